This design comes from an exercise in tuning for small area on the open sky130 flow, not from production work. Only simulation tests tie the RTL to the original design; equivalence was not proved. The runs stand in the order in which they began. Some may have run side by side, so a run need not build on the results above it, and the first need not be the original design. Some runs may be left out. An edit can pass the tests and still lose a function that they never use. Power is estimated from default activity; no workload was simulated.

===== DAC_filter_coeffs.mem =====
0000a
00014
00026
00041
00068
000a0
000ed
00155
001de
00290
00372
00490
005f3
007a6
009b6
00c31
00f23
0129c
016aa
01b5c
020bf
026e1
02dce
03593
03e37
047c2
05237
05d98
069e2
0770e
08511
093da
0a355
0b368
0c3f4
0d4d3
0e5de
0f6e4
107b5
11819
127d7
136b2
1446c
150c8
15b86
1646c
16b3d
16fc6
171d6
17143
16deb
167b4
15e90
15279
14377
1319b
11d06
105e2
0ec66
0d0d8
0b384
094c4
074f8
0548b
033ec
0138c
3f3e4
3d565
3b883
39dac
38549
36fb6
35d48
34e44
342e3
33b4c
33795
337c3
33bc8
34383
34ec2
35d40
36eaa
3829c
398a7
3b051
3c916
3e26f
3fbd2
014b3
02c8d
042e0
05733
0691c
0783d
0844a
08d09
09254
09417
09255
08d27
084b8
07947
06b25
05ab3
0485e
034a0
01ff9
00aee
3f607
3e1c5
3cea9
3bd29
3adb0
3a09c
39639
38ec1
38a5b
38919
38af8
38fe1
397a9
3a210
3aec8
3bd71
3cda3
3dee8
3f0c7
002c2
0145e
02521
0349b
04263
04e1e
05782
05e53
0626c
063b6
06233
05df7
05729
04e02
042cc
035de
0279b
0186f
008ca
3f922
3e9e7
3db88
3ce6b
3c2ee
3b95f
3b1fe
3acfd
3aa78
3aa7a
3acfc
3b1e3
3b903
3c21f
3ccee
3d918
3e63d
3f3f8
001dd
00f85
01c87
02883
03320
03c11
04317
04801
04ab0
04b17
04938
04529
03f10
03722
02da1
022dc
0172b
00aeb
3fe7f
3f245
3e69f
3dbe5
3d269
3ca71
3c439
3bfed
3bda8
3bd76
3bf55
3c32e
3c8de
3d032
3d8ec
3e2c2
3ed63
3f879
003a7
00e97
018f1
02264
02aa6
03178
036a8
03a10
03b9a
03b3f
03906
03507
02f66
02856
02015
016e7
00d1a
002ff
3f8ea
3ef2c
3e613
3dde8
3d6ec
3d153
3cd48
3cae8
3ca42
3cb56
3ce18
3d26b
3d828
3df1d
3e70d
3efb4
3f8c8
001fe
00b09
013a0
01b7d
02260
02812
02c69
02f43
0308e
03041
02e64
02b0b
02655
0206d
01988
011e1
009ba
00158
3f904
3f100
3e98f
3e2ef
3dd55
3d8ed
3d5d8
3d42d
3d3f6
3d532
3d7d2
3dbbc
3e0cd
3e6d6
3eda2
3f4f7
3fc94
00438
00ba5
0129b
018e1
01e44
02298
025bb
02797
0281e
02751
02538
021ea
01d85
01831
0121f
00b83
00498
3fd99
3f6c1
3f04b
3ea6b
3e554
3e12e
3de19
3dc2f
3db7b
3dc00
3ddb8
3e08f
3e46b
3e929
3ee9d
3f497
3fae2
00146
0078f
00d86
012f9
017ba
01ba3
01e94
02076
0213c
020e3
01f70
01cf3
01984
01543
01057
00aeb
00531
3ff5b
3f999
3f41f
3ef1a
3eab5
3e714
3e453
3e28a
3e1c4
3e205
3e348
3e580
3e897
3ec70
3f0e7
3f5d5
3fb0c
0005f
005a1
00aa3
00f3b
01342
01697
0191e
01ac4
01b7d
01b46
01a22
0181f
01550
011d0
00dbe
00941
00481
3ffa7
3fade
3f64f
3f221
3ee78
3eb73
3e929
3e7ad
3e709
3e740
3e84f
3ea2a
3ecbd
3eff1
3f3a8
3f7c0
3fc14
0007d
004d5
008f6
00cbd
0100a
012c0
014cb
01619
016a3
01664
01563
013a9
01148
00e57
00af1
00735
00345
3ff46
3fb57
3f79e
3f439
3f146
3eedd
3ed12
3ebf2
3eb86
3ebcf
3ecc9
3ee68
3f09d
3f352
3f66f
3f9d6
3fd69
00106
00491
007e8
00aef
00d8d
00fab
01138
01229
01278
01222
0112e
00fa5
00d97
00b18
0083f
00527
001ea
3fea9
3fb7c
3f881
3f5d2
3f386
3f1af
3f05d
3ef99
3ef68
3efca
3f0bb
3f22f
3f419
3f666
3f900
3fbcf
3febb
001a7
0047b
0071f
0097b
00b7b
00d0f
00e2a
00ec4
00ed9
00e6a
00d7d
00c1c
00a54
00836
005d7
0034c
000ad
3fe11
3fb8f
3f93c
3f72e
3f575
3f41f
3f338
3f2c5
3f2c9
3f342
3f42b
3f57a
3f721
3f912
3fb3a
3fd84
3ffdc
0022d
00462
00669
00830
009a8
00ac4
00b7d
00bcd
00bb2
00b30
00a4d
00910
00788
005c2
003cf
001c2
3ffad
3fda2
3fbb3
3f9f2
3f86e
3f732
3f649
3f5bb
3f58a
3f5b7
3f63f
3f71c
3f846
3f9af
3fb4c
3fd0d
3fee1
000b8
00282
0042f
005b0
006f8
007fd
008b7
00921
00937
008fa
0086f
0079a
00684
00538
003c3
00231
00093
3fef6
3fd69
3fbf8
3fab1
3f99f
3f8cb
3f83a
3f7f1
3f7f1
3f83a
3f8c7
3f992
3fa94
3fbc2
3fd11
3fe76
3ffe2
00149
0029f
003d9
004eb
005cc
00676
006e3
00710
006fd
006ac
00621
00561
00473
00362
00237
000fc
3ffc0
3fe89
3fd66
3fc5e
3fb7b
3fac5
3fa41
3f9f3
3f9dc
3f9fd
3fa54
3fadc
3fb90
3fc68
3fd5e
3fe66
3ff79
0008b
00194
0028a
00365
0041e
004ae
00512
00546
0054a
0051e
004c5
00443
0039c
002d8
001fe
00116
00028
3ff3e
3fe5e
3fd91
3fcdd
3fc49
3fbda
3fb91
3fb72
3fb7d
3fbb0
3fc09
3fc84
3fd1d
3fdcc
3fe8d
3ff56
00021
000e8
001a3
0024c
002dd
00351
003a5
003d7
003e5
003cf
00397
00340
002ce
00244
001a8
00100
00053
3ffa7
3ff00
3fe66
3fddd
3fd6b
3fd12
3fcd5
3fcb6
3fcb5
3fcd3
3fd0c
3fd5f
3fdc9
3fe44
3fecc
3ff5d
3fff0
00080
0010a
00187
001f4
0024d
00290
002b9
002c9
002c0
0029e
00264
00217
001b7
0014b
000d4
00059
3ffde
3ff66
3fef6
3fe92
3fe3d
3fdfa
3fdca
3fdb0
3fdab
3fdbc
3fde0
3fe18
3fe5f
3feb4
3ff13
3ff78
3ffe0
00045
000a7
00101
00150
00191
001c2
001e2
001f1
001ed
001d8
001b2
0017e
0013e
000f3
000a2
0004c
3fff7
3ffa4
3ff55
3ff0e
3fed2
3fea1
3fe7f
3fe6b
3fe65
3fe6f
3fe87
3feab
3fedb
3ff14
3ff55
3ff9a
3ffe1
00026
00069
000a7
000de
0010b
0012e
00145
00150
0014e
00141
00128
00106
000db
000a9
00072
00039
00000
3ffc7
3ff92
3ff62
3ff39
3ff18
3ff00
3fef2
3feee
3fef4
3ff04
3ff1c
3ff3b
3ff61
3ff8c
3ffba
3ffe9
00017
00043
0006c
00091
000af
000c6
000d5
000dc
000db
000d2
000c2
000ac
0008f
0006f
0004b
00025
00000
3ffdb
3ffb9
3ff9a
3ff7f
3ff6a
3ff5b
3ff52
3ff50
3ff54
3ff5e
3ff6e
3ff83
3ff9b
3ffb7
3ffd4
3fff3
00010
0002c
00046
0005d
00070
0007e
00087
0008b
0008a
00084
0007a
0006b
00059
00044
0002d
00015
3fffe
3ffe7
3ffd1
3ffbe
3ffae
3ffa1
3ff98
3ff93
3ff93
3ff96
3ff9d
3ffa7
3ffb4
3ffc4
3ffd6
3ffe8
3fffb
0000c
0001e
0002d
0003b
00046
0004e
00053
00055
00054
0004f
00048
0003f
00033
00026
00018
00009
3fffc
3ffee
3ffe2
3ffd6
3ffcd
3ffc6
3ffc1
3ffbf
3ffbf
3ffc2
3ffc6
3ffcd
3ffd6
3ffdf
3ffea
3fff5
00000
0000a
00014
0001d
00025
0002b
0002f
00031
00032
00030
0002d
00028
00022
0001b
00013
0000b
00002
3fffb
3fff3
3ffec
3ffe6
3ffe1
3ffde
3ffdc
3ffdb
3ffdc
3ffde
3ffe1
3ffe5
3ffea
3fff0
3fff6
3fffd
00002
00008
0000d
00012
00016
00019
0001b
0001b
0001b
0001a
00018
00014
00011
0000d
00008
00003
00000
3fffb
3fff7
3fff3
3fff0
3ffee
3ffed
3ffec
3ffec
3ffed
3ffef
3fff1
3fff3
3fff6
3fffa
3fffd
00000
00003
00006
00009
0000b
0000d
0000e
0000e
0000e
0000e
0000d
0000b
00009
00007
00005
00002
00000
3fffe
3fffc
3fffa
3fff8
3fff7
3fff6
3fff6
3fff6
3fff6
3fff7
3fff8
3fffa
3fffb
3fffd
3ffff
00000
00001
00003
00004
00005
00006
00007
00007
00007
00007
00006
00005
00004
00003
00002
00001
00000
3ffff
3fffe
3fffd
3fffc
3fffc
3fffb
3fffb
3fffb
3fffc
3fffc
3fffd
3fffd
3fffe
3ffff
00000
00000
00001
00001
00002
00002
00003
00003
00003
00003
00003
00002
00002
00001
00001
00000
00000
00000
00000
3ffff
3ffff
3fffe
3fffe
3fffe
3fffe
3fffe
3fffe
3ffff
3ffff
3ffff
00000
00000
00000
00000
00000
00001
00001
00001
00001
00001
00001
00001
00001
00001
00000
00000
00000
00000
00000
00000
00000
00000
00000
3ffff
3ffff
3ffff
00000

===== run.sh =====
#!/bin/bash
# synth_recipe.tcl (not shown) runs the flow's synth.tcl, then flattens the netlist and writes it again
# the make line also repeats each setting of config.mk as NAME=value (left out here)
make -C /OpenROAD-flow-scripts/flow DESIGN_CONFIG=/design/flow/config.mk WORK_HOME=/design/flow/orfs CLKGATE_MAP_FILE= SYNTH_SCRIPT=/design/flow/synth_recipe.tcl finish

===== config.mk =====
export PLATFORM = sky130hd
export DESIGN_NAME = top_level
export DESIGN_NICKNAME = top_level
export VERILOG_FILES = /design/flow/design.v
export SDC_FILE = /design/flow/constraint.sdc
export NUM_CORES = 4
export LEC_CHECK = 0
export CAP_MARGIN = 20
export CORE_MARGIN = 2
export CORE_UTILIZATION = 40
export SLEW_MARGIN = 20
export SYNTH_MEMORY_MAX_BITS = 32768

===== constraint.sdc =====
create_clock -name core_clock -period 14.0 [get_ports {clk_100mhz}]
set_input_delay 2.8000 -clock core_clock [delete_from_list [all_inputs] [get_ports {clk_100mhz}]]
set_output_delay 2.8000 -clock core_clock [all_outputs]
set_load 0.01 [all_outputs]

===== design.v =====
`timescale 1ns / 1ps
`default_nettype none
module divider #(
    parameter WIDTH = 32
) (
    input wire clk,
    input wire rst,
    input wire [WIDTH-1:0] dividend,
    input wire [WIDTH-1:0] divisor,
    input wire data_in_valid,
    output logic [WIDTH-1:0] quotient,
    output logic [WIDTH-1:0] remainder,
    output logic data_out_valid,
    output logic busy
);
  logic [$clog2(WIDTH)-1:0] i;
  logic                     divisor_fits;
  logic [      WIDTH*2-1:0] running_divisor;
  assign divisor_fits = running_divisor[WIDTH-1:0] <= remainder
                      && running_divisor[2*WIDTH-1:WIDTH] == 0;
  always_ff @(posedge clk) begin
    if (rst) begin
      quotient <= 0;
      remainder <= 0;
      data_out_valid <= 1'b0;
      busy <= 1'b0;
      i <= 0;
    end else if (busy) begin
      i <= i + 1;
      busy <= i != WIDTH - 1;
      data_out_valid <= i == WIDTH - 1;
      remainder <= divisor_fits ? remainder - running_divisor[WIDTH-1:0] : remainder;
      quotient <= {quotient[WIDTH-2:0], divisor_fits};
      running_divisor <= running_divisor >> 1;
    end else if (data_in_valid) begin
      i <= 0;
      busy <= 1'b1;
      data_out_valid <= 1'b0;
      remainder <= dividend;
      quotient <= 0;
      running_divisor <= divisor << WIDTH - 1;
    end else begin
      data_out_valid <= 1'b0;
      busy <= 1'b0;
    end
  end
endmodule   
`default_nettype wire
`timescale 1ns / 1ps
`default_nettype none
module counter (
    input wire clk,
    input wire rst,
    input wire [31:0] period,
    output logic [31:0] count
);
  always_ff @(posedge clk) begin
    if ((count >= period - 1) || rst) begin
      count <= 0;
    end else begin
      count <= count + 1;
    end
  end
endmodule
`default_nettype wire
`timescale 1ns / 1ps  
`default_nettype none
module uart_receive #(
    parameter INPUT_CLOCK_FREQ = 100_000_000,
    parameter BAUD_RATE = 9600
) (
    input  wire        clk,
    input  wire        rst,
    input  wire        din,
    output logic       dout_valid,
    output logic [7:0] dout
);
  localparam BAUD_BIT_PERIOD = INPUT_CLOCK_FREQ / BAUD_RATE;
  logic [$clog2(BAUD_BIT_PERIOD)-1:0] baud_count;
  logic [$clog2(BAUD_BIT_PERIOD)-1:0] next_baud_count;
  typedef enum {
    IDLE = 0,
    START = 1,
    DATA = 2,
    STOP = 3,
    TRANSMIT = 4
  } uart_state_t;
  logic              baud_trigger;
  uart_state_t       state;
  uart_state_t       next_state;
  logic        [7:0] data_recieved;
  logic        [7:0] next_data_recieved;
  logic        [2:0] bit_count;
  logic        [2:0] next_bit_count;
  assign dout_valid = state == TRANSMIT;
  assign dout = data_recieved;
  always_comb begin
    if (!rst && state != IDLE) begin
      if (baud_count == (BAUD_BIT_PERIOD - 1)) begin
        baud_trigger = 1'b1;
        next_baud_count = 0;
      end else begin
        baud_trigger = 1'b0;
        next_baud_count = baud_count + 1;
      end
    end else begin
      baud_trigger = 1'b0;
      next_baud_count = BAUD_BIT_PERIOD >> 1;
    end
  end
  always_comb begin
    if (rst) begin
      next_state = IDLE;
      next_bit_count = 3'b000;
      next_data_recieved = 8'h00;
    end else if (state == IDLE && ~din) begin
      next_state = START;
      next_bit_count = 3'b000;
      next_data_recieved = 8'h00;
    end else if (state == START && baud_trigger) begin
      if (din) begin
        next_state = IDLE;
        next_bit_count = 3'b000;
      end else begin
        next_state = DATA;
        next_bit_count = 3'b000;
      end
      next_data_recieved = 8'h00;
    end else if (state == DATA && baud_trigger) begin
      if (bit_count == 3'b111) begin
        next_state = STOP;
        next_bit_count = 3'b000;
      end else begin
        next_state = DATA;
        next_bit_count = bit_count + 1;
      end
      next_data_recieved = {din, data_recieved[7:1]};
    end else if (state == STOP && baud_trigger) begin
      if (din) begin
        next_state = TRANSMIT;
        next_data_recieved = data_recieved;
      end else begin
        next_state = IDLE;
        next_data_recieved = 8'h00;
      end
      next_bit_count = 3'b000;
    end else if (state == TRANSMIT) begin
      next_state = IDLE;
      next_bit_count = 3'b000;
      next_data_recieved = 8'h00;
    end else begin
      next_state = state;
      next_bit_count = bit_count;
      next_data_recieved = data_recieved;
    end
  end
  always_ff @(posedge clk) begin
    baud_count <= next_baud_count;
    state <= next_state;
    data_recieved <= next_data_recieved;
    bit_count <= next_bit_count;
  end
endmodule   
`default_nettype wire
`timescale 1ns / 1ps
`default_nettype none
module midi_receive (
    input wire clk,
    input wire rst,
    input wire din,
    output logic dout_valid,
    output logic [6:0] status,
    output logic [6:0] data1,
    output logic [6:0] data2
);
  logic uart_dout_valid;
  logic [7:0] uart_dout;
  logic is_reading_data;
  logic has_recieved_data_byte;
  logic is_single_data;   
  always_ff @(posedge clk) begin
    if (rst) begin
      dout_valid <= 0;
      is_reading_data <= 0;
      is_single_data <= 1'b0;
      has_recieved_data_byte <= 1'b0;
    end else begin
      if (uart_dout_valid) begin
        if (uart_dout[7]) begin
          status <= uart_dout[6:0];
          is_single_data <= uart_dout[6:5] == 2'b10;
          has_recieved_data_byte <= 0;
          is_reading_data <= 1'b1;
        end else if (is_reading_data) begin
          has_recieved_data_byte <= 1'b1;
          if (has_recieved_data_byte) begin
            data2 <= uart_dout[6:0];
          end else begin
            data1 <= uart_dout[6:0];
          end
          if (has_recieved_data_byte == 1 || is_single_data) begin
            dout_valid <= 1;
            is_reading_data <= 0;
          end
        end
      end else if (dout_valid) begin
        dout_valid <= 0;
      end
    end
  end
  uart_receive #(
      .BAUD_RATE(31250)
  ) uart_midi (
      .clk(clk),
      .rst(rst),
      .din(din),
      .dout_valid(uart_dout_valid),
      .dout(uart_dout)
  );
endmodule
`default_nettype wire
`timescale 1ns / 1ps
`default_nettype none
module sin_gen (
    input wire clk,
    input wire rst,
    input wire [29:0] delta_angle,   
    input wire get_next_sample,
    output logic [15:0] current_sample
);
  logic        is_negative;
  logic        last_is_negative;
  logic [30:0] current_angle;
  logic [31:0] next_angle;
  logic        next_angle_overflow;
  logic        next_angle_ready;
  logic [31:0] pi;
  logic [15:0] next_sample;
  logic [15:0] cordic_out;
  logic        cordic_busy;
  logic        cordic_out_valid;
  CORDIC_sin cordic (
      .clk(clk),
      .rst(rst),
      .angle_in(current_angle[30:7]),
      .input_valid(get_next_sample && !cordic_busy),
      .out(cordic_out),
      .out_valid(cordic_out_valid),
      .busy(cordic_busy)
  );
  assign next_angle_overflow = ((next_angle > {1'b0, pi[31:1]}) && next_angle[31] == 0);
  always_ff @(posedge clk) begin
    if (rst) begin
      current_angle <= 32'b0;
      next_angle <= 32'b0;
      next_angle_ready <= 1'b0;
      current_sample <= 16'b0;
      next_sample <= 16'b0;
      is_negative <= 1'b0;
      last_is_negative <= 1'b0;
      pi <= 32'h6487ED51;
    end else begin
      if (get_next_sample) begin
        next_angle <= {current_angle[30], current_angle} + {2'b0, delta_angle};
        next_angle_ready <= 1'b1;
        current_sample <= last_is_negative ? -next_sample : next_sample;
      end else begin
        next_angle_ready <= 1'b0;
      end
      if (next_angle_ready) begin
        current_angle <= next_angle_overflow ? next_angle - pi : next_angle;
        is_negative <= next_angle_overflow ? !is_negative : is_negative;
        last_is_negative <= is_negative;
      end
      if (cordic_out_valid) begin
        next_sample <= cordic_out;
      end
    end
  end
endmodule   
module CORDIC_sin (
    input  wire         clk,
    input  wire         rst,
    input  wire  [23:0] angle_in,
    input  wire         input_valid,
    output logic [15:0] out,
    output logic        out_valid,
    output logic        busy
);
  logic        [23:0] arc_tan_table  [7:0];
  logic        [23:0] arc_tan_approx;
  logic signed [23:0] x;
  logic signed [23:0] y;
  logic        [23:0] angle_error;
  logic        [ 4:0] i;
  logic        [23:0] arc_tan;
  logic               clk_wise;
  assign out = (y[22:6] + 17'h00001) >> 1;
  assign arc_tan = i < 8 ? arc_tan_table[i[2:0]] : arc_tan_approx;
  assign clk_wise = angle_error[23];   
  always_ff @(posedge clk) begin
    if (rst) begin
      i <= 5'b0;
      x <= 24'h26DD12;
      y <= 24'b0;
      angle_error <= 24'b0;
      busy <= 1'b0;
      out_valid <= 1'b0;
      arc_tan_approx <= 24'h400000;
      arc_tan_table[0] <= 24'h3243F7;
      arc_tan_table[1] <= 24'h1DAC67;
      arc_tan_table[2] <= 24'h0FADBB;
      arc_tan_table[3] <= 24'h07F56F;
      arc_tan_table[4] <= 24'h03FEAB;
      arc_tan_table[5] <= 24'h01FFD5;
      arc_tan_table[6] <= 24'h00FFFB;
      arc_tan_table[7] <= 24'h007FFF;
    end else if (busy) begin
      i <= i + 1;
      x <= clk_wise ? x + (y >>> i) : x - (y >>> i);
      y <= clk_wise ? y - (x >>> i) : y + (x >>> i);
      angle_error <= angle_error + (clk_wise ? arc_tan : -arc_tan);
      busy <= i < 19;
      out_valid <= i == 19;
      arc_tan_approx <= {1'b0, arc_tan_approx[23:1]};
    end else if (input_valid) begin
      i <= 5'b0;
      x <= 24'h26DD12;
      y <= 24'b0;
      angle_error <= angle_in;
      busy <= 1'b1;
      out_valid <= 1'b0;
      arc_tan_approx <= 24'h400000;
    end else begin   
      busy <= 1'b0;
      out_valid <= 1'b0;
    end
  end
endmodule   
`default_nettype wire
`timescale 1ns / 1ps
`default_nettype none
module dist_ram #(
    parameter WIDTH = 16,
    parameter DEPTH = 64
) (
    input  wire                      clk,
    input  wire  [$clog2(DEPTH)-1:0] addr,
    input  wire                      we,
    input  wire  [        WIDTH-1:0] din,
    output logic [        WIDTH-1:0] dout
);
  logic [WIDTH-1:0] data[DEPTH-1:0];
  assign dout = data[addr];
  always_ff @(posedge clk) begin
    if (we) begin
      data[addr] <= din;
    end
  end
endmodule
`default_nettype wire
`timescale 1ns / 1ps
`default_nettype none
module filter_coeff_rom (
    input  wire         clk,
    input  wire         rst,
    input  wire  [ 9:0] addr,
    output logic [17:0] dout
);
  logic [17:0] rom[0:1023];
  logic [17:0] ram_data;
  initial $readmemh("DAC_filter_coeffs.mem", rom);
  always_ff @(posedge clk) begin
    ram_data <= rom[addr];
  end
  always_ff @(posedge clk) begin
    if (rst) dout <= 18'd0;
    else dout <= ram_data;
  end
endmodule
`default_nettype wire
`timescale 1ns / 1ps
`default_nettype none
module upsampler (
    input wire clk,
    input wire rst,
    input wire [15:0] sample_in,
    input wire sample_in_valid,   
    output logic [15:0] sample_out   
);
  logic [15:0] sample_buffer_out;
  logic [15:0] sample_buffer_in;
  logic sample_buffer_we;
  logic [5:0] sample_buffer_addr;
  dist_ram sample_buffer_lutram (
      .clk (clk),
      .addr(sample_buffer_addr),
      .we  (sample_buffer_we),
      .din (sample_buffer_in),
      .dout(sample_buffer_out)
  );
  logic [5:0] buffer_start;
  logic [5:0] sample_index;
  logic [3:0] upsample_index;
  logic [9:0] filter_index;
  logic [7:0] sample_timer;
  assign sample_index = sample_timer[5:0];
  assign filter_index = {sample_index, upsample_index};
  logic signed [17:0] filter_data;
  logic signed [47:0] accum;
  logic signed [47:0] accumulator_next;
  always_comb begin
    if (sample_in_valid) begin
      sample_buffer_we   = 1'b1;
      sample_buffer_addr = buffer_start - 6'h1;
      sample_buffer_in   = sample_in;
    end else begin
      sample_buffer_we   = 1'b0;
      sample_buffer_addr = buffer_start + sample_index - 6'd2;
      sample_buffer_in   = 16'h0000;
    end
  end
  assign accumulator_next = accum + (filter_data * $signed(sample_buffer_out));
  logic next_upsample;
  assign next_upsample = sample_timer == 141;
  filter_coeff_rom image_BROM (
      .clk (clk),
      .rst (rst),
      .addr(filter_index),
      .dout(filter_data)
  );
  logic [15:0] next_sample_out;
  always_comb begin
    if ($signed(accum[47:32]) < -15'sd1) begin
      next_sample_out = 16'h8000;
    end else if ($signed(accum[47:32]) > 15'sd0) begin
      next_sample_out = 16'h7FFF;
    end else begin
      next_sample_out = accum[32:17];
    end
  end
  always_ff @(posedge clk) begin
    if (rst) begin
      sample_out <= 0;
    end else if (sample_timer == 66) begin
      sample_out <= next_sample_out;
    end
  end
  always_ff @(posedge clk) begin
    if (rst || sample_in_valid || next_upsample) begin
      accum <= 0;
      sample_timer <= 0;
    end else begin
      accum <= sample_timer < 8'd2 ? accum : accumulator_next;
      sample_timer <= sample_timer + 8'h1;
    end
  end
  always_ff @(posedge clk) begin
    if (rst) begin
      buffer_start   <= 0;
      upsample_index <= 0;
    end else begin
      if (sample_in_valid) begin
        upsample_index <= 0;
        buffer_start   <= buffer_start - 6'h1;
      end else if (next_upsample) begin
        upsample_index <= upsample_index + 4'h1;
      end
    end
  end
endmodule
`default_nettype wire
`timescale 1ns / 1ps
`default_nettype none
module dlt_sig_dac_1st_order (
    input wire clk,
    input wire rst,
    input wire [15:0] current_sample,
    output logic audio_out
);
  logic [23:0] noise_source;   
  logic [19:0] error_sum;
  logic [19:0] current_error;
  assign audio_out = error_sum[19] ? 0 : error_sum[18:0] >= 20'h20000 + noise_source[23:8];
  assign current_error = {3'b0 - {2'b0, audio_out}, 1'b0, ~current_sample[15], current_sample[14:0]} + 20'h02000;
  always_ff @(posedge clk) begin
    if (rst) begin
      noise_source <= 24'hFFFFFF;
      error_sum <= 0;
    end else begin
      noise_source <= {
        noise_source[22] ^ noise_source[23],
        noise_source[21] ^ noise_source[23],
        noise_source[20:17],
        noise_source[16] ^ noise_source[23],
        noise_source[15:0],
        noise_source[23]
      };
      error_sum <= error_sum + current_error;
    end
  end
endmodule   
module dlt_sig_dac_2nd_order (
    input wire clk,
    input wire rst,
    input wire [15:0] current_sample,
    output logic audio_out
);
  logic [23:0] noise_source;   
  logic [23:0] noise;
  logic [23:0] last_noise;
  logic [23:0] dither;
  logic [17:0] scaled_input;
  logic [23:0] a_sum;
  logic [23:0] a_error;
  logic [23:0] b_sum;
  logic [23:0] b_error;
  logic [23:0] next_a_sum;
  logic [23:0] next_b_sum;
  logic last_out;
  assign scaled_input = $signed(current_sample) + ($signed(current_sample) <<< 1);
  assign noise = $signed(
      {
        noise_source[19],
        noise_source[16],
        noise_source[22],
        noise_source[18],
        noise_source[15],
        noise_source[0],
        noise_source[8],
        noise_source[11],
        noise_source[4],
        noise_source[9],
        noise_source[12],
        noise_source[7],
        noise_source[2],
        noise_source[13],
        noise_source[5],
        noise_source[14],
        noise_source[3],
        noise_source[1],
        noise_source[6],
        noise_source[10]
      }
  );
  assign dither = noise - last_noise;
  assign audio_out = !last_out && ($signed(b_sum) >= 0);
  assign a_error = {~scaled_input[17], scaled_input[16:0]} - (audio_out << 19);
  assign b_error = a_sum + a_error - (audio_out << 19) + dither;
  always_comb begin
    next_a_sum = a_sum + a_error;
    next_b_sum = b_sum + b_error;
    if (next_a_sum[23] && ~next_a_sum[22]) begin   
      next_a_sum = 24'hC00000;   
    end else if (~next_a_sum[23] && next_a_sum[22]) begin   
      next_a_sum = 24'h400000;   
    end
    if (next_b_sum[23] && ~next_b_sum[22]) begin   
      next_b_sum = 24'hC00000;   
    end else if (~next_b_sum[23] && next_b_sum[22]) begin   
      next_b_sum = 24'h400000;   
    end
  end
  always_ff @(posedge clk) begin
    if (rst) begin
      noise_source <= 24'hFFFFFF;
      a_sum <= 0;
      b_sum <= 0;
      last_out <= 0;
      last_noise <= 0;
    end else begin
      last_out <= audio_out;
      noise_source <= {
        noise_source[22] ^ noise_source[23],
        noise_source[21] ^ noise_source[23],
        noise_source[20:17],
        noise_source[16] ^ noise_source[23],
        noise_source[15:0],
        noise_source[23]
      };
      last_noise <= noise;
      a_sum <= next_a_sum;
      b_sum <= next_b_sum;
    end
  end
endmodule
`default_nettype wire
`timescale 1ns / 1ps
`default_nettype none
module top_level (
    input  wire         clk_100mhz,
    output logic [15:0] led,
    input  wire  [15:0] sw,
    input  wire  [ 4:0] btn,
    output logic        spk,
    output logic        aud_sd_n,
    input wire JA1
);
  logic clk;
  assign clk = clk_100mhz;
  assign aud_sd_n = 1'b1;   
  assign led[7:0] = sw[7:0];
  assign led[15] = 1'b0;
  logic sys_rst;
  assign sys_rst = btn[0];
  logic        spk_out;
  logic        sin_wave;
  logic        square_wave;
  logic        impulse_approx;   
  logic [ 3:0] wave_shift;
  logic [31:0] wave_period;
  logic [31:0] wave_frequency;
  logic [31:0] square_count;
  logic        square_state;
  logic        divider_busy;
  logic [31:0] divider_out;
  logic        divider_out_valid;
  divider my_divide (
      .clk(clk_100mhz),
      .rst(sys_rst),
      .dividend(32'd50_000_000),
      .divisor(wave_frequency),
      .data_in_valid(!divider_busy),
      .quotient(divider_out),
      .remainder(),
      .data_out_valid(divider_out_valid),
      .busy(divider_busy)
  );
  always_ff @(posedge clk_100mhz) begin
    wave_frequency <= {27'b0, 1'b1, sw[15:12]} << sw[11:8];
    wave_shift <= 4'hF - sw[7:4];
    wave_period <= divider_out_valid ? divider_out : wave_period;
  end
  counter wave_count (
      .clk(clk_100mhz),
      .rst(sys_rst),
      .period(wave_period),
      .count(square_count)
  );
  logic midi_valid;
  logic [6:0] midi_status;
  logic [6:0] midi_data1;
  logic [6:0] midi_data2;
  midi_receive my_midi_receiver (
      .clk(clk_100mhz),
      .rst(sys_rst),
      .din(JA1),
      .dout_valid(midi_valid),
      .status(midi_status),
      .data1(midi_data1),
      .data2(midi_data2)
  );
  always_ff @(posedge clk) begin
    if (midi_valid) begin
      led[14:8] <= midi_status;
    end
  end
  logic signed [19:0] additive_sample;
  logic additive_sample_valid;
  assign additive_sample = 20'sd0;
  assign additive_sample_valid = 1'b0;
  logic [31:0] sample_cycle_count;
  counter sampled_counter (
      .clk(clk_100mhz),
      .rst(sys_rst),
      .period(2272),
      .count(sample_cycle_count)
  );
  logic [15:0] sin_sample;
  logic [15:0] sin_upsample;
  logic [15:0] sample_out;
  always_ff @(posedge clk_100mhz) begin
    sample_out <= sw[2] ? $signed(sin_upsample) >>> wave_shift : 0;
  end
  sin_gen my_sin_gen (
      .clk(clk_100mhz),
      .rst(sys_rst),
      .delta_angle(wave_frequency << 16),
      .get_next_sample(sample_cycle_count == 0),
      .current_sample(sin_sample)
  );
  logic [15:0] upsample_in;
  logic        upsample_in_valid;
  assign upsample_in = sw[0] ? sin_sample : additive_sample[17:2];
  assign upsample_in_valid = sw[0] ? sample_cycle_count == 2 : additive_sample_valid;
  upsampler my_upsample (
      .clk(clk_100mhz),
      .rst(sys_rst),
      .sample_in(upsample_in),
      .sample_in_valid(upsample_in_valid),
      .sample_out(sin_upsample)
  );
  dlt_sig_dac_2nd_order ds_dac (
      .clk(clk_100mhz),
      .rst(sys_rst),
      .current_sample(sample_out),
      .audio_out(sin_wave)
  );
  always_ff @(posedge clk_100mhz) begin
    if (sys_rst) begin
      square_state <= 1'b0;
    end else begin
      square_state <= (square_count == 0) ^ square_state;
    end
    impulse_approx <= square_state && (square_count < 1000);
    square_wave <= square_state;
  end
  always_ff @(posedge clk_100mhz) begin
    case (sw[1:0])
      2'b00:   spk_out <= sw[2] ? square_wave : 0;
      2'b01:   spk_out <= sw[2] ? impulse_approx : 0;
      default: spk_out <= sin_wave;
    endcase
    spk <= spk_out;
  end
endmodule
`default_nettype wire

==> impl_metrics.csv, run 1 <==
group,metric,value,unit
die,io_pins,41,
setup_path,crit_type,"input pin to flop",
layout,fillers,24100,
setup_path,reg2reg_to,"my_upsample.accum[42]",
detailed_routing,drc,0,
sta,max_freq,0.0731,GHz
status,status,"no timing/DRC/antenna violations",
setup_path,rrSetupSlack,1490,ps
global_route,grt_pass1_vias,87100,
synthesis,yosys_warnings,13,
pwr,leakagePower,48.8,nW
synthesis,syn_inst,10700,
pwr,p_sw,0.00860,W
setup_path,cp_common_cell,"buf_4",
placed_design,dp_hpwl,294000,um
die,core_area,259000,um2
pwr,combPwrFrac,53.4,%
detailed_routing,vias,90000,
sta,hold_viol_final,0,
sta,finalCritPeriodShare,97.7,%
synthesis,yosysMostFrequentCell,"edfxtp_1",
die,dieHeight,515,um
sta,fin_skew,129,ps
global_route,grt-ovfl-total,0,
setup_path,required,14760,ps
layout,nets,12000,
layout,areaGrowthSynthToFinish,15.4,%
sta,worst_pin_slew,1360,ps
synthesis,yosys.area.top_type,"edfxtp_1",
setup_path,reg2reg_from,"my_upsample.sample_timer[1]",
setup_path,r2r_cells,57,
synthesis,netlist_area,104000,um2
synthesis,netlist_top_cells_count,"edfxtp_1 (1,121), nor2_1 (1,032), nand2_1 (956)",
detailed_routing,first_pass_iters,9,
synthesis,synth-seq-cells,1742,
clocking,cts.htree.levels,4,
layout,ff_latch_area,46100,um2
sta,timing.final.ws_setup,321,ps
synthesis,syn_area_per_cell,9.76,um2
sta,period_minus_slack,13680,ps
setup_path,cp.arrival,14440,ps
clocking,cts_tree,"built",
synthesis,ys_seq_area_share,44.2,%
sta,setup_viol,0,
global_route,grt_usage,30.9,%
setup_path,crit_fanout,14,
detailed_routing,route.final.wire_length,422000,um
setup_path,cp-startpoint,"sw[0]",
pwr,internal_power,0.0142,W
layout,layout-drive-gt1-share,13.9,%
pwr,p_clk_share,21.7,%
placed_design,dp_slack,-1170,ps
pwr,seq_power_share,24.9,%
sta,slew_viol_final,0,
synthesis,ys.flop_type,"edfxtp_1",
clocking,numCtsBuffers,191,
hold_path,holdCritPathClass,"flop to flop",
synthesis,ys_top_cells_by_area,"edfxtp_1 (32%), dfxtp_1 (12%), fa_1 (6.2%), ha_1 (5.4%), nor2_1 (3.7%)",
setup_path,cp-endpoint,"my_upsample.accum[42]",
die,dieArea,265000,um2
detailed_routing,wl_met2,182000,um
setup_path,cp-start-kind,"input pin",
placed_design,gp_congestion,1.02,
setup_path,max_stage_delay,540,ps
layout,multi_input_area,53600,um2
global_route,grt_max_degree,159,
clocking,clk_latency,900,ps
die,dieWidth,515,um
placed_design,portBuffers,32,
pwr,power.density,190,nW/um2
global_route,antenna_found_initial,40,
setup_path,end_kind,"flop",
synthesis,ys_async_sr_fraction,0,%
job,cap_violations,0,
pwr,vdd_drop_max,0.000333,V
detailed_routing,drt_iter0_markers,10100,
clocking,cts-root-buf,"clkbuf_16",
synthesis,yosysUniqueCellTypes,101,
die,start_util,40.2,%
synthesis,synth_top_area_share,32.2,%
detailed_routing,wl_per_cell,28.6,um
setup_path,cp_slowest_cell,"fa_1",
die,num_rows,187,
detailed_routing,vias_per_cell,6.10,
detailed_routing,wl_met3,43100,um
clocking,clock_sinks,1742,
clocking,cts_buffer_depth,4,
sta,holdWs,331,ps
sta,maxSlewHeadroom,8.52,%
clocking,cts_hold_buf,0,
detailed_routing,routedLengthMet1,173000,um
detailed_routing,highest_layer,"met5",
synthesis,synth_edf_count,1121,
clocking,clk_pin_slew,60,ps
detailed_routing,postRouteAntennaNets,0,
pwr,swShare,37.7,%
global_route,grt_pass1_wl,606000,um
## power by group through the flow
stage	registers (W)	logic, W	clock network [W]
floorplan	0.00574	0.00724	0
global placement	0.00579	0.0117	0
detailed placement	0.00579	0.0118	0
CTS	0.00568	0.0119	0.00505
global route	0.00569	0.0135	0.00524
finish	0.00568	0.0122	0.00496
## registers in the layout, summed over array words and instances, names as in the netlist, 31 cells and up
register	count
my_sin_gen.current_angle	31
my_divide.remainder	32
my_upsample.sample_buffer_lutram.data	1024
sampled_counter.count	32
my_upsample.accum	48
wave_count.count	32
my_divide.running_divisor	51
wave_period	32
my_divide.quotient	32
my_sin_gen.next_angle	32
## critical path, delay by kind of cell
family	cells	cell delay [ps]
AOI/OAI and AO/OA	19	3280
xor gates and xnor gates	2	240
adders and majority gates	8	3540
buffers and inverters	14	2250
and+or+nand+nor	9	2290
## through the flow
step                power (W)  std cells  util [%]  setup TNS (ps)  area, um2
finish                 0.0228      14700      46.4               0     120000
global route           0.0244      14700      46.4            -466     120000
CTS                    0.0227      14700      46.2               0     120000
detailed placement     0.0176      14300      43.8          -17050     114000
global placement       0.0175      14300      43.8          -15820     114000
floorplan              0.0130      10700         -               0     104000
## per-layer routing
| metal | vias to the layer above | global-route usage [%] |
|---|---|---|
| met5 | - | 0 |
| met4 | 24 | 15.2 |
| met3 | 1127 | 8.43 |
| met2 | 4489 | 46.7 |
| met1 | 44500 | 40.7 |
| li1 | 39900 | - |
## worst min-delay path by stage
| stage | from | end | slack, ps | cells past startpoint |
|---|---|---|---|---|
| finish | spk_out | spk | 330 | 0 |
| floorplan | spk_out | spk | 310 | 0 |
| global placement | spk_out | spk | 320 | 0 |
| detailed placement | spk_out | spk | 320 | 0 |
| global route | spk_out | spk | 340 | 0 |
| CTS | spk_out | spk | 340 | 0 |
## logic make-up (layout without fill, tap and decap cells)
group,Yosys count,count (layout),synth area share (%)
adders and majority gates,772,772,11.6
muxes,238,238,3.17
buffers and inverters,1344,1947,5.16
other,2,38,0.00719
DFF,1742,1742,44.2
AOI/OAI and AO/OA,2882,2884,17.7
xor gates and xnor gates,461,461,3.88
and+or+nand+nor,3258,3258,14.4
## cells in the final DEF, fill, tap and decap left out, types with 75 or more instances in the layout
cell       Yosys  routed
edfxtp_1    1121    1121
nor2_1      1032    1005
nand2_1      956     949
buf_4         36     860
a21oi_1      760     746
inv_1        646     641
dfxtp_1      621     608
o21ai_0      521     511
ha_1         447     443
o22ai_1      406     406
fa_1         324     323
nor3_1       321     309
xnor2_1      288     286
nand3_1      202     201
clkbuf_16      0     198
a211oi_1     181     177
xor2_1       172     171
and2_1       174     156
a31oi_1      134     131
mux2i_1      126     125
a21o_1       122     122
nor2b_1      102      97
o221ai_1      97      96
o211ai_1      84      84
and3_1        76      75
or2_2         75      75
## repair_timing
action / in CTS / in global routing
gates resized for setup: 14 / 74
buffers inserted: 6 / 25
cloned: 1 / 5
pin swaps: 2 / 37
setup endpoints to repair: 11 / 20
## area by class of cell
cell class	instances	share of cell area [%]
clock inverter	86	0.650
antenna	16	0.0332
multi-input combinational	7635	44.5
sequential	1742	38.3
inverter	655	2.05
tap	3402	3.53
clock buffer	257	4.40
timing repair buffer	949	6.55
==> inputs of run 2 (changes only) <==
==> design.v (replaced) <==
`timescale 1ns / 1ps
`default_nettype none
module divider (
    input  wire         clk,
    input  wire         rst,
    input  wire  [ 3:0] freq_m,
    input  wire  [ 3:0] freq_s,
    output logic [21:0] period
);
  logic [5:0] phase;   
  logic       out_valid;
  logic [7:0] loaded;   
  logic [7:0] result;   
  always_ff @(posedge clk) begin
    if (rst) begin
      phase <= 6'd0;
      out_valid <= 1'b0;
    end else begin
      phase <= phase[5] ? 6'd0 : phase + 6'd1;
      out_valid <= phase[5];
    end
    if (!rst && phase == 6'd0) loaded <= {freq_m, freq_s};
    if (out_valid) result <= loaded;
  end
  logic [21:0] base;
  always_comb begin
    case (result[7:4])
      4'd0: base = 22'd3125000;
      4'd1: base = 22'd2941176;
      4'd2: base = 22'd2777777;
      4'd3: base = 22'd2631578;
      4'd4: base = 22'd2500000;
      4'd5: base = 22'd2380952;
      4'd6: base = 22'd2272727;
      4'd7: base = 22'd2173913;
      4'd8: base = 22'd2083333;
      4'd9: base = 22'd2000000;
      4'd10: base = 22'd1923076;
      4'd11: base = 22'd1851851;
      4'd12: base = 22'd1785714;
      4'd13: base = 22'd1724137;
      4'd14: base = 22'd1666666;
      default: base = 22'd1612903;
    endcase
  end
  assign period = base >> result[3:0];
endmodule   
`default_nettype wire
`timescale 1ns / 1ps
`default_nettype none
module counter #(
    parameter W = 32
) (
    input  wire          clk,
    input  wire          rst,
    input  wire  [W-1:0] last,
    output logic [W-1:0] count
);
  always_ff @(posedge clk) begin
    if ((count >= last) || rst) begin
      count <= 0;
    end else begin
      count <= count + 1;
    end
  end
endmodule
`default_nettype wire
`timescale 1ns / 1ps  
`default_nettype none
module uart_receive #(
    parameter INPUT_CLOCK_FREQ = 100_000_000,
    parameter BAUD_RATE = 9600
) (
    input  wire        clk,
    input  wire        rst,
    input  wire        din,
    output logic       dout_valid,
    output logic [7:0] dout
);
  localparam BAUD_BIT_PERIOD = INPUT_CLOCK_FREQ / BAUD_RATE;
  logic [$clog2(BAUD_BIT_PERIOD)-1:0] baud_count;
  logic [$clog2(BAUD_BIT_PERIOD)-1:0] next_baud_count;
  typedef enum {
    IDLE = 0,
    START = 1,
    DATA = 2,
    STOP = 3,
    TRANSMIT = 4
  } uart_state_t;
  logic              baud_trigger;
  uart_state_t       state;
  uart_state_t       next_state;
  logic        [7:0] data_recieved;
  logic        [7:0] next_data_recieved;
  logic        [2:0] bit_count;
  logic        [2:0] next_bit_count;
  assign dout_valid = state == TRANSMIT;
  assign dout = data_recieved;
  always_comb begin
    if (!rst && state != IDLE) begin
      if (baud_count == (BAUD_BIT_PERIOD - 1)) begin
        baud_trigger = 1'b1;
        next_baud_count = 0;
      end else begin
        baud_trigger = 1'b0;
        next_baud_count = baud_count + 1;
      end
    end else begin
      baud_trigger = 1'b0;
      next_baud_count = BAUD_BIT_PERIOD >> 1;
    end
  end
  always_comb begin
    if (rst) begin
      next_state = IDLE;
      next_bit_count = 3'b000;
      next_data_recieved = 8'h00;
    end else if (state == IDLE && ~din) begin
      next_state = START;
      next_bit_count = 3'b000;
      next_data_recieved = 8'h00;
    end else if (state == START && baud_trigger) begin
      if (din) begin
        next_state = IDLE;
        next_bit_count = 3'b000;
      end else begin
        next_state = DATA;
        next_bit_count = 3'b000;
      end
      next_data_recieved = 8'h00;
    end else if (state == DATA && baud_trigger) begin
      if (bit_count == 3'b111) begin
        next_state = STOP;
        next_bit_count = 3'b000;
      end else begin
        next_state = DATA;
        next_bit_count = bit_count + 1;
      end
      next_data_recieved = {din, data_recieved[7:1]};
    end else if (state == STOP && baud_trigger) begin
      if (din) begin
        next_state = TRANSMIT;
        next_data_recieved = data_recieved;
      end else begin
        next_state = IDLE;
        next_data_recieved = 8'h00;
      end
      next_bit_count = 3'b000;
    end else if (state == TRANSMIT) begin
      next_state = IDLE;
      next_bit_count = 3'b000;
      next_data_recieved = 8'h00;
    end else begin
      next_state = state;
      next_bit_count = bit_count;
      next_data_recieved = data_recieved;
    end
  end
  always_ff @(posedge clk) begin
    baud_count <= next_baud_count;
    state <= next_state;
    data_recieved <= next_data_recieved;
    bit_count <= next_bit_count;
  end
endmodule   
`default_nettype wire
`timescale 1ns / 1ps
`default_nettype none
module midi_receive (
    input wire clk,
    input wire rst,
    input wire din,
    output logic dout_valid,
    output logic [6:0] status
);
  logic uart_dout_valid;
  logic [7:0] uart_dout;
  logic is_reading_data;
  logic has_recieved_data_byte;
  logic is_single_data;   
  always_ff @(posedge clk) begin
    if (rst) begin
      dout_valid <= 0;
      is_reading_data <= 0;
      is_single_data <= 1'b0;
      has_recieved_data_byte <= 1'b0;
    end else begin
      if (uart_dout_valid) begin
        if (uart_dout[7]) begin
          status <= uart_dout[6:0];
          is_single_data <= uart_dout[6:5] == 2'b10;
          has_recieved_data_byte <= 0;
          is_reading_data <= 1'b1;
        end else if (is_reading_data) begin
          has_recieved_data_byte <= 1'b1;
          if (has_recieved_data_byte == 1 || is_single_data) begin
            dout_valid <= 1;
            is_reading_data <= 0;
          end
        end
      end else if (dout_valid) begin
        dout_valid <= 0;
      end
    end
  end
  uart_receive #(
      .BAUD_RATE(31250)
  ) uart_midi (
      .clk(clk),
      .rst(rst),
      .din(din),
      .dout_valid(uart_dout_valid),
      .dout(uart_dout)
  );
endmodule
`default_nettype wire
`timescale 1ns / 1ps
`default_nettype none
module sin_gen (
    input  wire         clk,
    input  wire         rst,
    input  wire  [ 3:0] freq_m,
    input  wire  [ 3:0] freq_s,
    input  wire         get_next_sample,
    output logic [15:0] sample,
    output logic        sample_zero
);
  localparam logic [31:0] PI = 32'h6487ED51;
  logic        is_negative;
  logic        last_is_negative;
  logic [30:0] current_angle;
  logic        cordic_zero;   
  logic [29:0] delta_angle;
  assign delta_angle = {({9'd0, 1'b1, freq_m} << freq_s), 16'd0};
  logic [31:0] next_angle;
  logic        next_angle_overflow;
  assign next_angle = {current_angle[30], current_angle} + {2'b0, delta_angle};
  assign next_angle_overflow = (next_angle > {1'b0, PI[31:1]}) && next_angle[31] == 0;
  logic [15:0] cordic_out;
  logic        start;
  assign start = get_next_sample && !rst;
  CORDIC_sin cordic (
      .clk(clk),
      .rst(rst),
      .angle_in(current_angle[30:7]),
      .input_valid(start),
      .out(cordic_out)
  );
  always_ff @(posedge clk) begin
    if (rst) begin
      current_angle <= 31'b0;
      is_negative <= 1'b0;
      last_is_negative <= 1'b0;
      cordic_zero <= 1'b1;
      sample_zero <= 1'b1;
    end else if (start) begin
      current_angle <= next_angle_overflow ? 31'(next_angle - PI) : next_angle[30:0];
      is_negative <= next_angle_overflow ? !is_negative : is_negative;
      last_is_negative <= is_negative;
      cordic_zero <= 1'b0;
      sample_zero <= cordic_zero;
    end
    if (start && !cordic_zero) begin
      sample <= last_is_negative ? -cordic_out : cordic_out;
    end
  end
endmodule   
module CORDIC_sin (
    input  wire         clk,
    input  wire         rst,
    input  wire  [23:0] angle_in,
    input  wire         input_valid,
    output logic [15:0] out
);
  logic signed [23:0] x;
  logic signed [23:0] y;
  logic        [23:0] angle_error;
  logic        [ 4:0] i;
  logic               busy;
  logic        [23:0] arc_tan;
  logic               clk_wise;
  assign out = 16'((y[22:6] + 17'h00001) >> 1);
  always_comb begin
    case (i)
      5'd0: arc_tan = 24'h3243F7;
      5'd1: arc_tan = 24'h1DAC67;
      5'd2: arc_tan = 24'h0FADBB;
      5'd3: arc_tan = 24'h07F56F;
      5'd4: arc_tan = 24'h03FEAB;
      5'd5: arc_tan = 24'h01FFD5;
      5'd6: arc_tan = 24'h00FFFB;
      5'd7: arc_tan = 24'h007FFF;
      default: arc_tan = 24'h400000 >> i;
    endcase
  end
  assign clk_wise = angle_error[23];   
  always_ff @(posedge clk) begin
    if (rst) begin
      i <= 5'b0;
      x <= 24'h26DD12;
      y <= 24'b0;
      angle_error <= 24'b0;
      busy <= 1'b0;
    end else if (busy) begin
      i <= i + 1;
      x <= clk_wise ? x + (y >>> i) : x - (y >>> i);
      y <= clk_wise ? y - (x >>> i) : y + (x >>> i);
      angle_error <= angle_error + (clk_wise ? arc_tan : -arc_tan);
      busy <= i < 19;
    end else if (input_valid) begin
      i <= 5'b0;
      x <= 24'h26DD12;
      y <= 24'b0;
      angle_error <= angle_in;
      busy <= 1'b1;
    end
  end
endmodule   
`default_nettype wire
`timescale 1ns / 1ps
`default_nettype none
module dist_ram #(
    parameter WIDTH = 16,
    parameter DEPTH = 64
) (
    input  wire              clk,
    input  wire              replace,
    input  wire  [WIDTH-1:0] din,
    output logic [WIDTH-1:0] tap,
    output logic [WIDTH-1:0] dout
);
  logic [WIDTH-1:0] data[DEPTH-1:0];
  assign tap  = data[DEPTH-1];
  assign dout = replace ? din : tap;
  always_ff @(posedge clk) begin
    data[0] <= dout;
    for (int k = 1; k < DEPTH; k++) data[k] <= data[k-1];
  end
endmodule
`default_nettype wire
`timescale 1ns / 1ps
`default_nettype none
module filter_coeff_rom (
    input  wire  [ 9:0] addr,
    output logic [17:0] dout
);
  logic [17:0] rom[0:1023];
  initial $readmemh("DAC_filter_coeffs.mem", rom);
  assign dout = rom[addr];
endmodule
`default_nettype wire
`timescale 1ns / 1ps
`default_nettype none
module upsampler (
    input wire clk,
    input wire rst,
    input wire [15:0] sample_in,
    input wire sample_in_zero,   
    input wire sample_in_valid,   
    output logic [15:0] sample_out   
);
  logic [5:0] buffer_start;
  logic [3:0] upsample_index;
  logic [7:0] sample_timer;
  logic [5:0] tap_addr;   
  logic pend_valid;
  logic [5:0] pend_addr;
  logic pend_zero;
  logic hit_sample;
  logic hit_zero;
  assign hit_sample = pend_valid && tap_addr == pend_addr;
  assign hit_zero = pend_zero && tap_addr == 6'd63;
  logic [15:0] x;
  logic [15:0] tap_unused;
  dist_ram sample_buffer_lutram (
      .clk(clk),
      .replace(hit_sample || hit_zero),
      .din(hit_zero ? 16'd0 : sample_in),
      .tap(tap_unused),
      .dout(x)
  );
  always_ff @(posedge clk) begin
    tap_addr <= tap_addr + 6'd1;
    pend_valid <= pend_valid && !hit_sample;
    pend_zero  <= pend_zero && !hit_zero;
    if (sample_in_valid) begin
      if (sample_in_zero) begin
        pend_zero <= 1'b1;
        if (pend_addr == 6'd63) pend_valid <= 1'b0;
      end else begin
        pend_valid <= 1'b1;
        pend_addr  <= buffer_start - 6'd1;
        if (buffer_start == 6'd0) pend_zero <= 1'b0;
      end
    end
  end
  logic [5:0] coeff_index;
  assign coeff_index = tap_addr + 6'd1 - buffer_start;
  logic [17:0] rom_out;
  filter_coeff_rom image_BROM (
      .addr({coeff_index, upsample_index}),
      .dout(rom_out)
  );
  logic signed [17:0] filter_data;
  always_ff @(posedge clk) filter_data <= rom_out;
  logic signed [33:0] product;
  logic signed [34:0] accum;
  assign product = filter_data * $signed(x);
  always_ff @(posedge clk) begin
    accum <= (sample_timer == 8'd2) ? 35'(product) : accum + 35'(product);
  end
  logic [15:0] next_sample_out;
  always_comb begin
    if (accum[34] && !(accum[33] && accum[32])) begin
      next_sample_out = 16'h8000;
    end else if (!accum[34] && (accum[33] || accum[32])) begin
      next_sample_out = 16'h7FFF;
    end else begin
      next_sample_out = accum[32:17];
    end
  end
  always_ff @(posedge clk) begin
    if (rst) begin
      sample_out <= 0;
    end else if (sample_timer == 66) begin
      sample_out <= next_sample_out;
    end
  end
  always_ff @(posedge clk) begin
    if (rst || sample_in_valid || sample_timer == 141) begin
      sample_timer <= 0;
    end else begin
      sample_timer <= sample_timer + 8'h1;
    end
  end
  always_ff @(posedge clk) begin
    if (rst) begin
      buffer_start   <= 0;
      upsample_index <= 0;
    end else begin
      if (sample_in_valid) begin
        upsample_index <= 0;
        buffer_start   <= buffer_start - 6'h1;
      end else if (sample_timer == 141) begin
        upsample_index <= upsample_index + 4'h1;
      end
    end
  end
endmodule
`default_nettype wire
`timescale 1ns / 1ps
`default_nettype none
module dlt_sig_dac_2nd_order (
    input wire clk,
    input wire rst,
    input wire [15:0] current_sample,
    output logic audio_out
);
  logic [23:0] noise_source;   
  logic [23:0] noise;
  logic [19:0] last_noise;   
  logic [23:0] dither;
  logic [17:0] scaled_input;
  logic [23:0] a_sum;
  logic [23:0] a_error;
  logic [23:0] b_sum;
  logic [23:0] b_error;
  logic [23:0] next_a_sum;
  logic [23:0] next_b_sum;
  logic last_out;
  assign scaled_input = $signed(current_sample) + ($signed(current_sample) <<< 1);
  assign noise = $signed(
      {
        noise_source[19],
        noise_source[16],
        noise_source[22],
        noise_source[18],
        noise_source[15],
        noise_source[0],
        noise_source[8],
        noise_source[11],
        noise_source[4],
        noise_source[9],
        noise_source[12],
        noise_source[7],
        noise_source[2],
        noise_source[13],
        noise_source[5],
        noise_source[14],
        noise_source[3],
        noise_source[1],
        noise_source[6],
        noise_source[10]
      }
  );
  assign dither = noise - {{4{last_noise[19]}}, last_noise};
  assign audio_out = !last_out && ($signed(b_sum) >= 0);
  assign a_error = {~scaled_input[17], scaled_input[16:0]} - (audio_out << 19);
  assign b_error = a_sum + a_error - (audio_out << 19) + dither;
  always_comb begin
    next_a_sum = a_sum + a_error;
    next_b_sum = b_sum + b_error;
    if (next_a_sum[23] && ~next_a_sum[22]) begin   
      next_a_sum = 24'hC00000;   
    end else if (~next_a_sum[23] && next_a_sum[22]) begin   
      next_a_sum = 24'h400000;   
    end
    if (next_b_sum[23] && ~next_b_sum[22]) begin   
      next_b_sum = 24'hC00000;   
    end else if (~next_b_sum[23] && next_b_sum[22]) begin   
      next_b_sum = 24'h400000;   
    end
  end
  always_ff @(posedge clk) begin
    if (rst) begin
      noise_source <= 24'hFFFFFF;
      a_sum <= 0;
      b_sum <= 0;
      last_out <= 0;
      last_noise <= 0;
    end else begin
      last_out <= audio_out;
      noise_source <= {
        noise_source[22] ^ noise_source[23],
        noise_source[21] ^ noise_source[23],
        noise_source[20:17],
        noise_source[16] ^ noise_source[23],
        noise_source[15:0],
        noise_source[23]
      };
      last_noise <= noise[19:0];
      a_sum <= next_a_sum;
      b_sum <= next_b_sum;
    end
  end
endmodule
`default_nettype wire
`timescale 1ns / 1ps
`default_nettype none
module top_level (
    input  wire         clk_100mhz,
    output logic [15:0] led,
    input  wire  [15:0] sw,
    input  wire  [ 4:0] btn,
    output logic        spk,
    output logic        aud_sd_n,
    input wire JA1
);
  assign aud_sd_n = 1'b1;   
  assign led[7:0] = sw[7:0];
  assign led[15] = 1'b0;
  logic sys_rst;
  assign sys_rst = btn[0];
  logic [3:0] freq_m;
  logic [3:0] freq_s;
  logic [3:0] shift_sw;   
  always_ff @(posedge clk_100mhz) begin
    freq_m   <= sw[15:12];
    freq_s   <= sw[11:8];
    shift_sw <= sw[7:4];
  end
  logic [21:0] wave_period;
  divider my_divide (
      .clk(clk_100mhz),
      .rst(sys_rst),
      .freq_m(freq_m),
      .freq_s(freq_s),
      .period(wave_period)
  );
  logic [21:0] square_count;
  counter #(
      .W(22)
  ) wave_count (
      .clk(clk_100mhz),
      .rst(sys_rst),
      .last(wave_period - 22'd1),
      .count(square_count)
  );
  logic square_state;
  logic impulse_approx;
  logic square_wave;
  always_ff @(posedge clk_100mhz) begin
    if (sys_rst) begin
      square_state <= 1'b0;
    end else begin
      square_state <= (square_count == 0) ^ square_state;
    end
    impulse_approx <= square_state && (square_count < 1000);
    square_wave <= square_state;
  end
  logic midi_valid;
  logic [6:0] midi_status;
  midi_receive my_midi_receiver (
      .clk(clk_100mhz),
      .rst(sys_rst),
      .din(JA1),
      .dout_valid(midi_valid),
      .status(midi_status)
  );
  always_ff @(posedge clk_100mhz) begin
    if (midi_valid) begin
      led[14:8] <= midi_status;
    end
  end
  logic [11:0] sample_cycle_count;
  counter #(
      .W(12)
  ) sampled_counter (
      .clk(clk_100mhz),
      .rst(sys_rst),
      .last(12'd2271),
      .count(sample_cycle_count)
  );
  logic [15:0] sin_sample;
  logic        sin_zero;
  sin_gen my_sin_gen (
      .clk(clk_100mhz),
      .rst(sys_rst),
      .freq_m(freq_m),
      .freq_s(freq_s),
      .get_next_sample(sample_cycle_count == 0),
      .sample(sin_sample),
      .sample_zero(sin_zero)
  );
  logic [15:0] sin_upsample;
  upsampler my_upsample (
      .clk(clk_100mhz),
      .rst(sys_rst),
      .sample_in(sin_sample),
      .sample_in_zero(sin_zero),
      .sample_in_valid(sw[0] && sample_cycle_count == 2),
      .sample_out(sin_upsample)
  );
  logic [15:0] sample_out;
  always_ff @(posedge clk_100mhz) begin
    sample_out <= sw[2] ? $signed(sin_upsample) >>> ~shift_sw : 16'sd0;
  end
  logic sin_wave;
  dlt_sig_dac_2nd_order ds_dac (
      .clk(clk_100mhz),
      .rst(sys_rst),
      .current_sample(sample_out),
      .audio_out(sin_wave)
  );
  logic spk_out;
  always_ff @(posedge clk_100mhz) begin
    case (sw[1:0])
      2'b00:   spk_out <= sw[2] ? square_wave : 1'b0;
      2'b01:   spk_out <= sw[2] ? impulse_approx : 1'b0;
      default: spk_out <= sin_wave;
    endcase
    spk <= spk_out;
  end
endmodule
`default_nettype wire
==> run 2 against run 1 <==
Net effect:
- still clean
- fmax increased by 33%
- combinational power decreased by 59%
- cell count decreased by 23%
- sequential power decreased by 14%
- worst hold slack got worse by 66 ps
- largest cell class unchanged
- highest routed layer unchanged
==> impl_metrics.csv, run 2 <==
group,metric,value,unit
status,status,"no timing/DRC/antenna violations",
detailed_routing,vias,67900,
synthesis,yosysMostFrequentCell,"dfxtp_1",
setup_path,crit_buf_inv,3,
pwr,leakagePower,36.9,nW
layout,layout.cells.most_common_list,"dfxtp_1 (1,444), nand2_1 (782), nor2_1 (695)",
synthesis,ys_seq_area_share,38.5,%
setup_path,cp.arrival,10910,ps
synthesis,yosysUniqueCellTypes,103,
synthesis,yosys_warnings,13,
setup_path,cp_slowest_cell,"fa_1",
die,dieWidth,450,um
global_route,grt_usage,31.1,%
pwr,p_clk_share,29.9,%
synthesis,yosys.area.top_type,"dfxtp_1",
sta,period_minus_slack,10250,ps
setup_path,reg2reg_to,"my_upsample.accum[34]",
global_route,grt-ovfl-total,0,
setup_path,crit_family,"adder cells",
die,num_rows,163,
pwr,internal_power,0.00897,W
global_route,antenna_found_initial,54,
setup_path,max_stage_delay,550,ps
placed_design,dpl.cell_count,11000,
clocking,cts.htree.levels,4,
sta,setup_viol,0,
setup_path,end_kind,"flop",
sta,holdWs,265,ps
sta,fin_setup_tns,0,ps
layout,nets,9295,
global_route,grt_pass1_vias,65700,
clocking,cts_setup_buffers,0,
setup_path,crit_type,"flop to flop",
placed_design,dp_hpwl,222000,um
job,cap_violations,0,
synthesis,netlist_area,79500,um2
global_route,grt_pass1_wl,462000,um
setup_path,cp_common_cell,"fa_1",
synthesis,synth_edf_count,52,
sta,slew_viol_final,0,
layout,layout_commonest_cell,"dfxtp_1",
placed_design,dp_slack,3100,ps
die,dieArea,202000,um2
synthesis,netlist_top_cells_count,"dfxtp_1 (1,451), nand2_1 (787), nor2_1 (716)",
hold_path,holdCritPathClass,"flop to flop",
sta,max_freq,0.0975,GHz
pwr,seq_power_share,34.7,%
setup_path,rrSetupSlack,3750,ps
placed_design,portBuffers,32,
detailed_routing,drc,0,
pwr,total_power,0.0141,W
pwr,power.density,159,nW/um2
clocking,numCtsBuffers,153,
layout,final_cells,11400,
pwr,swShare,36.2,%
clocking,cts_hold_buf,0,
die,core_area,197000,um2
sta,worst_pin_slew,1350,ps
detailed_routing,wl_per_cell,28.3,um
synthesis,syn_area_per_cell,9.11,um2
clocking,clk_latency,870,ps
setup_path,crit_fanout,14,
clocking,cts_tree,"built",
clocking,clock_sinks,1503,
clocking,clk_pin_slew,60,ps
sta,hold_viol_final,0,
synthesis,synth-seq-cells,1503,
clocking,ctsResizeCount,0,
hold_path,hp-start,"my_upsample.sample_buffer_lutram.data[22][1]",
detailed_routing,route.final.wire_length,321000,um
setup_path,reg2reg_from,"my_upsample.pend_addr[0]",
layout,layout-drive-gt1-share,8.57,%
setup_path,cp-start-kind,"flop",
hold_path,min_path_cells,0,
clocking,cts_buffer_depth,3,
setup_path,required,14660,ps
hold_path,hold_path_end,"my_upsample.sample_buffer_lutram.data[23][1]",
die,io_pins,41,
sta,finalCritPeriodShare,73.2,%
placed_design,gp_congestion,1.09,
pwr,vdd_drop_max,0.000307,V
layout,largest_register_ff_count,1024,
sta,rsz0062_at_grt,"no",
layout,regMostFlops,"my_upsample.sample_buffer_lutram.data",
synthesis,synth_top_area_share,36.6,%
synthesis,ys_top_cells_by_area,"dfxtp_1 (37%), fa_1 (8.1%), ha_1 (6.3%), a21oi_1 (3.8%), nand2_1 (3.7%)",
pwr,combPwrFrac,35.4,%
detailed_routing,first_pass_iters,7,
setup_path,r2r_cells,35,
sta,timing.final.ws_setup,3750,ps
detailed_routing,drt_iter0_markers,7890,
layout,areaGrowthSynthToFinish,11.2,%
synthesis,ys.flop_type,"dfxtp_1",
sta,maxSlewHeadroom,8.60,%
sta,fin_skew,81.1,ps
layout,reg_top3,"my_upsample.sample_buffer_lutram.data (1024), my_upsample.accum (35), my_sin_gen.current_angle (31)",
die,start_util,40.3,%
die,dieHeight,450,um
detailed_routing,postRouteAntennaNets,0,
global_route,grt_max_degree,149,
pwr,p_sw,0.00510,W
synthesis,ys_async_sr_fraction,0,%
detailed_routing,vias_per_cell,5.97,
clocking,cts-root-buf,"clkbuf_16",
synthesis,syn_inst,8725,
## run 2: cell count changes after synthesis, moves of 96 or more
cell / change
buf_2: -96
dfxtp_1: +830
o22ai_1: -338
nor2_1: -316
nand2_1: -169
a21oi_1: -155
nor3_1: -120
edfxtp_1: -1069
## run 2: final cells by class
class	instances	area (um2)
clock buffer	198	4180
antenna	62	155
inverter	557	2090
timing repair buffer	235	1950
fill	19100	109000
clock inverter	79	1160
tap	2640	3300
sequential	1503	30600
multi-input combinational	6099	44900
## run 2: layer usage
metal	global-route usage (%)	vias to the layer above	wire, um
met5	0	-	327
met4	21.2	42	26600
met3	9.65	1101	31900
met2	45.7	3560	135000
met1	38.9	33100	128000
li1	-	30100	-
## run 2: cells by family (layout without fill, tap and decap cells)
kind of cell / after synthesis / in the layout / share of synthesized area, %
other: 2 / 64 / 0.00945
multiplexers: 233 / 233 / 4.47
XOR/XNOR: 410 / 410 / 4.52
buffers and inverters: 1123 / 1069 / 5.43
AND/OR/NAND/NOR: 2531 / 2531 / 14.8
adder cells (fa/ha/maj): 723 / 723 / 14.4
AO/OA/AOI/OAI: 2200 / 2200 / 17.8
flip-flops: 1503 / 1503 / 38.5
## run 2: metrics by stage
stage	cell area [um2]	utilization (%)
finish	88400	44.8
global placement	82700	41.9
CTS	88100	44.6
detailed placement	82800	41.9
floorplan	79500	-
global route	88300	44.7
## run 2: worst max path at each step
stage | slack [ps] | depth (start not counted) | end | from
after floorplan | 4460 | 37 | my_upsample.accum[34] | my_upsample.pend_addr[0]
after global placement | 3090 | 33 | my_upsample.accum[33] | my_upsample.tap_addr[0]
after detailed placement | 3100 | 33 | my_upsample.accum[33] | my_upsample.tap_addr[0]
after CTS | 2980 | 33 | my_upsample.accum[33] | my_upsample.tap_addr[0]
after global routing | 2980 | 37 | my_upsample.accum[34] | my_upsample.tap_addr[0]
final | 3750 | 35 | my_upsample.accum[34] | my_upsample.pend_addr[0]
## run 2: power by group through the flow
stage / clock network (W) / registers, W / logic (W)
finish: 0.00421 / 0.00488 / 0.00497
global route: 0.00451 / 0.00490 / 0.00549
CTS: 0.00434 / 0.00487 / 0.00491
detailed placement: 0 / 0.00497 / 0.00487
global placement: 0 / 0.00495 / 0.00476
floorplan: 0 / 0.00473 / 0.00385
==> inputs of run 3 (changes only) <==
--- a/design.v
+++ b/design.v
@@ -222,96 +222,170 @@
     input  wire  [ 3:0] freq_m,
     input  wire  [ 3:0] freq_s,
-    input  wire         get_next_sample,
+    input  wire  [11:0] cnt,
     output logic [15:0] sample,
     output logic        sample_zero
 );
   localparam logic [31:0] PI = 32'h6487ED51;
+  localparam logic [31:0] HALF_PI = {1'b0, PI[31:1]};
+  localparam logic [23:0] X0 = 24'h26DD12;
+  logic start;
+  assign start = (cnt == 12'd0) && !rst;
+  logic [4:0] b;
+  assign b = cnt[4:0];
+  logic pass1;   
+  logic pass2;   
+  assign pass1 = cnt[11:5] == 7'd0;
+  assign pass2 = cnt[11:5] == 7'd1;
+  logic [31:0] ang;
+  logic        ang_zero;   
+  logic [ 7:0] delta_code;   
+  logic        carry;
+  logic        gt;   
+  logic        wlast;   
   logic        is_negative;
   logic        last_is_negative;
-  logic [30:0] current_angle;
-  logic        cordic_zero;   
-  logic [29:0] delta_angle;
-  assign delta_angle = {({9'd0, 1'b1, freq_m} << freq_s), 16'd0};
-  logic [31:0] next_angle;
-  logic        next_angle_overflow;
-  assign next_angle = {current_angle[30], current_angle} + {2'b0, delta_angle};
-  assign next_angle_overflow = (next_angle > {1'b0, PI[31:1]}) && next_angle[31] == 0;
-  logic [15:0] cordic_out;
-  logic        start;
-  assign start = get_next_sample && !rst;
-  CORDIC_sin cordic (
-      .clk(clk),
-      .rst(rst),
-      .angle_in(current_angle[30:7]),
-      .input_valid(start),
-      .out(cordic_out)
-  );
+  logic        cordic_zero;
+  logic        a_bit;
+  assign a_bit = ang[0] && !ang_zero;
+  logic       dbit;
+  logic [4:0] u;
+  assign u = {1'b0, b[3:0]} - {1'b0, delta_code[3:0]};
+  always_comb begin
+    dbit = 1'b0;
+    if (b[4] && b[3:0] <= 4'd13 && !u[4] && u <= 5'd4) dbit = (u == 5'd4) ? 1'b1 : delta_code[4+u[1:0]];
+  end
+  logic cin;
+  assign cin = (b == 5'd0) ? 1'b0 : carry;
+  logic sum1;   
+  assign sum1 = a_bit ^ dbit ^ cin;
+  logic dif2;   
+  assign dif2 = ang[0] ^ PI[b] ^ cin;
+  logic ang_in;
+  always_comb begin
+    if (pass1) ang_in = sum1;
+    else if (pass2) ang_in = (b == 5'd31) ? wlast : (gt ? dif2 : ang[0]);
+    else ang_in = ang[0];
+  end
   always_ff @(posedge clk) begin
+    ang <= {ang_in, ang[31:1]};
+    wlast <= ang_in;
+    if (start) delta_code <= {freq_m, freq_s};
+    if (pass1) begin
+      carry <= (a_bit & dbit) | (a_bit & cin) | (dbit & cin);
+      if (b == 5'd31) gt <= !sum1 && gt;
+      else if (sum1 != HALF_PI[b]) gt <= sum1;
+      else if (b == 5'd0) gt <= 1'b0;
+    end else begin
+      carry <= (!ang[0] & PI[b]) | (!(ang[0] ^ PI[b]) & cin);
+    end
     if (rst) begin
-      current_angle <= 31'b0;
+      ang_zero <= 1'b1;
       is_negative <= 1'b0;
       last_is_negative <= 1'b0;
       cordic_zero <= 1'b1;
       sample_zero <= 1'b1;
-    end else if (start) begin
-      current_angle <= next_angle_overflow ? 31'(next_angle - PI) : next_angle[30:0];
-      is_negative <= next_angle_overflow ? !is_negative : is_negative;
-      last_is_negative <= is_negative;
-      cordic_zero <= 1'b0;
-      sample_zero <= cordic_zero;
-    end
-    if (start && !cordic_zero) begin
-      sample <= last_is_negative ? -cordic_out : cordic_out;
+    end else begin
+      if (pass1 && b == 5'd31) begin
+        ang_zero <= 1'b0;
+        is_negative <= is_negative ^ (!sum1 && gt);
+      end
+      if (start) begin
+        last_is_negative <= is_negative;
+        cordic_zero <= 1'b0;
+        sample_zero <= cordic_zero;
+      end
     end
   end
-endmodule   
-module CORDIC_sin (
-    input  wire         clk,
-    input  wire         rst,
-    input  wire  [23:0] angle_in,
-    input  wire         input_valid,
-    output logic [15:0] out
-);
-  logic signed [23:0] x;
-  logic signed [23:0] y;
-  logic        [23:0] angle_error;
-  logic        [ 4:0] i;
-  logic               busy;
-  logic        [23:0] arc_tan;
-  logic               clk_wise;
-  assign out = 16'((y[22:6] + 17'h00001) >> 1);
+  logic [23:0] x;
+  logic [23:0] y;
+  logic [23:0] z;
+  logic [ 4:0] bb;   
+  logic [ 4:0] it;   
+  logic        run;
+  logic        cw;   
+  logic        xsign;
+  logic        ysign;
+  logic cx, cy, cz;
+  logic load;   
+  assign load = pass1 && b >= 5'd7 && b <= 5'd30;
+  logic [23:0] atan;
   always_comb begin
-    case (i)
-      5'd0: arc_tan = 24'h3243F7;
-      5'd1: arc_tan = 24'h1DAC67;
-      5'd2: arc_tan = 24'h0FADBB;
-      5'd3: arc_tan = 24'h07F56F;
-      5'd4: arc_tan = 24'h03FEAB;
-      5'd5: arc_tan = 24'h01FFD5;
-      5'd6: arc_tan = 24'h00FFFB;
-      5'd7: arc_tan = 24'h007FFF;
-      default: arc_tan = 24'h400000 >> i;
+    case (it)
+      5'd0: atan = 24'h3243F7;
+      5'd1: atan = 24'h1DAC67;
+      5'd2: atan = 24'h0FADBB;
+      5'd3: atan = 24'h07F56F;
+      5'd4: atan = 24'h03FEAB;
+      5'd5: atan = 24'h01FFD5;
+      5'd6: atan = 24'h00FFFB;
+      5'd7: atan = 24'h007FFF;
+      default: atan = 24'h400000 >> it;
     endcase
   end
-  assign clk_wise = angle_error[23];   
+  logic beyond;   
+  assign beyond = ({1'b0, bb} + {1'b0, it}) > 6'd23;
+  logic xs, ys;   
+  assign xs = beyond ? xsign : x[it];
+  assign ys = beyond ? ysign : y[it];
+  logic first;
+  assign first = bb == 5'd0;
+  logic ox, oy, oz;
+  assign ox = ys ^ !cw;
+  assign oy = xs ^ cw;
+  assign oz = atan[bb] ^ !cw;
+  logic kx, ky, kz;
+  assign kx = first ? !cw : cx;
+  assign ky = first ? cw : cy;
+  assign kz = first ? !cw : cz;
+  logic sx, sy, sz;
+  assign sx = x[0] ^ ox ^ kx;
+  assign sy = y[0] ^ oy ^ ky;
+  assign sz = z[0] ^ oz ^ kz;
+  logic xin, yin, zin;
+  assign xin = load ? X0[b-5'd7] : sx;
+  assign yin = load ? 1'b0 : sy;
+  assign zin = load ? a_bit : sz;
+  logic inc_c;
+  logic seen;
+  logic v;
+  assign v = sy ^ inc_c;
+  logic last_step;
+  assign last_step = run && it == 5'd19;
   always_ff @(posedge clk) begin
+    x <= {xin, x[23:1]};
+    y <= {yin, y[23:1]};
+    z <= {zin, z[23:1]};
+    cx <= (x[0] & ox) | (x[0] & kx) | (ox & kx);
+    cy <= (y[0] & oy) | (y[0] & ky) | (oy & ky);
+    cz <= (z[0] & oz) | (z[0] & kz) | (oz & kz);
+    if (first) begin
+      xsign <= x[23];
+      ysign <= y[23];
+    end
+    if ((pass1 && b == 5'd30) || (run && bb == 5'd23)) cw <= zin;
     if (rst) begin
-      i <= 5'b0;
-      x <= 24'h26DD12;
-      y <= 24'b0;
-      angle_error <= 24'b0;
-      busy <= 1'b0;
-    end else if (busy) begin
-      i <= i + 1;
-      x <= clk_wise ? x + (y >>> i) : x - (y >>> i);
-      y <= clk_wise ? y - (x >>> i) : y + (x >>> i);
-      angle_error <= angle_error + (clk_wise ? arc_tan : -arc_tan);
-      busy <= i < 19;
-    end else if (input_valid) begin
-      i <= 5'b0;
-      x <= 24'h26DD12;
-      y <= 24'b0;
-      angle_error <= angle_in;
-      busy <= 1'b1;
+      run <= 1'b0;
+    end else if (pass1 && b == 5'd30) begin
+      run <= 1'b1;
+      bb  <= 5'd0;
+      it  <= 5'd0;
+    end else if (run) begin
+      if (bb == 5'd23) begin
+        bb <= 5'd0;
+        it <= it + 5'd1;
+        if (it == 5'd19) run <= 1'b0;
+      end else begin
+        bb <= bb + 5'd1;
+      end
+    end
+    if (last_step) begin
+      if (bb == 5'd6) begin
+        inc_c <= sy;
+        seen  <= 1'b0;
+      end else begin
+        inc_c <= sy & inc_c;
+        seen  <= seen | v;
+      end
+      if (bb >= 5'd7 && bb <= 5'd22) sample <= {v ^ (last_is_negative & seen), sample[15:1]};
     end
   end
@@ -402,11 +476,23 @@
       .dout(rom_out)
   );
-  logic signed [17:0] filter_data;
+  logic [17:0] filter_data;
   always_ff @(posedge clk) filter_data <= rom_out;
-  logic signed [33:0] product;
-  logic signed [34:0] accum;
-  assign product = filter_data * $signed(x);
+  logic        clear;
+  assign clear = sample_timer == 8'd1;
+  logic [34:0] accum;
+  logic        accum_carry;   
+  logic [34:0] mac_sum;
+  logic        mac_carry;
+  mac_core mac (
+      .c(filter_data),
+      .x(sample_timer == 8'd65 ? 16'd0 : x),
+      .accin(clear ? 35'd0 : accum),
+      .cin_hi(!clear && accum_carry),
+      .sum(mac_sum),
+      .cout_lo(mac_carry)
+  );
   always_ff @(posedge clk) begin
-    accum <= (sample_timer == 8'd2) ? 35'(product) : accum + 35'(product);
+    accum <= mac_sum;
+    accum_carry <= mac_carry;
   end
   logic [15:0] next_sample_out;
@@ -448,4 +534,582 @@
   end
 endmodule
+module mac_core (
+    input  wire [17:0] c,
+    input  wire [15:0] x,
+    input  wire [34:0] accin,
+    input  wire        cin_hi,
+    output wire [34:0] sum,
+    output wire        cout_lo
+);
+  wire neg0 = x[1];
+  wire one0 = x[0] ^ 1'b0;
+  wire two0 = (x[1] & ~x[0] & ~1'b0) | (~x[1] & x[0] & 1'b0);
+  wire pp0_0 = ((one0 & c[0]) | (two0 & 1'b0)) ^ neg0;
+  wire pp0_1 = ((one0 & c[1]) | (two0 & c[0])) ^ neg0;
+  wire pp0_2 = ((one0 & c[2]) | (two0 & c[1])) ^ neg0;
+  wire pp0_3 = ((one0 & c[3]) | (two0 & c[2])) ^ neg0;
+  wire pp0_4 = ((one0 & c[4]) | (two0 & c[3])) ^ neg0;
+  wire pp0_5 = ((one0 & c[5]) | (two0 & c[4])) ^ neg0;
+  wire pp0_6 = ((one0 & c[6]) | (two0 & c[5])) ^ neg0;
+  wire pp0_7 = ((one0 & c[7]) | (two0 & c[6])) ^ neg0;
+  wire pp0_8 = ((one0 & c[8]) | (two0 & c[7])) ^ neg0;
+  wire pp0_9 = ((one0 & c[9]) | (two0 & c[8])) ^ neg0;
+  wire pp0_10 = ((one0 & c[10]) | (two0 & c[9])) ^ neg0;
+  wire pp0_11 = ((one0 & c[11]) | (two0 & c[10])) ^ neg0;
+  wire pp0_12 = ((one0 & c[12]) | (two0 & c[11])) ^ neg0;
+  wire pp0_13 = ((one0 & c[13]) | (two0 & c[12])) ^ neg0;
+  wire pp0_14 = ((one0 & c[14]) | (two0 & c[13])) ^ neg0;
+  wire pp0_15 = ((one0 & c[15]) | (two0 & c[14])) ^ neg0;
+  wire pp0_16 = ((one0 & c[16]) | (two0 & c[15])) ^ neg0;
+  wire pp0_17 = ((one0 & c[17]) | (two0 & c[16])) ^ neg0;
+  wire pp0_18 = ((one0 & c[17]) | (two0 & c[17])) ^ neg0;
+  wire neg1 = x[3];
+  wire one1 = x[2] ^ x[1];
+  wire two1 = (x[3] & ~x[2] & ~x[1]) | (~x[3] & x[2] & x[1]);
+  wire pp1_0 = ((one1 & c[0]) | (two1 & 1'b0)) ^ neg1;
+  wire pp1_1 = ((one1 & c[1]) | (two1 & c[0])) ^ neg1;
+  wire pp1_2 = ((one1 & c[2]) | (two1 & c[1])) ^ neg1;
+  wire pp1_3 = ((one1 & c[3]) | (two1 & c[2])) ^ neg1;
+  wire pp1_4 = ((one1 & c[4]) | (two1 & c[3])) ^ neg1;
+  wire pp1_5 = ((one1 & c[5]) | (two1 & c[4])) ^ neg1;
+  wire pp1_6 = ((one1 & c[6]) | (two1 & c[5])) ^ neg1;
+  wire pp1_7 = ((one1 & c[7]) | (two1 & c[6])) ^ neg1;
+  wire pp1_8 = ((one1 & c[8]) | (two1 & c[7])) ^ neg1;
+  wire pp1_9 = ((one1 & c[9]) | (two1 & c[8])) ^ neg1;
+  wire pp1_10 = ((one1 & c[10]) | (two1 & c[9])) ^ neg1;
+  wire pp1_11 = ((one1 & c[11]) | (two1 & c[10])) ^ neg1;
+  wire pp1_12 = ((one1 & c[12]) | (two1 & c[11])) ^ neg1;
+  wire pp1_13 = ((one1 & c[13]) | (two1 & c[12])) ^ neg1;
+  wire pp1_14 = ((one1 & c[14]) | (two1 & c[13])) ^ neg1;
+  wire pp1_15 = ((one1 & c[15]) | (two1 & c[14])) ^ neg1;
+  wire pp1_16 = ((one1 & c[16]) | (two1 & c[15])) ^ neg1;
+  wire pp1_17 = ((one1 & c[17]) | (two1 & c[16])) ^ neg1;
+  wire pp1_18 = ((one1 & c[17]) | (two1 & c[17])) ^ neg1;
+  wire neg2 = x[5];
+  wire one2 = x[4] ^ x[3];
+  wire two2 = (x[5] & ~x[4] & ~x[3]) | (~x[5] & x[4] & x[3]);
+  wire pp2_0 = ((one2 & c[0]) | (two2 & 1'b0)) ^ neg2;
+  wire pp2_1 = ((one2 & c[1]) | (two2 & c[0])) ^ neg2;
+  wire pp2_2 = ((one2 & c[2]) | (two2 & c[1])) ^ neg2;
+  wire pp2_3 = ((one2 & c[3]) | (two2 & c[2])) ^ neg2;
+  wire pp2_4 = ((one2 & c[4]) | (two2 & c[3])) ^ neg2;
+  wire pp2_5 = ((one2 & c[5]) | (two2 & c[4])) ^ neg2;
+  wire pp2_6 = ((one2 & c[6]) | (two2 & c[5])) ^ neg2;
+  wire pp2_7 = ((one2 & c[7]) | (two2 & c[6])) ^ neg2;
+  wire pp2_8 = ((one2 & c[8]) | (two2 & c[7])) ^ neg2;
+  wire pp2_9 = ((one2 & c[9]) | (two2 & c[8])) ^ neg2;
+  wire pp2_10 = ((one2 & c[10]) | (two2 & c[9])) ^ neg2;
+  wire pp2_11 = ((one2 & c[11]) | (two2 & c[10])) ^ neg2;
+  wire pp2_12 = ((one2 & c[12]) | (two2 & c[11])) ^ neg2;
+  wire pp2_13 = ((one2 & c[13]) | (two2 & c[12])) ^ neg2;
+  wire pp2_14 = ((one2 & c[14]) | (two2 & c[13])) ^ neg2;
+  wire pp2_15 = ((one2 & c[15]) | (two2 & c[14])) ^ neg2;
+  wire pp2_16 = ((one2 & c[16]) | (two2 & c[15])) ^ neg2;
+  wire pp2_17 = ((one2 & c[17]) | (two2 & c[16])) ^ neg2;
+  wire pp2_18 = ((one2 & c[17]) | (two2 & c[17])) ^ neg2;
+  wire neg3 = x[7];
+  wire one3 = x[6] ^ x[5];
+  wire two3 = (x[7] & ~x[6] & ~x[5]) | (~x[7] & x[6] & x[5]);
+  wire pp3_0 = ((one3 & c[0]) | (two3 & 1'b0)) ^ neg3;
+  wire pp3_1 = ((one3 & c[1]) | (two3 & c[0])) ^ neg3;
+  wire pp3_2 = ((one3 & c[2]) | (two3 & c[1])) ^ neg3;
+  wire pp3_3 = ((one3 & c[3]) | (two3 & c[2])) ^ neg3;
+  wire pp3_4 = ((one3 & c[4]) | (two3 & c[3])) ^ neg3;
+  wire pp3_5 = ((one3 & c[5]) | (two3 & c[4])) ^ neg3;
+  wire pp3_6 = ((one3 & c[6]) | (two3 & c[5])) ^ neg3;
+  wire pp3_7 = ((one3 & c[7]) | (two3 & c[6])) ^ neg3;
+  wire pp3_8 = ((one3 & c[8]) | (two3 & c[7])) ^ neg3;
+  wire pp3_9 = ((one3 & c[9]) | (two3 & c[8])) ^ neg3;
+  wire pp3_10 = ((one3 & c[10]) | (two3 & c[9])) ^ neg3;
+  wire pp3_11 = ((one3 & c[11]) | (two3 & c[10])) ^ neg3;
+  wire pp3_12 = ((one3 & c[12]) | (two3 & c[11])) ^ neg3;
+  wire pp3_13 = ((one3 & c[13]) | (two3 & c[12])) ^ neg3;
+  wire pp3_14 = ((one3 & c[14]) | (two3 & c[13])) ^ neg3;
+  wire pp3_15 = ((one3 & c[15]) | (two3 & c[14])) ^ neg3;
+  wire pp3_16 = ((one3 & c[16]) | (two3 & c[15])) ^ neg3;
+  wire pp3_17 = ((one3 & c[17]) | (two3 & c[16])) ^ neg3;
+  wire pp3_18 = ((one3 & c[17]) | (two3 & c[17])) ^ neg3;
+  wire neg4 = x[9];
+  wire one4 = x[8] ^ x[7];
+  wire two4 = (x[9] & ~x[8] & ~x[7]) | (~x[9] & x[8] & x[7]);
+  wire pp4_0 = ((one4 & c[0]) | (two4 & 1'b0)) ^ neg4;
+  wire pp4_1 = ((one4 & c[1]) | (two4 & c[0])) ^ neg4;
+  wire pp4_2 = ((one4 & c[2]) | (two4 & c[1])) ^ neg4;
+  wire pp4_3 = ((one4 & c[3]) | (two4 & c[2])) ^ neg4;
+  wire pp4_4 = ((one4 & c[4]) | (two4 & c[3])) ^ neg4;
+  wire pp4_5 = ((one4 & c[5]) | (two4 & c[4])) ^ neg4;
+  wire pp4_6 = ((one4 & c[6]) | (two4 & c[5])) ^ neg4;
+  wire pp4_7 = ((one4 & c[7]) | (two4 & c[6])) ^ neg4;
+  wire pp4_8 = ((one4 & c[8]) | (two4 & c[7])) ^ neg4;
+  wire pp4_9 = ((one4 & c[9]) | (two4 & c[8])) ^ neg4;
+  wire pp4_10 = ((one4 & c[10]) | (two4 & c[9])) ^ neg4;
+  wire pp4_11 = ((one4 & c[11]) | (two4 & c[10])) ^ neg4;
+  wire pp4_12 = ((one4 & c[12]) | (two4 & c[11])) ^ neg4;
+  wire pp4_13 = ((one4 & c[13]) | (two4 & c[12])) ^ neg4;
+  wire pp4_14 = ((one4 & c[14]) | (two4 & c[13])) ^ neg4;
+  wire pp4_15 = ((one4 & c[15]) | (two4 & c[14])) ^ neg4;
+  wire pp4_16 = ((one4 & c[16]) | (two4 & c[15])) ^ neg4;
+  wire pp4_17 = ((one4 & c[17]) | (two4 & c[16])) ^ neg4;
+  wire pp4_18 = ((one4 & c[17]) | (two4 & c[17])) ^ neg4;
+  wire neg5 = x[11];
+  wire one5 = x[10] ^ x[9];
+  wire two5 = (x[11] & ~x[10] & ~x[9]) | (~x[11] & x[10] & x[9]);
+  wire pp5_0 = ((one5 & c[0]) | (two5 & 1'b0)) ^ neg5;
+  wire pp5_1 = ((one5 & c[1]) | (two5 & c[0])) ^ neg5;
+  wire pp5_2 = ((one5 & c[2]) | (two5 & c[1])) ^ neg5;
+  wire pp5_3 = ((one5 & c[3]) | (two5 & c[2])) ^ neg5;
+  wire pp5_4 = ((one5 & c[4]) | (two5 & c[3])) ^ neg5;
+  wire pp5_5 = ((one5 & c[5]) | (two5 & c[4])) ^ neg5;
+  wire pp5_6 = ((one5 & c[6]) | (two5 & c[5])) ^ neg5;
+  wire pp5_7 = ((one5 & c[7]) | (two5 & c[6])) ^ neg5;
+  wire pp5_8 = ((one5 & c[8]) | (two5 & c[7])) ^ neg5;
+  wire pp5_9 = ((one5 & c[9]) | (two5 & c[8])) ^ neg5;
+  wire pp5_10 = ((one5 & c[10]) | (two5 & c[9])) ^ neg5;
+  wire pp5_11 = ((one5 & c[11]) | (two5 & c[10])) ^ neg5;
+  wire pp5_12 = ((one5 & c[12]) | (two5 & c[11])) ^ neg5;
+  wire pp5_13 = ((one5 & c[13]) | (two5 & c[12])) ^ neg5;
+  wire pp5_14 = ((one5 & c[14]) | (two5 & c[13])) ^ neg5;
+  wire pp5_15 = ((one5 & c[15]) | (two5 & c[14])) ^ neg5;
+  wire pp5_16 = ((one5 & c[16]) | (two5 & c[15])) ^ neg5;
+  wire pp5_17 = ((one5 & c[17]) | (two5 & c[16])) ^ neg5;
+  wire pp5_18 = ((one5 & c[17]) | (two5 & c[17])) ^ neg5;
+  wire neg6 = x[13];
+  wire one6 = x[12] ^ x[11];
+  wire two6 = (x[13] & ~x[12] & ~x[11]) | (~x[13] & x[12] & x[11]);
+  wire pp6_0 = ((one6 & c[0]) | (two6 & 1'b0)) ^ neg6;
+  wire pp6_1 = ((one6 & c[1]) | (two6 & c[0])) ^ neg6;
+  wire pp6_2 = ((one6 & c[2]) | (two6 & c[1])) ^ neg6;
+  wire pp6_3 = ((one6 & c[3]) | (two6 & c[2])) ^ neg6;
+  wire pp6_4 = ((one6 & c[4]) | (two6 & c[3])) ^ neg6;
+  wire pp6_5 = ((one6 & c[5]) | (two6 & c[4])) ^ neg6;
+  wire pp6_6 = ((one6 & c[6]) | (two6 & c[5])) ^ neg6;
+  wire pp6_7 = ((one6 & c[7]) | (two6 & c[6])) ^ neg6;
+  wire pp6_8 = ((one6 & c[8]) | (two6 & c[7])) ^ neg6;
+  wire pp6_9 = ((one6 & c[9]) | (two6 & c[8])) ^ neg6;
+  wire pp6_10 = ((one6 & c[10]) | (two6 & c[9])) ^ neg6;
+  wire pp6_11 = ((one6 & c[11]) | (two6 & c[10])) ^ neg6;
+  wire pp6_12 = ((one6 & c[12]) | (two6 & c[11])) ^ neg6;
+  wire pp6_13 = ((one6 & c[13]) | (two6 & c[12])) ^ neg6;
+  wire pp6_14 = ((one6 & c[14]) | (two6 & c[13])) ^ neg6;
+  wire pp6_15 = ((one6 & c[15]) | (two6 & c[14])) ^ neg6;
+  wire pp6_16 = ((one6 & c[16]) | (two6 & c[15])) ^ neg6;
+  wire pp6_17 = ((one6 & c[17]) | (two6 & c[16])) ^ neg6;
+  wire pp6_18 = ((one6 & c[17]) | (two6 & c[17])) ^ neg6;
+  wire neg7 = x[15];
+  wire one7 = x[14] ^ x[13];
+  wire two7 = (x[15] & ~x[14] & ~x[13]) | (~x[15] & x[14] & x[13]);
+  wire pp7_0 = ((one7 & c[0]) | (two7 & 1'b0)) ^ neg7;
+  wire pp7_1 = ((one7 & c[1]) | (two7 & c[0])) ^ neg7;
+  wire pp7_2 = ((one7 & c[2]) | (two7 & c[1])) ^ neg7;
+  wire pp7_3 = ((one7 & c[3]) | (two7 & c[2])) ^ neg7;
+  wire pp7_4 = ((one7 & c[4]) | (two7 & c[3])) ^ neg7;
+  wire pp7_5 = ((one7 & c[5]) | (two7 & c[4])) ^ neg7;
+  wire pp7_6 = ((one7 & c[6]) | (two7 & c[5])) ^ neg7;
+  wire pp7_7 = ((one7 & c[7]) | (two7 & c[6])) ^ neg7;
+  wire pp7_8 = ((one7 & c[8]) | (two7 & c[7])) ^ neg7;
+  wire pp7_9 = ((one7 & c[9]) | (two7 & c[8])) ^ neg7;
+  wire pp7_10 = ((one7 & c[10]) | (two7 & c[9])) ^ neg7;
+  wire pp7_11 = ((one7 & c[11]) | (two7 & c[10])) ^ neg7;
+  wire pp7_12 = ((one7 & c[12]) | (two7 & c[11])) ^ neg7;
+  wire pp7_13 = ((one7 & c[13]) | (two7 & c[12])) ^ neg7;
+  wire pp7_14 = ((one7 & c[14]) | (two7 & c[13])) ^ neg7;
+  wire pp7_15 = ((one7 & c[15]) | (two7 & c[14])) ^ neg7;
+  wire pp7_16 = ((one7 & c[16]) | (two7 & c[15])) ^ neg7;
+  wire pp7_17 = ((one7 & c[17]) | (two7 & c[16])) ^ neg7;
+  wire pp7_18 = ((one7 & c[17]) | (two7 & c[17])) ^ neg7;
+  wire s1 = (pp0_14) ^ (pp1_12);
+  wire c2 = (pp0_14) & (pp1_12);
+  wire s3 = (pp0_15) ^ (pp1_13);
+  wire c4 = (pp0_15) & (pp1_13);
+  wire s5 = (pp0_16) ^ (pp1_14);
+  wire c6 = (pp0_16) & (pp1_14);
+  wire s7 = (pp0_17) ^ (pp1_15);
+  wire c8 = (pp0_17) & (pp1_15);
+  wire s9 = (~pp0_18) ^ (pp1_16) ^ (pp2_14);
+  wire c10 = ((~pp0_18) & (pp1_16)) | ((~pp0_18) & (pp2_14)) | ((pp1_16) & (pp2_14));
+  wire s11 = (pp1_17) ^ (pp2_15);
+  wire c12 = (pp1_17) & (pp2_15);
+  wire s13 = (pp0_8) ^ (pp1_6);
+  wire c14 = (pp0_8) & (pp1_6);
+  wire s15 = (pp0_9) ^ (pp1_7);
+  wire c16 = (pp0_9) & (pp1_7);
+  wire s17 = (pp0_10) ^ (pp1_8) ^ (pp2_6);
+  wire c18 = ((pp0_10) & (pp1_8)) | ((pp0_10) & (pp2_6)) | ((pp1_8) & (pp2_6));
+  wire s19 = (pp3_4) ^ (pp4_2);
+  wire c20 = (pp3_4) & (pp4_2);
+  wire s21 = (pp0_11) ^ (pp1_9) ^ (pp2_7);
+  wire c22 = ((pp0_11) & (pp1_9)) | ((pp0_11) & (pp2_7)) | ((pp1_9) & (pp2_7));
+  wire s23 = (pp3_5) ^ (pp4_3);
+  wire c24 = (pp3_5) & (pp4_3);
+  wire s25 = (pp0_12) ^ (pp1_10) ^ (pp2_8);
+  wire c26 = ((pp0_12) & (pp1_10)) | ((pp0_12) & (pp2_8)) | ((pp1_10) & (pp2_8));
+  wire s27 = (pp3_6) ^ (pp4_4) ^ (pp5_2);
+  wire c28 = ((pp3_6) & (pp4_4)) | ((pp3_6) & (pp5_2)) | ((pp4_4) & (pp5_2));
+  wire s29 = (pp6_0) ^ (neg6);
+  wire c30 = (pp6_0) & (neg6);
+  wire s31 = (pp0_13) ^ (pp1_11) ^ (pp2_9);
+  wire c32 = ((pp0_13) & (pp1_11)) | ((pp0_13) & (pp2_9)) | ((pp1_11) & (pp2_9));
+  wire s33 = (pp3_7) ^ (pp4_5) ^ (pp5_3);
+  wire c34 = ((pp3_7) & (pp4_5)) | ((pp3_7) & (pp5_3)) | ((pp4_5) & (pp5_3));
+  wire s35 = (pp6_1) ^ accin[13];
+  wire c36 = (pp6_1) & accin[13];
+  wire s37 = (pp2_10) ^ (pp3_8) ^ (pp4_6);
+  wire c38 = ((pp2_10) & (pp3_8)) | ((pp2_10) & (pp4_6)) | ((pp3_8) & (pp4_6));
+  wire s39 = (pp5_4) ^ (pp6_2) ^ (pp7_0);
+  wire c40 = ((pp5_4) & (pp6_2)) | ((pp5_4) & (pp7_0)) | ((pp6_2) & (pp7_0));
+  wire s41 = (neg7) ^ accin[14] ^ s1;
+  wire c42 = ((neg7) & accin[14]) | ((neg7) & s1) | (accin[14] & s1);
+  wire s43 = (pp2_11) ^ (pp3_9) ^ (pp4_7);
+  wire c44 = ((pp2_11) & (pp3_9)) | ((pp2_11) & (pp4_7)) | ((pp3_9) & (pp4_7));
+  wire s45 = (pp5_5) ^ (pp6_3) ^ (pp7_1);
+  wire c46 = ((pp5_5) & (pp6_3)) | ((pp5_5) & (pp7_1)) | ((pp6_3) & (pp7_1));
+  wire s47 = accin[15] ^ c2 ^ s3;
+  wire c48 = (accin[15] & c2) | (accin[15] & s3) | (c2 & s3);
+  wire s49 = (pp2_12) ^ (pp3_10) ^ (pp4_8);
+  wire c50 = ((pp2_12) & (pp3_10)) | ((pp2_12) & (pp4_8)) | ((pp3_10) & (pp4_8));
+  wire s51 = (pp5_6) ^ (pp6_4) ^ (pp7_2);
+  wire c52 = ((pp5_6) & (pp6_4)) | ((pp5_6) & (pp7_2)) | ((pp6_4) & (pp7_2));
+  wire s53 = accin[16] ^ c4 ^ s5;
+  wire c54 = (accin[16] & c4) | (accin[16] & s5) | (c4 & s5);
+  wire s55 = (pp2_13) ^ (pp3_11) ^ (pp4_9);
+  wire c56 = ((pp2_13) & (pp3_11)) | ((pp2_13) & (pp4_9)) | ((pp3_11) & (pp4_9));
+  wire s57 = (pp5_7) ^ (pp6_5) ^ (pp7_3);
+  wire c58 = ((pp5_7) & (pp6_5)) | ((pp5_7) & (pp7_3)) | ((pp6_5) & (pp7_3));
+  wire s59 = accin[17] ^ c6 ^ s7;
+  wire c60 = (accin[17] & c6) | (accin[17] & s7) | (c6 & s7);
+  wire s61 = (pp3_12) ^ (pp4_10) ^ (pp5_8);
+  wire c62 = ((pp3_12) & (pp4_10)) | ((pp3_12) & (pp5_8)) | ((pp4_10) & (pp5_8));
+  wire s63 = (pp6_6) ^ (pp7_4) ^ (1'b1);
+  wire c64 = ((pp6_6) & (pp7_4)) | ((pp6_6) & (1'b1)) | ((pp7_4) & (1'b1));
+  wire s65 = accin[18] ^ c8 ^ s9;
+  wire c66 = (accin[18] & c8) | (accin[18] & s9) | (c8 & s9);
+  wire s67 = (pp3_13) ^ (pp4_11) ^ (pp5_9);
+  wire c68 = ((pp3_13) & (pp4_11)) | ((pp3_13) & (pp5_9)) | ((pp4_11) & (pp5_9));
+  wire s69 = (pp6_7) ^ (pp7_5) ^ (1'b1);
+  wire c70 = ((pp6_7) & (pp7_5)) | ((pp6_7) & (1'b1)) | ((pp7_5) & (1'b1));
+  wire s71 = accin[19] ^ c10 ^ s11;
+  wire c72 = (accin[19] & c10) | (accin[19] & s11) | (c10 & s11);
+  wire s73 = (~pp1_18) ^ (pp2_16) ^ (pp3_14);
+  wire c74 = ((~pp1_18) & (pp2_16)) | ((~pp1_18) & (pp3_14)) | ((pp2_16) & (pp3_14));
+  wire s75 = (pp4_12) ^ (pp5_10) ^ (pp6_8);
+  wire c76 = ((pp4_12) & (pp5_10)) | ((pp4_12) & (pp6_8)) | ((pp5_10) & (pp6_8));
+  wire s77 = (pp7_6) ^ accin[20] ^ c12;
+  wire c78 = ((pp7_6) & accin[20]) | ((pp7_6) & c12) | (accin[20] & c12);
+  wire s79 = (pp2_17) ^ (pp3_15) ^ (pp4_13);
+  wire c80 = ((pp2_17) & (pp3_15)) | ((pp2_17) & (pp4_13)) | ((pp3_15) & (pp4_13));
+  wire s81 = (pp5_11) ^ (pp6_9) ^ (pp7_7);
+  wire c82 = ((pp5_11) & (pp6_9)) | ((pp5_11) & (pp7_7)) | ((pp6_9) & (pp7_7));
+  wire s83 = (1'b1) ^ accin[21];
+  wire c84 = (1'b1) & accin[21];
+  wire s85 = (~pp2_18) ^ (pp3_16) ^ (pp4_14);
+  wire c86 = ((~pp2_18) & (pp3_16)) | ((~pp2_18) & (pp4_14)) | ((pp3_16) & (pp4_14));
+  wire s87 = (pp5_12) ^ (pp6_10) ^ (pp7_8);
+  wire c88 = ((pp5_12) & (pp6_10)) | ((pp5_12) & (pp7_8)) | ((pp6_10) & (pp7_8));
+  wire s89 = (pp3_17) ^ (pp4_15) ^ (pp5_13);
+  wire c90 = ((pp3_17) & (pp4_15)) | ((pp3_17) & (pp5_13)) | ((pp4_15) & (pp5_13));
+  wire s91 = (pp6_11) ^ (pp7_9);
+  wire c92 = (pp6_11) & (pp7_9);
+  wire s93 = (~pp3_18) ^ (pp4_16) ^ (pp5_14);
+  wire c94 = ((~pp3_18) & (pp4_16)) | ((~pp3_18) & (pp5_14)) | ((pp4_16) & (pp5_14));
+  wire s95 = (pp4_17) ^ (pp5_15);
+  wire c96 = (pp4_17) & (pp5_15);
+  wire s97 = (pp0_4) ^ (pp1_2);
+  wire c98 = (pp0_4) & (pp1_2);
+  wire s99 = (pp0_5) ^ (pp1_3);
+  wire c100 = (pp0_5) & (pp1_3);
+  wire s101 = (pp0_6) ^ (pp1_4) ^ (pp2_2);
+  wire c102 = ((pp0_6) & (pp1_4)) | ((pp0_6) & (pp2_2)) | ((pp1_4) & (pp2_2));
+  wire s103 = (pp3_0) ^ (neg3);
+  wire c104 = (pp3_0) & (neg3);
+  wire s105 = (pp0_7) ^ (pp1_5) ^ (pp2_3);
+  wire c106 = ((pp0_7) & (pp1_5)) | ((pp0_7) & (pp2_3)) | ((pp1_5) & (pp2_3));
+  wire s107 = (pp3_1) ^ accin[7];
+  wire c108 = (pp3_1) & accin[7];
+  wire s109 = (pp2_4) ^ (pp3_2) ^ (pp4_0);
+  wire c110 = ((pp2_4) & (pp3_2)) | ((pp2_4) & (pp4_0)) | ((pp3_2) & (pp4_0));
+  wire s111 = (neg4) ^ accin[8] ^ s13;
+  wire c112 = ((neg4) & accin[8]) | ((neg4) & s13) | (accin[8] & s13);
+  wire s113 = (pp2_5) ^ (pp3_3) ^ (pp4_1);
+  wire c114 = ((pp2_5) & (pp3_3)) | ((pp2_5) & (pp4_1)) | ((pp3_3) & (pp4_1));
+  wire s115 = accin[9] ^ c14 ^ s15;
+  wire c116 = (accin[9] & c14) | (accin[9] & s15) | (c14 & s15);
+  wire s117 = (pp5_0) ^ (neg5) ^ accin[10];
+  wire c118 = ((pp5_0) & (neg5)) | ((pp5_0) & accin[10]) | ((neg5) & accin[10]);
+  wire s119 = c16 ^ s17 ^ s19;
+  wire c120 = (c16 & s17) | (c16 & s19) | (s17 & s19);
+  wire s121 = (pp5_1) ^ accin[11] ^ c18;
+  wire c122 = ((pp5_1) & accin[11]) | ((pp5_1) & c18) | (accin[11] & c18);
+  wire s123 = c20 ^ s21 ^ s23;
+  wire c124 = (c20 & s21) | (c20 & s23) | (s21 & s23);
+  wire s125 = accin[12] ^ c22 ^ c24;
+  wire c126 = (accin[12] & c22) | (accin[12] & c24) | (c22 & c24);
+  wire s127 = s25 ^ s27 ^ s29;
+  wire c128 = (s25 & s27) | (s25 & s29) | (s27 & s29);
+  wire s129 = c26 ^ c28 ^ c30;
+  wire c130 = (c26 & c28) | (c26 & c30) | (c28 & c30);
+  wire s131 = s31 ^ s33 ^ s35;
+  wire c132 = (s31 & s33) | (s31 & s35) | (s33 & s35);
+  wire s133 = c32 ^ c34 ^ c36;
+  wire c134 = (c32 & c34) | (c32 & c36) | (c34 & c36);
+  wire s135 = s37 ^ s39 ^ s41;
+  wire c136 = (s37 & s39) | (s37 & s41) | (s39 & s41);
+  wire s137 = c38 ^ c40 ^ c42;
+  wire c138 = (c38 & c40) | (c38 & c42) | (c40 & c42);
+  wire s139 = s43 ^ s45 ^ s47;
+  wire c140 = (s43 & s45) | (s43 & s47) | (s45 & s47);
+  wire s141 = c44 ^ c46 ^ c48;
+  wire c142 = (c44 & c46) | (c44 & c48) | (c46 & c48);
+  wire s143 = s49 ^ s51 ^ s53;
+  wire c144 = (s49 & s51) | (s49 & s53) | (s51 & s53);
+  wire s145 = c50 ^ c52 ^ c54;
+  wire c146 = (c50 & c52) | (c50 & c54) | (c52 & c54);
+  wire s147 = s55 ^ s57 ^ s59;
+  wire c148 = (s55 & s57) | (s55 & s59) | (s57 & s59);
+  wire s149 = c56 ^ c58 ^ c60;
+  wire c150 = (c56 & c58) | (c56 & c60) | (c58 & c60);
+  wire s151 = s61 ^ s63 ^ s65;
+  wire c152 = (s61 & s63) | (s61 & s65) | (s63 & s65);
+  wire s153 = c62 ^ c64 ^ c66;
+  wire c154 = (c62 & c64) | (c62 & c66) | (c64 & c66);
+  wire s155 = s67 ^ s69 ^ s71;
+  wire c156 = (s67 & s69) | (s67 & s71) | (s69 & s71);
+  wire s157 = c68 ^ c70 ^ c72;
+  wire c158 = (c68 & c70) | (c68 & c72) | (c70 & c72);
+  wire s159 = s73 ^ s75 ^ s77;
+  wire c160 = (s73 & s75) | (s73 & s77) | (s75 & s77);
+  wire s161 = c74 ^ c76 ^ c78;
+  wire c162 = (c74 & c76) | (c74 & c78) | (c76 & c78);
+  wire s163 = s79 ^ s81 ^ s83;
+  wire c164 = (s79 & s81) | (s79 & s83) | (s81 & s83);
+  wire s165 = accin[22] ^ c80 ^ c82;
+  wire c166 = (accin[22] & c80) | (accin[22] & c82) | (c80 & c82);
+  wire s167 = c84 ^ s85 ^ s87;
+  wire c168 = (c84 & s85) | (c84 & s87) | (s85 & s87);
+  wire s169 = (1'b1) ^ accin[23] ^ c86;
+  wire c170 = ((1'b1) & accin[23]) | ((1'b1) & c86) | (accin[23] & c86);
+  wire s171 = c88 ^ s89 ^ s91;
+  wire c172 = (c88 & s89) | (c88 & s91) | (s89 & s91);
+  wire s173 = (pp6_12) ^ (pp7_10) ^ accin[24];
+  wire c174 = ((pp6_12) & (pp7_10)) | ((pp6_12) & accin[24]) | ((pp7_10) & accin[24]);
+  wire s175 = c90 ^ c92 ^ s93;
+  wire c176 = (c90 & c92) | (c90 & s93) | (c92 & s93);
+  wire s177 = (pp6_13) ^ (pp7_11) ^ (1'b1);
+  wire c178 = ((pp6_13) & (pp7_11)) | ((pp6_13) & (1'b1)) | ((pp7_11) & (1'b1));
+  wire s179 = accin[25] ^ c94 ^ s95;
+  wire c180 = (accin[25] & c94) | (accin[25] & s95) | (c94 & s95);
+  wire s181 = (~pp4_18) ^ (pp5_16) ^ (pp6_14);
+  wire c182 = ((~pp4_18) & (pp5_16)) | ((~pp4_18) & (pp6_14)) | ((pp5_16) & (pp6_14));
+  wire s183 = (pp7_12) ^ accin[26] ^ c96;
+  wire c184 = ((pp7_12) & accin[26]) | ((pp7_12) & c96) | (accin[26] & c96);
+  wire s185 = (pp5_17) ^ (pp6_15) ^ (pp7_13);
+  wire c186 = ((pp5_17) & (pp6_15)) | ((pp5_17) & (pp7_13)) | ((pp6_15) & (pp7_13));
+  wire s187 = (1'b1) ^ accin[27];
+  wire c188 = (1'b1) & accin[27];
+  wire s189 = (~pp5_18) ^ (pp6_16) ^ (pp7_14);
+  wire c190 = ((~pp5_18) & (pp6_16)) | ((~pp5_18) & (pp7_14)) | ((pp6_16) & (pp7_14));
+  wire s191 = (pp6_17) ^ (pp7_15);
+  wire c192 = (pp6_17) & (pp7_15);
+  wire s193 = (pp0_2) ^ (pp1_0);
+  wire c194 = (pp0_2) & (pp1_0);
+  wire s195 = (pp0_3) ^ (pp1_1);
+  wire c196 = (pp0_3) & (pp1_1);
+  wire s197 = (pp2_0) ^ (neg2) ^ accin[4];
+  wire c198 = ((pp2_0) & (neg2)) | ((pp2_0) & accin[4]) | ((neg2) & accin[4]);
+  wire s199 = (pp2_1) ^ accin[5] ^ c98;
+  wire c200 = ((pp2_1) & accin[5]) | ((pp2_1) & c98) | (accin[5] & c98);
+  wire s201 = accin[6] ^ c100 ^ s101;
+  wire c202 = (accin[6] & c100) | (accin[6] & s101) | (c100 & s101);
+  wire s203 = c102 ^ c104 ^ s105;
+  wire c204 = (c102 & c104) | (c102 & s105) | (c104 & s105);
+  wire s205 = c106 ^ c108 ^ s109;
+  wire c206 = (c106 & c108) | (c106 & s109) | (c108 & s109);
+  wire s207 = c110 ^ c112 ^ s113;
+  wire c208 = (c110 & c112) | (c110 & s113) | (c112 & s113);
+  wire s209 = c114 ^ c116 ^ s117;
+  wire c210 = (c114 & c116) | (c114 & s117) | (c116 & s117);
+  wire s211 = c118 ^ c120 ^ s121;
+  wire c212 = (c118 & c120) | (c118 & s121) | (c120 & s121);
+  wire s213 = c122 ^ c124 ^ s125;
+  wire c214 = (c122 & c124) | (c122 & s125) | (c124 & s125);
+  wire s215 = c126 ^ c128 ^ s129;
+  wire c216 = (c126 & c128) | (c126 & s129) | (c128 & s129);
+  wire s217 = c130 ^ c132 ^ s133;
+  wire c218 = (c130 & c132) | (c130 & s133) | (c132 & s133);
+  wire s219 = c134 ^ c136 ^ s137;
+  wire c220 = (c134 & c136) | (c134 & s137) | (c136 & s137);
+  wire s221 = c138 ^ c140 ^ s141;
+  wire c222 = (c138 & c140) | (c138 & s141) | (c140 & s141);
+  wire s223 = c142 ^ c144 ^ s145;
+  wire c224 = (c142 & c144) | (c142 & s145) | (c144 & s145);
+  wire s225 = c146 ^ c148 ^ s149;
+  wire c226 = (c146 & c148) | (c146 & s149) | (c148 & s149);
+  wire s227 = c150 ^ c152 ^ s153;
+  wire c228 = (c150 & c152) | (c150 & s153) | (c152 & s153);
+  wire s229 = c154 ^ c156 ^ s157;
+  wire c230 = (c154 & c156) | (c154 & s157) | (c156 & s157);
+  wire s231 = c158 ^ c160 ^ s161;
+  wire c232 = (c158 & c160) | (c158 & s161) | (c160 & s161);
+  wire s233 = c162 ^ c164 ^ s165;
+  wire c234 = (c162 & c164) | (c162 & s165) | (c164 & s165);
+  wire s235 = c166 ^ c168 ^ s169;
+  wire c236 = (c166 & c168) | (c166 & s169) | (c168 & s169);
+  wire s237 = c170 ^ c172 ^ s173;
+  wire c238 = (c170 & c172) | (c170 & s173) | (c172 & s173);
+  wire s239 = c174 ^ c176 ^ s177;
+  wire c240 = (c174 & c176) | (c174 & s177) | (c176 & s177);
+  wire s241 = c178 ^ c180 ^ s181;
+  wire c242 = (c178 & c180) | (c178 & s181) | (c180 & s181);
+  wire s243 = c182 ^ c184 ^ s185;
+  wire c244 = (c182 & c184) | (c182 & s185) | (c184 & s185);
+  wire s245 = accin[28] ^ c186 ^ c188;
+  wire c246 = (accin[28] & c186) | (accin[28] & c188) | (c186 & c188);
+  wire s247 = (1'b1) ^ accin[29] ^ c190;
+  wire c248 = ((1'b1) & accin[29]) | ((1'b1) & c190) | (accin[29] & c190);
+  wire s249 = (~pp6_18) ^ (pp7_16) ^ accin[30];
+  wire c250 = ((~pp6_18) & (pp7_16)) | ((~pp6_18) & accin[30]) | ((pp7_16) & accin[30]);
+  wire s251 = (pp7_17) ^ (1'b1);
+  wire c252 = (pp7_17) & (1'b1);
+  wire s253 = (pp0_0) ^ (neg0);
+  wire c254 = (pp0_0) & (neg0);
+  wire s255 = (pp0_1) ^ accin[1];
+  wire c256 = (pp0_1) & accin[1];
+  wire s257 = (neg1) ^ accin[2] ^ s193;
+  wire c258 = ((neg1) & accin[2]) | ((neg1) & s193) | (accin[2] & s193);
+  wire s259 = accin[3] ^ c194 ^ s195;
+  wire c260 = (accin[3] & c194) | (accin[3] & s195) | (c194 & s195);
+  wire s261 = s97 ^ c196 ^ s197;
+  wire c262 = (s97 & c196) | (s97 & s197) | (c196 & s197);
+  wire s263 = s99 ^ c198 ^ s199;
+  wire c264 = (s99 & c198) | (s99 & s199) | (c198 & s199);
+  wire s265 = s103 ^ c200 ^ s201;
+  wire c266 = (s103 & c200) | (s103 & s201) | (c200 & s201);
+  wire s267 = s107 ^ c202 ^ s203;
+  wire c268 = (s107 & c202) | (s107 & s203) | (c202 & s203);
+  wire s269 = s111 ^ c204 ^ s205;
+  wire c270 = (s111 & c204) | (s111 & s205) | (c204 & s205);
+  wire s271 = s115 ^ c206 ^ s207;
+  wire c272 = (s115 & c206) | (s115 & s207) | (c206 & s207);
+  wire s273 = s119 ^ c208 ^ s209;
+  wire c274 = (s119 & c208) | (s119 & s209) | (c208 & s209);
+  wire s275 = s123 ^ c210 ^ s211;
+  wire c276 = (s123 & c210) | (s123 & s211) | (c210 & s211);
+  wire s277 = s127 ^ c212 ^ s213;
+  wire c278 = (s127 & c212) | (s127 & s213) | (c212 & s213);
+  wire s279 = s131 ^ c214 ^ s215;
+  wire c280 = (s131 & c214) | (s131 & s215) | (c214 & s215);
+  wire s281 = s135 ^ c216 ^ s217;
+  wire c282 = (s135 & c216) | (s135 & s217) | (c216 & s217);
+  wire s283 = s139 ^ c218 ^ s219;
+  wire c284 = (s139 & c218) | (s139 & s219) | (c218 & s219);
+  wire s285 = s143 ^ c220 ^ s221;
+  wire c286 = (s143 & c220) | (s143 & s221) | (c220 & s221);
+  wire s287 = s147 ^ c222 ^ s223;
+  wire c288 = (s147 & c222) | (s147 & s223) | (c222 & s223);
+  wire s289 = s151 ^ c224 ^ s225;
+  wire c290 = (s151 & c224) | (s151 & s225) | (c224 & s225);
+  wire s291 = s155 ^ c226 ^ s227;
+  wire c292 = (s155 & c226) | (s155 & s227) | (c226 & s227);
+  wire s293 = s159 ^ c228 ^ s229;
+  wire c294 = (s159 & c228) | (s159 & s229) | (c228 & s229);
+  wire s295 = s163 ^ c230 ^ s231;
+  wire c296 = (s163 & c230) | (s163 & s231) | (c230 & s231);
+  wire s297 = s167 ^ c232 ^ s233;
+  wire c298 = (s167 & c232) | (s167 & s233) | (c232 & s233);
+  wire s299 = s171 ^ c234 ^ s235;
+  wire c300 = (s171 & c234) | (s171 & s235) | (c234 & s235);
+  wire s301 = s175 ^ c236 ^ s237;
+  wire c302 = (s175 & c236) | (s175 & s237) | (c236 & s237);
+  wire s303 = s179 ^ c238 ^ s239;
+  wire c304 = (s179 & c238) | (s179 & s239) | (c238 & s239);
+  wire s305 = s183 ^ c240 ^ s241;
+  wire c306 = (s183 & c240) | (s183 & s241) | (c240 & s241);
+  wire s307 = s187 ^ c242 ^ s243;
+  wire c308 = (s187 & c242) | (s187 & s243) | (c242 & s243);
+  wire s309 = s189 ^ c244 ^ s245;
+  wire c310 = (s189 & c244) | (s189 & s245) | (c244 & s245);
+  wire s311 = s191 ^ c246 ^ s247;
+  wire c312 = (s191 & c246) | (s191 & s247) | (c246 & s247);
+  wire s313 = c192 ^ c248 ^ s249;
+  wire c314 = (c192 & c248) | (c192 & s249) | (c248 & s249);
+  wire s315 = accin[31] ^ c250 ^ s251;
+  wire c316 = (accin[31] & c250) | (accin[31] & s251) | (c250 & s251);
+  wire s317 = (~pp7_18) ^ accin[32] ^ c252;
+  wire c318 = ((~pp7_18) & accin[32]) | ((~pp7_18) & c252) | (accin[32] & c252);
+  wire s319 = (1'b1) ^ accin[33];
+  wire c320 = (1'b1) & accin[33];
+  wire s321 = (1'b1) ^ accin[34];
+  wire c322 = (1'b1) & accin[34];
+  assign sum[0] = accin[0] ^ s253 ^ 1'b0;
+  wire k323 = (accin[0] & s253) | (accin[0] & 1'b0) | (s253 & 1'b0);
+  assign sum[1] = c254 ^ s255 ^ k323;
+  wire k324 = (c254 & s255) | (c254 & k323) | (s255 & k323);
+  assign sum[2] = c256 ^ s257 ^ k324;
+  wire k325 = (c256 & s257) | (c256 & k324) | (s257 & k324);
+  assign sum[3] = c258 ^ s259 ^ k325;
+  wire k326 = (c258 & s259) | (c258 & k325) | (s259 & k325);
+  assign sum[4] = c260 ^ s261 ^ k326;
+  wire k327 = (c260 & s261) | (c260 & k326) | (s261 & k326);
+  assign sum[5] = c262 ^ s263 ^ k327;
+  wire k328 = (c262 & s263) | (c262 & k327) | (s263 & k327);
+  assign sum[6] = c264 ^ s265 ^ k328;
+  wire k329 = (c264 & s265) | (c264 & k328) | (s265 & k328);
+  assign sum[7] = c266 ^ s267 ^ k329;
+  wire k330 = (c266 & s267) | (c266 & k329) | (s267 & k329);
+  assign sum[8] = c268 ^ s269 ^ k330;
+  wire k331 = (c268 & s269) | (c268 & k330) | (s269 & k330);
+  assign sum[9] = c270 ^ s271 ^ k331;
+  wire k332 = (c270 & s271) | (c270 & k331) | (s271 & k331);
+  assign sum[10] = c272 ^ s273 ^ k332;
+  wire k333 = (c272 & s273) | (c272 & k332) | (s273 & k332);
+  assign sum[11] = c274 ^ s275 ^ k333;
+  wire k334 = (c274 & s275) | (c274 & k333) | (s275 & k333);
+  assign sum[12] = c276 ^ s277 ^ k334;
+  wire k335 = (c276 & s277) | (c276 & k334) | (s277 & k334);
+  assign sum[13] = c278 ^ s279 ^ k335;
+  wire k336 = (c278 & s279) | (c278 & k335) | (s279 & k335);
+  assign sum[14] = c280 ^ s281 ^ k336;
+  wire k337 = (c280 & s281) | (c280 & k336) | (s281 & k336);
+  assign sum[15] = c282 ^ s283 ^ k337;
+  wire k338 = (c282 & s283) | (c282 & k337) | (s283 & k337);
+  assign sum[16] = c284 ^ s285 ^ k338;
+  wire k339 = (c284 & s285) | (c284 & k338) | (s285 & k338);
+  assign cout_lo = k339;
+  assign sum[17] = c286 ^ s287 ^ cin_hi;
+  wire k340 = (c286 & s287) | (c286 & cin_hi) | (s287 & cin_hi);
+  assign sum[18] = c288 ^ s289 ^ k340;
+  wire k341 = (c288 & s289) | (c288 & k340) | (s289 & k340);
+  assign sum[19] = c290 ^ s291 ^ k341;
+  wire k342 = (c290 & s291) | (c290 & k341) | (s291 & k341);
+  assign sum[20] = c292 ^ s293 ^ k342;
+  wire k343 = (c292 & s293) | (c292 & k342) | (s293 & k342);
+  assign sum[21] = c294 ^ s295 ^ k343;
+  wire k344 = (c294 & s295) | (c294 & k343) | (s295 & k343);
+  assign sum[22] = c296 ^ s297 ^ k344;
+  wire k345 = (c296 & s297) | (c296 & k344) | (s297 & k344);
+  assign sum[23] = c298 ^ s299 ^ k345;
+  wire k346 = (c298 & s299) | (c298 & k345) | (s299 & k345);
+  assign sum[24] = c300 ^ s301 ^ k346;
+  wire k347 = (c300 & s301) | (c300 & k346) | (s301 & k346);
+  assign sum[25] = c302 ^ s303 ^ k347;
+  wire k348 = (c302 & s303) | (c302 & k347) | (s303 & k347);
+  assign sum[26] = c304 ^ s305 ^ k348;
+  wire k349 = (c304 & s305) | (c304 & k348) | (s305 & k348);
+  assign sum[27] = c306 ^ s307 ^ k349;
+  wire k350 = (c306 & s307) | (c306 & k349) | (s307 & k349);
+  assign sum[28] = c308 ^ s309 ^ k350;
+  wire k351 = (c308 & s309) | (c308 & k350) | (s309 & k350);
+  assign sum[29] = c310 ^ s311 ^ k351;
+  wire k352 = (c310 & s311) | (c310 & k351) | (s311 & k351);
+  assign sum[30] = c312 ^ s313 ^ k352;
+  wire k353 = (c312 & s313) | (c312 & k352) | (s313 & k352);
+  assign sum[31] = c314 ^ s315 ^ k353;
+  wire k354 = (c314 & s315) | (c314 & k353) | (s315 & k353);
+  assign sum[32] = c316 ^ s317 ^ k354;
+  wire k355 = (c316 & s317) | (c316 & k354) | (s317 & k354);
+  assign sum[33] = c318 ^ s319 ^ k355;
+  wire k356 = (c318 & s319) | (c318 & k355) | (s319 & k355);
+  assign sum[34] = c320 ^ s321 ^ k356;
+  wire k357 = (c320 & s321) | (c320 & k356) | (s321 & k356);
+endmodule
 `default_nettype wire
 `timescale 1ns / 1ps
@@ -619,5 +1283,5 @@
       .freq_m(freq_m),
       .freq_s(freq_s),
-      .get_next_sample(sample_cycle_count == 0),
+      .cnt(sample_cycle_count),
       .sample(sin_sample),
       .sample_zero(sin_zero)
==> run 3 against run 2 <==
Net effect:
- worst hold slack better by 13 ps
- die area down 15%
- design area fell by 14%
- non-clock buffer count rose by 32
- synthesized area decreased by 15%
- global-route usage increased by 1.5 points
- register-to-register slack lost 2100 ps
- largest cell class unchanged
- largest power group is now sequential cells
- highest routed layer unchanged
==> impl_metrics.csv, run 3 <==
group,metric,value,unit
placed_design,portBuffers,32,
synthesis,netlist_top_cells_count,"dfxtp_1 (1,452), nor2_1 (661), nand2_1 (636)",
sta,max_freq,0.0809,GHz
setup_path,cp.arrival,13050,ps
synthesis,synth-seq-cells,1529,
die,dieArea,172000,um2
sta,finalCritPeriodShare,88.3,%
layout,ff_latch_area,31400,um2
sta,setup_viol,0,
global_route,grt_usage,32.6,%
synthesis,ys_async_sr_fraction,0,%
layout,multi_input_area,32900,um2
placed_design,dp_hpwl,196000,um
placed_design,dpl.cell_count,9127,
detailed_routing,first_pass_iters,7,
job,cap_violations,0,
die,num_rows,150,
synthesis,ys.flop_type,"dfxtp_1",
clocking,cts-root-buf,"clkbuf_16",
setup_path,cp_common_cell,"fa_1",
setup_path,r2r_cells,38,
placed_design,gp_congestion,1.11,
setup_path,cp_slowest_cell,"or2_2",
synthesis,ys_seq_area_share,46.5,%
synthesis,ys_top_cells_by_area,"dfxtp_1 (43%), fa_1 (5.8%), o21ai_0 (4.6%), ha_1 (4.3%), a21oi_1 (3.8%)",
setup_path,crit_fanout,20,
pwr,leakagePower,30.2,nW
clocking,cts_buffer_depth,3,
synthesis,syn_area_per_cell,9.34,um2
clocking,numCtsBuffers,152,
pwr,combPwrFrac,31.8,%
synthesis,yosysUniqueCellTypes,93,
sta,timing.final.ws_setup,1640,ps
detailed_routing,postRouteAntennaNets,0,
setup_path,cp-start-kind,"flop",
pwr,p_sw,0.00445,W
pwr,swShare,34.1,%
synthesis,netlist_area,67500,um2
layout,regMostFlops,"my_upsample.sample_buffer_lutram.data",
sta,slew_viol_final,0,
placed_design,dp_slack,1650,ps
detailed_routing,drc,0,
global_route,grt_pass1_wl,404000,um
die,io_pins,41,
layout,fillers,16000,
die,start_util,40.3,%
detailed_routing,drt_iter0_markers,7711,
detailed_routing,vias,57500,
global_route,grt_pass1_vias,54200,
pwr,vdd_drop_max,0.000505,V
detailed_routing,vias_per_cell,6.07,
sta,rsz0062_at_grt,"no",
setup_path,required,14700,ps
detailed_routing,wl_per_cell,30.4,um
setup_path,crit_type,"flop to flop",
die,core_area,167000,um2
setup_path,max_stage_delay,560,ps
layout,layout_commonest_cell,"dfxtp_1",
clocking,clk_pin_slew,60,ps
hold_path,min_path_cells,0,
layout,reg_top3,"my_upsample.sample_buffer_lutram.data (1024), my_upsample.accum (35), my_sin_gen.ang (32)",
clocking,clock_sinks,1529,
synthesis,yosysMostFrequentCell,"dfxtp_1",
clocking,ctsResizeCount,0,
setup_path,end_kind,"flop",
layout,layout.cells.most_common_list,"dfxtp_1 (1,448), nor2_1 (646), nand2_1 (631)",
clocking,cts_hold_buf,0,
global_route,grt-ovfl-total,0,
pwr,internal_power,0.00860,W
layout,areaGrowthSynthToFinish,12.9,%
layout,nets,7533,
sta,fin_skew,64.1,ps
die,dieHeight,415,um
pwr,seq_power_share,35.4,%
status,status,"no timing/DRC/antenna violations",
synthesis,syn_inst,7222,
layout,largest_register_ff_count,1024,
synthesis,yosys_warnings,12,
sta,fin_setup_tns,0,ps
global_route,grt_max_degree,127,
synthesis,synth_top_area_share,43.1,%
clocking,cts_setup_buffers,0,
die,dieWidth,415,um
clocking,clk_latency,820,ps
hold_path,holdCritPathClass,"flop to flop",
sta,hold_viol_final,0,
detailed_routing,route.final.wire_length,288000,um
global_route,antenna_found_initial,44,
synthesis,synth_edf_count,77,
pwr,p_clk_share,32.9,%
pwr,power.density,171,nW/um2
sta,worst_pin_slew,1380,ps
layout,final_cells,9475,
sta,maxSlewHeadroom,7.16,%
layout,layout-drive-gt1-share,9.41,%
sta,period_minus_slack,12360,ps
clocking,cts.htree.levels,4,
clocking,cts_tree,"built",
synthesis,yosys.area.top_type,"dfxtp_1",
## run 3: changes by cell type in the layout (fill, tap and decap cells not counted), moves of 114 or more
| cell | delta |
|---|---|
| inv_1 | -217 |
| ha_1 | -171 |
| nand2_1 | -151 |
| xnor2_1 | -149 |
| and2_1 | -139 |
| fa_1 | -128 |
| o21ai_0 | +120 |
| a22oi_1 | +114 |
## run 3: metal layers
| layer | up-vias | routed length [um] | part of all wire (%) | GRT usage [%] |
|---|---|---|---|---|
| met5 | - | 186 | 0.065 | 0 |
| li1 | 25100 | - | - | - |
| met1 | 27900 | 115000 | 40 | 41.5 |
| met4 | 26 | 23900 | 8.3 | 22.8 |
| met3 | 1020 | 31000 | 11 | 10.8 |
| met2 | 3474 | 118000 | 41 | 46.5 |
## run 3: final cells by class
cell class                 instances  share of cell area, %
clock buffer                     209                   5.77
clock inverter                    73                   1.51
antenna                           59                  0.194
tap                             2204                   3.62
multi-input combinational       4794                   43.1
timing repair buffer             267                   2.85
sequential                      1529                   41.2
inverter                         340                   1.68
## run 3: final timing paths
check | slack (ps) | start | endpoint
max | 1640 | my_upsample.pend_addr[1] | my_upsample.accum[34]
max reg2reg | 1640 | my_upsample.pend_addr[1] | my_upsample.accum[34]
min reg2reg | 280 | my_upsample.sample_buffer_lutram.data[45][14] | my_upsample.sample_buffer_lutram.data[46][14]
min | 280 | my_upsample.sample_buffer_lutram.data[45][14] | my_upsample.sample_buffer_lutram.data[46][14]
## run 3: critical path, delay by kind of cell, from the launching register on
family	cells	cell delay, ps
buffers and inverters	6	830
muxes	1	350
AOI/OAI and AO/OA	3	460
and+or+nand+nor	4	1520
xor gates and xnor gates	2	350
DFF	1	410
adders and majority gates	22	8300
## run 3: power groups by stage
stage | sequential [W] | combinational (W) | clock (W)
after detailed placement | 0.00471 | 0.00410 | 0
after CTS | 0.00462 | 0.00411 | 0.00441
after global placement | 0.00471 | 0.00401 | 0
final | 0.00462 | 0.00415 | 0.00429
after floorplan | 0.00470 | 0.00305 | 0
after global routing | 0.00463 | 0.00460 | 0.00459
## run 3: kinds of logic after synthesis
kind of cell	synth area share [%]
muxes	3.71
xor gates and xnor gates	2.75
other	0.0111
buffers and inverters	5.17
DFF	46.5
adders and majority gates	10.1
and+or+nand+nor	12.7
AOI/OAI and AO/OA	19.1
## run 3: metrics by stage
step                util [%]  hold WS [ps]  cell area, um2  power [W]
finish                  45.5           278           76100     0.0131
detailed placement      42.0           312           70300    0.00881
global placement        42.0           309           70300    0.00871
floorplan                  -           310           67500    0.00775
CTS                     45.3           265           75900     0.0131
global route            45.5           267           76100     0.0138
==> inputs of run 4 (changes only) <==
--- a/design.v
+++ b/design.v
@@ -23,25 +23,7 @@
     if (out_valid) result <= loaded;
   end
+  localparam logic [16*22-1:0] BASE = {22'd1612903, 22'd1666666, 22'd1724137, 22'd1785714, 22'd1851851, 22'd1923076, 22'd2000000, 22'd2083333, 22'd2173913, 22'd2272727, 22'd2380952, 22'd2500000, 22'd2631578, 22'd2777777, 22'd2941176, 22'd3125000};
   logic [21:0] base;
-  always_comb begin
-    case (result[7:4])
-      4'd0: base = 22'd3125000;
-      4'd1: base = 22'd2941176;
-      4'd2: base = 22'd2777777;
-      4'd3: base = 22'd2631578;
-      4'd4: base = 22'd2500000;
-      4'd5: base = 22'd2380952;
-      4'd6: base = 22'd2272727;
-      4'd7: base = 22'd2173913;
-      4'd8: base = 22'd2083333;
-      4'd9: base = 22'd2000000;
-      4'd10: base = 22'd1923076;
-      4'd11: base = 22'd1851851;
-      4'd12: base = 22'd1785714;
-      4'd13: base = 22'd1724137;
-      4'd14: base = 22'd1666666;
-      default: base = 22'd1612903;
-    endcase
-  end
+  assign base = BASE[22*result[7:4] +: 22];
   assign period = base >> result[3:0];
 endmodule   
@@ -54,12 +36,14 @@
     input  wire          clk,
     input  wire          rst,
-    input  wire  [W-1:0] last,
+    input  wire  [W-1:0] period,
     output logic [W-1:0] count
 );
+  logic [W-1:0] next;
+  assign next = count + 1'b1;
   always_ff @(posedge clk) begin
-    if ((count >= last) || rst) begin
+    if ((next >= period) || rst) begin
       count <= 0;
     end else begin
-      count <= count + 1;
+      count <= next;
     end
   end
@@ -1238,5 +1222,5 @@
       .clk(clk_100mhz),
       .rst(sys_rst),
-      .last(wave_period - 22'd1),
+      .period(wave_period),
       .count(square_count)
   );
@@ -1273,5 +1257,5 @@
       .clk(clk_100mhz),
       .rst(sys_rst),
-      .last(12'd2271),
+      .period(12'd2272),
       .count(sample_cycle_count)
   );
==> flow/run.sh (new file) <==
#!/bin/bash
# Layout flow: the standard ORFS flow (standard.sh) with one change in
# synthesis: combinational logic is mapped with an area-oriented ABC script
# (flow/abc_area_map.script) instead of ORFS's delay-oriented one, and Yosys's
# early "abc -fast" inside synth is skipped (-noabc) so that the hand-built
# full-adder trees reach extract_fa as written.  Registers, their names and
# cell types are exactly those of the standard synthesis; floorplan,
# placement, routing and finishing are the standard ones.  Clock tree
# synthesis runs with the standard options plus -dont_use_dummy_load (no
# dummy load cells added to balance the tree).
set -euo pipefail
WORK=$(pwd)

# private copy of ORFS's scripts with the ABC script replaced
rm -rf "$WORK/scripts_area"
cp -r "$FLOW_HOME/scripts" "$WORK/scripts_area"
cp "$WORK/flow/abc_area_map.script" "$WORK/scripts_area/abc_speed.script"
cp "$WORK/flow/abc_area_map.script" "$WORK/scripts_area/abc_area.script"
export SCRIPTS_DIR="$WORK/scripts_area"
export SYNTH_OPERATIONS_ARGS="-noabc"
export CTS_ARGS="-sink_clustering_enable -repair_clock_nets -buf_list sky130_fd_sc_hd__clkbuf_4 -dont_use_dummy_load"

bash standard.sh synth > "$WORK/synth.log" 2>&1
bash standard.sh > "$WORK/layout.log" 2>&1
==> flow/abc_area_map.script (new file) <==
strash
dc2
&get -n
&dch -f
&nf -R 1000
&put
strash
dc2
&get -n
&dch -f
&nf -R 1000
&put
topo
==> standard.sh (new file) <==
#!/bin/bash
# synth_recipe.tcl (not shown) runs the flow's synth.tcl, then flattens the netlist and writes it again
# the make line also repeats each setting of config.mk as NAME=value (left out here)
make -C /OpenROAD-flow-scripts/flow DESIGN_CONFIG=/design/flow/config.mk WORK_HOME=/design/flow/orfs CLKGATE_MAP_FILE= SYNTH_SCRIPT=/design/flow/synth_recipe.tcl "${@:-finish}"
--- a/config.mk
+++ b/config.mk
@@ -6,7 +6,7 @@
 export NUM_CORES = 4
 export LEC_CHECK = 0
-export CAP_MARGIN = 20
+export CAP_MARGIN = 0
 export CORE_MARGIN = 2
-export CORE_UTILIZATION = 40
-export SLEW_MARGIN = 20
+export CORE_UTILIZATION = 45
+export SLEW_MARGIN = 0
 export SYNTH_MEMORY_MAX_BITS = 32768
removed: run.sh
==> run 4 against run 3 <==
Net effect:
- critical path depth down 3
- synthesized cell count decreased by 24%
- global-route usage increased by 12 points
- the layout now fails its checks (max-capacitance violations)
- design area shrank 15%
- clock power fell by 38%
- sequential share of layout area increased by 6.4 points
- clock-buffer cell count rose by 145
- highest routed layer unchanged
- non-clock buffer count down 5
- worst setup slack got worse by 480 ps
==> impl_metrics.csv, run 4 <==
group,metric,value,unit
layout,postLayoutCoreUtil,50.9,%
synthesis,ys_async_sr_fraction,0,%
setup_path,crit_buf_inv,4,
clocking,cts-root-buf,"clkbuf_4",
setup_path,cp-start-kind,"flop",
synthesis,syn_inst,5458,
synthesis,netlist_top_cells_count,"dfxtp_1 (1,430), nand2_1 (487), nor2_1 (481)",
sta,max_freq,0.0779,GHz
layout,fin_area,64900,um2
detailed_routing,vias_per_cell,6.46,
pwr,leakagePower,26.0,nW
global_route,antenna_found_initial,64,
setup_path,crit_fanout,16,
synthesis,ys_top_cells_by_area,"dfxtp_1 (50%), fa_1 (8.2%), ha_1 (5.0%), edfxtp_1 (4.0%), a21oi_1 (3.6%)",
global_route,grt_pass1_wl,404000,um
layout,layout-drive-gt1-share,10.9,%
sta,fin_skew,186,ps
layout,areaGrowthSynthToFinish,12.3,%
sta,worst_pin_slew,1520,ps
detailed_routing,drc,0,
global_route,grt_usage,44.7,%
sta,maxSlewHeadroom,-1.17,%
setup_path,max_stage_delay,850,ps
placed_design,dp_hpwl,204000,um
synthesis,yosysUniqueCellTypes,65,
sta,holdWs,159,ps
clocking,numCtsBuffers,354,
synthesis,yosysMostFrequentCell,"dfxtp_1",
clocking,cts_hold_buf,0,
synthesis,ys_seq_area_share,53.5,%
sta,fin_setup_tns,0,ps
clocking,cts.htree.levels,5,
setup_path,cp_common_cell,"fa_1",
clocking,cts_buffer_depth,4,
layout,nets,6557,
placed_design,dp_slack,1460,ps
global_route,grt_max_degree,95,
die,dieHeight,362,um
job,cap_violations,1,
global_route,grt-ovfl-total,0,
synthesis,synth_edf_count,77,
sta,finalCritPeriodShare,91.7,%
detailed_routing,wl_per_cell,37.9,um
sta,timing.final.ws_setup,1160,ps
die,dieArea,131000,um2
layout,layout.cells.most_common_list,"dfxtp_1 (1,428), nand2_1 (477), nor2_1 (442)",
layout,regMostFlops,"my_upsample.sample_buffer_lutram.data",
setup_path,crit_family,"adder cells",
detailed_routing,postRouteAntennaNets,0,
layout,fillers,11000,
sta,rsz0062_at_grt,"no",
sta,period_minus_slack,12840,ps
synthesis,syn_area_per_cell,10.6,um2
sta,hold_viol_final,0,
sta,slew_viol_final,2,
detailed_routing,drt_iter0_markers,6975,
synthesis,ys.flop_type,"dfxtp_1",
clocking,ctsResizeCount,0,
hold_path,holdCritPathClass,"flop to flop",
synthesis,yosys_warnings,12,
pwr,power.density,151,nW/um2
setup_path,end_kind,"flop",
clocking,clk_pin_slew,70,ps
pwr,vdd_drop_max,0.000385,V
die,core_area,128000,um2
setup_path,cp_slowest_cell,"o22ai_1",
placed_design,gp_congestion,1.21,
detailed_routing,vias,50100,
synthesis,synth_top_area_share,49.5,%
global_route,grt_pass1_vias,50700,
setup_path,crit_type,"flop to flop",
setup_path,required,15140,ps
detailed_routing,route.final.wire_length,294000,um
die,num_rows,131,
die,dieWidth,362,um
clocking,cts_setup_buffers,0,
sta,setup_viol,0,
status,failed_checks,"max-capacitance violations",
layout,largest_register_ff_count,1024,
clocking,cts_tree,"built",
synthesis,netlist_area,57800,um2
clocking,clock_sinks,1507,
status,status,"failed layout checks",
synthesis,yosys.area.top_type,"dfxtp_1",
placed_design,post_dp_cell_area,62100,um2
placed_design,portBuffers,32,
setup_path,cp.arrival,13980,ps
layout,reg_top3,"my_upsample.sample_buffer_lutram.data (1024), my_upsample.accum (35), my_sin_gen.ang (32)",
die,io_pins,41,
layout,layout_commonest_cell,"dfxtp_1",
die,start_util,45.3,%
detailed_routing,first_pass_iters,9,
clocking,clk_latency,1340,ps
synthesis,synth-seq-cells,1507,
run 4: layout make-up:
class / instances / area (um2) / share of cell area, %
Antenna cell: 29 / 72.6 / 0.112
Clock buffer: 354 / 2660 / 4.09
Tap cell: 1662 / 2080 / 3.20
Multi-Input combinational cell: 3701 / 26200 / 40.4
Sequential cell: 1507 / 30900 / 47.7
Timing Repair Buffer: 262 / 2070 / 3.18
Inverter: 240 / 902 / 1.39
run 4: worst reg2reg max path: cells and delay by family (launching register included):
family / cells / cell delay (ps)
AND/OR/NAND/NOR: 3 / 870
XOR/XNOR: 1 / 270
buffers and inverters: 4 / 490
flip-flops: 1 / 390
AO/OA/AOI/OAI: 6 / 1800
adder cells (fa/ha/maj): 21 / 8800
run 4: power by group:
group / internal, W / leakage [nW] / switching, W
combinational: 0.000919 / 12.1 / 0.00157
sequential: 0.00450 / 12.3 / 0.000142
clock: 0.00115 / 1.63 / 0.00151
run 4: path summary, 6_finish.rpt:
path                                                    start                                           to  slack (ps)  cells past startpoint
setup / recovery                     my_upsample.pend_addr[2]                        my_upsample.accum[33]        1160                     35
hold reg to reg   my_upsample.sample_buffer_lutram.data[8][0]  my_upsample.sample_buffer_lutram.data[9][0]         160                      0
hold / removal    my_upsample.sample_buffer_lutram.data[8][0]  my_upsample.sample_buffer_lutram.data[9][0]         160                      0
setup reg to reg                     my_upsample.pend_addr[2]                        my_upsample.accum[33]        1160                     35
run 4: cell families after synthesis:
logic type      after synthesis  share of synthesized area [%]
simple gates               1509                           11.7
compound gates             1461                           15.8
buf+inv                     250                           1.69
flops                      1507                           53.5
other cells                   2                         0.0130
mux                          35                          0.639
xor+xnor                    226                           3.43
fa+ha+maj                   468                           13.2
run 4: layer usage:
| layer | global-route usage (%) | vias up | wire, um |
|---|---|---|---|
| met5 | 1.44 | - | 471 |
| met4 | 33.1 | 48 | 25600 |
| met3 | 18.6 | 1230 | 34500 |
| met2 | 64.7 | 3640 | 123000 |
| met1 | 52.7 | 24500 | 110000 |
| li1 | - | 20700 | - |
run 4: per-stage QoR:
step           total power [W]  std cells
6_report               0.00979       7755
5_1_grt                 0.0103       7736
4_1_cts                0.00987       7724
3_5_place_dp           0.00718       7370
3_3_place_gp           0.00700       7370
2_1_floorplan          0.00633       5458
==> inputs of run 5 (changes only) <==
--- a/design.v
+++ b/design.v
@@ -1102,59 +1102,97 @@
     input wire clk,
     input wire rst,
-    input wire [15:0] current_sample,
+    input wire [17:0] offset_input,
     output logic audio_out
 );
   logic [23:0] noise_source;   
-  logic [23:0] noise;
-  logic [19:0] last_noise;   
-  logic [23:0] dither;
-  logic [17:0] scaled_input;
+  logic [20:0] dither;   
   logic [23:0] a_sum;
-  logic [23:0] a_error;
   logic [23:0] b_sum;
-  logic [23:0] b_error;
+  logic last_out;
+  logic [23:0] noise_next;
+  assign noise_next = {
+    noise_source[22] ^ noise_source[23],
+    noise_source[21] ^ noise_source[23],
+    noise_source[20:17],
+    noise_source[16] ^ noise_source[23],
+    noise_source[15:0],
+    noise_source[23]
+  };
+  logic [19:0] noise;
+  logic [19:0] noise_new;
+  assign noise = {
+    noise_source[19], noise_source[16], noise_source[22], noise_source[18], noise_source[15],
+    noise_source[0], noise_source[8], noise_source[11], noise_source[4], noise_source[9],
+    noise_source[12], noise_source[7], noise_source[2], noise_source[13], noise_source[5],
+    noise_source[14], noise_source[3], noise_source[1], noise_source[6], noise_source[10]
+  };
+  assign noise_new = {
+    noise_next[19], noise_next[16], noise_next[22], noise_next[18], noise_next[15],
+    noise_next[0], noise_next[8], noise_next[11], noise_next[4], noise_next[9],
+    noise_next[12], noise_next[7], noise_next[2], noise_next[13], noise_next[5],
+    noise_next[14], noise_next[3], noise_next[1], noise_next[6], noise_next[10]
+  };
+  logic [20:0] dither_next;
+  ripple_add #(
+      .W(21)
+  ) dither_sub (
+      .a({noise_new[19], noise_new}),
+      .b(~{noise[19], noise}),
+      .cin(1'b1),
+      .sum(dither_next)
+  );
+  assign audio_out = !last_out && !b_sum[23];
+  logic [23:0] offset;
+  assign offset = {6'd0, offset_input};
+  logic [23:0] dither_ext;
+  assign dither_ext = {{3{dither[20]}}, dither};
+  logic [23:0] sum_a;   
+  ripple_add #(
+      .W(24)
+  ) add_a (
+      .a(a_sum),
+      .b(offset),
+      .cin(1'b0),
+      .sum(sum_a)
+  );
+  logic [23:0] s1, c1, s2, c2;
+  logic [23:0] sum_b;
+  always_comb begin
+    for (int i = 0; i < 24; i++) begin
+      s1[i] = b_sum[i] ^ a_sum[i] ^ offset[i];
+      c1[i] = (b_sum[i] & a_sum[i]) | (b_sum[i] & offset[i]) | (a_sum[i] & offset[i]);
+    end
+    for (int i = 0; i < 24; i++) begin
+      logic cc;
+      cc = (i == 0) ? 1'b0 : c1[i-1];
+      s2[i] = s1[i] ^ cc ^ dither_ext[i];
+      c2[i] = (s1[i] & cc) | (s1[i] & dither_ext[i]) | (cc & dither_ext[i]);
+    end
+  end
+  ripple_add #(
+      .W(24)
+  ) add_b (
+      .a(s2),
+      .b({c2[22:0], 1'b0}),
+      .cin(1'b0),
+      .sum(sum_b)
+  );
   logic [23:0] next_a_sum;
   logic [23:0] next_b_sum;
-  logic last_out;
-  assign scaled_input = $signed(current_sample) + ($signed(current_sample) <<< 1);
-  assign noise = $signed(
-      {
-        noise_source[19],
-        noise_source[16],
-        noise_source[22],
-        noise_source[18],
-        noise_source[15],
-        noise_source[0],
-        noise_source[8],
-        noise_source[11],
-        noise_source[4],
-        noise_source[9],
-        noise_source[12],
-        noise_source[7],
-        noise_source[2],
-        noise_source[13],
-        noise_source[5],
-        noise_source[14],
-        noise_source[3],
-        noise_source[1],
-        noise_source[6],
-        noise_source[10]
-      }
-  );
-  assign dither = noise - {{4{last_noise[19]}}, last_noise};
-  assign audio_out = !last_out && ($signed(b_sum) >= 0);
-  assign a_error = {~scaled_input[17], scaled_input[16:0]} - (audio_out << 19);
-  assign b_error = a_sum + a_error - (audio_out << 19) + dither;
+  logic [23:0] raw_a;
+  logic [23:0] raw_b;
   always_comb begin
-    next_a_sum = a_sum + a_error;
-    next_b_sum = b_sum + b_error;
-    if (next_a_sum[23] && ~next_a_sum[22]) begin   
+    raw_a = {sum_a[23:19] - {4'd0, audio_out}, sum_a[18:0]};
+    raw_b = {sum_b[23:20] - {3'd0, audio_out}, sum_b[19:0]};
+    next_a_sum = raw_a;
+    next_b_sum = raw_b;
+    if (raw_a[23] && ~raw_a[22]) begin   
       next_a_sum = 24'hC00000;   
-    end else if (~next_a_sum[23] && next_a_sum[22]) begin   
+    end else if (~raw_a[23] && raw_a[22]) begin   
       next_a_sum = 24'h400000;   
     end
-    if (next_b_sum[23] && ~next_b_sum[22]) begin   
+    if (raw_b[23] && ~raw_b[22]) begin   
       next_b_sum = 24'hC00000;   
-    end else if (~next_b_sum[23] && next_b_sum[22]) begin   
+    end else if (~raw_b[23] && raw_b[22]) begin   
       next_b_sum = 24'h400000;   
     end
@@ -1163,19 +1201,12 @@
     if (rst) begin
       noise_source <= 24'hFFFFFF;
+      dither <= 21'h1FFFFF;   
       a_sum <= 0;
       b_sum <= 0;
       last_out <= 0;
-      last_noise <= 0;
     end else begin
       last_out <= audio_out;
-      noise_source <= {
-        noise_source[22] ^ noise_source[23],
-        noise_source[21] ^ noise_source[23],
-        noise_source[20:17],
-        noise_source[16] ^ noise_source[23],
-        noise_source[15:0],
-        noise_source[23]
-      };
-      last_noise <= noise[19:0];
+      noise_source <= noise_next;
+      dither <= dither_next;
       a_sum <= next_a_sum;
       b_sum <= next_b_sum;
@@ -1183,4 +1214,21 @@
   end
 endmodule
+module ripple_add #(
+    parameter W = 8
+) (
+    input  wire  [W-1:0] a,
+    input  wire  [W-1:0] b,
+    input  wire          cin,
+    output logic [W-1:0] sum
+);
+  logic [W:0] c;
+  always_comb begin
+    c[0] = cin;
+    for (int i = 0; i < W; i++) begin
+      sum[i] = a[i] ^ b[i] ^ c[i];
+      c[i+1] = (a[i] & b[i]) | (a[i] & c[i]) | (b[i] & c[i]);
+    end
+  end
+endmodule
 `default_nettype wire
 `timescale 1ns / 1ps
@@ -1280,7 +1328,20 @@
       .sample_out(sin_upsample)
   );
-  logic [15:0] sample_out;
+  logic signed [15:0] scaled_sample;
+  assign scaled_sample = sw[2] ? $signed(sin_upsample) >>> ~shift_sw : 16'sd0;
+  logic signed [17:0] scaled_wide;
+  assign scaled_wide = scaled_sample;   
+  logic [17:0] scaled3;
+  ripple_add #(
+      .W(18)
+  ) times3 (
+      .a(scaled_wide),
+      .b({scaled_wide[16:0], 1'b0}),
+      .cin(1'b0),
+      .sum(scaled3)
+  );
+  logic [17:0] offset_sample;
   always_ff @(posedge clk_100mhz) begin
-    sample_out <= sw[2] ? $signed(sin_upsample) >>> ~shift_sw : 16'sd0;
+    offset_sample <= {~scaled3[17], scaled3[16:0]};   
   end
   logic sin_wave;
@@ -1288,5 +1349,5 @@
       .clk(clk_100mhz),
       .rst(sys_rst),
-      .current_sample(sample_out),
+      .offset_input(offset_sample),
       .audio_out(sin_wave)
   );
--- a/config.mk
+++ b/config.mk
@@ -9,4 +9,5 @@
 export CORE_MARGIN = 2
 export CORE_UTILIZATION = 45
+export GPL_TIMING_DRIVEN = 0
 export SLEW_MARGIN = 0
 export SYNTH_MEMORY_MAX_BITS = 32768
==> run 5 against run 4 <==
Net effect:
- fails the layout checks on max-capacitance violations, max-slew violations
- register-to-register slack worse by 480 ps
- worst hold slack better by 53 ps
- worst setup slack worse by 480 ps
- combinational power shrank 39%
- global-route usage shrank 3.9 points
- non-clock buffer count fell by 143
- clock-buffer cell count unchanged
- clock power is 2% lower
- design area is 1.6% lower
- first-iteration DRC count down 15%
- core utilization is essentially flat
- synthesized cell count shrank 4.4%
- largest power group unchanged
==> impl_metrics.csv, run 5 <==
group,metric,value,unit
global_route,grt_pass1_vias,47700,
pwr,leakagePower,25.0,nW
sta,rsz0062_at_grt,"no",
detailed_routing,postRouteAntennaNets,0,
global_route,grt_usage,40.8,%
detailed_routing,routedLengthMet1,106000,um
synthesis,syn_inst,5216,
synthesis,synth_edf_count,77,
global_route,grt_max_degree,86,
layout,postLayoutCoreUtil,50.9,%
global_route,antenna_found_initial,39,
sta,period_minus_slack,13320,ps
die,dieArea,129000,um2
die,num_rows,130,
sta,finalCritPeriodShare,95.1,%
pwr,swShare,29.2,%
clocking,cts_tree,"built",
clocking,clock_sinks,1510,
detailed_routing,wl_per_cell,36.2,um
clocking,cts_buffer_depth,4,
detailed_routing,route.final.wire_length,266000,um
layout,regMostFlops,"my_upsample.sample_buffer_lutram.data",
layout,areaGrowthSynthToFinish,12.1,%
synthesis,yosysUniqueCellTypes,66,
synthesis,ys_top_cells_by_area,"dfxtp_1 (50%), fa_1 (10%), edfxtp_1 (4.1%), ha_1 (3.4%), a21oi_1 (3.3%)",
synthesis,ys.flop_type,"dfxtp_1",
detailed_routing,vias,47200,
pwr,internal_power,0.00624,W
layout,largest_register_ff_count,1024,
setup_path,cp_slowest_cell,"o22ai_4",
layout,layout_commonest_cell,"dfxtp_1",
synthesis,synth-seq-cells,1510,
detailed_routing,vias_per_cell,6.41,
pwr,combPwrFrac,17.3,%
setup_path,crit_buf_inv,2,
synthesis,synth_top_area_share,50.3,%
synthesis,ys_async_sr_fraction,0,%
hold_path,holdCritPathClass,"flop to flop",
layout,reg_top3,"my_upsample.sample_buffer_lutram.data (1024), my_upsample.accum (35), my_sin_gen.ang (32)",
sta,setup_viol,0,
clocking,cts-root-buf,"clkbuf_4",
layout,layout-drive-gt1-share,9.30,%
sta,worst_pin_slew,1710,ps
placed_design,portBuffers,33,
die,core_area,126000,um2
placed_design,dp_hpwl,187000,um
clocking,clk_pin_slew,60,ps
die,dieHeight,360,um
setup_path,crit_family,"adder cells",
global_route,grt-ovfl-total,0,
synthesis,syn_area_per_cell,10.9,um2
sta,fin_skew,150,ps
sta,slew_viol_final,91,
setup_path,end_kind,"flop",
die,io_pins,41,
layout,layout.cells.most_common_list,"dfxtp_1 (1,429), nand2_1 (419), nor2_1 (418)",
job,cap_violations,18,
setup_path,crit_type,"flop to flop",
layout,fillers,10800,
status,failed_checks,"max-capacitance violations, max-slew violations",
setup_path,required,15140,ps
setup_path,cp_common_cell,"fa_1",
placed_design,post_dp_cell_area,61100,um2
pwr,power.density,138,nW/um2
pwr,seq_power_share,53.1,%
detailed_routing,drt_iter0_markers,5962,
layout,fin_area,63900,um2
synthesis,yosys_warnings,15,
detailed_routing,drc,0,
synthesis,netlist_top_cells_count,"dfxtp_1 (1,433), nor2_1 (449), nand2_1 (425)",
clocking,numCtsBuffers,354,
clocking,clk_latency,1280,ps
detailed_routing,wl_met2,111000,um
die,dieWidth,360,um
placed_design,gp_congestion,1.10,
sta,maxSlewHeadroom,-14.9,%
clocking,cts.htree.levels,5,
status,status,"failed layout checks",
synthesis,netlist_area,57000,um2
global_route,grt_pass1_wl,369000,um
setup_path,cp.arrival,14450,ps
pwr,p_clk_share,29.6,%
pwr,vdd_drop_max,0.000144,V
detailed_routing,first_pass_iters,7,
setup_path,max_stage_delay,670,ps
clocking,cts_setup_buffers,0,
synthesis,ys_seq_area_share,54.4,%
sta,hold_viol_final,0,
die,start_util,45.4,%
setup_path,cp-start-kind,"flop",
detailed_routing,highest_layer,"met5",
sta,max_freq,0.0751,GHz
synthesis,yosysMostFrequentCell,"dfxtp_1",
pwr,p_sw,0.00258,W
setup_path,crit_fanout,22,
synthesis,yosys.area.top_type,"dfxtp_1",
layout,nets,6144,
detailed_routing,wl_met3,28700,um
[run 5: power by group through the flow]
stage | clock network, W | logic [W] | registers, W
3_5_place_dp | 0 | 0.00147 | 0.00476
5_1_grt | 0.00291 | 0.00171 | 0.00469
3_3_place_gp | 0 | 0.00138 | 0.00476
6_report | 0.00261 | 0.00152 | 0.00468
2_1_floorplan | 0 | 0.000977 | 0.00470
4_1_cts | 0.00272 | 0.00149 | 0.00467
[run 5: stage by stage]
stage | setup WS (ps) | TNS [ps] | hold slack, ps | total power (W) | cells
floorplan | 1430 | 0 | 310 | 0.00567 | 5216
global placement | -6710 | -93840 | 310 | 0.00614 | 6899
detailed placement | -979 | -2540 | 312 | 0.00624 | 6973
CTS | 216 | 0 | 212 | 0.00888 | 7327
global route | 170 | 0 | 201 | 0.00931 | 7340
finish | 684 | 0 | 213 | 0.00882 | 7358
[run 5: area by class of cell]
class | instances | area, um2 | share of cell area [%]
buffer | 10 | 75.1 | 0.117
timing repair buffer | 109 | 1750 | 2.74
clock buffer | 354 | 2660 | 4.16
inverter | 133 | 499 | 0.781
tap | 1650 | 2060 | 3.23
antenna | 29 | 72.6 | 0.114
sequential | 1510 | 31000 | 48.5
multi-input combinational | 3563 | 25800 | 40.3
[run 5: logic make-up after synthesis]
family | after synthesis | synth area share (%)
compound gates | 1402 | 15.4
xor+xnor | 195 | 3.00
fa+ha+maj | 440 | 13.4
buf+inv | 143 | 1.01
flops | 1510 | 54.4
mux | 38 | 0.698
other cells | 2 | 0.0132
simple gates | 1486 | 12.1
[run 5: per-layer routing]
layer / global-route usage [%] / vias up
met3: 15.0 / 1000
met4: 28.5 / 26
li1: - / 19600
met1: 51.0 / 23400
met5: 0 / -
met2: 58.3 / 3144
[run 5: final timing paths]
kind	from	end	slack, ps	depth (start not counted)
max	my_upsample.pend_addr[1]	my_upsample.accum[33]	680	34
min reg2reg	my_upsample.sample_buffer_lutram.data[21][15]	my_upsample.sample_buffer_lutram.data[22][15]	210	0
min	my_upsample.sample_buffer_lutram.data[21][15]	my_upsample.sample_buffer_lutram.data[22][15]	210	0
max reg2reg	my_upsample.pend_addr[1]	my_upsample.accum[33]	680	34
[run 5: what timing repair did]
item	CTS	global route
hold buffers	0	0
endpoints found under the setup margin	4	2
resized for setup	3	2
==> inputs of run 6 (changes only) <==
--- a/flow/run.sh
+++ b/flow/run.sh
@@ -7,6 +7,6 @@
 # cell types are exactly those of the standard synthesis; floorplan,
 # placement, routing and finishing are the standard ones.  Clock tree
-# synthesis runs with the standard options plus -dont_use_dummy_load (no
-# dummy load cells added to balance the tree).
+# synthesis uses clkbuf_4 buffers, clusters of at most 8 sinks within 60 um,
+# and no dummy load cells (-dont_use_dummy_load).
 set -euo pipefail
 WORK=$(pwd)
@@ -19,5 +19,5 @@
 export SCRIPTS_DIR="$WORK/scripts_area"
 export SYNTH_OPERATIONS_ARGS="-noabc"
-export CTS_ARGS="-sink_clustering_enable -repair_clock_nets -buf_list sky130_fd_sc_hd__clkbuf_4 -dont_use_dummy_load"
+export CTS_ARGS="-sink_clustering_enable -repair_clock_nets -buf_list sky130_fd_sc_hd__clkbuf_4 -sink_clustering_size 8 -sink_clustering_max_diameter 60 -dont_use_dummy_load"
 
 bash standard.sh synth > "$WORK/synth.log" 2>&1
--- a/config.mk
+++ b/config.mk
@@ -6,8 +6,7 @@
 export NUM_CORES = 4
 export LEC_CHECK = 0
-export CAP_MARGIN = 0
+export CAP_MARGIN = 20
 export CORE_MARGIN = 2
 export CORE_UTILIZATION = 45
-export GPL_TIMING_DRIVEN = 0
-export SLEW_MARGIN = 0
+export SLEW_MARGIN = 20
 export SYNTH_MEMORY_MAX_BITS = 32768
==> run 6 against run 5 <==
Net effect:
- fmax is 4.6% higher
- clock-buffer cell count is 141 lower
- critical path depth is 1 higher
- clock skew is 17 ps lower
- the run now finishes clean
- global-route usage is 0.49 points higher
==> impl_metrics.csv, run 6 <==
group,metric,value,unit
setup_path,cp_common_cell,"fa_1",
detailed_routing,postRouteAntennaNets,0,
setup_path,cp_slowest_cell,"o22ai_1",
detailed_routing,route.final.wire_length,268000,um
synthesis,syn_inst,5216,
synthesis,ys_seq_area_share,54.4,%
clocking,clock_sinks,1510,
setup_path,crit_fanout,22,
sta,fin_setup_tns,0,ps
clocking,clk_latency,1190,ps
die,io_pins,41,
placed_design,dp_slack,1320,ps
synthesis,synth_top_area_share,50.3,%
synthesis,synth_xor_xnor_area_share,3.00,%
job,cap_violations,0,
sta,hold_viol_final,0,
die,num_rows,130,
synthesis,yosys_warnings,15,
global_route,grt_max_degree,104,
layout,largest_register_ff_count,1024,
hold_path,hold_path_end,"my_upsample.sample_buffer_lutram.data[39][11]",
die,start_util,45.4,%
die,dieArea,129000,um2
sta,rsz0062_at_grt,"no",
clocking,cts_hold_buf,0,
layout,areaGrowthSynthToFinish,10.5,%
layout,layout-drive-gt1-share,8.93,%
layout,layout_commonest_cell,"dfxtp_1",
sta,finalCritPeriodShare,90.9,%
global_route,grt_pass1_vias,46500,
synthesis,synth_edf_count,77,
synthesis,synth_top_family_by_area,"compound AO/OA/AOI/OAI gates",
synthesis,ys_async_sr_fraction,0,%
setup_path,crit_buf_inv,4,
clocking,cts_tree,"built",
synthesis,ys.flop_type,"dfxtp_1",
detailed_routing,drc,0,
setup_path,max_stage_delay,780,ps
global_route,grt_pass1_wl,370000,um
setup_path,reg2reg_to,"my_upsample.accum[33]",
die,dieHeight,360,um
clocking,ctsResizeCount,0,
detailed_routing,drt_iter0_markers,6227,
sta,slew_viol_final,0,
synthesis,yosys.area.top_type,"dfxtp_1",
detailed_routing,vias_per_cell,6.37,
sta,timing.final.ws_setup,1270,ps
setup_path,cp-start-kind,"flop",
clocking,cts-root-buf,"clkbuf_4",
synthesis,yosysUniqueCellTypes,66,
synthesis,syn_area_per_cell,10.9,um2
setup_path,rrSetupSlack,1270,ps
placed_design,portBuffers,32,
synthesis,ys_top_cells_by_area,"dfxtp_1 (50%), fa_1 (10%), edfxtp_1 (4.1%), ha_1 (3.4%), a21oi_1 (3.3%)",
sta,period_minus_slack,12730,ps
clocking,numCtsBuffers,213,
synthesis,synth-seq-cells,1510,
hold_path,min_path_cells,0,
synthesis,yosysMostFrequentCell,"dfxtp_1",
synthesis,netlist_top_cells_count,"dfxtp_1 (1,433), nor2_1 (449), nand2_1 (425)",
pwr,power.density,130,nW/um2
layout,nets,6145,
hold_path,holdCritPathClass,"flop to flop",
sta,maxSlewHeadroom,10.1,%
setup_path,required,15120,ps
placed_design,gp_congestion,1.13,
global_route,antenna_found_initial,36,
die,core_area,126000,um2
clocking,clk_pin_slew,80,ps
synthesis,netlist_area,57000,um2
clocking,cts.htree.levels,4,
clocking,cts_buffer_depth,3,
sta,max_freq,0.0786,GHz
global_route,grt_usage,41.3,%
die,dieWidth,360,um
pwr,leakagePower,24.7,nW
layout,reg_top3,"my_upsample.sample_buffer_lutram.data (1024), my_upsample.accum (35), my_sin_gen.ang (32)",
detailed_routing,vias,46800,
setup_path,cp.arrival,13850,ps
synthesis,synthAdderAreaFrac,13.4,%
detailed_routing,first_pass_iters,9,
status,status,"no timing/DRC/antenna violations",
setup_path,end_kind,"flop",
placed_design,dp_hpwl,189000,um
global_route,grt-ovfl-total,0,
pwr,vdd_drop_max,0.000106,V
sta,fin_skew,133,ps
setup_path,crit_family,"adder cells",
setup_path,crit_type,"flop to flop",
clocking,cts_setup_buffers,0,
setup_path,reg2reg_from,"my_upsample.pend_addr[4]",
layout,layout.cells.most_common_list,"dfxtp_1 (1,431), nand2_1 (419), nor2_1 (418)",
layout,regMostFlops,"my_upsample.sample_buffer_lutram.data",
hold_path,hp-start,"my_upsample.sample_buffer_lutram.data[38][11]",
synthesis,synth.area.mux_share,0.698,%
synthesis,yosys.area_share.simple,12.1,%
sta,worst_pin_slew,1330,ps
synthesis,synth-compound-area-share,15.4,%
detailed_routing,wl_per_cell,36.5,um
sta,setup_viol,0,
setup_path,r2r_cells,35,
[run 6: cell counts after synthesis]
No cell type changed its count.
[run 6: power by group]
part	leakage (nW)	switching, W	internal, W
logic	11.4	0.000994	0.000580
registers	12.3	0.000147	0.00449
clock network	0.980	0.00131	0.000693
total	24.7	0.00245	0.00576
[run 6: area by class of cell]
class | instances | area [um2]
diodes | 24 | 60.1
clock buffers | 213 | 1600
fillers | 11100 | 62600
inverters | 133 | 499
multi-input cells | 3563 | 25600
flip-flops and latches | 1510 | 31000
well taps | 1650 | 2060
repair buffers | 261 | 2090
[run 6: worst max path at each step]
| stage | slack, ps | cells after the start | startpoint | end |
|---|---|---|---|---|
| final | 1270 | 35 | my_upsample.pend_addr[4] | my_upsample.accum[33] |
| after global routing | 730 | 35 | my_upsample.pend_addr[4] | my_upsample.accum[33] |
| after CTS | 1270 | 35 | my_upsample.pend_addr[4] | my_upsample.accum[33] |
| after detailed placement | 1320 | 35 | my_upsample.pend_addr[4] | my_upsample.accum[33] |
| after global placement | 1500 | 35 | my_upsample.pend_addr[4] | my_upsample.accum[33] |
| after floorplan | 1430 | 34 | my_upsample.pend_addr[4] | my_upsample.accum[33] |
[run 6: logic make-up after synthesis]
group / Yosys count
buf+inv: 143
fa+ha+maj: 440
flops: 1510
simple gates: 1486
other cells: 2
mux: 38
compound gates: 1402
xor+xnor: 195
[run 6: routing by layer]
| metal | track usage, % | vias up | part of all wire, % |
|---|---|---|---|
| li1 | - | 19600 | - |
| met2 | 57.9 | 3131 | 40 |
| met4 | 27.2 | 24 | 8.0 |
| met3 | 17.3 | 1019 | 12 |
| met1 | 51.7 | 23100 | 39 |
| met5 | 0.851 | - | 0.12 |
[run 6: stage by stage]
step | total power, W | area [um2] | hold slack, ps | util (%) | std cells
floorplan | 0.00567 | 57000 | 310 | - | 5216
CTS | 0.00827 | 62800 | 233 | 50.0 | 7326
global route | 0.00866 | 62900 | 235 | 50.1 | 7336
detailed placement | 0.00627 | 61200 | 312 | 48.8 | 7113
global placement | 0.00616 | 61200 | 310 | 48.7 | 7111
finish | 0.00821 | 63000 | 236 | 50.1 | 7354
==> inputs of run 7 (changes only) <==
--- a/config.mk
+++ b/config.mk
@@ -9,4 +9,5 @@
 export CORE_MARGIN = 2
 export CORE_UTILIZATION = 45
+export GPL_TIMING_DRIVEN = 0
 export SLEW_MARGIN = 20
 export SYNTH_MEMORY_MAX_BITS = 32768
==> run 7 against run 6 <==
Net effect:
- sequential share of layout area down 0.30 points
- still clean on timing, DRC and antenna
- flip-flop and latch count unchanged
- design area grew 0.65%
- worst hold slack worse by 62 ps
- sequential power about the same
- cell count fell by 1.7%
- worst setup slack worse by 650 ps
==> impl_metrics.csv, run 7 <==
group,metric,value,unit
placed_design,dp_hpwl,189000,um
job,cap_violations,0,
synthesis,netlist_top_cells_count,"dfxtp_1 (1,433), nor2_1 (449), nand2_1 (425)",
clocking,cts-root-buf,"clkbuf_4",
layout,fin_area,63400,um2
synthesis,syn_inst,5216,
die,io_pins,41,
detailed_routing,wl_per_cell,36.3,um
sta,finalCritPeriodShare,95.6,%
pwr,vdd_drop_max,0.000129,V
global_route,antenna_found_initial,34,
sta,slew_viol_final,0,
placed_design,portBuffers,33,
clocking,clock_sinks,1510,
detailed_routing,drc,0,
sta,worst_pin_slew,1320,ps
pwr,leakagePower,24.5,nW
synthesis,ys_async_sr_fraction,0,%
layout,layout.cells.most_common_list,"dfxtp_1 (1,429), nand2_1 (410), nor2_1 (392)",
detailed_routing,postRouteAntennaNets,0,
clocking,cts.htree.levels,4,
setup_path,crit_type,"flop to flop",
detailed_routing,vias_per_cell,6.41,
sta,rsz0062_at_grt,"no",
layout,areaGrowthSynthToFinish,11.2,%
sta,hold_viol_final,0,
die,dieArea,129000,um2
global_route,grt_pass1_vias,46200,
pwr,total_power,0.00817,W
sta,period_minus_slack,13380,ps
clocking,clk_latency,1230,ps
pwr,power.density,129,nW/um2
sta,timing.final.ws_setup,620,ps
die,dieWidth,360,um
layout,regMostFlops,"my_upsample.sample_buffer_lutram.data",
layout,reg_top3,"my_upsample.sample_buffer_lutram.data (1024), my_upsample.accum (35), my_sin_gen.ang (32)",
synthesis,yosys_warnings,15,
synthesis,synth_top_area_share,50.3,%
setup_path,crit_fanout,22,
global_route,grt_usage,40.2,%
detailed_routing,drt_iter0_markers,5734,
setup_path,max_stage_delay,660,ps
detailed_routing,vias,46300,
placed_design,gp_congestion,1.10,
layout,layout_commonest_cell,"dfxtp_1",
die,dieHeight,360,um
layout,final_cells,7227,
placed_design,post_dp_cell_area,61700,um2
die,num_rows,130,
clocking,numCtsBuffers,209,
setup_path,required,15080,ps
global_route,grt_pass1_wl,363000,um
setup_path,end_kind,"flop",
layout,nets,6016,
placed_design,dpl.cell_count,6991,
clocking,clk_pin_slew,90,ps
detailed_routing,route.final.wire_length,262000,um
setup_path,cp-start-kind,"flop",
setup_path,cp_slowest_cell,"o22ai_4",
synthesis,ys_seq_area_share,54.4,%
setup_path,cp.arrival,14460,ps
status,status,"no timing/DRC/antenna violations",
global_route,grt_max_degree,69,
clocking,cts_buffer_depth,3,
setup_path,cp_common_cell,"fa_1",
synthesis,yosysMostFrequentCell,"dfxtp_1",
sta,fin_skew,182,ps
synthesis,ys_top_cells_by_area,"dfxtp_1 (50%), fa_1 (10%), edfxtp_1 (4.1%), ha_1 (3.4%), a21oi_1 (3.3%)",
synthesis,yosysUniqueCellTypes,66,
placed_design,dp_slack,-174,ps
layout,largest_register_ff_count,1024,
global_route,grt-ovfl-total,0,
sta,setup_viol,0,
synthesis,netlist_area,57000,um2
clocking,cts_setup_buffers,0,
layout,layout-drive-gt1-share,8.25,%
detailed_routing,first_pass_iters,10,
sta,maxSlewHeadroom,11.7,%
setup_path,rrSetupSlack,620,ps
die,start_util,45.4,%
hold_path,holdCritPathClass,"flop to flop",
die,core_area,126000,um2
sta,max_freq,0.0747,GHz
synthesis,synth-seq-cells,1510,
clocking,cts_tree,"built",
synthesis,synth_edf_count,77,
synthesis,syn_area_per_cell,10.9,um2
clocking,cts_hold_buf,0,
synthesis,ys.flop_type,"dfxtp_1",
synthesis,yosys.area.top_type,"dfxtp_1",
run 7: changes by cell type in the layout (fill, tap and decap cells not counted), moves of 6 or more:
cell / delta
nand2_2: +8
nor2_1: -26
nand2_1: -9
buf_4: -207
nor2_2: +14
buf_12: +15
buf_16: +31
o22ai_1: -6
buf_8: +14
nand2b_1: -7
buf_6: +21
nor2_4: +12
run 7: power by group:
group / switching (W) / leakage [nW] / internal (W) / total [W]
Clock: 0.00130 / 0.962 / 0.000681 / 0.00198
Sequential: 0.000183 / 12.3 / 0.00449 / 0.00467
Combinational: 0.000923 / 11.3 / 0.000594 / 0.00152
run 7: critical path, delay by kind of cell (launching register included):
kind,cells,cell delay (ps)
AOI/OAI and AO/OA,5,2000
xor gates and xnor gates,1,170
adders and majority gates,22,8880
buffers and inverters,3,200
DFF,1,370
and+or+nand+nor,3,1730
run 7: worst paths after layout:
check / startpoint / endpoint / cells past startpoint
hold reg to reg: my_upsample.sample_buffer_lutram.data[17][6] / my_upsample.sample_buffer_lutram.data[18][6] / 0
setup reg to reg: my_upsample.pend_addr[3] / my_upsample.accum[33] / 34
hold / removal: my_upsample.sample_buffer_lutram.data[17][6] / my_upsample.sample_buffer_lutram.data[18][6] / 0
setup / recovery: my_upsample.pend_addr[3] / my_upsample.accum[33] / 34
run 7: kinds of logic (layout without fill, tap and decap cells):
family / after synthesis / in the layout / synth area share (%)
adder cells (fa/ha/maj): 440 / 440 / 13.4
XOR/XNOR: 195 / 195 / 3.00
AND/OR/NAND/NOR: 1486 / 1486 / 12.1
buffers and inverters: 143 / 478 / 1.01
AO/OA/AOI/OAI: 1402 / 1402 / 15.4
other: 2 / 28 / 0.0132
flip-flops: 1510 / 1510 / 54.4
multiplexers: 38 / 38 / 0.698
run 7: layout make-up:
type,count,area (um2)
Antenna cell,26,65.1
Buffer,10,75.1
Clock buffer,209,1570
Fill cell,10900,62200
Inverter,133,502
Multi-Input combinational cell,3563,26000
Sequential cell,1510,31000
Tap cell,1650,2060
Timing Repair Buffer,126,2060
run 7: stage by stage:
stage               hold slack (ps)  TNS (ps)  utilization [%]
detailed placement              312      -195             49.1
global route                    158         0             50.4
CTS                             152         0             50.3
floorplan                       310         0                -
finish                          174         0             50.5
global placement                310    -93840             47.3
run 7: what timing repair did:
action / in CTS / in global routing
pin swaps: 0 / 0
setup endpoints to repair: 2 / 3
gates resized for setup: 1 / 2
run 7: routing by layer:
layer  up-vias  GRT usage, %  part of all wire, %
li1      19300             -                    -
met1     23200          51.2                   40
met2      2967          57.7                   42
met3       893          13.0                   10
met4        14          28.1                  8.1
met5         -             0                0.035
==> inputs of run 8 (changes only) <==
--- a/flow/run.sh
+++ b/flow/run.sh
@@ -7,5 +7,5 @@
 # cell types are exactly those of the standard synthesis; floorplan,
 # placement, routing and finishing are the standard ones.  Clock tree
-# synthesis uses clkbuf_4 buffers, clusters of at most 8 sinks within 60 um,
+# synthesis uses clkbuf_4 buffers, clusters of at most 10 sinks within 60 um,
 # and no dummy load cells (-dont_use_dummy_load).
 set -euo pipefail
@@ -19,5 +19,5 @@
 export SCRIPTS_DIR="$WORK/scripts_area"
 export SYNTH_OPERATIONS_ARGS="-noabc"
-export CTS_ARGS="-sink_clustering_enable -repair_clock_nets -buf_list sky130_fd_sc_hd__clkbuf_4 -sink_clustering_size 8 -sink_clustering_max_diameter 60 -dont_use_dummy_load"
+export CTS_ARGS="-sink_clustering_enable -repair_clock_nets -buf_list sky130_fd_sc_hd__clkbuf_4 -sink_clustering_size 10 -sink_clustering_max_diameter 60 -dont_use_dummy_load"
 
 bash standard.sh synth > "$WORK/synth.log" 2>&1
--- a/config.mk
+++ b/config.mk
@@ -9,5 +9,4 @@
 export CORE_MARGIN = 2
 export CORE_UTILIZATION = 45
-export GPL_TIMING_DRIVEN = 0
 export SLEW_MARGIN = 20
 export SYNTH_MEMORY_MAX_BITS = 32768
==> run 8 against run 7 <==
Net effect:
- clock-buffer cell count down 32
- sequential share of layout area increased by 0.52 points
- sequential power barely moved
- synthesized area is the same
- clock skew is 49 ps lower
- clock power is 7% lower
- non-clock buffer count increased by 124
- flip-flop and latch count unchanged
- die area stayed put
- core utilization is 0.55 points lower
- critical path depth grew 1
- fmax is 5.0% higher
- critical path type unchanged
- highest routed layer unchanged
==> impl_metrics.csv, run 8 <==
group,metric,value,unit
status,status,"no timing/DRC/antenna violations",
detailed_routing,drt_iter0_markers,6242,
synthesis,ys.flop_type,"dfxtp_1",
layout,reg_top3,"my_upsample.sample_buffer_lutram.data (1024), my_upsample.accum (35), my_sin_gen.ang (32)",
synthesis,yosys_warnings,15,
sta,setup_viol,0,
clocking,cts_hold_buf,0,
setup_path,max_stage_delay,770,ps
clocking,cts_tree,"built",
setup_path,cp_slowest_cell,"o22ai_1",
pwr,total_power,0.00807,W
global_route,grt-ovfl-total,0,
setup_path,path_depth,35,
detailed_routing,wl_met3,31600,um
sta,fin_setup_tns,0,ps
pwr,internal_power,0.00565,W
global_route,antenna_found_initial,36,
layout,layout-drive-gt1-share,8.36,%
detailed_routing,routedLengthMet1,107000,um
synthesis,synth_edf_count,77,
sta,finalCritPeriodShare,91.0,%
clocking,numCtsBuffers,177,
setup_path,cp.arrival,13860,ps
setup_path,cp-startpoint,"my_upsample.pend_addr[4]",
detailed_routing,wl_per_cell,36.6,um
placed_design,dpl.cell_count,7113,
die,start_util,45.4,%
layout,regMostFlops,"my_upsample.sample_buffer_lutram.data",
synthesis,ys_seq_area_share,54.4,%
setup_path,end_kind,"flop",
setup_path,cp_common_cell,"fa_1",
pwr,combPwrFrac,19.5,%
sta,fin_skew,133,ps
detailed_routing,postRouteAntennaNets,0,
layout,fillers,11100,
sta,worst_pin_slew,1360,ps
synthesis,syn_inst,5216,
layout,areaGrowthSynthToFinish,9.98,%
layout,ff_latch_area,31000,um2
setup_path,cp-start-kind,"flop",
synthesis,ys_top_cells_by_area,"dfxtp_1 (50%), fa_1 (10%), edfxtp_1 (4.1%), ha_1 (3.4%), a21oi_1 (3.3%)",
clocking,cts_setup_buffers,0,
clocking,cts_buffer_depth,3,
layout,nets,6108,
die,dieHeight,360,um
setup_path,crit_family,"adder cells",
sta,hold_viol_final,0,
layout,layout.cells.most_common_list,"dfxtp_1 (1,431), nand2_1 (419), nor2_1 (417)",
placed_design,dp_hpwl,189000,um
placed_design,post_dp_cell_area,61200,um2
clocking,clk_latency,1240,ps
detailed_routing,wl_met2,108000,um
detailed_routing,first_pass_iters,8,
layout,layout_commonest_cell,"dfxtp_1",
setup_path,cp-endpoint,"my_upsample.accum[33]",
detailed_routing,highest_layer,"met5",
clocking,clock_sinks,1510,
synthesis,yosys.area.top_type,"dfxtp_1",
sta,slew_viol_final,0,
die,dieWidth,360,um
synthesis,yosysUniqueCellTypes,66,
setup_path,reg2reg_to,"my_upsample.accum[33]",
detailed_routing,vias_per_cell,6.36,
setup_path,reg2reg_from,"my_upsample.pend_addr[4]",
pwr,swShare,29.9,%
setup_path,rrSetupSlack,1260,ps
layout,fin_area,62700,um2
sta,rsz0062_at_grt,"no",
global_route,grt_max_degree,104,
pwr,p_clk_share,23.0,%
synthesis,ys_async_sr_fraction,0,%
placed_design,gp_congestion,1.13,
layout,largest_register_ff_count,1024,
detailed_routing,route.final.wire_length,268000,um
pwr,p_sw,0.00242,W
pwr,vdd_drop_max,0.000103,V
placed_design,portBuffers,32,
layout,multi_input_area,25600,um2
synthesis,syn_area_per_cell,10.9,um2
synthesis,synth-seq-cells,1510,
synthesis,yosysMostFrequentCell,"dfxtp_1",
pwr,leakagePower,24.5,nW
die,io_pins,41,
setup_path,r2r_cells,35,
hold_path,min_path_cells,0,
clocking,cts-root-buf,"clkbuf_4",
job,cap_violations,0,
clocking,ctsResizeCount,0,
synthesis,netlist_top_cells_count,"dfxtp_1 (1,433), nor2_1 (449), nand2_1 (425)",
layout,final_cells,7321,
sta,max_freq,0.0785,GHz
hold_path,holdCritPathClass,"flop to flop",
detailed_routing,vias,46600,
sta,period_minus_slack,12740,ps
sta,maxSlewHeadroom,8.14,%
setup_path,required,15120,ps
global_route,grt_usage,41.2,%
pwr,seq_power_share,57.5,%
clocking,clk_pin_slew,100,ps
global_route,grt_pass1_wl,369000,um
die,dieArea,129000,um2
global_route,grt_pass1_vias,46000,
synthesis,synth_top_area_share,50.3,%
setup_path,crit_buf_inv,4,
pwr,power.density,129,nW/um2
setup_path,crit_type,"flop to flop",
detailed_routing,drc,0,
clocking,cts.htree.levels,4,
die,core_area,126000,um2
synthesis,netlist_area,57000,um2
setup_path,crit_fanout,22,
die,num_rows,130,
==> run 8: cell count changes in the layout (fill, tap and decap cells not counted), sizes merged <==
| cell | before | now |
|---|---|---|
| buf | 104 | 229 |
| clkbuf | 209 | 177 |
| clkdlybuf4s50 | 32 | 31 |
| diode | 26 | 28 |
==> run 8: through the flow <==
| step | utilization, % | setup slack [ps] | hold WS (ps) |
|---|---|---|---|
| 5_1_grt | 49.9 | 690 | 228 |
| 2_1_floorplan | - | 1430 | 310 |
| 4_1_cts | 49.8 | 1250 | 243 |
| 3_5_place_dp | 48.8 | 1320 | 312 |
| 6_report | 49.9 | 1260 | 257 |
| 3_3_place_gp | 48.7 | 1500 | 310 |
==> run 8: power groups by stage <==
stage	sequential (W)	combinational (W)	clock, W
floorplan	0.00470	0.000977	0
global placement	0.00473	0.00144	0
detailed placement	0.00473	0.00154	0
CTS	0.00464	0.00156	0.00193
global route	0.00466	0.00176	0.00209
finish	0.00464	0.00157	0.00185
==> run 8: worst min-delay path by stage <==
stage                                                        startpoint                                            end
after floorplan                                       my_sin_gen.ang[1]                              my_sin_gen.ang[0]
after global placement    my_upsample.sample_buffer_lutram.data[55][13]  my_upsample.sample_buffer_lutram.data[56][13]
after detailed placement                              my_sin_gen.ang[5]                              my_sin_gen.ang[4]
after CTS                 my_upsample.sample_buffer_lutram.data[60][13]  my_upsample.sample_buffer_lutram.data[61][13]
after global routing       my_upsample.sample_buffer_lutram.data[53][9]   my_upsample.sample_buffer_lutram.data[54][9]
final                     my_upsample.sample_buffer_lutram.data[47][15]  my_upsample.sample_buffer_lutram.data[48][15]
==> run 8: kinds of logic after synthesis <==
group | share of synthesized area (%)
XOR/XNOR | 3.00
buffers and inverters | 1.01
adder cells (fa/ha/maj) | 13.4
AO/OA/AOI/OAI | 15.4
other | 0.0132
flip-flops | 54.4
AND/OR/NAND/NOR | 12.1
multiplexers | 0.698
==> run 8: metal layers <==
metal / vias up / global-route usage [%]
met1: 23000 / 52.4
met3: 983 / 16.5
met4: 30 / 26.9
met2: 3075 / 57.7
li1: 19500 / -
met5: - / 0
==> run 8: final cells by class <==
type	instances	share of cell area (%)
diodes	28	0.112
multi-input cells	3563	40.9
clock buffers	177	2.12
inverters	133	0.797
flip-flops and latches	1510	49.5
repair buffers	260	3.28
well taps	1650	3.29
==> inputs of run 9 (changes only) <==
--- a/flow/run.sh
+++ b/flow/run.sh
@@ -7,5 +7,5 @@
 # cell types are exactly those of the standard synthesis; floorplan,
 # placement, routing and finishing are the standard ones.  Clock tree
-# synthesis uses clkbuf_4 buffers, clusters of at most 10 sinks within 60 um,
+# synthesis uses clkbuf_4 buffers, clusters of at most 8 sinks within 60 um,
 # and no dummy load cells (-dont_use_dummy_load).
 set -euo pipefail
@@ -19,5 +19,5 @@
 export SCRIPTS_DIR="$WORK/scripts_area"
 export SYNTH_OPERATIONS_ARGS="-noabc"
-export CTS_ARGS="-sink_clustering_enable -repair_clock_nets -buf_list sky130_fd_sc_hd__clkbuf_4 -sink_clustering_size 10 -sink_clustering_max_diameter 60 -dont_use_dummy_load"
+export CTS_ARGS="-sink_clustering_enable -repair_clock_nets -buf_list sky130_fd_sc_hd__clkbuf_4 -sink_clustering_size 8 -sink_clustering_max_diameter 60 -dont_use_dummy_load"
 
 bash standard.sh synth > "$WORK/synth.log" 2>&1
--- a/config.mk
+++ b/config.mk
@@ -8,5 +8,5 @@
 export CAP_MARGIN = 20
 export CORE_MARGIN = 2
-export CORE_UTILIZATION = 45
+export CORE_UTILIZATION = 50
 export SLEW_MARGIN = 20
 export SYNTH_MEMORY_MAX_BITS = 32768
==> run 9 against run 8 <==
Net effect:
- design area is essentially flat
- non-clock buffer count decreased by 22
- sequential power increased by 0.9%
- register-to-register slack worse by 500 ps
- worst hold slack got worse by 22 ps
- combinational power barely moved
- clock-buffer cell count up 35
- first-iteration DRC count is 31% higher
- largest cell class unchanged
- power is 2.9% higher
==> impl_metrics.csv, run 9 <==
group,metric,value,unit
sta,slew_viol_final,0,
layout,layout-drive-gt1-share,8.70,%
synthesis,yosysUniqueCellTypes,66,
synthesis,syn_area_per_cell,10.9,um2
detailed_routing,drt_iter0_markers,8206,
synthesis,yosys.area.top_type,"dfxtp_1",
synthesis,ys.flop_type,"dfxtp_1",
job,cap_violations,0,
clocking,cts_buffer_depth,3,
clocking,cts.htree.levels,4,
setup_path,crit_fanout,17,
layout,reg_top3,"my_upsample.sample_buffer_lutram.data (1024), my_upsample.accum (35), my_sin_gen.ang (32)",
sta,worst_pin_slew,1370,ps
synthesis,synth_top_area_share,50.3,%
sta,fin_setup_tns,0,ps
die,dieHeight,342,um
sta,period_minus_slack,13240,ps
global_route,grt_pass1_wl,382000,um
synthesis,ys_seq_area_share,54.4,%
clocking,cts_setup_buffers,0,
sta,max_freq,0.0755,GHz
pwr,total_power,0.00830,W
detailed_routing,drc,0,
pwr,vdd_drop_max,0.000146,V
sta,fin_skew,136,ps
die,dieArea,117000,um2
layout,regMostFlops,"my_upsample.sample_buffer_lutram.data",
clocking,numCtsBuffers,212,
detailed_routing,first_pass_iters,23,
clocking,cts_hold_buf,0,
detailed_routing,postRouteAntennaNets,0,
detailed_routing,vias,49200,
setup_path,r2r_cells,36,
detailed_routing,route.final.wire_length,278000,um
synthesis,yosys_warnings,15,
setup_path,end_kind,"flop",
clocking,cts-root-buf,"clkbuf_4",
setup_path,cp_common_cell,"fa_1",
layout,layout.cells.most_common_list,"dfxtp_1 (1,431), nand2_1 (420), nor2_1 (416)",
setup_path,cp_slowest_cell,"o21a_1",
detailed_routing,vias_per_cell,6.85,
sta,rsz0062_at_grt,"no",
clocking,cts_tree,"built",
synthesis,ys_top_cells_by_area,"dfxtp_1 (50%), fa_1 (10%), edfxtp_1 (4.1%), ha_1 (3.4%), a21oi_1 (3.3%)",
sta,maxSlewHeadroom,8.70,%
global_route,grt_pass1_vias,49100,
layout,layout_commonest_cell,"dfxtp_1",
setup_path,cp.arrival,14300,ps
global_route,grt_max_degree,57,
clocking,ctsResizeCount,0,
sta,hold_viol_final,0,
placed_design,portBuffers,32,
detailed_routing,wl_per_cell,38.7,um
setup_path,crit_type,"flop to flop",
die,io_pins,41,
sta,setup_viol,0,
pwr,power.density,132,nW/um2
clocking,clock_sinks,1510,
synthesis,synth-seq-cells,1510,
die,num_rows,123,
placed_design,gp_congestion,1.18,
synthesis,netlist_area,57000,um2
global_route,grt-ovfl-total,0,
die,start_util,50.5,%
global_route,antenna_found_initial,48,
global_route,grt_usage,47.6,%
layout,nets,6121,
synthesis,yosysMostFrequentCell,"dfxtp_1",
placed_design,dp_hpwl,193000,um
synthesis,netlist_top_cells_count,"dfxtp_1 (1,433), nor2_1 (449), nand2_1 (425)",
die,dieWidth,342,um
clocking,clk_pin_slew,80,ps
pwr,leakagePower,24.6,nW
setup_path,required,15060,ps
setup_path,max_stage_delay,660,ps
setup_path,cp-start-kind,"flop",
hold_path,holdCritPathClass,"flop to flop",
synthesis,synth_edf_count,77,
synthesis,ys_async_sr_fraction,0,%
layout,areaGrowthSynthToFinish,9.93,%
layout,largest_register_ff_count,1024,
synthesis,syn_inst,5216,
clocking,clk_latency,1230,ps
die,core_area,113000,um2
status,status,"no timing/DRC/antenna violations",
sta,finalCritPeriodShare,94.6,%
hold_path,min_path_cells,0,
[run 9: layer usage]
layer | GRT usage, % | share of wire (%) | vias to the layer above
met4 | 38.7 | 10 | 40
met2 | 66.8 | 40 | 4192
met3 | 24.0 | 14 | 1689
met5 | 3.35 | 0.24 | -
li1 | - | - | 19500
met1 | 54.1 | 35 | 23800
[run 9: cell type report]
class | instances | area, um2
clock buffer | 212 | 1590
multi-input combinational | 3563 | 25700
tap | 1500 | 1880
sequential | 1510 | 31000
fill | 9139 | 50200
timing repair buffer | 238 | 1900
antenna | 25 | 62.6
inverter | 133 | 499
[run 9: worst max-delay path: cells and delay by family (launching register included)]
| family | cells | cell delay, ps |
|---|---|---|
| fa+ha+maj | 22 | 8980 |
| compound gates | 6 | 2090 |
| simple gates | 3 | 850 |
| buf+inv | 4 | 470 |
| xor+xnor | 1 | 390 |
| flops | 1 | 370 |
[run 9: cell families after synthesis]
family | count (synthesis) | share of synthesized area [%]
other | 2 | 0.0132
AND/OR/NAND/NOR | 1486 | 12.1
buffers and inverters | 143 | 1.01
flip-flops | 1510 | 54.4
multiplexers | 38 | 0.698
AO/OA/AOI/OAI | 1402 | 15.4
adder cells (fa/ha/maj) | 440 | 13.4
XOR/XNOR | 195 | 3.00
[run 9: power by group]
group	switching [W]	internal, W
clock network	0.00133	0.000690
logic	0.00100	0.000599
registers	0.000185	0.00449
total	0.00252	0.00578
[run 9: final timing paths]
path | start | end | slack, ps
worst max-delay path | my_upsample.pend_addr[4] | my_upsample.accum[33] | 760
worst min-delay path | my_upsample.sample_buffer_lutram.data[34][6] | my_upsample.sample_buffer_lutram.data[35][6] | 230
worst min register to register | my_upsample.sample_buffer_lutram.data[34][6] | my_upsample.sample_buffer_lutram.data[35][6] | 230
worst max register to register | my_upsample.pend_addr[4] | my_upsample.accum[33] | 760
[run 9: metrics by stage]
| stage | util [%] | cells | hold slack, ps | setup WS [ps] | instance area [um2] |
|---|---|---|---|---|---|
| after floorplan | - | 5216 | 310 | 1430 | 57000 |
| after global placement | 53.9 | 6942 | 310 | 1710 | 60900 |
| after detailed placement | 53.9 | 6942 | 312 | 1410 | 60900 |
| after CTS | 55.4 | 7154 | 207 | 1010 | 62400 |
| after global routing | 55.5 | 7162 | 207 | 617 | 62600 |
| final | 55.5 | 7181 | 235 | 763 | 62600 |
==> inputs of run 10 (changes only) <==
--- a/config.mk
+++ b/config.mk
@@ -8,5 +8,5 @@
 export CAP_MARGIN = 20
 export CORE_MARGIN = 2
-export CORE_UTILIZATION = 50
-export SLEW_MARGIN = 20
+export CORE_UTILIZATION = 45
+export SLEW_MARGIN = 10
 export SYNTH_MEMORY_MAX_BITS = 32768
==> run 10 against run 9 <==
Net effect:
- core utilization is 5.4 points lower
- power shrank 0.72%
- clock power hardly changed
- critical endpoint unchanged
==> impl_metrics.csv, run 10 <==
group,metric,value,unit
setup_path,max_stage_delay,730,ps
synthesis,yosys.area.top_type,"dfxtp_1",
clocking,ctsResizeCount,0,
global_route,grt-ovfl-total,0,
detailed_routing,drt_iter0_markers,5981,
status,status,"no timing/DRC/antenna violations",
synthesis,netlist_top_cells_count,"dfxtp_1 (1,433), nor2_1 (449), nand2_1 (425)",
sta,fin_skew,156,ps
clocking,cts.htree.levels,4,
setup_path,reg2reg_from,"my_upsample.pend_addr[4]",
layout,regMostFlops,"my_upsample.sample_buffer_lutram.data",
global_route,antenna_found_initial,31,
die,dieArea,129000,um2
job,cap_violations,0,
clocking,cts_hold_buf,0,
setup_path,cp_common_cell,"fa_1",
sta,fin_setup_tns,0,ps
detailed_routing,postRouteAntennaNets,0,
pwr,vdd_drop_max,0.000132,V
synthesis,yosysUniqueCellTypes,66,
sta,worst_pin_slew,1270,ps
setup_path,required,15050,ps
sta,timing.final.ws_setup,1370,ps
setup_path,cp_slowest_cell,"o22ai_1",
synthesis,synthAdderAreaFrac,13.4,%
detailed_routing,first_pass_iters,8,
setup_path,cp.arrival,13680,ps
synthesis,yosys.area_share.simple,12.1,%
synthesis,synth.area.mux_share,0.698,%
die,num_rows,130,
die,dieHeight,360,um
clocking,clock_sinks,1510,
synthesis,synth-compound-area-share,15.4,%
hold_path,hp-start,"my_upsample.sample_buffer_lutram.data[3][8]",
sta,setup_viol,0,
pwr,total_power,0.00824,W
setup_path,cp-startpoint,"my_upsample.pend_addr[4]",
sta,slew_viol_final,0,
clocking,cts_setup_buffers,0,
clocking,cts-root-buf,"clkbuf_4",
clocking,cts_buffer_depth,3,
placed_design,dp_slack,1400,ps
layout,layout-drive-gt1-share,8.94,%
synthesis,syn_area_per_cell,10.9,um2
sta,period_minus_slack,12630,ps
clocking,numCtsBuffers,213,
die,core_area,126000,um2
placed_design,gp_congestion,1.13,
pwr,power.density,131,nW/um2
layout,multi_input_area,25600,um2
synthesis,ys_seq_area_share,54.4,%
detailed_routing,drc,0,
clocking,clk_latency,1190,ps
global_route,grt_pass1_wl,369000,um
synthesis,syn_inst,5216,
setup_path,end_kind,"flop",
layout,layout_commonest_cell,"dfxtp_1",
global_route,grt_usage,41.1,%
sta,maxSlewHeadroom,14.8,%
layout,areaGrowthSynthToFinish,10.5,%
synthesis,yosysMostFrequentCell,"dfxtp_1",
layout,ff_latch_area,31000,um2
die,io_pins,41,
detailed_routing,vias_per_cell,6.35,
die,dieWidth,360,um
global_route,grt_max_degree,104,
synthesis,ys_async_sr_fraction,0,%
layout,reg_top3,"my_upsample.sample_buffer_lutram.data (1024), my_upsample.accum (35), my_sin_gen.ang (32)",
detailed_routing,route.final.wire_length,268000,um
placed_design,post_dp_cell_area,61200,um2
synthesis,synth-seq-cells,1510,
die,start_util,45.4,%
clocking,cts_tree,"built",
global_route,grt_pass1_vias,46300,
synthesis,ys.flop_type,"dfxtp_1",
clocking,clk_pin_slew,100,ps
detailed_routing,vias,46800,
synthesis,netlist_area,57000,um2
layout,largest_register_ff_count,1024,
setup_path,crit_fanout,22,
sta,max_freq,0.0792,GHz
placed_design,portBuffers,32,
sta,finalCritPeriodShare,90.2,%
synthesis,synth_top_area_share,50.3,%
detailed_routing,wl_per_cell,36.4,um
setup_path,cp-start-kind,"flop",
layout,fin_area,63000,um2
synthesis,yosys_warnings,15,
synthesis,synth_xor_xnor_area_share,3.00,%
hold_path,holdCritPathClass,"flop to flop",
layout,nets,6149,
sta,rsz0062_at_grt,"no",
placed_design,dp_hpwl,189000,um
layout,layout.cells.most_common_list,"dfxtp_1 (1,431), nor2_1 (420), nand2_1 (419)",
pwr,leakagePower,24.7,nW
setup_path,crit_type,"flop to flop",
layout,fillers,11100,
sta,hold_viol_final,0,
synthesis,synth_top_family_by_area,"compound AO/OA/AOI/OAI gates",
synthesis,ys_top_cells_by_area,"dfxtp_1 (50%), fa_1 (10%), edfxtp_1 (4.1%), ha_1 (3.4%), a21oi_1 (3.3%)",
synthesis,synth_edf_count,77,
[run 10: worst max-delay path, delay by kind of cell, from the launching register on]
family	cells	cell delay [ps]
fa+ha+maj	22	8660
compound gates	5	1630
simple gates	3	1200
buf+inv	4	450
flops	1	360
xor+xnor	1	220
[run 10: cells by family (layout without fill, tap and decap cells)]
logic type / after synthesis / after routing
xor+xnor: 195 / 195
compound gates: 1402 / 1402
other cells: 2 / 33
fa+ha+maj: 440 / 440
buf+inv: 143 / 611
flops: 1510 / 1510
mux: 38 / 38
simple gates: 1486 / 1486
[run 10: layer usage]
| metal | up-vias | routed length, um | track usage [%] |
|---|---|---|---|
| met5 | - | 200 | 0.222 |
| met4 | 20 | 20200 | 26.1 |
| met3 | 943 | 30900 | 16.0 |
| met2 | 3076 | 109000 | 57.9 |
| met1 | 23200 | 107000 | 52.6 |
| li1 | 19600 | - | - |
[run 10: area by class of cell]
type | count | share of cell area (%)
sequential | 1510 | 49.2
multi-input combinational | 3563 | 40.7
timing repair buffer | 265 | 3.34
tap | 1650 | 3.28
clock buffer | 213 | 2.54
inverter | 133 | 0.793
antenna | 31 | 0.123
[run 10: final timing paths]
kind	endpoint	slack, ps	cells after the start
worst min register to register	my_upsample.sample_buffer_lutram.data[4][8]	220	0
worst min-delay path	my_upsample.sample_buffer_lutram.data[4][8]	220	0
worst max register to register	my_upsample.accum[33]	1370	35
worst max-delay path	my_upsample.accum[33]	1370	35
[run 10: power breakdown]
part / total, W / switching [W] / internal [W]
Sequential: 0.00463 / 0.000145 / 0.00449
Clock: 0.00199 / 0.00130 / 0.000693
Combinational: 0.00161 / 0.00101 / 0.000601
[run 10: through the flow]
stage          hold slack, ps  utilization, %  cells
2_1_floorplan             310               -   5216
3_3_place_gp              310            48.7   7111
3_5_place_dp              312            48.8   7116
4_1_cts                   215            50.0   7329
5_1_grt                   218            50.1   7345
6_report                  225            50.2   7365

==> what the ideal ports hide <==
In the flow no input, the clock included, has a driving cell. The finished layouts below were timed again as built, in two steps.
Step 1 (the two cells are an assumption about what drives the block):
set clk [get_ports {clk_100mhz}]
set_driving_cell -lib_cell sky130_fd_sc_hd__clkbuf_16 $clk
set_driving_cell -lib_cell sky130_fd_sc_hd__buf_2 [delete_from_list [all_inputs] $clk]
Step 2 times the ports against the registers' clock, not the clock port: input delays grow and output delays shrink by t, the midpoint of the rising clock arrivals with the driver on.
Three values: ideal, step 1, step 2; two values: the first two.
run | shift t [ns] | slack for setup (ns) | latest minus earliest clock arrival (ns)
run 1 | 0.925 | 0.321 / 0.387 / -0.539 | 0.134 / 0.133
run 2 | 0.907 | 3.747 / 3.747 / 3.747 | 0.101 / 0.101
run 3 | 0.885 | 1.641 / 1.641 / 1.641 | 0.078 / 0.079
run 4 | 1.329 | 1.160 / 1.160 / 1.160 | 0.208 / 0.208
run 5 | 1.305 | 0.684 / 0.684 / 0.684 | 0.221 / 0.221
run 6 | 1.216 | 1.270 / 1.270 / 1.270 | 0.161 / 0.161
run 7 | 1.220 | 0.620 / 0.620 / 0.620 | 0.193 / 0.193
run 8 | 1.249 | 1.260 / 1.260 / 1.260 | 0.154 / 0.154
run 9 | 1.236 | 0.763 / 0.763 / 0.763 | 0.218 / 0.218
run 10 | 1.218 | 1.369 / 1.369 / 1.369 | 0.211 / 0.212
With both steps, setup timing fails in run 1, where it was met with ideal ports. For run 1, which loses most, drivers alone change the setup slack by +0.066 ns; drivers and shift together by -0.860 ns.
